Background: an optimization exercise with open tools, aiming at small area, a short achievable clock period and few clock cycles per item. Do not read the settings as production practice.
RTL that was checked went through simulation tests only; none was proved equivalent to the original.
Order is by start time. A run may have started before the one above it ended, and the first run may already hold edits.
The series may have gaps, and a smaller design here may also do less where the tests do not look.
The RTL of runs 3 to 5 was laid out without a check of its function.
Power and IR drop assume default switching activity.

`flow/config.mk`:
```
export PLATFORM = sky130hd
export DESIGN_NAME = magma
export DESIGN_NICKNAME = magma
export VERILOG_FILES = /design/flow/design.v
export SDC_FILE = /design/flow/constraint.sdc
export NUM_CORES = 4
export LEC_CHECK = 0
export CAP_MARGIN = 20
export CORE_MARGIN = 2
export CORE_UTILIZATION = 40
export SLEW_MARGIN = 20
```
`flow/constraint.sdc`:
```
create_clock -name core_clock -period 8.0 [get_ports {clk}]
set_input_delay 1.6000 -clock core_clock [delete_from_list [all_inputs] [get_ports {clk}]]
set_output_delay 1.6000 -clock core_clock [all_outputs]
set_load 0.01 [all_outputs]
```
`flow/design.v`:
```
module magma (
    input wire          clk,           
    input wire          reset_,        
    input wire          start,          
    input wire [63:0]   data_in,        
    input wire [255:0]  key,            
    input wire          encr_decr,      
    output reg [63:0]   data_out,       
    output reg          done            
);
    reg  [31:0] left, right;            
    wire [31:0] round_keys [0:31];      
    reg  [5:0]  round;                  
    reg  [31:0] temp;                   
    reg  [1:0] cntrl;                   
    reg done_r, done_rr;                
    reg work;                           
    reg en_de;              
    always @(posedge clk or negedge reset_)
        if (~reset_)
            en_de <= 1'b1;  
        else
            en_de <= (start)? encr_decr : en_de;
        wire [0:3] T [7 : 0];
         genvar j;
         generate
         for (j = 0; j < 8; j = j + 1) begin : T_block                     
             assign T[j] = temp[4 * j + 3 : 4 * j];
         end
         endgenerate
    wire [3:0] SBOX [0:7][0:15];
    assign  {SBOX[0][0],SBOX[0][1],SBOX[0][2],SBOX[0][3],SBOX[0][4],SBOX[0][5],SBOX[0][6],SBOX[0][7],
            SBOX[0][8],SBOX[0][9],SBOX[0][10],SBOX[0][11],SBOX[0][12],SBOX[0][13],SBOX[0][14],SBOX[0][15]}
        =   {4'd12, 4'd4, 4'd6, 4'd2, 4'd10, 4'd5, 4'd11, 4'd9, 4'd14, 4'd8, 4'd13, 4'd7, 4'd0, 4'd3, 4'd15, 4'd1};
    assign  {SBOX[1][0],SBOX[1][1],SBOX[1][2],SBOX[1][3],SBOX[1][4],SBOX[1][5],SBOX[1][6],SBOX[1][7],
            SBOX[1][8],SBOX[1][9],SBOX[1][10],SBOX[1][11],SBOX[1][12],SBOX[1][13],SBOX[1][14],SBOX[1][15]}
        =   {4'd6, 4'd8, 4'd2, 4'd3, 4'd9, 4'd10, 4'd5, 4'd12, 4'd1, 4'd14, 4'd4, 4'd7, 4'd11, 4'd13, 4'd0, 4'd15};
    assign  {SBOX[2][0],SBOX[2][1],SBOX[2][2],SBOX[2][3],SBOX[2][4],SBOX[2][5],SBOX[2][6],SBOX[2][7],
            SBOX[2][8],SBOX[2][9],SBOX[2][10],SBOX[2][11],SBOX[2][12],SBOX[2][13],SBOX[2][14],SBOX[2][15]}
        =   {4'd11, 4'd3, 4'd5, 4'd8, 4'd2, 4'd15, 4'd10, 4'd13, 4'd14, 4'd1, 4'd7, 4'd4, 4'd12, 4'd9, 4'd6, 4'd0};
    assign  {SBOX[3][0],SBOX[3][1],SBOX[3][2],SBOX[3][3],SBOX[3][4],SBOX[3][5],SBOX[3][6],SBOX[3][7],
            SBOX[3][8],SBOX[3][9],SBOX[3][10],SBOX[3][11],SBOX[3][12],SBOX[3][13],SBOX[3][14],SBOX[3][15]}
        =   {4'd12, 4'd8, 4'd2, 4'd1, 4'd13, 4'd4, 4'd15, 4'd6, 4'd7, 4'd0, 4'd10, 4'd5, 4'd3, 4'd14, 4'd9, 4'd11};
    assign  {SBOX[4][0],SBOX[4][1],SBOX[4][2],SBOX[4][3],SBOX[4][4],SBOX[4][5],SBOX[4][6],SBOX[4][7],
            SBOX[4][8],SBOX[4][9],SBOX[4][10],SBOX[4][11],SBOX[4][12],SBOX[4][13],SBOX[4][14],SBOX[4][15]}
        =   {4'd7, 4'd15, 4'd5, 4'd10, 4'd8, 4'd1, 4'd6, 4'd13, 4'd0, 4'd9, 4'd3, 4'd14, 4'd11, 4'd4, 4'd2, 4'd12};
    assign  {SBOX[5][0],SBOX[5][1],SBOX[5][2],SBOX[5][3],SBOX[5][4],SBOX[5][5],SBOX[5][6],SBOX[5][7],
            SBOX[5][8],SBOX[5][9],SBOX[5][10],SBOX[5][11],SBOX[5][12],SBOX[5][13],SBOX[5][14],SBOX[5][15]}
        =   {4'd5, 4'd13, 4'd15, 4'd6, 4'd9, 4'd2, 4'd12, 4'd10, 4'd11, 4'd7, 4'd8, 4'd1, 4'd4, 4'd3, 4'd14, 4'd0};
    assign  {SBOX[6][0],SBOX[6][1],SBOX[6][2],SBOX[6][3],SBOX[6][4],SBOX[6][5],SBOX[6][6],SBOX[6][7],
            SBOX[6][8],SBOX[6][9],SBOX[6][10],SBOX[6][11],SBOX[6][12],SBOX[6][13],SBOX[6][14],SBOX[6][15]}
        =   {4'd8, 4'd14, 4'd2, 4'd5, 4'd6, 4'd9, 4'd1, 4'd12, 4'd15, 4'd4, 4'd11, 4'd0, 4'd13, 4'd10, 4'd3, 4'd7};
    assign  {SBOX[7][0],SBOX[7][1],SBOX[7][2],SBOX[7][3],SBOX[7][4],SBOX[7][5],SBOX[7][6],SBOX[7][7],
            SBOX[7][8],SBOX[7][9],SBOX[7][10],SBOX[7][11],SBOX[7][12],SBOX[7][13],SBOX[7][14],SBOX[7][15]}
        =   {4'd1, 4'd7, 4'd14, 4'd13, 4'd0, 4'd5, 4'd8, 4'd3, 4'd4, 4'd15, 4'd10, 4'd6, 4'd9, 4'd12, 4'd11, 4'd2};
        genvar i;
        generate
            for (i = 0; i < 8; i = i + 1) begin : gen_round_keys_1                      
                    assign round_keys[i] = key[255 - (i % 8) * 32 -: 32];              
            end
        endgenerate
        generate
            for (i = 8; i < 24; i = i + 1) begin : gen_round_keys_23                    
                    assign round_keys[i] = (en_de)? key[255 - (i % 8) * 32 -: 32] :    
                                                    key[255 - (7 - i % 8) * 32 -: 32]; 
            end
        endgenerate
        generate
            for (i = 24; i < 32; i = i + 1) begin : gen_round_keys_4                    
                    assign round_keys[i] = key[255 - (7 - i % 8) * 32 -: 32];          
            end
        endgenerate
        always @(posedge clk or negedge reset_)
            if (~reset_)
                {done, done_r} <= 2'b0;
            else
                {done, done_r} <= (start)? 2'b0 : {done_r & done_rr, done_rr};
        always @(posedge clk or negedge reset_)
            if (~reset_)
                work <= 1'b0;
            else
                work <= (start  )? 1'b1 :
                        (done & done_r)? 1'b0 :
                        work;
        always @(posedge clk or negedge reset_) begin
            if (~reset_) begin
                left    <= 1'b0;
                right   <= 1'b0;
                done_rr <= 1'b0;
                temp    <= 64'b0;
                round <= 1'b0;
                cntrl <= 1'b0;
            end else
            if (work) begin
                if (round == 0) begin
                    left   <= data_in[63:32];
                    right  <= data_in[31:0];
                    done_rr <= 1'b0;
                    round  <= 1;
                    cntrl  <= 0;
                end else if (round <= 32) begin
                    cntrl  <= (cntrl < 3)? cntrl + 1 : 0;
                    if (cntrl == 0) begin
                        temp <= right + round_keys[round - 1];
                    end
                    else if (cntrl == 1) begin
                        temp <= {SBOX[7][T[7]], SBOX[6][T[6]],
                                 SBOX[5][T[5]], SBOX[4][T[4]],
                                 SBOX[3][T[3]], SBOX[2][T[2]],
                                 SBOX[1][T[1]], SBOX[0][T[0]]};
                    end
                    else if (cntrl == 2) begin
                        temp <= {temp[20:0], temp[31:21]};
                    end
                    else if (cntrl == 3) begin
                        right <= left ^ temp;
                        left  <= right;
                        round <= round + 1;
                    end
                end
                else begin
                    data_out <= {right, left};
                    done_rr <= 1'b1;
                end
            end 
            else
                round <= 0;
        end
endmodule
```
`flow/run.sh`:
```
#!/bin/bash
# synth_recipe.tcl (not shown) runs the flow's synth.tcl, then flattens the netlist and writes it again
# the make line also repeats each setting of config.mk as NAME=value (left out here)
make -C /OpenROAD-flow-scripts/flow DESIGN_CONFIG=/design/flow/config.mk WORK_HOME=/design/flow/orfs CLKGATE_MAP_FILE= SYNTH_SCRIPT=/design/flow/synth_recipe.tcl finish
```
==> parameters.txt, run 1 <==
Parameter                              Value

Outcome
  Result of the run ... no timing/DRC/antenna violations

Worst setup path
  Arr. time, crit path ... 7.57 ns
  Critical Path Source ... round[0]$_DFFE_PN0P_
  Type of destination of the critical path ... flip-flop
  Required time of the critical path ... ~8.3 ns
  CP startpoint kind ... flip-flop
  Critical path fanouts, max ... 25
  Setup Crit Path Kind ... flip-flop to flip-flop
  Source of the worst register-to-register timing path ... round[0]$_DFFE_PN0P_

Synth
  Synthesized area per cell ... roughly 8.4 sq um
  Proportion of netlist area held by the largest area contributor ... 0.182
  Yosys Warn Count ... 1
  Async set-or-reset flop fraction in the synthesized netlist ... 0.630
  Leading post-synthesis cells by cell area ... sky130_fd_sc_hd__dfrtp_1, sky130_fd_sc_hd__edfxtp_1, sky130_fd_sc_hd__ha_1
  Post-synth cell types ... 82
  Part of the Yosys area used for sequential elements ... 0.314
  Number of instances in the synthesized netlist ... around 1.8k
  Netlist Area Pre-Place ... ~15,000 sq um
  EDFF count, synth ... 64
  Most area-hungry cell type in the Yosys netlist ... sky130_fd_sc_hd__dfrtp_1
  Net count of the mapped netlist ... between 2k and 2.5k
  Flop and latch count out of synthesis ... ~170
  Most used flip-flop cell after synthesis ... sky130_fd_sc_hd__dfrtp_1

Floorplanning
  Effective utilization at floorplan ... 0.406
  I/O pin count ... just under 400
  Area of the core ... approximately 37,000 sq um
  Die span in x ... about 200 um
  Die Area ... between 30,000 and 40,000 sq um
  Die height ... between 150 and 200 um
  # rows ... 70

GRT
  Total global routing overflow ... 0
  Antenna violations before repair ... 3
  Total routing resource utilization after global routing ... 0.336
  Global-route wire length before repair ... around 98 mm
  Pin count of the biggest net entering global routing ... 129
  Number of global-route vias before repair ... approximately 15k

STA
  Setup-failing EPs final ... 0
  Worst slew pin tran ... 0.918 ns
  Worst-case clock skew ... about 0.011 ns
  Least setup slack across all paths after layout ... between 0.7 and 0.8 ns
  Count of final max-slew check failures ... 0
  Period utilisation layout ... 0.905
  Fin. Hold Viols ... 0
  Time the worst path needs with I/O delays and setup ... between 7 and 8 ns
  Worst-case headroom to the max-slew limit ... 0.388
  Fin Setup TNS ... 0 ns
  Highest clock rate ... 138 MHz
  Setup repair after global routing missed its margin ... no

Layout
  Final cell count without fillers ... 2,536
  Fin nets ... ~2.5k
  Layout overhead on the synthesized area ... 31.7%
  Share of final-layout standard cells stronger than drive strength 1 ... 0.0532
  Final std cell area, no fill ... about 20,000 sq um
  Most frequent cells in the layout ... sky130_fd_sc_hd__clkdlybuf4s50_1, sky130_fd_sc_hd__nand2_1, sky130_fd_sc_hd__a21oi_1
  Most frequent standard cell in the layout excluding fill and tap cells ... sky130_fd_sc_hd__clkdlybuf4s50_1

Flow run
  Max-cap violations ... 0

Clock network
  TritonCTS clock tree ... done
  Maximum root-to-sink buffer count ... 2
  Clock tree root buffer cell ... sky130_fd_sc_hd__clkbuf_16
  PostCTS Resize Cnt ... 0
  Clock transition time at the flip-flop clock pins of the worst setup and hold paths ... 0.07 ns
  Setup Fix Bufs, Post-CTS ... 0
  Cts hold-fix bufs ... 0
  Cts bufs inserted ... 17
  CTS sink count ... 173
  Maximum level of the CTS H-tree ... 4
  Clock Latency Late Sink ... about 0.45 ns

Hold path
  Type of the tightest min-delay check ... flip-flop to flip-flop
  Min-delay src ... done_r$_DFF_PN0_

Placement
  Gpl congestion ... ~1
  Placed insts ... between 2k and 3k
  Instance area after placement ... roughly 19,000 sq um
  Buffers on Ports ... 388
  Minimum setup slack after placement ... between 0.9 and 1 ns
  HPWL after detailed placement ... 51.9 mm

Power and ir drop
  Fraction of power spent switching nets ... 0.534
  Total power draw ... ~9 mW
  Power density cells ... 456 nW/um^2
  Net Switching ... 4.76 mW
  Clock network power share ... 0.088
  Internal cell power ... 4.15 mW
  Worst supply voltage drop on vdd ... between 0.2 and 0.3 mV
  Leak pwr ... 7.69 nW
  Relative contribution of sequential cells to total power ... 0.201
  Comb pwr share ... 0.712

Route
  DRC violation count after routing ... 0
  Via count normalized by instance count ... between 6 and 7
  Routed Antenna Nets ... 0
  DRT Wirelength ... approximately 67 mm
  Routed WL per cell ... 26.5 um
  Number of search-and-repair iterations in the first detailed-routing pass ... 11
  Vias ... 16.3k
  Number of violations reported at the end of detailed-routing iteration 0 ... roughly 2.5k
## critical path: stages, from the launching register on
cell	delay (ns)
sky130_fd_sc_hd__dfrtp_1	0.55
sky130_fd_sc_hd__inv_1	0.19
sky130_fd_sc_hd__ha_1	0.70
sky130_fd_sc_hd__nor2b_1	0.37
sky130_fd_sc_hd__nand2_1	0.13
sky130_fd_sc_hd__o21ai_0	0.41
sky130_fd_sc_hd__a21o_1	0.42
sky130_fd_sc_hd__nand4bb_1	0.29
sky130_fd_sc_hd__or3_1	0.63
sky130_fd_sc_hd__a211oi_1	0.13
sky130_fd_sc_hd__a41oi_1	0.28
sky130_fd_sc_hd__ha_1	0.33
sky130_fd_sc_hd__and4_1	0.21
sky130_fd_sc_hd__o311ai_0	0.66
sky130_fd_sc_hd__o21ai_0	0.46
sky130_fd_sc_hd__a31oi_1	0.48
sky130_fd_sc_hd__a211oi_1	0.17
sky130_fd_sc_hd__o311ai_0	0.40
sky130_fd_sc_hd__mux2i_1	0.23
sky130_fd_sc_hd__nand2_1	0.06
## layout make-up
type | instances | area (sq um)
Clock inverter | 14 | 113
Tap cell | 468 | 586
Inverter | 44 | 165
Clock buffer | 18 | 429
Timing Repair Buffer | 421 | 4130
Multi-Input combinational cell | 1396 | 9440
Fill cell | 3424 | 17000
Sequential cell | 173 | 4650
Antenna cell | 2 | 5.00
## cells in the mapped netlist, types with 15 or more instances
library cell	number
sky130_fd_sc_hd__inv_1	44
sky130_fd_sc_hd__nand2_1	185
sky130_fd_sc_hd__dfrtp_1	108
sky130_fd_sc_hd__a21oi_1	149
sky130_fd_sc_hd__a21o_1	41
sky130_fd_sc_hd__mux2i_1	69
sky130_fd_sc_hd__nor2b_1	26
sky130_fd_sc_hd__a22oi_1	35
sky130_fd_sc_hd__nor2_1	120
sky130_fd_sc_hd__nand3_1	35
sky130_fd_sc_hd__nand4_1	21
sky130_fd_sc_hd__a221oi_1	52
sky130_fd_sc_hd__a31oi_1	29
sky130_fd_sc_hd__xor2_1	19
sky130_fd_sc_hd__nor3_1	25
sky130_fd_sc_hd__o211ai_1	18
sky130_fd_sc_hd__ha_1	76
sky130_fd_sc_hd__clkbuf_1	112
sky130_fd_sc_hd__buf_2	21
sky130_fd_sc_hd__and3_1	15
sky130_fd_sc_hd__xnor2_1	44
sky130_fd_sc_hd__a222oi_1	65
sky130_fd_sc_hd__o21ai_0	143
sky130_fd_sc_hd__edfxtp_1	64
sky130_fd_sc_hd__a211oi_1	29
## flip-flops by register name, summed over array words and instances, names as in the netlist
name	cells
work	1
cntrl	2
round	6
done_r	1
en_de	1
temp	32
done	1
left	32
right	32
data_out	64
done_rr	1
## final timing paths
path	slack, ns	cells past startpoint	endpoint
hold / removal	0.49	1	done$_DFF_PN0_
min in group asynchronous	1.23	1	right[21]$_DFFE_PN0P_
hold reg to reg	0.49	1	done$_DFF_PN0_
setup reg to reg	0.76	19	temp[29]$_DFFE_PN0P_
setup / recovery	0.76	19	temp[29]$_DFFE_PN0P_
max in group asynchronous	5.51	2	left[12]$_DFFE_PN0P_
## metrics by stage
stage | hold slack [ns] | util
2_1_floorplan | 0.454 | -
3_3_place_gp | 0.464 | 0.520
3_5_place_dp | 0.469 | 0.520
4_1_cts | 0.486 | 0.534
5_1_grt | 0.505 | 0.535
6_report | 0.492 | 0.535
## cells by family (layout without fill, tap and decap cells)
kind of cell / after synthesis / count (layout) / share of synthesized area
and+or+nand+nor: 500 / 500 / 0.160
xor gates and xnor gates: 63 / 63 / 0.0372
DFF: 173 / 173 / 0.314
AOI/OAI and AO/OA: 674 / 674 / 0.313
buffers and inverters: 191 / 497 / 0.0519
muxes: 82 / 82 / 0.0587
adders and majority gates: 77 / 77 / 0.0655
other: 0 / 2 / 0
## power groups by stage
| stage | Combinational (mW) | Sequential (mW) | Clock [mW] |
|---|---|---|---|
| after floorplan | 4.63 | 1.46 | 0 |
| after global placement | 6.08 | 1.79 | 0 |
| after detailed placement | 6.17 | 1.80 | 0 |
| after CTS | 6.21 | 1.79 | 0.793 |
| after global routing | 6.91 | 1.83 | 0.825 |
| final | 6.34 | 1.79 | 0.782 |
## metal layers
layer | wire length [um] | vias to the layer above | track usage | part of all wire
met5 | 16 | - | 0 | 0.00024
met4 | 3660 | 2 | 0.174 | 0.054
met3 | 5400 | 184 | 0.0472 | 0.080
met2 | 31000 | 1007 | 0.542 | 0.46
met1 | 27200 | 7821 | 0.440 | 0.40
li1 | - | 7331 | - | -
Testbench counts, summed over its fixed seeds: cycles 51,456, items 384.
==> inputs of run 2 (changes only) <==
==> flow/design.v (replaced) <==
module magma (
    input  wire         clk,
    input  wire         reset_,
    input  wire         start,
    input  wire [63:0]  data_in,
    input  wire [255:0] key,
    input  wire         encr_decr,
    output wire [63:0]  data_out,
    output reg          done
);
    reg  [31:0] left, right;    
    reg  [31:0] rkey;           
    reg  [4:0]  round;          
    reg         busy;
    reg         en_de;          
    wire [31:0] sum = right + rkey;
    reg  [31:0] sub;
    always @* begin
        case (sum[3:0])
            4'h0: sub[3:0] = 4'hC; 4'h1: sub[3:0] = 4'h4; 4'h2: sub[3:0] = 4'h6; 4'h3: sub[3:0] = 4'h2;
            4'h4: sub[3:0] = 4'hA; 4'h5: sub[3:0] = 4'h5; 4'h6: sub[3:0] = 4'hB; 4'h7: sub[3:0] = 4'h9;
            4'h8: sub[3:0] = 4'hE; 4'h9: sub[3:0] = 4'h8; 4'hA: sub[3:0] = 4'hD; 4'hB: sub[3:0] = 4'h7;
            4'hC: sub[3:0] = 4'h0; 4'hD: sub[3:0] = 4'h3; 4'hE: sub[3:0] = 4'hF; default: sub[3:0] = 4'h1;
        endcase
        case (sum[7:4])
            4'h0: sub[7:4] = 4'h6; 4'h1: sub[7:4] = 4'h8; 4'h2: sub[7:4] = 4'h2; 4'h3: sub[7:4] = 4'h3;
            4'h4: sub[7:4] = 4'h9; 4'h5: sub[7:4] = 4'hA; 4'h6: sub[7:4] = 4'h5; 4'h7: sub[7:4] = 4'hC;
            4'h8: sub[7:4] = 4'h1; 4'h9: sub[7:4] = 4'hE; 4'hA: sub[7:4] = 4'h4; 4'hB: sub[7:4] = 4'h7;
            4'hC: sub[7:4] = 4'hB; 4'hD: sub[7:4] = 4'hD; 4'hE: sub[7:4] = 4'h0; default: sub[7:4] = 4'hF;
        endcase
        case (sum[11:8])
            4'h0: sub[11:8] = 4'hB; 4'h1: sub[11:8] = 4'h3; 4'h2: sub[11:8] = 4'h5; 4'h3: sub[11:8] = 4'h8;
            4'h4: sub[11:8] = 4'h2; 4'h5: sub[11:8] = 4'hF; 4'h6: sub[11:8] = 4'hA; 4'h7: sub[11:8] = 4'hD;
            4'h8: sub[11:8] = 4'hE; 4'h9: sub[11:8] = 4'h1; 4'hA: sub[11:8] = 4'h7; 4'hB: sub[11:8] = 4'h4;
            4'hC: sub[11:8] = 4'hC; 4'hD: sub[11:8] = 4'h9; 4'hE: sub[11:8] = 4'h6; default: sub[11:8] = 4'h0;
        endcase
        case (sum[15:12])
            4'h0: sub[15:12] = 4'hC; 4'h1: sub[15:12] = 4'h8; 4'h2: sub[15:12] = 4'h2; 4'h3: sub[15:12] = 4'h1;
            4'h4: sub[15:12] = 4'hD; 4'h5: sub[15:12] = 4'h4; 4'h6: sub[15:12] = 4'hF; 4'h7: sub[15:12] = 4'h6;
            4'h8: sub[15:12] = 4'h7; 4'h9: sub[15:12] = 4'h0; 4'hA: sub[15:12] = 4'hA; 4'hB: sub[15:12] = 4'h5;
            4'hC: sub[15:12] = 4'h3; 4'hD: sub[15:12] = 4'hE; 4'hE: sub[15:12] = 4'h9; default: sub[15:12] = 4'hB;
        endcase
        case (sum[19:16])
            4'h0: sub[19:16] = 4'h7; 4'h1: sub[19:16] = 4'hF; 4'h2: sub[19:16] = 4'h5; 4'h3: sub[19:16] = 4'hA;
            4'h4: sub[19:16] = 4'h8; 4'h5: sub[19:16] = 4'h1; 4'h6: sub[19:16] = 4'h6; 4'h7: sub[19:16] = 4'hD;
            4'h8: sub[19:16] = 4'h0; 4'h9: sub[19:16] = 4'h9; 4'hA: sub[19:16] = 4'h3; 4'hB: sub[19:16] = 4'hE;
            4'hC: sub[19:16] = 4'hB; 4'hD: sub[19:16] = 4'h4; 4'hE: sub[19:16] = 4'h2; default: sub[19:16] = 4'hC;
        endcase
        case (sum[23:20])
            4'h0: sub[23:20] = 4'h5; 4'h1: sub[23:20] = 4'hD; 4'h2: sub[23:20] = 4'hF; 4'h3: sub[23:20] = 4'h6;
            4'h4: sub[23:20] = 4'h9; 4'h5: sub[23:20] = 4'h2; 4'h6: sub[23:20] = 4'hC; 4'h7: sub[23:20] = 4'hA;
            4'h8: sub[23:20] = 4'hB; 4'h9: sub[23:20] = 4'h7; 4'hA: sub[23:20] = 4'h8; 4'hB: sub[23:20] = 4'h1;
            4'hC: sub[23:20] = 4'h4; 4'hD: sub[23:20] = 4'h3; 4'hE: sub[23:20] = 4'hE; default: sub[23:20] = 4'h0;
        endcase
        case (sum[27:24])
            4'h0: sub[27:24] = 4'h8; 4'h1: sub[27:24] = 4'hE; 4'h2: sub[27:24] = 4'h2; 4'h3: sub[27:24] = 4'h5;
            4'h4: sub[27:24] = 4'h6; 4'h5: sub[27:24] = 4'h9; 4'h6: sub[27:24] = 4'h1; 4'h7: sub[27:24] = 4'hC;
            4'h8: sub[27:24] = 4'hF; 4'h9: sub[27:24] = 4'h4; 4'hA: sub[27:24] = 4'hB; 4'hB: sub[27:24] = 4'h0;
            4'hC: sub[27:24] = 4'hD; 4'hD: sub[27:24] = 4'hA; 4'hE: sub[27:24] = 4'h3; default: sub[27:24] = 4'h7;
        endcase
        case (sum[31:28])
            4'h0: sub[31:28] = 4'h1; 4'h1: sub[31:28] = 4'h7; 4'h2: sub[31:28] = 4'hE; 4'h3: sub[31:28] = 4'hD;
            4'h4: sub[31:28] = 4'h0; 4'h5: sub[31:28] = 4'h5; 4'h6: sub[31:28] = 4'h8; 4'h7: sub[31:28] = 4'h3;
            4'h8: sub[31:28] = 4'h4; 4'h9: sub[31:28] = 4'hF; 4'hA: sub[31:28] = 4'hA; 4'hB: sub[31:28] = 4'h6;
            4'hC: sub[31:28] = 4'h9; 4'hD: sub[31:28] = 4'hC; 4'hE: sub[31:28] = 4'hB; default: sub[31:28] = 4'h2;
        endcase
    end
    wire [31:0] fout = {sub[20:0], sub[31:21]};    
    wire [4:0] nround = start ? 5'd0 : round + 5'd1;
    wire       nenc   = start ? encr_decr : en_de;
    wire       rev    = nenc ? (nround[4:3] == 2'b11) : (nround[4:3] != 2'b00);
    wire [2:0] idx    = rev ? ~nround[2:0] : nround[2:0];
    always @(posedge clk)
        rkey <= key[255 - 32 * idx -: 32];
    always @(posedge clk)
        if (start) begin
            left  <= data_in[63:32];
            right <= data_in[31:0];
        end else if (busy) begin
            left  <= right;
            right <= left ^ fout;
        end
    assign data_out = {right, left};
    always @(posedge clk)
        if (start) begin
            round <= 5'd0;
            en_de <= encr_decr;
        end else if (busy)
            round <= round + 5'd1;
    always @(posedge clk or negedge reset_)
        if (~reset_) begin
            busy <= 1'b0;
            done <= 1'b0;
        end else if (start) begin
            busy <= 1'b1;
            done <= 1'b0;
        end else if (busy && round == 5'd31) begin
            busy <= 1'b0;
            done <= 1'b1;
        end
endmodule
==> run 2 against run 1 <==
Effect of this change: still clean; synthesized cell count shrank 43%; worst setup slack gained 2.4 ns; die area shrank 34%; fmax grew 48%; clock power shrank 42%; hold slack gained 0.021 ns; combinational power shrank 33%; sequential cell count shrank 69; clock skew grew 0.0033 ns; count of clock-buffer cells in the layout shrank 8; register-to-register slack gained 2.7 ns; largest power group unchanged.
==> parameters.txt, run 2 <==
Parameter                              Value

Clock network
  Clock transition time at the flip-flop clock pins of the worst setup and hold paths ... about 0.08 ns
  Maximum root-to-sink buffer count ... 2
  Maximum level of the CTS H-tree ... 3
  CTS sink count ... 104
  Clock tree root buffer cell ... sky130_fd_sc_hd__clkbuf_16
  PostCTS Resize Cnt ... 0
  Cts hold-fix bufs ... 0
  Clock Latency Late Sink ... 0.37 ns
  Setup Fix Bufs, Post-CTS ... 0
  TritonCTS clock tree ... done
  Cts bufs inserted ... 9

Power and ir drop
  Power density cells ... 405 nW/um^2
  Fraction of power spent switching nets ... 0.458
  Relative contribution of sequential cells to total power ... 0.182
  Comb pwr share ... 0.739
  Internal cell power ... about 3.1 mW
  Clock network power share ... 0.079
  Worst supply voltage drop on vdd ... ~0.18 mV
  Net Switching ... between 2 and 3 mW
  Leak pwr ... ~5.6 nW

Worst setup path
  Capturing point of the worst reg2reg path ... right[7]$_DFFE_PP_
  CP startpoint kind ... input pin
  Type of destination of the critical path ... flip-flop
  R2R Setup Slk ... 3.43 ns
  Setup Crit Path Kind ... input pin to flip-flop
  Critical path fanouts, max ... 63
  Source of the worst register-to-register timing path ... right[0]$_DFFE_PP_
  Required time of the critical path ... just over 8 ns
  Arr. time, crit path ... just over 5 ns
  Depth of the most critical reg-to-reg path ... 17

STA
  Setup-failing EPs final ... 0
  Worst-case headroom to the max-slew limit ... 0.305
  Fin. Hold Viols ... 0
  Time the worst path needs with I/O delays and setup ... roughly 5 ns
  Period utilisation layout ... 0.610
  Fin Setup TNS ... 0 ns
  Highest clock rate ... about 200 MHz
  Worst-case clock skew ... 0.0142 ns
  Least setup slack across all paths after layout ... 3.12 ns
  Worst slew pin tran ... roughly 1.0 ns
  Worst-case hold slack ... roughly 0.51 ns
  Count of final max-slew check failures ... 0
  Setup repair after global routing missed its margin ... no

GRT
  Antenna violations before repair ... 3
  Total global routing overflow ... 0
  Global-route wire length before repair ... around 52 mm
  Pin count of the biggest net entering global routing ... 82
  Total routing resource utilization after global routing ... 0.266
  Number of global-route vias before repair ... approximately 9.0k

Synth
  Post-synth cell types ... 75
  Most area-hungry cell type in the Yosys netlist ... sky130_fd_sc_hd__edfxtp_1
  Part of the Yosys area used for sequential elements ... 0.282
  Netlist Area Pre-Place ... a little under 10,000 sq um
  Async set-or-reset flop fraction in the synthesized netlist ... 0.0192
  Yosys Warn Count ... 1
  Flop and latch count out of synthesis ... between 100 and 150
  Most used flip-flop cell after synthesis ... sky130_fd_sc_hd__edfxtp_1
  Leading cell type by number of instances after synthesis ... sky130_fd_sc_hd__a21oi_1
  Net count of the mapped netlist ... roughly 1.4k
  Leading post-synthesis cells by cell area ... sky130_fd_sc_hd__edfxtp_1, sky130_fd_sc_hd__mux2_2, sky130_fd_sc_hd__mux4_2
  Commonest cells in the synthesized netlist ... sky130_fd_sc_hd__a21oi_1, sky130_fd_sc_hd__mux2_2, sky130_fd_sc_hd__ha_1, sky130_fd_sc_hd__nor2_1, sky130_fd_sc_hd__edfxtp_1
  EDFF count, synth ... 64
  Synthesized area per cell ... 9.69 sq um
  Proportion of netlist area held by the largest area contributor ... 0.199
  Number of instances in the synthesized netlist ... 999

Route
  Via count normalized by instance count ... approximately 5.4
  DRC violation count after routing ... 0
  Number of violations reported at the end of detailed-routing iteration 0 ... 641
  Vias ... approximately 9.1k
  Routed WL per cell ... 20.7 um
  Routed Antenna Nets ... 0
  DRT Wirelength ... approximately 35 mm
  Number of search-and-repair iterations in the first detailed-routing pass ... 5

Outcome
  Result of the run ... no timing/DRC/antenna violations

Hold path
  Instance count along the most critical hold path ... 2
  Type of the tightest min-delay check ... flip-flop to flip-flop
  Endpoint, Worst Hold ... done$_DFFE_PN0P_
  Min-delay src ... done$_DFFE_PN0P_

Floorplanning
  Die span in x ... between 150 and 200 um
  Area of the core ... between 20,000 and 25,000 sq um
  Die height ... about 160 um
  Effective utilization at floorplan ... 0.410
  I/O pin count ... between 300 and 400
  # rows ... 56
  Die Area ... around 25,000 sq um

Layout
  Layout overhead on the synthesized area ... 45.8%
  Most frequent standard cell in the layout excluding fill and tap cells ... sky130_fd_sc_hd__clkdlybuf4s50_1
  Share of final-layout standard cells stronger than drive strength 1 ... 0.122
  Most frequent cells in the layout ... sky130_fd_sc_hd__clkdlybuf4s50_1, sky130_fd_sc_hd__a21oi_1, sky130_fd_sc_hd__mux2_2
  Final cell count without fillers ... 1,673
  Registers with the most flip-flops ... left x32, right x32, rkey x32
  Fin nets ... about 1.7k
  Fill cell count ... between 2k and 2.5k

Placement
  HPWL after detailed placement ... roughly 28 mm
  Gpl congestion ... 0.921
  Buffers on Ports ... 388
  Minimum setup slack after placement ... around 2.7 ns
  Placed insts ... 1,654

Flow run
  Max-cap violations ... 0
[run 2: cell count changes in the layout (fill, tap and decap cells not counted), moves of 44 or more]
cell / before / now
sky130_fd_sc_hd__a21oi_1: 149 / 103
sky130_fd_sc_hd__nor2_1: 118 / 70
sky130_fd_sc_hd__mux2_2: 10 / 82
sky130_fd_sc_hd__a222oi_1: 65 / 0
sky130_fd_sc_hd__nand2_1: 185 / 61
sky130_fd_sc_hd__mux2i_1: 69 / 25
sky130_fd_sc_hd__a221oi_1: 52 / 1
sky130_fd_sc_hd__dfrtp_1: 108 / 2
sky130_fd_sc_hd__o21ai_0: 143 / 42
[run 2: cells by family after synthesis]
| family | count (synthesis) | share of synthesized area |
|---|---|---|
| flops | 104 | 0.282 |
| mux | 149 | 0.218 |
| xor+xnor | 64 | 0.0579 |
| simple gates | 263 | 0.139 |
| buf+inv | 93 | 0.0375 |
| compound gates | 253 | 0.170 |
| fa+ha+maj | 73 | 0.0949 |
[run 2: worst max-delay path, stage by stage]
cell and delay [ns]:
sky130_fd_sc_hd__buf_2 0.10, sky130_fd_sc_hd__inv_1 0.74, sky130_fd_sc_hd__nand2_4 0.51, sky130_fd_sc_hd__ha_4 0.35, sky130_fd_sc_hd__xnor2_2 0.14, sky130_fd_sc_hd__buf_4 0.53, sky130_fd_sc_hd__inv_1 0.18, sky130_fd_sc_hd__nor3_2 0.42
sky130_fd_sc_hd__buf_4 0.39, sky130_fd_sc_hd__a22o_1 0.20
[run 2: cell type report]
cell class	count	area [sq um]	share of cell area
diodes	3	7.51	0.000532
well taps	319	399	0.0283
flip-flops and latches	104	2730	0.194
clock inverters	6	61.3	0.00434
inverters	34	128	0.00904
multi-input cells	802	6620	0.469
repair buffers	395	3930	0.279
clock buffers	10	229	0.0162
[run 2: metrics by stage]
step                power (mW)  cell area (sq um)   util
floorplan                 4.05               9680      -
global placement          5.18              13800  0.585
detailed placement        5.26              13800  0.585
CTS                       5.74              14100  0.597
global route              6.22              14100  0.598
finish                    5.71              14100  0.598
[run 2: power groups by stage]
stage          combinational (mW)  clock (mW)  sequential, mW
2_1_floorplan                3.04           0            1.01
3_3_place_gp                 4.13           0            1.05
3_5_place_dp                 4.21           0            1.05
4_1_cts                      4.24       0.459            1.04
5_1_grt                      4.68       0.483            1.06
6_report                     4.22       0.451            1.04
[run 2: worst max-delay path by stage]
stage                from           endpoint  cells after the start
floorplan           start  left[0]$_DFFE_PP_                      5
global placement    start    rkey[3]$_DFF_P_                     10
detailed placement  start   rkey[21]$_DFF_P_                     10
CTS                 start   rkey[21]$_DFF_P_                     10
global route        start   rkey[23]$_DFF_P_                     10
finish              start   rkey[21]$_DFF_P_                     10
[run 2: routing by layer]
layer | part of all wire | wire [um] | up-vias | global-route usage
met3 | 0.060 | 2060 | 46 | 0.0448
met4 | 0.023 | 803 | 0 | 0.0752
met1 | 0.41 | 14300 | 4273 | 0.330
met5 | 0 | 0 | - | 0
met2 | 0.50 | 17500 | 329 | 0.473
li1 | - | - | 4460 | -
Testbench counts for the RTL of run 2, summed over its fixed seeds: cycles 13,056, items 384.
==> inputs of run 3 (changes only) <==
--- a/flow/design.v
+++ b/flow/design.v
@@ -66,12 +66,11 @@
         endcase
     end
     wire [31:0] fout = {sub[20:0], sub[31:21]};    
-    wire [4:0] nround = start ? 5'd0 : round + 5'd1;
-    wire       nenc   = start ? encr_decr : en_de;
-    wire       rev    = nenc ? (nround[4:3] == 2'b11) : (nround[4:3] != 2'b00);
+    wire [4:0] nround = round + 5'd1;
+    wire       rev    = en_de ? (nround[4:3] == 2'b11) : (nround[4:3] != 2'b00);
     wire [2:0] idx    = rev ? ~nround[2:0] : nround[2:0];
     always @(posedge clk)
-        rkey <= key[255 - 32 * idx -: 32];
+        rkey <= start ? key[255:224] : key[255 - 32 * idx -: 32];
     always @(posedge clk)
         if (start) begin
             left  <= data_in[63:32];
==> flow/flow/run.sh (new file) <==
#!/bin/bash
# Standard ORFS layout, but with the smallest buffer on every port.
set -euo pipefail
export BUFFER_PORTS_ARGS="-buffer_cell sky130_fd_sc_hd__buf_1"
bash standard.sh > standard.log 2>&1
==> flow/standard.sh (new file) <==
#!/bin/bash
# synth_recipe.tcl (not shown) runs the flow's synth.tcl, then flattens the netlist and writes it again
# the make line also repeats each setting of config.mk as NAME=value (left out here)
make -C /OpenROAD-flow-scripts/flow DESIGN_CONFIG=/design/flow/config.mk WORK_HOME=/design/flow/orfs CLKGATE_MAP_FILE= SYNTH_SCRIPT=/design/flow/synth_recipe.tcl "${@:-finish}"
--- a/flow/config.mk
+++ b/flow/config.mk
@@ -7,5 +7,6 @@
 export LEC_CHECK = 0
 export CAP_MARGIN = 20
 export CORE_MARGIN = 2
-export CORE_UTILIZATION = 40
+export CORE_UTILIZATION = 55
+export SETUP_SLACK_MARGIN = 4.5
 export SLEW_MARGIN = 20
removed: flow/run.sh
==> run 3 against run 2 <==
Effect of this change: still clean on timing, DRC and antenna; sequential power about the same; global-route usage increased by 8.6 points; cell area decreased by 10%; combinational power increased by 23%; non-clock buffer count increased by 66; sequential share of layout area increased by 2.3 points; synthesized cell count increased by 3.3%; via count increased by 11%; final cell count about the same; first-iteration DRC count increased by 69%; area after synthesis decreased by 1.3%; worst setup slack improved by 1.3 ns; largest cell class unchanged; largest power group unchanged.
==> parameters.txt, run 3 <==
Parameter                              Value

Flow run
  Max-cap violations ... 0

Layout
  Fill cell count ... between 1k and 1.5k
  Most frequent standard cell in the layout excluding fill and tap cells ... sky130_fd_sc_hd__buf_1
  Share of final-layout standard cells stronger than drive strength 1 ... 0.214
  Registers with the most flip-flops ... left x32, right x32, rkey x32
  Multi-input gate area ... 7110 sq um
  Layout overhead on the synthesized area ... 33.0%
  Fin nets ... approximately 1.8k
  Most frequent cells in the layout ... sky130_fd_sc_hd__buf_1, sky130_fd_sc_hd__nand2_1, sky130_fd_sc_hd__a21oi_1
  FF+latch area ... between 2000 and 3000 sq um

STA
  Count of final max-slew check failures ... 0
  Time the worst path needs with I/O delays and setup ... 3.62 ns
  Highest clock rate ... around 280 MHz
  Period utilisation layout ... 0.453
  Fin Setup TNS ... 0 ns
  Worst-case headroom to the max-slew limit ... 0.423
  Setup-failing EPs final ... 0
  Worst slew pin tran ... 0.865 ns
  Least setup slack across all paths after layout ... ~4.4 ns
  Fin. Hold Viols ... 0
  Worst-case clock skew ... between 0.015 and 0.02 ns
  Setup repair after global routing missed its margin ... yes

Clock network
  Clock transition time at the flip-flop clock pins of the worst setup and hold paths ... ~0.080 ns
  TritonCTS clock tree ... done
  Cts hold-fix bufs ... 0
  CTS sink count ... approximately 100
  Clock Latency Late Sink ... between 0.3 and 0.4 ns
  Maximum root-to-sink buffer count ... 2
  Maximum level of the CTS H-tree ... 3
  Cts bufs inserted ... 9
  Clock tree root buffer cell ... sky130_fd_sc_hd__clkbuf_16

GRT
  Number of global-route vias before repair ... between 8k and 9k
  Pin count of the biggest net entering global routing ... 81
  Total global routing overflow ... 0
  Total routing resource utilization after global routing ... 0.352
  Global-route wire length before repair ... 49.3 mm
  Antenna violations before repair ... 2

Placement
  HPWL after detailed placement ... 25.4 mm
  Buffers on Ports ... 388
  Minimum setup slack after placement ... around 3.7 ns
  Gpl congestion ... between 0.9 and 1

Power and ir drop
  Net Switching ... ~3.1 mW
  Comb pwr share ... 0.778
  Worst supply voltage drop on vdd ... about 0.27 mV
  Leak pwr ... ~4.9 nW
  Fraction of power spent switching nets ... 0.469
  Power density cells ... approximately 530 nW/um^2
  Clock network power share ... 0.067
  Internal cell power ... roughly 3.6 mW
  Relative contribution of sequential cells to total power ... 0.155

Route
  Routed Antenna Nets ... 0
  Via count normalized by instance count ... about 6
  DRC violation count after routing ... 0
  DRT Wirelength ... 34.7 mm
  Vias ... 10.1k
  Number of search-and-repair iterations in the first detailed-routing pass ... 5
  Number of violations reported at the end of detailed-routing iteration 0 ... around 1.1k
  Routed WL per cell ... 20.7 um

Floorplanning
  Area of the core ... ~17,000 sq um
  I/O pin count ... between 300 and 400
  Die span in x ... approximately 140 um
  Die Area ... between 15,000 and 20,000 sq um
  Effective utilization at floorplan ... 0.558
  # rows ... 48
  Die height ... 136 um

Synth
  Post-synth cell types ... between 70 and 80
  EDFF count, synth ... between 60 and 70
  Proportion of netlist area held by the largest area contributor ... 0.204
  Most used flip-flop cell after synthesis ... sky130_fd_sc_hd__edfxtp_1
  Commonest cells in the synthesized netlist ... sky130_fd_sc_hd__nand2_1, sky130_fd_sc_hd__a21oi_1, sky130_fd_sc_hd__ha_1, sky130_fd_sc_hd__nor2_1, sky130_fd_sc_hd__edfxtp_1
  Part of the Yosys area used for sequential elements ... 0.287
  Synthesized area per cell ... about 9.3 sq um
  Most area-hungry cell type in the Yosys netlist ... sky130_fd_sc_hd__edfxtp_1
  Yosys Warn Count ... 1
  Flop and latch count out of synthesis ... around 100
  Async set-or-reset flop fraction in the synthesized netlist ... 0.0192
  Net count of the mapped netlist ... about 1.4k
  Leading post-synthesis cells by cell area ... sky130_fd_sc_hd__edfxtp_1, sky130_fd_sc_hd__mux4_2, sky130_fd_sc_hd__ha_1
  Number of instances in the synthesized netlist ... about 1.0k
  Leading cell type by number of instances after synthesis ... sky130_fd_sc_hd__nand2_1
  Netlist Area Pre-Place ... between 9000 and 10,000 sq um

Worst setup path
  Critical Path Source ... right[9]$_DFFE_PP_
  Critical path fanouts, max ... 5
  Critical path destination ... right[7]$_DFFE_PP_
  Depth of the most critical reg-to-reg path ... 14
  Required time of the critical path ... slightly above 8 ns
  Type of destination of the critical path ... flip-flop
  CP startpoint kind ... flip-flop
  Source of the worst register-to-register timing path ... right[9]$_DFFE_PP_
  Setup Crit Path Kind ... flip-flop to flip-flop
  Capturing point of the worst reg2reg path ... right[7]$_DFFE_PP_
  Arr. time, crit path ... 3.71 ns
  R2R Setup Slk ... 4.38 ns

Outcome
  Result of the run ... no timing/DRC/antenna violations

Hold path
  Type of the tightest min-delay check ... flip-flop to flip-flop
[run 3: kinds of logic (layout without fill, tap and decap cells)]
family | count (synthesis) | after routing | synth area share
AO/OA/AOI/OAI | 285 | 285 | 0.195
other | 0 | 4 | 0
adder cells (fa/ha/maj) | 72 | 72 | 0.0950
multiplexers | 109 | 109 | 0.176
AND/OR/NAND/NOR | 286 | 286 | 0.135
buffers and inverters | 110 | 521 | 0.0474
XOR/XNOR | 66 | 66 | 0.0644
flip-flops | 104 | 104 | 0.287
[run 3: worst max-delay path, stage by stage (launching register included)]
cell                        delay (ns)
sky130_fd_sc_hd__edfxtp_1         0.47
sky130_fd_sc_hd__ha_4             0.31
sky130_fd_sc_hd__buf_4            0.14
sky130_fd_sc_hd__a21oi_1          0.18
sky130_fd_sc_hd__o21a_2           0.19
sky130_fd_sc_hd__o2bb2ai_1        0.13
sky130_fd_sc_hd__or3_1            0.42
sky130_fd_sc_hd__a31oi_2          0.20
sky130_fd_sc_hd__xnor2_2          0.16
sky130_fd_sc_hd__inv_2            0.17
sky130_fd_sc_hd__ha_2             0.21
sky130_fd_sc_hd__nor2_1           0.05
sky130_fd_sc_hd__mux4_2           0.47
sky130_fd_sc_hd__xor2_1           0.15
sky130_fd_sc_hd__o21ai_1          0.09
[run 3: worst min-delay path by stage]
stage                           from               endpoint  cells past startpoint
2_1_floorplan  round[4]$_SDFFE_PP0P_  round[4]$_SDFFE_PP0P_                      2
3_3_place_gp        done$_DFFE_PN0P_       done$_DFFE_PN0P_                      2
3_5_place_dp   round[4]$_SDFFE_PP0P_  round[4]$_SDFFE_PP0P_                      2
4_1_cts        round[4]$_SDFFE_PP0P_  round[4]$_SDFFE_PP0P_                      2
5_1_grt        round[4]$_SDFFE_PP0P_  round[4]$_SDFFE_PP0P_                      2
6_report       round[4]$_SDFFE_PP0P_  round[4]$_SDFFE_PP0P_                      2
[run 3: cell type report]
cell class / count / area share
Clock buffer: 11 / 0.0200
Multi-Input combinational cell: 818 / 0.560
Antenna cell: 4 / 0.000788
Inverter: 44 / 0.0130
Clock inverter: 5 / 0.00286
Sequential cell: 104 / 0.216
Tap cell: 225 / 0.0222
Timing Repair Buffer: 461 / 0.165
[run 3: metrics by stage]
step | power [mW] | hold slack (ns) | cell area, sq um | instances | utilization
finish | 6.69 | 0.530 | 12700 | 1672 | 0.742
global route | 7.15 | 0.568 | 12700 | 1670 | 0.742
CTS | 6.02 | 0.512 | 12100 | 1639 | 0.707
detailed placement | 5.10 | 0.492 | 11100 | 1585 | 0.648
global placement | 5.01 | 0.496 | 11100 | 1585 | 0.648
floorplan | 4.21 | 0.467 | 9570 | 1032 | -
[run 3: power by group through the flow]
stage	clock [mW]	sequential, mW	combinational (mW)
2_1_floorplan	0	1.00	3.21
3_3_place_gp	0	1.03	3.98
3_5_place_dp	0	1.03	4.07
4_1_cts	0.449	1.03	4.54
5_1_grt	0.467	1.05	5.63
6_report	0.450	1.04	5.21
[run 3: what timing repair did]
action | 4_1_cts | 5_1_grt
gates cloned | 2 | 1
buffers inserted | 36 | 28
endpoints found under the setup margin | 52 | 54
pin swaps | 26 | 50
gates resized for setup | 70 | 72
hold endpoints to repair | 0 | 0
[run 3: routing by layer]
layer,up-vias,wire [um],GRT usage
met4,0,1310,0.139
met5,-,0,0
met2,594,16500,0.566
met1,4757,14000,0.482
li1,4626,-,-
met3,98,2830,0.0501
==> inputs of run 4 (changes only) <==
==> flow/flow/run.sh (replaced) <==
#!/bin/bash
# Standard ORFS layout, but with the smallest buffer on every port and
# no half/full-adder cell extraction in synthesis.
set -euo pipefail
export BUFFER_PORTS_ARGS="-buffer_cell sky130_fd_sc_hd__buf_1"
bash standard.sh ADDER_MAP_FILE= > standard.log 2>&1
==> run 4 against run 3 <==
Effect of this change: still clean; total power decreased by 11%; global-route usage increased by 2.5 points; final cell count increased by 10%; utilization decreased by 1.5 points; largest cell class unchanged.
==> parameters.txt, run 4 <==
Parameter                              Value

STA
  Fin. Hold Viols ... 0
  Count of final max-slew check failures ... 0
  Worst-case hold slack ... around 0.54 ns
  Setup-failing EPs final ... 0
  Worst-case clock skew ... between 0.01 and 0.015 ns
  Worst slew pin tran ... between 0.8 and 0.9 ns
  Highest clock rate ... about 260 MHz
  Worst-case headroom to the max-slew limit ... 0.407
  Setup repair after global routing missed its margin ... yes
  Period utilisation layout ... 0.475
  Time the worst path needs with I/O delays and setup ... about 3.8 ns
  Fin Setup TNS ... 0 ns

Hold path
  Type of the tightest min-delay check ... flip-flop to flip-flop

Route
  DRC violation count after routing ... 0
  Number of violations reported at the end of detailed-routing iteration 0 ... slightly below 1k
  Via count normalized by instance count ... 6.09
  Number of search-and-repair iterations in the first detailed-routing pass ... 6
  Routed Antenna Nets ... 0
  Vias ... 11.2k
  DRT Wirelength ... approximately 38 mm
  Routed WL per cell ... approximately 20 um

Worst setup path
  Critical path fanouts, max ... 6
  Slowest library cell on the worst path ... sky130_fd_sc_hd__edfxtp_1
  Arr. time, crit path ... 3.92 ns
  Top Family by Delay on Critical Path ... compound AO/OA/AOI/OAI gates
  Required time of the critical path ... approximately 8.1 ns
  Sequence of cells on the critical path ... buf_4 -> xor2_2 -> and2_2 -> nand3_2 -> a211o_1 -> a21o_4 -> o2111ai_2 -> nand3_2 -> a311oi_4 -> buf_4 -> o21a_1 -> o221ai_1 -> a311oi_1 -> nor3_1
  CP startpoint kind ... flip-flop
  Type of destination of the critical path ... flip-flop
  Biggest cell delay along the critical path ... slightly below 0.5 ns
  Setup Crit Path Kind ... flip-flop to flip-flop
  Count of buffer and inverter cells on the critical path ... 2

Synth
  EDFF count, synth ... 65
  Net count of the mapped netlist ... approximately 1.5k
  Leading post-synthesis cells by cell area ... sky130_fd_sc_hd__edfxtp_1, sky130_fd_sc_hd__nand2_1, sky130_fd_sc_hd__dfxtp_1
  Post-synth cell types ... 92
  Async set-or-reset flop fraction in the synthesized netlist ... 0.0192
  Synthesized area per cell ... roughly 7.8 sq um
  Commonest cells in the synthesized netlist ... sky130_fd_sc_hd__nand2_1, sky130_fd_sc_hd__o21ai_0, sky130_fd_sc_hd__a21oi_1, sky130_fd_sc_hd__clkbuf_1, sky130_fd_sc_hd__edfxtp_1
  Leading cell type by number of instances after synthesis ... sky130_fd_sc_hd__nand2_1
  Yosys Warn Count ... 1
  Netlist Area Pre-Place ... approximately 9600 sq um
  Proportion of netlist area held by the largest area contributor ... 0.204
  Most used flip-flop cell after synthesis ... sky130_fd_sc_hd__edfxtp_1
  Flop and latch count out of synthesis ... approximately 100
  Number of instances in the synthesized netlist ... around 1.2k
  Most area-hungry cell type in the Yosys netlist ... sky130_fd_sc_hd__edfxtp_1
  Part of the Yosys area used for sequential elements ... 0.286

Layout
  Fin nets ... ~1.9k
  Fill cell count ... about 1.4k
  Share of final-layout standard cells stronger than drive strength 1 ... 0.147
  Registers with the most flip-flops ... left x32, right x32, rkey x32
  Final std cell area, no fill ... 12,500 sq um
  Most frequent cells in the layout ... sky130_fd_sc_hd__buf_1, sky130_fd_sc_hd__nand2_1, sky130_fd_sc_hd__o21ai_0
  Share of the core filled with cells ... 0.727
  Multi-input gate area ... about 7000 sq um
  FF+latch area ... 2750 sq um
  Most frequent standard cell in the layout excluding fill and tap cells ... sky130_fd_sc_hd__buf_1
  Layout overhead on the synthesized area ... 30.3%

Clock network
  Maximum root-to-sink buffer count ... 2
  Clock transition time at the flip-flop clock pins of the worst setup and hold paths ... 0.08 ns
  Clock Latency Late Sink ... approximately 0.37 ns
  Cts bufs inserted ... 9
  TritonCTS clock tree ... done
  CTS sink count ... ~100
  Clock tree root buffer cell ... sky130_fd_sc_hd__clkbuf_16
  Maximum level of the CTS H-tree ... 3

Floorplanning
  Area of the core ... 17,200 sq um
  Die Area ... about 19,000 sq um
  Effective utilization at floorplan ... 0.558
  # rows ... 48
  I/O pin count ... between 300 and 400
  Die height ... between 100 and 150 um
  Die span in x ... ~140 um

GRT
  Antenna violations before repair ... 3
  Total global routing overflow ... 0
  Total routing resource utilization after global routing ... 0.377
  Number of global-route vias before repair ... ~10k
  Global-route wire length before repair ... 53.4 mm
  Pin count of the biggest net entering global routing ... a little over 80

Placement
  Buffers on Ports ... about 390
  Instance area after placement ... 11,100 sq um
  HPWL after detailed placement ... ~28 mm
  Gpl congestion ... 1.03

Flow run
  Max-cap violations ... 0

Power and ir drop
  Clock network power share ... 0.084
  Internal cell power ... about 3.0 mW
  Power density cells ... approximately 470 nW/um^2
  Worst supply voltage drop on vdd ... between 0.3 and 0.4 mV
  Net Switching ... about 2.9 mW
  Leak pwr ... 4.68 nW
  Total power draw ... between 5 and 6 mW
  Relative contribution of sequential cells to total power ... 0.186
  Fraction of power spent switching nets ... 0.493
  Comb pwr share ... 0.731

Outcome
  Result of the run ... no timing/DRC/antenna violations
run 4: changes by cell type after synthesis, sizes merged, moves of 37 or more:
cell,before,now
nand2,144,262
ha,70,0
mux4,43,0
o21ai,71,110
a21oi,104,67
and3,5,42
run 4: worst min-delay path: cells and delay by family (launching register included):
kind	cells	cell delay, ns
AO/OA/AOI/OAI	1	0.05
flip-flops	1	0.38
AND/OR/NAND/NOR	1	0.08
run 4: power groups by stage:
| stage | Clock (mW) | Sequential, mW | Combinational, mW |
|---|---|---|---|
| 5_1_grt | 0.515 | 1.11 | 4.64 |
| 3_5_place_dp | 0 | 1.12 | 3.33 |
| 4_1_cts | 0.495 | 1.09 | 3.91 |
| 3_3_place_gp | 0 | 1.11 | 3.26 |
| 2_1_floorplan | 0 | 1.05 | 2.61 |
| 6_report | 0.496 | 1.10 | 4.33 |
run 4: timing repair:
action / in CTS / in global routing
gates cloned: 0 / 2
endpoints found under the hold margin: 0 / 0
resized for setup: 60 / 40
pin swaps: 27 / 14
hold buffers: 0 / 0
endpoints found under the setup margin: 25 / 47
buffers inserted: 45 / 14
run 4: layout make-up:
class | count | share of cell area
Antenna cell | 3 | 0.000601
Clock inverter | 7 | 0.00811
Timing Repair Buffer | 455 | 0.159
Inverter | 18 | 0.00541
Multi-Input combinational cell | 1022 | 0.566
Clock buffer | 9 | 0.0180
Sequential cell | 104 | 0.220
Tap cell | 225 | 0.0225
run 4: logic make-up after synthesis:
| logic type | count (synthesis) | synth area share |
|---|---|---|
| XOR/XNOR | 101 | 0.0958 |
| adder cells (fa/ha/maj) | 18 | 0.0192 |
| AND/OR/NAND/NOR | 499 | 0.242 |
| flip-flops | 104 | 0.286 |
| buffers and inverters | 98 | 0.0429 |
| multiplexers | 81 | 0.0897 |
| AO/OA/AOI/OAI | 321 | 0.224 |
run 4: worst paths after layout:
path / from / to / slack, ns / cells after the start
setup / recovery: right[12]$_DFFE_PP_ / right[10]$_DFFE_PP_ / 4.20 / 14
hold / removal: done$_DFFE_PN0P_ / done$_DFFE_PN0P_ / 0.54 / 2
setup reg to reg: right[12]$_DFFE_PP_ / right[10]$_DFFE_PP_ / 4.20 / 14
hold reg to reg: done$_DFFE_PN0P_ / done$_DFFE_PN0P_ / 0.54 / 2
max in group asynchronous: reset_ / busy$_DFFE_PN0P_ / 6.83 / 1
min in group asynchronous: reset_ / done$_DFFE_PN0P_ / 1.03 / 1
run 4: per-layer routing:
metal	GRT usage	wire [um]
met1	0.517	15300
met5	0	11
met4	0.145	1400
met2	0.590	17200
met3	0.0701	3760
run 4: through the flow:
step | setup WS, ns | cells
finish | 4.20 | 1843
global route | 4.19 | 1842
CTS | 4.35 | 1824
detailed placement | 3.99 | 1763
global placement | 4.12 | 1763
floorplan | 4.33 | 1222
==> inputs of run 5 (changes only) <==
==> flow/flow/run.sh (replaced) <==
#!/bin/bash
# Standard ORFS layout, but with the smallest buffer on every port.
set -euo pipefail
export BUFFER_PORTS_ARGS="-buffer_cell sky130_fd_sc_hd__buf_1"
bash standard.sh > standard.log 2>&1
--- a/flow/config.mk
+++ b/flow/config.mk
@@ -8,5 +8,6 @@
 export CAP_MARGIN = 20
 export CORE_MARGIN = 2
 export CORE_UTILIZATION = 55
-export SETUP_SLACK_MARGIN = 4.5
+export CTS_BUF_LIST = sky130_fd_sc_hd__clkbuf_4 sky130_fd_sc_hd__clkbuf_8
+export SETUP_SLACK_MARGIN = 3.5
 export SLEW_MARGIN = 20
==> run 5 against run 4 <==
Effect of this change: still clean on timing, DRC and antenna; utilization is 6.7 points lower; area after synthesis is 0.38% lower; hold slack worse by 0.031 ns; final cell count is 13% lower; global-route usage is 3.4 points lower; sequential share of layout area is 2.3 points higher; synthesized cell count is 16% lower; count of clock-buffer cells in the layout is 2 higher; critical path depth stayed put; critical path type unchanged.
==> parameters.txt, run 5 <==
Parameter                              Value

Clock network
  Cts bufs inserted ... 9
  Setup Fix Bufs, Post-CTS ... 0
  Clock tree root buffer cell ... sky130_fd_sc_hd__clkbuf_8
  TritonCTS clock tree ... done
  PostCTS Resize Cnt ... 0
  Clock Latency Late Sink ... 0.40 ns
  Maximum level of the CTS H-tree ... 3
  Cts hold-fix bufs ... 0
  CTS sink count ... about 100
  Clock transition time at the flip-flop clock pins of the worst setup and hold paths ... 0.11 ns
  Maximum root-to-sink buffer count ... 2

Floorplanning
  Effective utilization at floorplan ... 0.558
  Area of the core ... roughly 17,000 sq um
  Die height ... between 100 and 150 um
  # rows ... 48
  I/O pin count ... roughly 390
  Die Area ... between 15,000 and 20,000 sq um
  Die span in x ... 136 um

Placement
  Gpl congestion ... roughly 0.96
  Buffers on Ports ... ~390
  HPWL after detailed placement ... 26.0 mm

Flow run
  Max-cap violations ... 0

Synth
  Proportion of netlist area held by the largest area contributor ... 0.204
  Post-synth cell types ... 79
  Netlist Area Pre-Place ... 9550 sq um
  Number of instances in the synthesized netlist ... between 1k and 1.5k
  Leading post-synthesis cells by cell area ... sky130_fd_sc_hd__edfxtp_1, sky130_fd_sc_hd__mux4_2, sky130_fd_sc_hd__ha_1
  Most area-hungry cell type in the Yosys netlist ... sky130_fd_sc_hd__edfxtp_1
  EDFF count, synth ... 65
  Part of the Yosys area used for sequential elements ... 0.287
  Synthesized area per cell ... between 9 and 10 sq um
  Yosys Warn Count ... 1
  Flop and latch count out of synthesis ... about 100
  Net count of the mapped netlist ... about 1.4k
  Leading cell type by number of instances after synthesis ... sky130_fd_sc_hd__nand2_1
  Commonest cells in the synthesized netlist ... sky130_fd_sc_hd__nand2_1, sky130_fd_sc_hd__a21oi_1, sky130_fd_sc_hd__ha_1, sky130_fd_sc_hd__nor2_1, sky130_fd_sc_hd__edfxtp_1
  Most used flip-flop cell after synthesis ... sky130_fd_sc_hd__edfxtp_1
  Async set-or-reset flop fraction in the synthesized netlist ... 0.0192

STA
  Highest clock rate ... roughly 250 MHz
  Worst-case clock skew ... between 0.015 and 0.02 ns
  Time the worst path needs with I/O delays and setup ... between 3 and 4 ns
  Period utilisation layout ... 0.499
  Setup-failing EPs final ... 0
  Worst-case hold slack ... about 0.51 ns
  Worst-case headroom to the max-slew limit ... 0.346
  Setup repair after global routing missed its margin ... no
  Fin. Hold Viols ... 0
  Worst slew pin tran ... about 0.98 ns
  Count of final max-slew check failures ... 0
  Fin Setup TNS ... 0 ns

Route
  Vias ... approximately 9.4k
  Routed WL per cell ... approximately 20 um
  Via count normalized by instance count ... just under 6
  Routed Antenna Nets ... 0
  DRC violation count after routing ... 0
  Number of search-and-repair iterations in the first detailed-routing pass ... 7
  DRT Wirelength ... 32.1 mm
  Number of violations reported at the end of detailed-routing iteration 0 ... slightly below 700

Power and ir drop
  Power density cells ... roughly 500 nW/um^2
  Leak pwr ... around 4.3 nW
  Worst supply voltage drop on vdd ... about 0.25 mV

Worst setup path
  Type of destination of the critical path ... flip-flop
  CP startpoint kind ... flip-flop
  Required time of the critical path ... 8.15 ns
  Critical path fanouts, max ... 6
  Arr. time, crit path ... around 4.1 ns
  Setup Crit Path Kind ... flip-flop to flip-flop

Hold path
  Type of the tightest min-delay check ... flip-flop to flip-flop

GRT
  Total routing resource utilization after global routing ... 0.343
  Total global routing overflow ... 0
  Number of global-route vias before repair ... between 8k and 9k
  Antenna violations before repair ... 2
  Pin count of the biggest net entering global routing ... 76
  Global-route wire length before repair ... 47.6 mm

Layout
  Fin nets ... between 1.5k and 2k
  Registers with the most flip-flops ... left x32, right x32, rkey x32
  Most frequent cells in the layout ... sky130_fd_sc_hd__buf_1, sky130_fd_sc_hd__nand2_1, sky130_fd_sc_hd__a21oi_1
  Layout overhead on the synthesized area ... 18.2%
  Most frequent standard cell in the layout excluding fill and tap cells ... sky130_fd_sc_hd__buf_1
  Share of final-layout standard cells stronger than drive strength 1 ... 0.107

Outcome
  Result of the run ... no timing/DRC/antenna violations
run 5: logic make-up (layout without fill, tap and decap cells):
| kind of cell | Yosys count | in the layout | share of synthesized area |
|---|---|---|---|
| and+or+nand+nor | 286 | 286 | 0.135 |
| AOI/OAI and AO/OA | 285 | 285 | 0.195 |
| buffers and inverters | 110 | 456 | 0.0474 |
| muxes | 109 | 109 | 0.176 |
| DFF | 104 | 104 | 0.287 |
| adders and majority gates | 72 | 72 | 0.0950 |
| xor gates and xnor gates | 66 | 66 | 0.0644 |
| other | 0 | 2 | 0 |
run 5: through the flow:
| step | setup slack, ns | std cells | total power, mW | utilization | area, sq um |
|---|---|---|---|---|---|
| after floorplan | 4.46 | 1032 | 4.20 | - | 9550 |
| after global placement | 4.21 | 1587 | 5.07 | 0.648 | 11100 |
| after detailed placement | 4.08 | 1587 | 5.15 | 0.648 | 11100 |
| after CTS | 4.05 | 1603 | 5.52 | 0.659 | 11300 |
| after global routing | 3.81 | 1605 | 6.04 | 0.660 | 11300 |
| final | 4.01 | 1605 | 5.53 | 0.660 | 11300 |
run 5: final timing paths:
kind	startpoint	to	slack, ns	cells past startpoint
worst max-delay path	right[0]$_DFFE_PP_	right[27]$_DFFE_PP_	4.01	14
worst min register to register	done$_DFFE_PN0P_	done$_DFFE_PN0P_	0.51	2
min in group asynchronous	reset_	done$_DFFE_PN0P_	0.96	1
worst max register to register	right[0]$_DFFE_PP_	right[27]$_DFFE_PP_	4.01	14
max in group asynchronous	reset_	busy$_DFFE_PN0P_	6.91	1
worst min-delay path	done$_DFFE_PN0P_	done$_DFFE_PN0P_	0.51	2
run 5: cell type report:
cell class	instances	area (sq um)
fill	1582	5830
clock buffer	11	139
inverter	44	165
timing repair buffer	396	1520
sequential	104	2740
multi-input combinational	818	6380
clock inverter	5	56.3
tap	225	282
antenna	2	5.00
run 5: where the power goes:
group | internal (mW) | total [mW] | leakage [nW] | switching (mW)
clock network | 0.152 | 0.345 | 0.101 | 0.193
registers | 0.830 | 0.994 | 1.03 | 0.164
logic | 1.83 | 4.19 | 3.21 | 2.36
total | 2.81 | 5.53 | 4.34 | 2.72
run 5: critical path: stages (launching register included):
cell and delay, ns:
sky130_fd_sc_hd__edfxtp_1 0.39, sky130_fd_sc_hd__ha_1 0.23, sky130_fd_sc_hd__inv_1 0.08, sky130_fd_sc_hd__fa_1 0.42, sky130_fd_sc_hd__nor2b_1 0.27, sky130_fd_sc_hd__o21ai_2 0.14, sky130_fd_sc_hd__a21o_1 0.22, sky130_fd_sc_hd__o21ai_2 0.20
sky130_fd_sc_hd__a21oi_1 0.11, sky130_fd_sc_hd__xnor2_1 0.41, sky130_fd_sc_hd__inv_1 0.18, sky130_fd_sc_hd__ha_1 0.21, sky130_fd_sc_hd__mux4_2 0.47, sky130_fd_sc_hd__xor2_1 0.15, sky130_fd_sc_hd__mux2_2 0.25
run 5: per-layer routing:
layer	vias up	share of wire	global-route usage	routed length [um]
met5	-	0	0	0
li1	4488	-	-	-
met4	0	0.017	0.0903	555
met1	4486	0.43	0.479	13900
met3	34	0.071	0.0479	2280
met2	403	0.48	0.564	15400
==> inputs of run 6 (changes only) <==
==> flow/design.v (replaced) <==
module magma (
    input  wire         clk,
    input  wire         reset_,
    input  wire         start,
    input  wire [63:0]  data_in,
    input  wire [255:0] key,
    input  wire         encr_decr,
    output wire [63:0]  data_out,
    output reg          done
);
    reg  [31:0] left, right;    
    reg  [31:0] rkey;           
    reg  [4:0]  round;          
    reg         busy;
    reg         en_de;          
    wire [31:0] sum = right + rkey;
    reg  [31:0] sub;
    always @* begin
        case (sum[3:0])
            4'h0: sub[3:0] = 4'hC;
            4'h1: sub[3:0] = 4'h4;
            4'h2: sub[3:0] = 4'h6;
            4'h3: sub[3:0] = 4'h2;
            4'h4: sub[3:0] = 4'hA;
            4'h5: sub[3:0] = 4'h5;
            4'h6: sub[3:0] = 4'hB;
            4'h7: sub[3:0] = 4'h9;
            4'h8: sub[3:0] = 4'hE;
            4'h9: sub[3:0] = 4'h8;
            4'hA: sub[3:0] = 4'hD;
            4'hB: sub[3:0] = 4'h7;
            4'hC: sub[3:0] = 4'h0;
            4'hD: sub[3:0] = 4'h3;
            4'hE: sub[3:0] = 4'hF;
            default: sub[3:0] = 4'h1;
        endcase
        case (sum[7:4])
            4'h0: sub[7:4] = 4'h6;
            4'h1: sub[7:4] = 4'h8;
            4'h2: sub[7:4] = 4'h2;
            4'h3: sub[7:4] = 4'h3;
            4'h4: sub[7:4] = 4'h9;
            4'h5: sub[7:4] = 4'hA;
            4'h6: sub[7:4] = 4'h5;
            4'h7: sub[7:4] = 4'hC;
            4'h8: sub[7:4] = 4'h1;
            4'h9: sub[7:4] = 4'hE;
            4'hA: sub[7:4] = 4'h4;
            4'hB: sub[7:4] = 4'h7;
            4'hC: sub[7:4] = 4'hB;
            4'hD: sub[7:4] = 4'hD;
            4'hE: sub[7:4] = 4'h0;
            default: sub[7:4] = 4'hF;
        endcase
        case (sum[11:8])
            4'h0: sub[11:8] = 4'hB;
            4'h1: sub[11:8] = 4'h3;
            4'h2: sub[11:8] = 4'h5;
            4'h3: sub[11:8] = 4'h8;
            4'h4: sub[11:8] = 4'h2;
            4'h5: sub[11:8] = 4'hF;
            4'h6: sub[11:8] = 4'hA;
            4'h7: sub[11:8] = 4'hD;
            4'h8: sub[11:8] = 4'hE;
            4'h9: sub[11:8] = 4'h1;
            4'hA: sub[11:8] = 4'h7;
            4'hB: sub[11:8] = 4'h4;
            4'hC: sub[11:8] = 4'hC;
            4'hD: sub[11:8] = 4'h9;
            4'hE: sub[11:8] = 4'h6;
            default: sub[11:8] = 4'h0;
        endcase
        case (sum[15:12])
            4'h0: sub[15:12] = 4'hC;
            4'h1: sub[15:12] = 4'h8;
            4'h2: sub[15:12] = 4'h2;
            4'h3: sub[15:12] = 4'h1;
            4'h4: sub[15:12] = 4'hD;
            4'h5: sub[15:12] = 4'h4;
            4'h6: sub[15:12] = 4'hF;
            4'h7: sub[15:12] = 4'h6;
            4'h8: sub[15:12] = 4'h7;
            4'h9: sub[15:12] = 4'h0;
            4'hA: sub[15:12] = 4'hA;
            4'hB: sub[15:12] = 4'h5;
            4'hC: sub[15:12] = 4'h3;
            4'hD: sub[15:12] = 4'hE;
            4'hE: sub[15:12] = 4'h9;
            default: sub[15:12] = 4'hB;
        endcase
        case (sum[19:16])
            4'h0: sub[19:16] = 4'h7;
            4'h1: sub[19:16] = 4'hF;
            4'h2: sub[19:16] = 4'h5;
            4'h3: sub[19:16] = 4'hA;
            4'h4: sub[19:16] = 4'h8;
            4'h5: sub[19:16] = 4'h1;
            4'h6: sub[19:16] = 4'h6;
            4'h7: sub[19:16] = 4'hD;
            4'h8: sub[19:16] = 4'h0;
            4'h9: sub[19:16] = 4'h9;
            4'hA: sub[19:16] = 4'h3;
            4'hB: sub[19:16] = 4'hE;
            4'hC: sub[19:16] = 4'hB;
            4'hD: sub[19:16] = 4'h4;
            4'hE: sub[19:16] = 4'h2;
            default: sub[19:16] = 4'hC;
        endcase
        case (sum[23:20])
            4'h0: sub[23:20] = 4'h5;
            4'h1: sub[23:20] = 4'hD;
            4'h2: sub[23:20] = 4'hF;
            4'h3: sub[23:20] = 4'h6;
            4'h4: sub[23:20] = 4'h9;
            4'h5: sub[23:20] = 4'h2;
            4'h6: sub[23:20] = 4'hC;
            4'h7: sub[23:20] = 4'hA;
            4'h8: sub[23:20] = 4'hB;
            4'h9: sub[23:20] = 4'h7;
            4'hA: sub[23:20] = 4'h8;
            4'hB: sub[23:20] = 4'h1;
            4'hC: sub[23:20] = 4'h4;
            4'hD: sub[23:20] = 4'h3;
            4'hE: sub[23:20] = 4'hE;
            default: sub[23:20] = 4'h0;
        endcase
        case (sum[27:24])
            4'h0: sub[27:24] = 4'h8;
            4'h1: sub[27:24] = 4'hE;
            4'h2: sub[27:24] = 4'h2;
            4'h3: sub[27:24] = 4'h5;
            4'h4: sub[27:24] = 4'h6;
            4'h5: sub[27:24] = 4'h9;
            4'h6: sub[27:24] = 4'h1;
            4'h7: sub[27:24] = 4'hC;
            4'h8: sub[27:24] = 4'hF;
            4'h9: sub[27:24] = 4'h4;
            4'hA: sub[27:24] = 4'hB;
            4'hB: sub[27:24] = 4'h0;
            4'hC: sub[27:24] = 4'hD;
            4'hD: sub[27:24] = 4'hA;
            4'hE: sub[27:24] = 4'h3;
            default: sub[27:24] = 4'h7;
        endcase
        case (sum[31:28])
            4'h0: sub[31:28] = 4'h1;
            4'h1: sub[31:28] = 4'h7;
            4'h2: sub[31:28] = 4'hE;
            4'h3: sub[31:28] = 4'hD;
            4'h4: sub[31:28] = 4'h0;
            4'h5: sub[31:28] = 4'h5;
            4'h6: sub[31:28] = 4'h8;
            4'h7: sub[31:28] = 4'h3;
            4'h8: sub[31:28] = 4'h4;
            4'h9: sub[31:28] = 4'hF;
            4'hA: sub[31:28] = 4'hA;
            4'hB: sub[31:28] = 4'h6;
            4'hC: sub[31:28] = 4'h9;
            4'hD: sub[31:28] = 4'hC;
            4'hE: sub[31:28] = 4'hB;
            default: sub[31:28] = 4'h2;
        endcase
    end
    wire [31:0] fout = {sub[20:0], sub[31:21]};    
    reg  [7:0] ksel;
    wire [4:0] r2   = round + 5'd2;
    wire       rev  = en_de ? (r2[4:3] == 2'b11) : (r2[4:3] != 2'b00);
    wire [2:0] idx  = rev ? ~r2[2:0] : r2[2:0];
    always @(posedge clk or negedge reset_)
        if (~reset_)
            ksel <= 8'b0000_0001;
        else if (start)
            ksel <= 8'b0000_0010;
        else if (busy && round != 5'd31)
            ksel <= 8'b1 << idx;
        else
            ksel <= 8'b0000_0001;
    reg  [31:0] kmux;
    integer k;
    always @* begin
        kmux = 32'b0;
        for (k = 0; k < 8; k = k + 1)
            kmux = kmux | (key[255 - 32 * k -: 32] & {32{ksel[k]}});
    end
    always @(posedge clk)
        rkey <= kmux;
    always @(posedge clk)
        if (start) begin
            left  <= data_in[63:32];
            right <= data_in[31:0];
        end else if (busy) begin
            left  <= right;
            right <= left ^ fout;
        end
    assign data_out = {right, left};
    always @(posedge clk)
        if (start) begin
            round <= 5'd0;
            en_de <= encr_decr;
        end else if (busy)
            round <= round + 5'd1;
    always @(posedge clk or negedge reset_)
        if (~reset_) begin
            busy <= 1'b0;
            done <= 1'b0;
        end else if (start) begin
            busy <= 1'b1;
            done <= 1'b0;
        end else if (busy && round == 5'd31) begin
            busy <= 1'b0;
            done <= 1'b1;
        end
endmodule
==> flow/flow/run.sh (replaced) <==
#!/bin/bash
# Standard ORFS layout, but with the smallest buffer on every port and
# no half/full-adder cell extraction in synthesis.
set -euo pipefail
export BUFFER_PORTS_ARGS="-buffer_cell sky130_fd_sc_hd__buf_1"
bash standard.sh ADDER_MAP_FILE= > standard.log 2>&1
--- a/flow/config.mk
+++ b/flow/config.mk
@@ -9,5 +9,5 @@
 export CORE_MARGIN = 2
 export CORE_UTILIZATION = 55
 export CTS_BUF_LIST = sky130_fd_sc_hd__clkbuf_4 sky130_fd_sc_hd__clkbuf_8
-export SETUP_SLACK_MARGIN = 3.5
+export SETUP_SLACK_MARGIN = 4.5
 export SLEW_MARGIN = 20
==> run 6 against run 5 <==
Effect of this change: still clean; clock skew down 0.0058 ns; fmax up 7.9%; final cell count fell by 1.9%; total power decreased by 0.11%; routed wire length increased by 16%; utilization is 6.7 points higher; worst setup slack better by 0.29 ns; combinational power fell by 4%; register-to-register slack gained 0.29 ns; area after synthesis down 8.9%; critical path depth down 1; critical path type unchanged.
==> parameters.txt, run 6 <==
Parameter                              Value

Outcome
  Result of the run ... no timing/DRC/antenna violations

Floorplanning
  Effective utilization at floorplan ... 0.568
  I/O pin count ... 389
  Die Area ... 16,800 sq um
  Area of the core ... ~15,000 sq um
  Die span in x ... between 100 and 150 um
  # rows ... 45
  Die height ... 130 um

Synth
  Synthesized area per cell ... approximately 9 sq um
  Async set-or-reset flop fraction in the synthesized netlist ... 0.0893
  Net count of the mapped netlist ... approximately 1.3k
  Part of the Yosys area used for sequential elements ... 0.338
  EDFF count, synth ... between 60 and 70
  Leading cell type by number of instances after synthesis ... sky130_fd_sc_hd__a22oi_1
  Yosys Warn Count ... 1
  Netlist Area Pre-Place ... between 8000 and 9000 sq um
  Most used flip-flop cell after synthesis ... sky130_fd_sc_hd__edfxtp_1
  Post-synth cell types ... 86
  Commonest cells in the synthesized netlist ... sky130_fd_sc_hd__a22oi_1, sky130_fd_sc_hd__nor2_1, sky130_fd_sc_hd__edfxtp_1, sky130_fd_sc_hd__xnor2_1, sky130_fd_sc_hd__nand2_1
  Proportion of netlist area held by the largest area contributor ... 0.224
  Leading post-synthesis cells by cell area ... sky130_fd_sc_hd__edfxtp_1, sky130_fd_sc_hd__a22oi_1, sky130_fd_sc_hd__dfxtp_1
  Number of instances in the synthesized netlist ... roughly 970
  Most area-hungry cell type in the Yosys netlist ... sky130_fd_sc_hd__edfxtp_1
  Flop and latch count out of synthesis ... roughly 110

Worst setup path
  Type of destination of the critical path ... flip-flop
  R2R Setup Slk ... 4.30 ns
  CP startpoint kind ... flip-flop
  Arr. time, crit path ... approximately 3.8 ns
  Setup Crit Path Kind ... flip-flop to flip-flop
  Capturing point of the worst reg2reg path ... right[4]$_DFFE_PP_
  Source of the worst register-to-register timing path ... right[2]$_DFFE_PP_
  Required time of the critical path ... between 8 and 9 ns
  Critical path fanouts, max ... 5
  Depth of the most critical reg-to-reg path ... 13

Clock network
  Cts bufs inserted ... 9
  Maximum level of the CTS H-tree ... 3
  TritonCTS clock tree ... done
  Cts hold-fix bufs ... 0
  Clock Latency Late Sink ... 0.41 ns
  Clock transition time at the flip-flop clock pins of the worst setup and hold paths ... between 0.1 and 0.15 ns
  CTS sink count ... around 110
  Clock tree root buffer cell ... sky130_fd_sc_hd__clkbuf_8
  Maximum root-to-sink buffer count ... 2

GRT
  Global-route wire length before repair ... between 50 and 60 mm
  Antenna violations before repair ... 13
  Pin count of the biggest net entering global routing ... 68
  Total routing resource utilization after global routing ... 0.421
  Total global routing overflow ... 0
  Number of global-route vias before repair ... 8,888

Flow run
  Max-cap violations ... 0

Layout
  Most frequent standard cell in the layout excluding fill and tap cells ... sky130_fd_sc_hd__buf_1
  Registers with the most flip-flops ... left x32, right x32, rkey x32
  Layout overhead on the synthesized area ... 27.8%
  Share of the core filled with cells ... 0.726
  Fin nets ... about 1.7k
  Share of final-layout standard cells stronger than drive strength 1 ... 0.140
  Most frequent cells in the layout ... sky130_fd_sc_hd__buf_1, sky130_fd_sc_hd__a22oi_1, sky130_fd_sc_hd__nor2_1

STA
  Worst slew pin tran ... between 0.9 and 1 ns
  Period utilisation layout ... 0.462
  Worst-case clock skew ... 0.0131 ns
  Highest clock rate ... 271 MHz
  Setup repair after global routing missed its margin ... yes
  Fin. Hold Viols ... 0
  Worst-case headroom to the max-slew limit ... 0.394
  Time the worst path needs with I/O delays and setup ... ~3.7 ns
  Fin Setup TNS ... 0 ns
  Setup-failing EPs final ... 0
  Count of final max-slew check failures ... 0

Hold path
  Min-delay src ... done$_DFFE_PN0P_
  Instance count along the most critical hold path ... 2
  Type of the tightest min-delay check ... flip-flop to flip-flop
  Endpoint, Worst Hold ... done$_DFFE_PN0P_

Placement
  Buffers on Ports ... slightly below 400
  HPWL after detailed placement ... between 20 and 30 mm
  Gpl congestion ... 1.07

Route
  Number of violations reported at the end of detailed-routing iteration 0 ... 1,049
  DRT Wirelength ... approximately 37 mm
  Vias ... ~10k
  Number of search-and-repair iterations in the first detailed-routing pass ... 6
  Routed WL per cell ... between 20 and 25 um
  Via count normalized by instance count ... about 6.5
  DRC violation count after routing ... 0
  Routed Antenna Nets ... 0

Power and ir drop
  Power density cells ... slightly below 500 nW/um^2
  Leak pwr ... between 3 and 4 nW
  Worst supply voltage drop on vdd ... between 0.2 and 0.3 mV
-- run 6: cell families (layout without fill, tap and decap cells) --
logic type,Yosys count,in the layout,share of synthesized area
AOI/OAI and AO/OA,339,339,0.277
and+or+nand+nor,272,272,0.156
DFF,112,112,0.338
xor gates and xnor gates,109,109,0.112
buffers and inverters,73,455,0.0355
muxes,50,50,0.0640
adders and majority gates,14,14,0.0167
other,0,12,0
-- run 6: worst max path at each step --
stage | startpoint | to | slack (ns) | depth (start not counted)
2_1_floorplan | right[10]$_DFFE_PP_ | right[5]$_DFFE_PP_ | 4.56 | 13
3_3_place_gp | right[7]$_DFFE_PP_ | right[0]$_DFFE_PP_ | 4.32 | 12
3_5_place_dp | right[0]$_DFFE_PP_ | right[25]$_DFFE_PP_ | 4.19 | 12
4_1_cts | right[7]$_DFFE_PP_ | right[25]$_DFFE_PP_ | 4.42 | 12
5_1_grt | right[7]$_DFFE_PP_ | right[4]$_DFFE_PP_ | 4.21 | 14
6_report | right[2]$_DFFE_PP_ | right[4]$_DFFE_PP_ | 4.30 | 13
-- run 6: cell type report --
type	count	area (sq um)
clock buffers	9	124
inverters	8	30.0
diodes	12	30.0
flip-flops and latches	112	2950
well taps	211	264
fillers	1207	4190
multi-input cells	784	5870
repair buffers	431	1790
clock inverters	7	73.8
-- run 6: layer usage --
metal / up-vias / track usage / part of all wire
li1: 4499 / - / -
met1: 4776 / 0.555 / 0.38
met2: 761 / 0.638 / 0.44
met3: 118 / 0.139 / 0.14
met4: 8 / 0.180 / 0.045
met5: - / 0 / 0.0015
-- run 6: through the flow --
stage / area, sq um / hold WS, ns / worst slack, ns / std cells / power, mW
after floorplan: 8700 / 0.529 / 4.56 / 969 / 3.67
after global placement: 10200 / 0.485 / 4.32 / 1512 / 4.38
after detailed placement: 10200 / 0.494 / 4.19 / 1512 / 4.46
after CTS: 10700 / 0.522 / 4.42 / 1546 / 5.12
after global routing: 11100 / 0.566 / 4.21 / 1567 / 5.85
final: 11100 / 0.526 / 4.30 / 1574 / 5.52
-- run 6: repair_timing --
item / in CTS / in global routing
buffers inserted: 18 / 16
endpoints found under the setup margin: 23 / 26
gates resized for setup: 36 / 37
pin swaps: 6 / 21
cloned: 0 / 0
-- run 6: power breakdown --
group | total [mW] | switching (mW) | internal [mW]
Sequential | 1.16 | 0.296 | 0.862
Combinational | 4.02 | 2.27 | 1.75
Clock | 0.349 | 0.226 | 0.123
-- run 6: critical path: stages (launching register included) --
cell and delay (ns):
sky130_fd_sc_hd__edfxtp_1 0.48, sky130_fd_sc_hd__or2_2 0.38, sky130_fd_sc_hd__and3_1 0.17, sky130_fd_sc_hd__a21o_1 0.24
sky130_fd_sc_hd__o2111ai_2 0.30, sky130_fd_sc_hd__nand4_4 0.18, sky130_fd_sc_hd__a31oi_4 0.32, sky130_fd_sc_hd__o31ai_4 0.10
sky130_fd_sc_hd__xor2_2 0.20, sky130_fd_sc_hd__buf_4 0.18, sky130_fd_sc_hd__or4b_4 0.55, sky130_fd_sc_hd__o31ai_4 0.08
sky130_fd_sc_hd__xnor2_1 0.16, sky130_fd_sc_hd__o21ai_1 0.09
Testbench counts for the RTL of run 6, summed over its fixed seeds: cycles 13,056, items 384.
==> inputs of run 7 (changes only) <==
==> flow/design.v (replaced) <==
module magma (
    input  wire         clk,
    input  wire         reset_,
    input  wire         start,
    input  wire [63:0]  data_in,
    input  wire [255:0] key,
    input  wire         encr_decr,
    output wire [63:0]  data_out,
    output reg          done
);
    reg  [31:0] left, right;    
    reg  [31:0] rkey;           
    reg  [4:0]  round;          
    reg         busy;
    reg         en_de;          
    wire [7:0]  ng, np;
    wire [31:0] s0, s1;
    wire [4:0] ns0 = right[3:0] + rkey[3:0];
    assign s0[3:0] = ns0[3:0];
    assign s1[3:0] = right[3:0] + rkey[3:0] + 4'd1;
    assign ng[0] = ns0[4];
    assign np[0] = &(right[3:0] ^ rkey[3:0]);
    wire [4:0] ns1 = right[7:4] + rkey[7:4];
    assign s0[7:4] = ns1[3:0];
    assign s1[7:4] = right[7:4] + rkey[7:4] + 4'd1;
    assign ng[1] = ns1[4];
    assign np[1] = &(right[7:4] ^ rkey[7:4]);
    wire [4:0] ns2 = right[11:8] + rkey[11:8];
    assign s0[11:8] = ns2[3:0];
    assign s1[11:8] = right[11:8] + rkey[11:8] + 4'd1;
    assign ng[2] = ns2[4];
    assign np[2] = &(right[11:8] ^ rkey[11:8]);
    wire [4:0] ns3 = right[15:12] + rkey[15:12];
    assign s0[15:12] = ns3[3:0];
    assign s1[15:12] = right[15:12] + rkey[15:12] + 4'd1;
    assign ng[3] = ns3[4];
    assign np[3] = &(right[15:12] ^ rkey[15:12]);
    wire [4:0] ns4 = right[19:16] + rkey[19:16];
    assign s0[19:16] = ns4[3:0];
    assign s1[19:16] = right[19:16] + rkey[19:16] + 4'd1;
    assign ng[4] = ns4[4];
    assign np[4] = &(right[19:16] ^ rkey[19:16]);
    wire [4:0] ns5 = right[23:20] + rkey[23:20];
    assign s0[23:20] = ns5[3:0];
    assign s1[23:20] = right[23:20] + rkey[23:20] + 4'd1;
    assign ng[5] = ns5[4];
    assign np[5] = &(right[23:20] ^ rkey[23:20]);
    wire [4:0] ns6 = right[27:24] + rkey[27:24];
    assign s0[27:24] = ns6[3:0];
    assign s1[27:24] = right[27:24] + rkey[27:24] + 4'd1;
    assign ng[6] = ns6[4];
    assign np[6] = &(right[27:24] ^ rkey[27:24]);
    wire [4:0] ns7 = right[31:28] + rkey[31:28];
    assign s0[31:28] = ns7[3:0];
    assign s1[31:28] = right[31:28] + rkey[31:28] + 4'd1;
    assign ng[7] = ns7[4];
    assign np[7] = &(right[31:28] ^ rkey[31:28]);
    wire g10 = ng[1] | np[1] & ng[0];
    wire g32 = ng[3] | np[3] & ng[2];
    wire p32 = np[3] & np[2];
    wire g54 = ng[5] | np[5] & ng[4];
    wire p54 = np[5] & np[4];
    wire g30 = g32 | p32 & g10;
    wire g20 = ng[2] | np[2] & g10;
    wire g40 = ng[4] | np[4] & g30;
    wire g50 = g54 | p54 & g30;
    wire g60 = ng[6] | np[6] & g50;
    wire [7:0] cin = {g60, g50, g40, g30, g20, g10, ng[0], 1'b0};
    reg  [31:0] sub0, sub1;
    wire [31:0] sub0_w;
    magma_sbox0 u_sub00 (.x(s0[3:0]), .y(sub0_w[3:0]));
    magma_sbox1 u_sub01 (.x(s0[7:4]), .y(sub0_w[7:4]));
    magma_sbox2 u_sub02 (.x(s0[11:8]), .y(sub0_w[11:8]));
    magma_sbox3 u_sub03 (.x(s0[15:12]), .y(sub0_w[15:12]));
    magma_sbox4 u_sub04 (.x(s0[19:16]), .y(sub0_w[19:16]));
    magma_sbox5 u_sub05 (.x(s0[23:20]), .y(sub0_w[23:20]));
    magma_sbox6 u_sub06 (.x(s0[27:24]), .y(sub0_w[27:24]));
    magma_sbox7 u_sub07 (.x(s0[31:28]), .y(sub0_w[31:28]));
    always @* sub0 = sub0_w;
    wire [31:0] sub1_w;
    magma_sbox0 u_sub10 (.x(s1[3:0]), .y(sub1_w[3:0]));
    magma_sbox1 u_sub11 (.x(s1[7:4]), .y(sub1_w[7:4]));
    magma_sbox2 u_sub12 (.x(s1[11:8]), .y(sub1_w[11:8]));
    magma_sbox3 u_sub13 (.x(s1[15:12]), .y(sub1_w[15:12]));
    magma_sbox4 u_sub14 (.x(s1[19:16]), .y(sub1_w[19:16]));
    magma_sbox5 u_sub15 (.x(s1[23:20]), .y(sub1_w[23:20]));
    magma_sbox6 u_sub16 (.x(s1[27:24]), .y(sub1_w[27:24]));
    magma_sbox7 u_sub17 (.x(s1[31:28]), .y(sub1_w[31:28]));
    always @* sub1 = sub1_w;
    reg  [31:0] sub;
    integer b;
    always @* begin
        for (b = 0; b < 32; b = b + 1)
            sub[b] = cin[b / 4] ? sub1[b] : sub0[b];
    end
    wire [31:0] fout = {sub[20:0], sub[31:21]};    
    reg  [7:0] ksel;
    wire [4:0] r2   = round + 5'd2;
    wire       rev  = en_de ? (r2[4:3] == 2'b11) : (r2[4:3] != 2'b00);
    wire [2:0] idx  = rev ? ~r2[2:0] : r2[2:0];
    always @(posedge clk or negedge reset_)
        if (~reset_)
            ksel <= 8'b0000_0001;
        else if (start)
            ksel <= 8'b0000_0010;
        else if (busy && round != 5'd31)
            ksel <= 8'b1 << idx;
        else
            ksel <= 8'b0000_0001;
    reg  [31:0] kmux;
    integer k;
    always @* begin
        kmux = 32'b0;
        for (k = 0; k < 8; k = k + 1)
            kmux = kmux | (key[255 - 32 * k -: 32] & {32{ksel[k]}});
    end
    always @(posedge clk)
        rkey <= kmux;
    always @(posedge clk)
        if (start) begin
            left  <= data_in[63:32];
            right <= data_in[31:0];
        end else if (busy) begin
            left  <= right;
            right <= left ^ fout;
        end
    assign data_out = {right, left};
    always @(posedge clk)
        if (start) begin
            round <= 5'd0;
            en_de <= encr_decr;
        end else if (busy)
            round <= round + 5'd1;
    always @(posedge clk or negedge reset_)
        if (~reset_) begin
            busy <= 1'b0;
            done <= 1'b0;
        end else if (start) begin
            busy <= 1'b1;
            done <= 1'b0;
        end else if (busy && round == 5'd31) begin
            busy <= 1'b0;
            done <= 1'b1;
        end
endmodule
module magma_sbox0 (input wire [3:0] x, output reg [3:0] y);
    always @*
        case (x)
            4'h0: y = 4'hC;
            4'h1: y = 4'h4;
            4'h2: y = 4'h6;
            4'h3: y = 4'h2;
            4'h4: y = 4'hA;
            4'h5: y = 4'h5;
            4'h6: y = 4'hB;
            4'h7: y = 4'h9;
            4'h8: y = 4'hE;
            4'h9: y = 4'h8;
            4'hA: y = 4'hD;
            4'hB: y = 4'h7;
            4'hC: y = 4'h0;
            4'hD: y = 4'h3;
            4'hE: y = 4'hF;
            default: y = 4'h1;
        endcase
endmodule
module magma_sbox1 (input wire [3:0] x, output reg [3:0] y);
    always @*
        case (x)
            4'h0: y = 4'h6;
            4'h1: y = 4'h8;
            4'h2: y = 4'h2;
            4'h3: y = 4'h3;
            4'h4: y = 4'h9;
            4'h5: y = 4'hA;
            4'h6: y = 4'h5;
            4'h7: y = 4'hC;
            4'h8: y = 4'h1;
            4'h9: y = 4'hE;
            4'hA: y = 4'h4;
            4'hB: y = 4'h7;
            4'hC: y = 4'hB;
            4'hD: y = 4'hD;
            4'hE: y = 4'h0;
            default: y = 4'hF;
        endcase
endmodule
module magma_sbox2 (input wire [3:0] x, output reg [3:0] y);
    always @*
        case (x)
            4'h0: y = 4'hB;
            4'h1: y = 4'h3;
            4'h2: y = 4'h5;
            4'h3: y = 4'h8;
            4'h4: y = 4'h2;
            4'h5: y = 4'hF;
            4'h6: y = 4'hA;
            4'h7: y = 4'hD;
            4'h8: y = 4'hE;
            4'h9: y = 4'h1;
            4'hA: y = 4'h7;
            4'hB: y = 4'h4;
            4'hC: y = 4'hC;
            4'hD: y = 4'h9;
            4'hE: y = 4'h6;
            default: y = 4'h0;
        endcase
endmodule
module magma_sbox3 (input wire [3:0] x, output reg [3:0] y);
    always @*
        case (x)
            4'h0: y = 4'hC;
            4'h1: y = 4'h8;
            4'h2: y = 4'h2;
            4'h3: y = 4'h1;
            4'h4: y = 4'hD;
            4'h5: y = 4'h4;
            4'h6: y = 4'hF;
            4'h7: y = 4'h6;
            4'h8: y = 4'h7;
            4'h9: y = 4'h0;
            4'hA: y = 4'hA;
            4'hB: y = 4'h5;
            4'hC: y = 4'h3;
            4'hD: y = 4'hE;
            4'hE: y = 4'h9;
            default: y = 4'hB;
        endcase
endmodule
module magma_sbox4 (input wire [3:0] x, output reg [3:0] y);
    always @*
        case (x)
            4'h0: y = 4'h7;
            4'h1: y = 4'hF;
            4'h2: y = 4'h5;
            4'h3: y = 4'hA;
            4'h4: y = 4'h8;
            4'h5: y = 4'h1;
            4'h6: y = 4'h6;
            4'h7: y = 4'hD;
            4'h8: y = 4'h0;
            4'h9: y = 4'h9;
            4'hA: y = 4'h3;
            4'hB: y = 4'hE;
            4'hC: y = 4'hB;
            4'hD: y = 4'h4;
            4'hE: y = 4'h2;
            default: y = 4'hC;
        endcase
endmodule
module magma_sbox5 (input wire [3:0] x, output reg [3:0] y);
    always @*
        case (x)
            4'h0: y = 4'h5;
            4'h1: y = 4'hD;
            4'h2: y = 4'hF;
            4'h3: y = 4'h6;
            4'h4: y = 4'h9;
            4'h5: y = 4'h2;
            4'h6: y = 4'hC;
            4'h7: y = 4'hA;
            4'h8: y = 4'hB;
            4'h9: y = 4'h7;
            4'hA: y = 4'h8;
            4'hB: y = 4'h1;
            4'hC: y = 4'h4;
            4'hD: y = 4'h3;
            4'hE: y = 4'hE;
            default: y = 4'h0;
        endcase
endmodule
module magma_sbox6 (input wire [3:0] x, output reg [3:0] y);
    always @*
        case (x)
            4'h0: y = 4'h8;
            4'h1: y = 4'hE;
            4'h2: y = 4'h2;
            4'h3: y = 4'h5;
            4'h4: y = 4'h6;
            4'h5: y = 4'h9;
            4'h6: y = 4'h1;
            4'h7: y = 4'hC;
            4'h8: y = 4'hF;
            4'h9: y = 4'h4;
            4'hA: y = 4'hB;
            4'hB: y = 4'h0;
            4'hC: y = 4'hD;
            4'hD: y = 4'hA;
            4'hE: y = 4'h3;
            default: y = 4'h7;
        endcase
endmodule
module magma_sbox7 (input wire [3:0] x, output reg [3:0] y);
    always @*
        case (x)
            4'h0: y = 4'h1;
            4'h1: y = 4'h7;
            4'h2: y = 4'hE;
            4'h3: y = 4'hD;
            4'h4: y = 4'h0;
            4'h5: y = 4'h5;
            4'h6: y = 4'h8;
            4'h7: y = 4'h3;
            4'h8: y = 4'h4;
            4'h9: y = 4'hF;
            4'hA: y = 4'hA;
            4'hB: y = 4'h6;
            4'hC: y = 4'h9;
            4'hD: y = 4'hC;
            4'hE: y = 4'hB;
            default: y = 4'h2;
        endcase
endmodule
==> flow/flow/run.sh (replaced) <==
#!/bin/bash
# Standard ORFS layout (standard.sh), with two changes:
#  - every port gets the smallest buffer (buf_1) instead of the default choice;
#  - synthesis does not extract half/full-adder cells (ADDER_MAP_FILE empty), so
#    ABC maps the adder and S-box logic itself.
set -euo pipefail
export BUFFER_PORTS_ARGS="-buffer_cell sky130_fd_sc_hd__buf_1"
bash standard.sh ADDER_MAP_FILE= > standard.log 2>&1
--- a/flow/config.mk
+++ b/flow/config.mk
@@ -8,6 +8,6 @@
 export CAP_MARGIN = 20
 export CORE_MARGIN = 2
 export CORE_UTILIZATION = 55
-export CTS_BUF_LIST = sky130_fd_sc_hd__clkbuf_4 sky130_fd_sc_hd__clkbuf_8
-export SETUP_SLACK_MARGIN = 4.5
+export SETUP_SLACK_MARGIN = 5
 export SLEW_MARGIN = 20
+export SYNTH_HIERARCHICAL = 1
==> run 7 against run 6 <==
Effect of this change: hold slack got worse by 0.0036 ns; first-iteration DRC count grew 6.9%; register-to-register slack better by 0.56 ns; largest cell class unchanged.
==> parameters.txt, run 7 <==
Parameter                              Value

Outcome
  Result of the run ... no timing/DRC/antenna violations

Clock network
  Clock Latency Late Sink ... between 0.3 and 0.4 ns
  Cts bufs inserted ... 9
  Maximum root-to-sink buffer count ... 2
  Maximum level of the CTS H-tree ... 3
  TritonCTS clock tree ... done
  Clock transition time at the flip-flop clock pins of the worst setup and hold paths ... approximately 0.090 ns
  Clock tree root buffer cell ... sky130_fd_sc_hd__clkbuf_16
  CTS sink count ... 112
  Cts hold-fix bufs ... 0

GRT
  Total routing resource utilization after global routing ... 0.415
  Global-route wire length before repair ... about 56 mm
  Pin count of the biggest net entering global routing ... 77
  Total global routing overflow ... 0
  Number of global-route vias before repair ... slightly above 9k
  Antenna violations before repair ... 12

Synth
  Most used flip-flop cell after synthesis ... sky130_fd_sc_hd__edfxtp_1
  Part of the Yosys area used for sequential elements ... 0.307
  Net count of the mapped netlist ... 1,394
  Post-synthesis compound-gate area fraction ... 0.281
  Xor and xnor fraction of the mapped netlist area ... 0.105
  Yosys Warn Count ... 15
  Leading cell type by number of instances after synthesis ... sky130_fd_sc_hd__a22oi_1
  Async set-or-reset flop fraction in the synthesized netlist ... 0.0893
  Proportion of synthesized area in mux cells ... 0.0489
  Post-synth cell types ... roughly 80
  Number of instances in the synthesized netlist ... between 1k and 1.5k
  EDFF count, synth ... 65
  Proportion of netlist area held by the largest area contributor ... 0.204
  Area fraction in and, or, nand and nor cells after synthesis ... 0.183
  Commonest cells in the synthesized netlist ... sky130_fd_sc_hd__a22oi_1, sky130_fd_sc_hd__xnor2_1, sky130_fd_sc_hd__nand2_1, sky130_fd_sc_hd__edfxtp_1, sky130_fd_sc_hd__nor2_1
  Post-synthesis adder-cell area fraction ... 0.0228
  Leading post-synthesis cells by cell area ... sky130_fd_sc_hd__edfxtp_1, sky130_fd_sc_hd__a22oi_1, sky130_fd_sc_hd__dfxtp_1
  Combinational family with the most area after synthesis ... compound AO/OA/AOI/OAI gates
  Netlist Area Pre-Place ... ~9600 sq um
  Flop and latch count out of synthesis ... around 110
  Synthesized area per cell ... around 9 sq um
  Most area-hungry cell type in the Yosys netlist ... sky130_fd_sc_hd__edfxtp_1

Placement
  Buffers on Ports ... slightly below 400
  Gpl congestion ... 1.01
  Placed insts ... approximately 1.6k
  HPWL after detailed placement ... 30.9 mm

Layout
  Most frequent cells in the layout ... sky130_fd_sc_hd__buf_1, sky130_fd_sc_hd__a22oi_1, sky130_fd_sc_hd__nand2_1
  Fin nets ... 1,760
  Final cell count without fillers ... between 1.5k and 2k
  Most frequent standard cell in the layout excluding fill and tap cells ... sky130_fd_sc_hd__buf_1
  Share of final-layout standard cells stronger than drive strength 1 ... 0.129
  Registers with the most flip-flops ... left x32, right x32, rkey x32
  Layout overhead on the synthesized area ... 25.3%

Worst setup path
  Number of stages on the worst setup path ... 10
  CP startpoint kind ... flip-flop
  Setup Crit Path Kind ... flip-flop to flip-flop
  Count of buffer and inverter cells on the critical path ... 0
  Type of destination of the critical path ... flip-flop
  Critical path fanouts, max ... 7
  Biggest cell delay along the critical path ... 0.48 ns
  Top Family by Delay on Critical Path ... simple AND/OR/NAND/NOR gates
  Slowest library cell on the worst path ... sky130_fd_sc_hd__edfxtp_1
  Sequence of cells on the critical path ... or2_4 -> maj3_2 -> maj3_2 -> xnor2_4 -> nand2b_4 -> a21oi_1 -> a22oi_2 -> or3b_4 -> a211o_1 -> nand3_1
  Arr. time, crit path ... 3.38 ns
  Required time of the critical path ... a little over 8 ns
  CP dominant cell by count ... sky130_fd_sc_hd__maj3_2
  Depth of the most critical reg-to-reg path ... 10

Route
  Via count normalized by instance count ... 6.39
  Routed WL per cell ... ~24 um
  Number of violations reported at the end of detailed-routing iteration 0 ... 1,121
  Vias ... between 10k and 15k
  Routed Antenna Nets ... 0
  Number of search-and-repair iterations in the first detailed-routing pass ... 6
  DRC violation count after routing ... 0
  DRT Wirelength ... roughly 40 mm

Hold path
  Instance count along the most critical hold path ... 2
  Type of the tightest min-delay check ... flip-flop to flip-flop

Power and ir drop
  Worst supply voltage drop on vdd ... approximately 0.26 mV
  Power density cells ... 500 nW/um^2
  Leak pwr ... ~4.3 nW

Floorplanning
  I/O pin count ... a little under 400
  Die height ... 136 um
  Die Area ... approximately 19,000 sq um
  Area of the core ... around 17,000 sq um
  # rows ... 48
  Die span in x ... 136 um
  Effective utilization at floorplan ... 0.558

Flow run
  Max-cap violations ... 0

STA
  Setup repair after global routing missed its margin ... yes
  Fin. Hold Viols ... 0
  Highest clock rate ... approximately 320 MHz
  Worst-case clock skew ... 0.00963 ns
  Setup-failing EPs final ... 0
  Count of final max-slew check failures ... 0
  Period utilisation layout ... 0.393
  Worst-case headroom to the max-slew limit ... 0.343
  Fin Setup TNS ... 0 ns
  Time the worst path needs with I/O delays and setup ... approximately 3.1 ns
  Worst slew pin tran ... about 1 ns
## run 7: power breakdown
| group | leakage, nW | switching (mW) | internal, mW | total (mW) |
|---|---|---|---|---|
| logic | 2.99 | 2.44 | 1.95 | 4.38 |
| registers | 1.13 | 0.287 | 0.842 | 1.13 |
| clock network | 0.159 | 0.247 | 0.254 | 0.501 |
| total | 4.28 | 2.97 | 3.04 | 6.01 |
## run 7: worst paths after layout
check / from / endpoint / slack, ns
worst max-delay path: right[24]$_DFFE_PP_ / right[4]$_DFFE_PP_ / 4.86
max in group asynchronous: reset_ / ksel[4]$_DFF_PN0_ / 6.34
worst min register to register: done$_DFFE_PN0P_ / done$_DFFE_PN0P_ / 0.52
worst max register to register: right[24]$_DFFE_PP_ / right[4]$_DFFE_PP_ / 4.86
worst min-delay path: done$_DFFE_PN0P_ / done$_DFFE_PN0P_ / 0.52
min in group asynchronous: reset_ / done$_DFFE_PN0P_ / 1.23
## run 7: cells by family after synthesis
family,after synthesis
xor+xnor,115
compound gates,354
simple gates,311
mux,43
fa+ha+maj,21
flops,112
buf+inv,114
## run 7: per-module statistics from Yosys (local to each module, per instance)
| module | copies in the design | cell area [sq um] | cells | flops+latches |
|---|---|---|---|---|
| magma | 1 | 7840 | 809 | 112 |
| magma_sbox6 | 2 | 140 | 22 | 0 |
| magma_sbox3 | 2 | 129 | 19 | 0 |
| magma_sbox4 | 2 | 123 | 16 | 0 |
| magma_sbox5 | 2 | 113 | 17 | 0 |
| magma_sbox7 | 2 | 113 | 17 | 0 |
| magma_sbox0 | 1 | 109 | 17 | 0 |
| magma_sbox2 | 2 | 101 | 15 | 0 |
| magma_sbox1 | 2 | 100 | 16 | 0 |
## run 7: layer usage
metal | up-vias | GRT usage | wire length, um
met4 | 6 | 0.143 | 1110
met5 | - | 0 | 42
met3 | 91 | 0.0910 | 4970
li1 | 4853 | - | -
met1 | 5133 | 0.587 | 15800
met2 | 660 | 0.625 | 17800
## run 7: timing repair
item	CTS	global route
pin swaps	4	25
resized for setup	22	44
setup buffers	13	8
endpoints found under the setup margin	109	23
## run 7: stage by stage
stage	total power [mW]	area [sq um]	utilization	worst slack, ns	hold WS, ns
final	6.01	12000	0.700	4.86	0.522
after detailed placement	5.01	11100	0.649	4.26	0.501
after CTS	5.69	11700	0.680	4.90	0.518
after global routing	6.42	12000	0.698	4.81	0.535
after global placement	4.92	11100	0.649	4.29	0.492
after floorplan	4.25	9650	-	5.01	0.529
## run 7: cell type report
cell class	count	area (sq um)
timing repair buffer	417	1710
fill	1466	5160
sequential	112	2950
multi-input combinational	844	6520
inverter	52	195
tap	225	282
clock buffer	9	225
antenna	16	40.0
clock inverter	7	97.6
## run 7: worst register-to-register path, cell delays in order (launching register included)
cell and delay, ns:
sky130_fd_sc_hd__edfxtp_1 0.48, sky130_fd_sc_hd__or2_4 0.29, sky130_fd_sc_hd__maj3_2 0.34, sky130_fd_sc_hd__maj3_2 0.37, sky130_fd_sc_hd__xnor2_4 0.29, sky130_fd_sc_hd__nand2b_4 0.20, sky130_fd_sc_hd__a21oi_1 0.08, sky130_fd_sc_hd__a22oi_2 0.18
sky130_fd_sc_hd__or3b_4 0.39, sky130_fd_sc_hd__a211o_1 0.30, sky130_fd_sc_hd__nand3_1 0.09
Testbench counts for the RTL of run 7, summed over its fixed seeds: cycles 13,056, items 384.
==> inputs of run 8 (changes only) <==
--- a/flow/design.v
+++ b/flow/design.v
@@ -14,47 +14,39 @@
     reg         busy;
     reg         en_de;          
     wire [7:0]  ng, np;
-    wire [31:0] s0, s1;
-    wire [4:0] ns0 = right[3:0] + rkey[3:0];
-    assign s0[3:0] = ns0[3:0];
-    assign s1[3:0] = right[3:0] + rkey[3:0] + 4'd1;
-    assign ng[0] = ns0[4];
-    assign np[0] = &(right[3:0] ^ rkey[3:0]);
-    wire [4:0] ns1 = right[7:4] + rkey[7:4];
-    assign s0[7:4] = ns1[3:0];
-    assign s1[7:4] = right[7:4] + rkey[7:4] + 4'd1;
-    assign ng[1] = ns1[4];
-    assign np[1] = &(right[7:4] ^ rkey[7:4]);
-    wire [4:0] ns2 = right[11:8] + rkey[11:8];
-    assign s0[11:8] = ns2[3:0];
-    assign s1[11:8] = right[11:8] + rkey[11:8] + 4'd1;
-    assign ng[2] = ns2[4];
-    assign np[2] = &(right[11:8] ^ rkey[11:8]);
-    wire [4:0] ns3 = right[15:12] + rkey[15:12];
-    assign s0[15:12] = ns3[3:0];
-    assign s1[15:12] = right[15:12] + rkey[15:12] + 4'd1;
-    assign ng[3] = ns3[4];
-    assign np[3] = &(right[15:12] ^ rkey[15:12]);
-    wire [4:0] ns4 = right[19:16] + rkey[19:16];
-    assign s0[19:16] = ns4[3:0];
-    assign s1[19:16] = right[19:16] + rkey[19:16] + 4'd1;
-    assign ng[4] = ns4[4];
-    assign np[4] = &(right[19:16] ^ rkey[19:16]);
-    wire [4:0] ns5 = right[23:20] + rkey[23:20];
-    assign s0[23:20] = ns5[3:0];
-    assign s1[23:20] = right[23:20] + rkey[23:20] + 4'd1;
-    assign ng[5] = ns5[4];
-    assign np[5] = &(right[23:20] ^ rkey[23:20]);
-    wire [4:0] ns6 = right[27:24] + rkey[27:24];
-    assign s0[27:24] = ns6[3:0];
-    assign s1[27:24] = right[27:24] + rkey[27:24] + 4'd1;
-    assign ng[6] = ns6[4];
-    assign np[6] = &(right[27:24] ^ rkey[27:24]);
-    wire [4:0] ns7 = right[31:28] + rkey[31:28];
-    assign s0[31:28] = ns7[3:0];
-    assign s1[31:28] = right[31:28] + rkey[31:28] + 4'd1;
-    assign ng[7] = ns7[4];
-    assign np[7] = &(right[31:28] ^ rkey[31:28]);
+    wire [31:0] sub0, sub1;
+    wire [3:0] s0_0, s1_0;
+    magma_nadd u_nadd0 (.a(right[3:0]), .b(rkey[3:0]), .s0(s0_0), .s1(s1_0), .g(ng[0]), .p(np[0]));
+    magma_sbox0 u_sb0_0 (.x(s0_0), .y(sub0[3:0]));
+    magma_sbox0 u_sb1_0 (.x(s1_0), .y(sub1[3:0]));
+    wire [3:0] s0_1, s1_1;
+    magma_nadd u_nadd1 (.a(right[7:4]), .b(rkey[7:4]), .s0(s0_1), .s1(s1_1), .g(ng[1]), .p(np[1]));
+    magma_sbox1 u_sb0_1 (.x(s0_1), .y(sub0[7:4]));
+    magma_sbox1 u_sb1_1 (.x(s1_1), .y(sub1[7:4]));
+    wire [3:0] s0_2, s1_2;
+    magma_nadd u_nadd2 (.a(right[11:8]), .b(rkey[11:8]), .s0(s0_2), .s1(s1_2), .g(ng[2]), .p(np[2]));
+    magma_sbox2 u_sb0_2 (.x(s0_2), .y(sub0[11:8]));
+    magma_sbox2 u_sb1_2 (.x(s1_2), .y(sub1[11:8]));
+    wire [3:0] s0_3, s1_3;
+    magma_nadd u_nadd3 (.a(right[15:12]), .b(rkey[15:12]), .s0(s0_3), .s1(s1_3), .g(ng[3]), .p(np[3]));
+    magma_sbox3 u_sb0_3 (.x(s0_3), .y(sub0[15:12]));
+    magma_sbox3 u_sb1_3 (.x(s1_3), .y(sub1[15:12]));
+    wire [3:0] s0_4, s1_4;
+    magma_nadd u_nadd4 (.a(right[19:16]), .b(rkey[19:16]), .s0(s0_4), .s1(s1_4), .g(ng[4]), .p(np[4]));
+    magma_sbox4 u_sb0_4 (.x(s0_4), .y(sub0[19:16]));
+    magma_sbox4 u_sb1_4 (.x(s1_4), .y(sub1[19:16]));
+    wire [3:0] s0_5, s1_5;
+    magma_nadd u_nadd5 (.a(right[23:20]), .b(rkey[23:20]), .s0(s0_5), .s1(s1_5), .g(ng[5]), .p(np[5]));
+    magma_sbox5 u_sb0_5 (.x(s0_5), .y(sub0[23:20]));
+    magma_sbox5 u_sb1_5 (.x(s1_5), .y(sub1[23:20]));
+    wire [3:0] s0_6, s1_6;
+    magma_nadd u_nadd6 (.a(right[27:24]), .b(rkey[27:24]), .s0(s0_6), .s1(s1_6), .g(ng[6]), .p(np[6]));
+    magma_sbox6 u_sb0_6 (.x(s0_6), .y(sub0[27:24]));
+    magma_sbox6 u_sb1_6 (.x(s1_6), .y(sub1[27:24]));
+    wire [3:0] s0_7, s1_7;
+    magma_nadd u_nadd7 (.a(right[31:28]), .b(rkey[31:28]), .s0(s0_7), .s1(s1_7), .g(ng[7]), .p(np[7]));
+    magma_sbox7 u_sb0_7 (.x(s0_7), .y(sub0[31:28]));
+    magma_sbox7 u_sb1_7 (.x(s1_7), .y(sub1[31:28]));
     wire g10 = ng[1] | np[1] & ng[0];
     wire g32 = ng[3] | np[3] & ng[2];
     wire p32 = np[3] & np[2];
@@ -66,27 +58,6 @@
     wire g50 = g54 | p54 & g30;
     wire g60 = ng[6] | np[6] & g50;
     wire [7:0] cin = {g60, g50, g40, g30, g20, g10, ng[0], 1'b0};
-    reg  [31:0] sub0, sub1;
-    wire [31:0] sub0_w;
-    magma_sbox0 u_sub00 (.x(s0[3:0]), .y(sub0_w[3:0]));
-    magma_sbox1 u_sub01 (.x(s0[7:4]), .y(sub0_w[7:4]));
-    magma_sbox2 u_sub02 (.x(s0[11:8]), .y(sub0_w[11:8]));
-    magma_sbox3 u_sub03 (.x(s0[15:12]), .y(sub0_w[15:12]));
-    magma_sbox4 u_sub04 (.x(s0[19:16]), .y(sub0_w[19:16]));
-    magma_sbox5 u_sub05 (.x(s0[23:20]), .y(sub0_w[23:20]));
-    magma_sbox6 u_sub06 (.x(s0[27:24]), .y(sub0_w[27:24]));
-    magma_sbox7 u_sub07 (.x(s0[31:28]), .y(sub0_w[31:28]));
-    always @* sub0 = sub0_w;
-    wire [31:0] sub1_w;
-    magma_sbox0 u_sub10 (.x(s1[3:0]), .y(sub1_w[3:0]));
-    magma_sbox1 u_sub11 (.x(s1[7:4]), .y(sub1_w[7:4]));
-    magma_sbox2 u_sub12 (.x(s1[11:8]), .y(sub1_w[11:8]));
-    magma_sbox3 u_sub13 (.x(s1[15:12]), .y(sub1_w[15:12]));
-    magma_sbox4 u_sub14 (.x(s1[19:16]), .y(sub1_w[19:16]));
-    magma_sbox5 u_sub15 (.x(s1[23:20]), .y(sub1_w[23:20]));
-    magma_sbox6 u_sub16 (.x(s1[27:24]), .y(sub1_w[27:24]));
-    magma_sbox7 u_sub17 (.x(s1[31:28]), .y(sub1_w[31:28]));
-    always @* sub1 = sub1_w;
     reg  [31:0] sub;
     integer b;
     always @* begin
@@ -311,3 +282,18 @@
             default: y = 4'h2;
         endcase
 endmodule
+module magma_nadd (input wire [3:0] a, input wire [3:0] b,
+                   output wire [3:0] s0, output wire [3:0] s1, output wire g, output wire p);
+    wire [3:0] gk = a & b;
+    wire [3:0] pk = a ^ b;
+    wire c1 = gk[0];
+    wire c2 = gk[1] | pk[1] & gk[0];
+    wire c3 = gk[2] | pk[2] & gk[1] | pk[2] & pk[1] & gk[0];
+    wire d0 = gk[0] | pk[0];
+    wire d1 = gk[1] | pk[1] & d0;
+    wire d2 = gk[2] | pk[2] & gk[1] | pk[2] & pk[1] & d0;
+    assign s0 = pk ^ {c3, c2, c1, 1'b0};
+    assign s1 = pk ^ {d2, d1, d0, 1'b1};
+    assign g  = gk[3] | pk[3] & c3;
+    assign p  = &pk;
+endmodule
==> run 8 against run 7 <==
Effect of this change: cell area shrank 3.9%; utilization shrank 0.84 points; largest cell class unchanged; sequential share of layout area grew 0.99 points; worst setup slack gained 0.18 ns; count of clock-buffer cells in the layout grew 1; global-route usage shrank 4.5 points; area after synthesis shrank 1.4%.
==> parameters.txt, run 8 <==
Parameter                              Value

GRT
  Antenna violations before repair ... 10
  Pin count of the biggest net entering global routing ... 82
  Total routing resource utilization after global routing ... 0.370
  Global-route wire length before repair ... 50.6 mm
  Number of global-route vias before repair ... around 8.9k
  Total global routing overflow ... 0

Layout
  Registers with the most flip-flops ... left x32, right x32, rkey x32
  Most frequent standard cell in the layout excluding fill and tap cells ... sky130_fd_sc_hd__buf_1
  Layout overhead on the synthesized area ... 22.1%
  Most frequent cells in the layout ... sky130_fd_sc_hd__buf_1, sky130_fd_sc_hd__a22oi_1, sky130_fd_sc_hd__nand2_1
  Share of final-layout standard cells stronger than drive strength 1 ... 0.110
  Fin nets ... ~1.7k
  Final cell count without fillers ... around 1.6k

Clock network
  Cts hold-fix bufs ... 0
  Clock transition time at the flip-flop clock pins of the worst setup and hold paths ... about 0.080 ns
  TritonCTS clock tree ... done
  Maximum level of the CTS H-tree ... 3
  Cts bufs inserted ... 9
  CTS sink count ... between 100 and 150
  Clock tree root buffer cell ... sky130_fd_sc_hd__clkbuf_16
  Clock Latency Late Sink ... 0.37 ns
  Maximum root-to-sink buffer count ... 2

Floorplanning
  Effective utilization at floorplan ... 0.566
  I/O pin count ... roughly 390
  Die span in x ... approximately 140 um
  Area of the core ... roughly 17,000 sq um
  Die Area ... 18,300 sq um
  Die height ... about 140 um
  # rows ... 47

Flow run
  Max-cap violations ... 0

STA
  Time the worst path needs with I/O delays and setup ... around 3.0 ns
  Setup repair after global routing missed its margin ... yes
  Setup-failing EPs final ... 0
  Count of final max-slew check failures ... 0
  Worst-case headroom to the max-slew limit ... 0.319
  Fin. Hold Viols ... 0
  Worst slew pin tran ... between 1 and 1.5 ns
  Worst-case hold slack ... between 0.5 and 0.6 ns
  Worst-case clock skew ... around 0.010 ns
  Least setup slack across all paths after layout ... between 5 and 6 ns
  Period utilisation layout ... 0.370
  Fin Setup TNS ... 0 ns
  Highest clock rate ... about 340 MHz

Route
  Number of violations reported at the end of detailed-routing iteration 0 ... roughly 890
  Routed Antenna Nets ... 0
  DRT Wirelength ... 35.5 mm
  Via count normalized by instance count ... approximately 6.1
  Routed WL per cell ... around 22 um
  Vias ... around 10k
  DRC violation count after routing ... 0
  Number of search-and-repair iterations in the first detailed-routing pass ... 5

Placement
  Gpl congestion ... a little over 0.9
  Placed insts ... 1,604
  Buffers on Ports ... ~390
  Minimum setup slack after placement ... slightly below 4 ns
  HPWL after detailed placement ... ~27 mm

Worst setup path
  R2R Setup Slk ... 5.04 ns
  Count of buffer and inverter cells on the critical path ... 2
  Setup Crit Path Kind ... flip-flop to flip-flop
  Sequence of cells on the critical path ... xor2_1 -> inv_2 -> nor4_2 -> nand3_2 -> o221ai_4 -> buf_4 -> mux2i_1 -> xor2_1 -> o21ai_0
  Type of destination of the critical path ... flip-flop
  Biggest cell delay along the critical path ... between 0.5 and 0.6 ns
  Required time of the critical path ... ~8.1 ns
  Arr. time, crit path ... just over 3 ns
  Top Family by Delay on Critical Path ... simple AND/OR/NAND/NOR gates
  Critical path fanouts, max ... 11
  Capturing point of the worst reg2reg path ... right[2]$_DFFE_PP_
  Source of the worst register-to-register timing path ... right[9]$_DFFE_PP_
  Slowest library cell on the worst path ... sky130_fd_sc_hd__edfxtp_1
  CP dominant cell by count ... sky130_fd_sc_hd__xor2_1
  CP startpoint kind ... flip-flop
  Depth of the most critical reg-to-reg path ... 9

Power and ir drop
  Worst supply voltage drop on vdd ... around 0.24 mV
  Power density cells ... around 500 nW/um^2
  Leak pwr ... approximately 4 nW

Synth
  Number of instances in the synthesized netlist ... around 1.1k
  Synthesized area per cell ... 8.95 sq um
  Net count of the mapped netlist ... roughly 1.4k
  Yosys Warn Count ... 15
  Netlist Area Pre-Place ... approximately 9500 sq um

Hold path
  Endpoint, Worst Hold ... done$_DFFE_PN0P_
  Type of the tightest min-delay check ... flip-flop to flip-flop
  Min-delay src ... done$_DFFE_PN0P_
  Instance count along the most critical hold path ... 2

Outcome
  Result of the run ... no timing/DRC/antenna violations
[run 8: final cells by class]
cell class	instances	area, sq um
inverter	40	150
timing repair buffer	405	1640
clock inverter	6	46.3
multi-input combinational	838	6210
clock buffer	10	250
tap	220	275
antenna	9	22.5
sequential	112	2940
fill	1458	5160
[run 8: worst max path at each step]
stage	from	to	slack, ns	depth (start not counted)
2_1_floorplan	start	left[0]$_DFFE_PP_	5.01	4
3_3_place_gp	start	right[9]$_DFFE_PP_	3.92	7
3_5_place_dp	start	right[7]$_DFFE_PP_	3.91	7
4_1_cts	start	right[7]$_DFFE_PP_	5.01	7
5_1_grt	right[29]$_DFFE_PP_	right[10]$_DFFE_PP_	4.87	8
6_report	right[9]$_DFFE_PP_	right[2]$_DFFE_PP_	5.04	9
[run 8: worst reg2reg max path, delay by kind of cell (launching register included)]
kind / cells / cell delay [ns]
compound gates: 2 / 0.48
xor+xnor: 2 / 0.51
buf+inv: 2 / 0.28
flops: 1 / 0.52
mux: 1 / 0.24
simple gates: 2 / 0.68
[run 8: power by group]
group	total [mW]	internal, mW	switching (mW)
clock network	0.472	0.235	0.237
logic	4.13	1.75	2.38
registers	1.14	0.851	0.289
[run 8: routing by layer]
metal | GRT usage | vias to the layer above | routed length, um
met5 | 0 | - | 33
met4 | 0.177 | 4 | 1600
met3 | 0.0890 | 82 | 2980
met2 | 0.591 | 483 | 16800
met1 | 0.472 | 4719 | 14200
li1 | - | 4717 | -
[run 8: what timing repair did]
action	in CTS	in global routing
buffers inserted	2	6
setup endpoints to repair	96	19
gates resized for setup	10	19
pin swaps	2	3
cloned	1	2
[run 8: metrics by stage]
stage | total power, mW | instance area (sq um) | utilization
after floorplan | 4.30 | 9470 | -
after global placement | 4.95 | 10900 | 0.653
after detailed placement | 5.03 | 10900 | 0.653
after CTS | 5.57 | 11300 | 0.677
after global routing | 6.17 | 11500 | 0.691
final | 5.75 | 11500 | 0.691
Testbench counts for the RTL of run 8, summed over its fixed seeds: cycles 13,056, items 384.
==> inputs of run 9 (changes only) <==
==> flow/design.v (replaced) <==
module magma (
    input  wire         clk,
    input  wire         reset_,
    input  wire         start,
    input  wire [63:0]  data_in,
    input  wire [255:0] key,
    input  wire         encr_decr,
    output wire [63:0]  data_out,
    output reg          done
);
    reg  [31:0] left, right;    
    reg  [31:0] rkey;           
    reg  [4:0]  round;          
    reg         busy;
    reg         en_de;          
    wire [7:0]  ng, np;
    wire [31:0] sub0, sub1;
    wire [3:0] s0_0;
    magma_nadd u_nadd0 (.a(right[3:0]), .b(rkey[3:0]), .s(s0_0), .g(ng[0]), .p(np[0]));
    magma_sbox0 u_sb0 (.x(s0_0), .y(sub0[3:0]));
    assign sub1[3:0] = sub0[3:0];
    wire [3:0] s0_1;
    magma_nadd u_nadd1 (.a(right[7:4]), .b(rkey[7:4]), .s(s0_1), .g(ng[1]), .p(np[1]));
    magma_sboxd1 u_sbd1 (.x(s0_1), .y0(sub0[7:4]), .y1(sub1[7:4]));
    wire [3:0] s0_2;
    magma_nadd u_nadd2 (.a(right[11:8]), .b(rkey[11:8]), .s(s0_2), .g(ng[2]), .p(np[2]));
    magma_sboxd2 u_sbd2 (.x(s0_2), .y0(sub0[11:8]), .y1(sub1[11:8]));
    wire [3:0] s0_3;
    magma_nadd u_nadd3 (.a(right[15:12]), .b(rkey[15:12]), .s(s0_3), .g(ng[3]), .p(np[3]));
    magma_sboxd3 u_sbd3 (.x(s0_3), .y0(sub0[15:12]), .y1(sub1[15:12]));
    wire [3:0] s0_4;
    magma_nadd u_nadd4 (.a(right[19:16]), .b(rkey[19:16]), .s(s0_4), .g(ng[4]), .p(np[4]));
    magma_sboxd4 u_sbd4 (.x(s0_4), .y0(sub0[19:16]), .y1(sub1[19:16]));
    wire [3:0] s0_5;
    magma_nadd u_nadd5 (.a(right[23:20]), .b(rkey[23:20]), .s(s0_5), .g(ng[5]), .p(np[5]));
    magma_sboxd5 u_sbd5 (.x(s0_5), .y0(sub0[23:20]), .y1(sub1[23:20]));
    wire [3:0] s0_6;
    magma_nadd u_nadd6 (.a(right[27:24]), .b(rkey[27:24]), .s(s0_6), .g(ng[6]), .p(np[6]));
    magma_sboxd6 u_sbd6 (.x(s0_6), .y0(sub0[27:24]), .y1(sub1[27:24]));
    wire [3:0] s0_7;
    magma_nadd u_nadd7 (.a(right[31:28]), .b(rkey[31:28]), .s(s0_7), .g(ng[7]), .p(np[7]));
    magma_sboxd7 u_sbd7 (.x(s0_7), .y0(sub0[31:28]), .y1(sub1[31:28]));
    wire g10 = ng[1] | np[1] & ng[0];
    wire g32 = ng[3] | np[3] & ng[2];
    wire p32 = np[3] & np[2];
    wire g54 = ng[5] | np[5] & ng[4];
    wire p54 = np[5] & np[4];
    wire g30 = g32 | p32 & g10;
    wire g20 = ng[2] | np[2] & g10;
    wire g40 = ng[4] | np[4] & g30;
    wire g50 = g54 | p54 & g30;
    wire g60 = ng[6] | np[6] & g50;
    wire [7:0] cin = {g60, g50, g40, g30, g20, g10, ng[0], 1'b0};
    reg  [31:0] sub;
    integer b;
    always @* begin
        for (b = 0; b < 32; b = b + 1)
            sub[b] = cin[b / 4] ? sub1[b] : sub0[b];
    end
    wire [31:0] fout = {sub[20:0], sub[31:21]};    
    reg  [7:0] ksel;
    wire [4:0] r2   = round + 5'd2;
    wire       rev  = en_de ? (r2[4:3] == 2'b11) : (r2[4:3] != 2'b00);
    wire [2:0] idx  = rev ? ~r2[2:0] : r2[2:0];
    always @(posedge clk or negedge reset_)
        if (~reset_)
            ksel <= 8'b0000_0001;
        else if (start)
            ksel <= 8'b0000_0010;
        else if (busy && round != 5'd31)
            ksel <= 8'b1 << idx;
        else
            ksel <= 8'b0000_0001;
    reg  [31:0] kmux;
    integer k;
    always @* begin
        kmux = 32'b0;
        for (k = 0; k < 8; k = k + 1)
            kmux = kmux | (key[255 - 32 * k -: 32] & {32{ksel[k]}});
    end
    always @(posedge clk)
        rkey <= kmux;
    always @(posedge clk)
        if (start) begin
            left  <= data_in[63:32];
            right <= data_in[31:0];
        end else if (busy) begin
            left  <= right;
            right <= left ^ fout;
        end
    assign data_out = {right, left};
    always @(posedge clk)
        if (start) begin
            round <= 5'd0;
            en_de <= encr_decr;
        end else if (busy)
            round <= round + 5'd1;
    always @(posedge clk or negedge reset_)
        if (~reset_) begin
            busy <= 1'b0;
            done <= 1'b0;
        end else if (start) begin
            busy <= 1'b1;
            done <= 1'b0;
        end else if (busy && round == 5'd31) begin
            busy <= 1'b0;
            done <= 1'b1;
        end
endmodule
module magma_nadd (input wire [3:0] a, input wire [3:0] b,
                   output wire [3:0] s, output wire g, output wire p);
    wire [4:0] t = {1'b0, a} + {1'b0, b};
    assign s = t[3:0];
    assign g = t[4];
    assign p = &(a ^ b);
endmodule
module magma_sbox0 (input wire [3:0] x, output reg [3:0] y);
    always @*
        case (x)
            4'h0: y = 4'hC;
            4'h1: y = 4'h4;
            4'h2: y = 4'h6;
            4'h3: y = 4'h2;
            4'h4: y = 4'hA;
            4'h5: y = 4'h5;
            4'h6: y = 4'hB;
            4'h7: y = 4'h9;
            4'h8: y = 4'hE;
            4'h9: y = 4'h8;
            4'hA: y = 4'hD;
            4'hB: y = 4'h7;
            4'hC: y = 4'h0;
            4'hD: y = 4'h3;
            4'hE: y = 4'hF;
            default: y = 4'h1;
        endcase
endmodule
module magma_sboxd1 (input wire [3:0] x, output reg [3:0] y0, output reg [3:0] y1);
    always @*
        case (x)
            4'h0: begin y0 = 4'h6; y1 = 4'h8; end
            4'h1: begin y0 = 4'h8; y1 = 4'h2; end
            4'h2: begin y0 = 4'h2; y1 = 4'h3; end
            4'h3: begin y0 = 4'h3; y1 = 4'h9; end
            4'h4: begin y0 = 4'h9; y1 = 4'hA; end
            4'h5: begin y0 = 4'hA; y1 = 4'h5; end
            4'h6: begin y0 = 4'h5; y1 = 4'hC; end
            4'h7: begin y0 = 4'hC; y1 = 4'h1; end
            4'h8: begin y0 = 4'h1; y1 = 4'hE; end
            4'h9: begin y0 = 4'hE; y1 = 4'h4; end
            4'hA: begin y0 = 4'h4; y1 = 4'h7; end
            4'hB: begin y0 = 4'h7; y1 = 4'hB; end
            4'hC: begin y0 = 4'hB; y1 = 4'hD; end
            4'hD: begin y0 = 4'hD; y1 = 4'h0; end
            4'hE: begin y0 = 4'h0; y1 = 4'hF; end
            default: begin y0 = 4'hF; y1 = 4'h6; end
        endcase
endmodule
module magma_sboxd2 (input wire [3:0] x, output reg [3:0] y0, output reg [3:0] y1);
    always @*
        case (x)
            4'h0: begin y0 = 4'hB; y1 = 4'h3; end
            4'h1: begin y0 = 4'h3; y1 = 4'h5; end
            4'h2: begin y0 = 4'h5; y1 = 4'h8; end
            4'h3: begin y0 = 4'h8; y1 = 4'h2; end
            4'h4: begin y0 = 4'h2; y1 = 4'hF; end
            4'h5: begin y0 = 4'hF; y1 = 4'hA; end
            4'h6: begin y0 = 4'hA; y1 = 4'hD; end
            4'h7: begin y0 = 4'hD; y1 = 4'hE; end
            4'h8: begin y0 = 4'hE; y1 = 4'h1; end
            4'h9: begin y0 = 4'h1; y1 = 4'h7; end
            4'hA: begin y0 = 4'h7; y1 = 4'h4; end
            4'hB: begin y0 = 4'h4; y1 = 4'hC; end
            4'hC: begin y0 = 4'hC; y1 = 4'h9; end
            4'hD: begin y0 = 4'h9; y1 = 4'h6; end
            4'hE: begin y0 = 4'h6; y1 = 4'h0; end
            default: begin y0 = 4'h0; y1 = 4'hB; end
        endcase
endmodule
module magma_sboxd3 (input wire [3:0] x, output reg [3:0] y0, output reg [3:0] y1);
    always @*
        case (x)
            4'h0: begin y0 = 4'hC; y1 = 4'h8; end
            4'h1: begin y0 = 4'h8; y1 = 4'h2; end
            4'h2: begin y0 = 4'h2; y1 = 4'h1; end
            4'h3: begin y0 = 4'h1; y1 = 4'hD; end
            4'h4: begin y0 = 4'hD; y1 = 4'h4; end
            4'h5: begin y0 = 4'h4; y1 = 4'hF; end
            4'h6: begin y0 = 4'hF; y1 = 4'h6; end
            4'h7: begin y0 = 4'h6; y1 = 4'h7; end
            4'h8: begin y0 = 4'h7; y1 = 4'h0; end
            4'h9: begin y0 = 4'h0; y1 = 4'hA; end
            4'hA: begin y0 = 4'hA; y1 = 4'h5; end
            4'hB: begin y0 = 4'h5; y1 = 4'h3; end
            4'hC: begin y0 = 4'h3; y1 = 4'hE; end
            4'hD: begin y0 = 4'hE; y1 = 4'h9; end
            4'hE: begin y0 = 4'h9; y1 = 4'hB; end
            default: begin y0 = 4'hB; y1 = 4'hC; end
        endcase
endmodule
module magma_sboxd4 (input wire [3:0] x, output reg [3:0] y0, output reg [3:0] y1);
    always @*
        case (x)
            4'h0: begin y0 = 4'h7; y1 = 4'hF; end
            4'h1: begin y0 = 4'hF; y1 = 4'h5; end
            4'h2: begin y0 = 4'h5; y1 = 4'hA; end
            4'h3: begin y0 = 4'hA; y1 = 4'h8; end
            4'h4: begin y0 = 4'h8; y1 = 4'h1; end
            4'h5: begin y0 = 4'h1; y1 = 4'h6; end
            4'h6: begin y0 = 4'h6; y1 = 4'hD; end
            4'h7: begin y0 = 4'hD; y1 = 4'h0; end
            4'h8: begin y0 = 4'h0; y1 = 4'h9; end
            4'h9: begin y0 = 4'h9; y1 = 4'h3; end
            4'hA: begin y0 = 4'h3; y1 = 4'hE; end
            4'hB: begin y0 = 4'hE; y1 = 4'hB; end
            4'hC: begin y0 = 4'hB; y1 = 4'h4; end
            4'hD: begin y0 = 4'h4; y1 = 4'h2; end
            4'hE: begin y0 = 4'h2; y1 = 4'hC; end
            default: begin y0 = 4'hC; y1 = 4'h7; end
        endcase
endmodule
module magma_sboxd5 (input wire [3:0] x, output reg [3:0] y0, output reg [3:0] y1);
    always @*
        case (x)
            4'h0: begin y0 = 4'h5; y1 = 4'hD; end
            4'h1: begin y0 = 4'hD; y1 = 4'hF; end
            4'h2: begin y0 = 4'hF; y1 = 4'h6; end
            4'h3: begin y0 = 4'h6; y1 = 4'h9; end
            4'h4: begin y0 = 4'h9; y1 = 4'h2; end
            4'h5: begin y0 = 4'h2; y1 = 4'hC; end
            4'h6: begin y0 = 4'hC; y1 = 4'hA; end
            4'h7: begin y0 = 4'hA; y1 = 4'hB; end
            4'h8: begin y0 = 4'hB; y1 = 4'h7; end
            4'h9: begin y0 = 4'h7; y1 = 4'h8; end
            4'hA: begin y0 = 4'h8; y1 = 4'h1; end
            4'hB: begin y0 = 4'h1; y1 = 4'h4; end
            4'hC: begin y0 = 4'h4; y1 = 4'h3; end
            4'hD: begin y0 = 4'h3; y1 = 4'hE; end
            4'hE: begin y0 = 4'hE; y1 = 4'h0; end
            default: begin y0 = 4'h0; y1 = 4'h5; end
        endcase
endmodule
module magma_sboxd6 (input wire [3:0] x, output reg [3:0] y0, output reg [3:0] y1);
    always @*
        case (x)
            4'h0: begin y0 = 4'h8; y1 = 4'hE; end
            4'h1: begin y0 = 4'hE; y1 = 4'h2; end
            4'h2: begin y0 = 4'h2; y1 = 4'h5; end
            4'h3: begin y0 = 4'h5; y1 = 4'h6; end
            4'h4: begin y0 = 4'h6; y1 = 4'h9; end
            4'h5: begin y0 = 4'h9; y1 = 4'h1; end
            4'h6: begin y0 = 4'h1; y1 = 4'hC; end
            4'h7: begin y0 = 4'hC; y1 = 4'hF; end
            4'h8: begin y0 = 4'hF; y1 = 4'h4; end
            4'h9: begin y0 = 4'h4; y1 = 4'hB; end
            4'hA: begin y0 = 4'hB; y1 = 4'h0; end
            4'hB: begin y0 = 4'h0; y1 = 4'hD; end
            4'hC: begin y0 = 4'hD; y1 = 4'hA; end
            4'hD: begin y0 = 4'hA; y1 = 4'h3; end
            4'hE: begin y0 = 4'h3; y1 = 4'h7; end
            default: begin y0 = 4'h7; y1 = 4'h8; end
        endcase
endmodule
module magma_sboxd7 (input wire [3:0] x, output reg [3:0] y0, output reg [3:0] y1);
    always @*
        case (x)
            4'h0: begin y0 = 4'h1; y1 = 4'h7; end
            4'h1: begin y0 = 4'h7; y1 = 4'hE; end
            4'h2: begin y0 = 4'hE; y1 = 4'hD; end
            4'h3: begin y0 = 4'hD; y1 = 4'h0; end
            4'h4: begin y0 = 4'h0; y1 = 4'h5; end
            4'h5: begin y0 = 4'h5; y1 = 4'h8; end
            4'h6: begin y0 = 4'h8; y1 = 4'h3; end
            4'h7: begin y0 = 4'h3; y1 = 4'h4; end
            4'h8: begin y0 = 4'h4; y1 = 4'hF; end
            4'h9: begin y0 = 4'hF; y1 = 4'hA; end
            4'hA: begin y0 = 4'hA; y1 = 4'h6; end
            4'hB: begin y0 = 4'h6; y1 = 4'h9; end
            4'hC: begin y0 = 4'h9; y1 = 4'hC; end
            4'hD: begin y0 = 4'hC; y1 = 4'hB; end
            4'hE: begin y0 = 4'hB; y1 = 4'h2; end
            default: begin y0 = 4'h2; y1 = 4'h1; end
        endcase
endmodule
==> run 9 against run 8 <==
Effect of this change: hold slack improved by 0.0092 ns; sequential cell count did not move; first-iteration DRC count increased by 17%; register-to-register slack improved by 0.12 ns; combinational power fell by 6.3%; non-clock buffer count is 17 higher; critical endpoint is now data_out[33]; worst setup slack better by 0.024 ns; critical path type is now flip-flop to output port; clock power down 4.4%; largest cell class unchanged.
==> parameters.txt, run 9 <==
Parameter                              Value

Power and ir drop
  Net Switching ... ~2.7 mW
  Clock network power share ... 0.083
  Internal cell power ... between 2 and 3 mW
  Power density cells ... about 480 nW/um^2
  Worst supply voltage drop on vdd ... around 0.23 mV
  Fraction of power spent switching nets ... 0.499
  Leak pwr ... around 3.9 nW
  Relative contribution of sequential cells to total power ... 0.206
  Comb pwr share ... 0.711

STA
  Fin Setup TNS ... 0 ns
  Period utilisation layout ... 0.367
  Setup repair after global routing missed its margin ... yes
  Worst-case headroom to the max-slew limit ... 0.342
  Time the worst path needs with I/O delays and setup ... between 2 and 3 ns
  Fin. Hold Viols ... 0
  Worst slew pin tran ... slightly below 1 ns
  Worst-case clock skew ... slightly below 0.008 ns
  Setup-failing EPs final ... 0
  Count of final max-slew check failures ... 0
  Highest clock rate ... roughly 340 MHz

Clock network
  CTS sink count ... between 100 and 150
  Clock tree root buffer cell ... sky130_fd_sc_hd__clkbuf_16
  Maximum root-to-sink buffer count ... 2
  Cts hold-fix bufs ... 0
  TritonCTS clock tree ... done
  Maximum level of the CTS H-tree ... 3
  Clock Latency Late Sink ... around 0.37 ns
  Clock transition time at the flip-flop clock pins of the worst setup and hold paths ... 0.08 ns
  Cts bufs inserted ... 9

Route
  DRT Wirelength ... ~36 mm
  Number of search-and-repair iterations in the first detailed-routing pass ... 6
  DRC violation count after routing ... 0
  Vias ... just under 10k
  Routed WL per cell ... ~23 um
  Via count normalized by instance count ... about 6.3
  Number of violations reported at the end of detailed-routing iteration 0 ... 1,041
  Routed Antenna Nets ... 0

Layout
  Registers with the most flip-flops ... left x32, right x32, rkey x32
  Share of final-layout standard cells stronger than drive strength 1 ... 0.123
  Layout overhead on the synthesized area ... 25.3%
  Fin nets ... roughly 1.7k
  Fill cell count ... about 1.4k
  Share of the core filled with cells ... 0.707
  Most frequent cells in the layout ... sky130_fd_sc_hd__buf_1, sky130_fd_sc_hd__a22oi_1, sky130_fd_sc_hd__nand2_1
  Final cell count without fillers ... approximately 1.6k
  Final std cell area, no fill ... approximately 11,000 sq um
  Most frequent standard cell in the layout excluding fill and tap cells ... sky130_fd_sc_hd__buf_1

Floorplanning
  I/O pin count ... between 300 and 400
  Die height ... roughly 130 um
  Die Area ... around 17,000 sq um
  Die span in x ... about 130 um
  Area of the core ... between 15,000 and 20,000 sq um
  # rows ... 46
  Effective utilization at floorplan ... 0.564

GRT
  Number of global-route vias before repair ... approximately 9.1k
  Total routing resource utilization after global routing ... 0.391
  Total global routing overflow ... 0
  Global-route wire length before repair ... about 52 mm
  Antenna violations before repair ... 4
  Pin count of the biggest net entering global routing ... 65

Placement
  Instance area after placement ... approximately 10,000 sq um
  Buffers on Ports ... approximately 390
  Gpl congestion ... 1.04
  HPWL after detailed placement ... 27.1 mm
  Placed insts ... about 1.5k

Synth
  Netlist Area Pre-Place ... ~9000 sq um
  Net count of the mapped netlist ... between 1k and 1.5k
  Synthesized area per cell ... a little over 9 sq um
  Yosys Warn Count ... 15
  Number of instances in the synthesized netlist ... ~990

Outcome
  Result of the run ... no timing/DRC/antenna violations

Worst setup path
  Setup Crit Path Kind ... flip-flop to output port
  CP startpoint kind ... flip-flop
  Type of destination of the critical path ... output port
  Required time of the critical path ... about 6.4 ns
  Critical path fanouts, max ... 4
  Arr. time, crit path ... 1.34 ns

Hold path
  Type of the tightest min-delay check ... flip-flop to flip-flop

Flow run
  Max-cap violations ... 0
-- run 9: area by class of cell --
type,instances,area [sq um],share of cell area
Multi-Input combinational cell,780,5880,0.522
Clock buffer,10,239,0.0212
Sequential cell,112,2950,0.261
Antenna cell,7,17.5,0.00155
Tap cell,216,270,0.0240
Timing Repair Buffer,422,1790,0.158
Inverter,20,75.1,0.00666
Clock inverter,6,52.6,0.00466
-- run 9: power groups by stage --
stage,registers (mW),clock network [mW],logic (mW)
3_5_place_dp,1.14,0,3.43
2_1_floorplan,1.09,0,2.84
4_1_cts,1.13,0.453,3.56
3_3_place_gp,1.14,0,3.36
6_report,1.12,0.451,3.87
5_1_grt,1.13,0.474,4.22
-- run 9: timing repair --
action,4_1_cts,5_1_grt
buffers inserted,6,17
hold endpoints to repair,0,0
pin swaps,1,6
resized for setup,25,18
setup endpoints to repair,47,22
cloned,1,1
-- run 9: layer usage --
metal / up-vias / track usage / wire (um)
li1: 4489 / - / -
met1: 4691 / 0.516 / 14000
met2: 660 / 0.595 / 16200
met3: 108 / 0.110 / 4090
met4: 2 / 0.170 / 1390
met5: - / 0.0389 / 93
-- run 9: path summary, 6_finish.rpt --
kind | startpoint | endpoint | slack [ns] | depth (start not counted)
worst max-delay path | right[1]$_DFFE_PP_ | data_out[33] | 5.06 | 2
worst min-delay path | done$_DFFE_PN0P_ | done$_DFFE_PN0P_ | 0.53 | 2
worst max register to register | right[0]$_DFFE_PP_ | right[10]$_DFFE_PP_ | 5.16 | 10
worst min register to register | done$_DFFE_PN0P_ | done$_DFFE_PN0P_ | 0.53 | 2
max in group asynchronous | reset_ | ksel[6]$_DFF_PN0_ | 6.41 | 1
min in group asynchronous | reset_ | done$_DFFE_PN0P_ | 1.19 | 1
-- run 9: stage by stage --
step                setup slack, ns  total power [mW]  hold slack, ns
finish                         5.06              5.44           0.528
global route                   4.95              5.83           0.584
CTS                            5.00              5.14           0.510
detailed placement             4.02              4.57           0.492
global placement               4.03              4.50           0.478
floorplan                      5.01              3.94           0.529
-- run 9: critical path: stages (launching register included) --
cell and delay, ns:
sky130_fd_sc_hd__edfxtp_1 0.57, sky130_fd_sc_hd__buf_4 0.20, sky130_fd_sc_hd__buf_1 0.20
Testbench counts for the RTL of run 9, summed over its fixed seeds: cycles 13,056, items 384.
==> inputs of run 10 (changes only) <==
--- a/flow/design.v
+++ b/flow/design.v
@@ -40,16 +40,20 @@
     wire [3:0] s0_7;
     magma_nadd u_nadd7 (.a(right[31:28]), .b(rkey[31:28]), .s(s0_7), .g(ng[7]), .p(np[7]));
     magma_sboxd7 u_sbd7 (.x(s0_7), .y0(sub0[31:28]), .y1(sub1[31:28]));
-    wire g10 = ng[1] | np[1] & ng[0];
-    wire g32 = ng[3] | np[3] & ng[2];
+    wire g10, g32, g54, g30, g20, g40, g50, g60;
     wire p32 = np[3] & np[2];
-    wire g54 = ng[5] | np[5] & ng[4];
     wire p54 = np[5] & np[4];
-    wire g30 = g32 | p32 & g10;
-    wire g20 = ng[2] | np[2] & g10;
-    wire g40 = ng[4] | np[4] & g30;
-    wire g50 = g54 | p54 & g30;
-    wire g60 = ng[6] | np[6] & g50;
+    magma_gnode u_g10 (.gh(ng[1]), .ph(np[1]), .gl(ng[0]), .g(g10));
+    magma_gnode u_g32 (.gh(ng[3]), .ph(np[3]), .gl(ng[2]), .g(g32));
+    magma_gnode u_g54 (.gh(ng[5]), .ph(np[5]), .gl(ng[4]), .g(g54));
+    magma_gnode u_g30 (.gh(g32), .ph(p32), .gl(g10), .g(g30));
+    magma_gnode u_g20 (.gh(ng[2]), .ph(np[2]), .gl(g10), .g(g20));
+    magma_gnode u_g40 (.gh(ng[4]), .ph(np[4]), .gl(g30), .g(g40));
+    magma_gnode u_g50 (.gh(g54), .ph(p54), .gl(g30), .g(g50));
+    wire g64;
+    wire p64 = np[6] & p54;
+    magma_gnode u_g64 (.gh(ng[6]), .ph(np[6]), .gl(g54), .g(g64));
+    magma_gnode u_g60 (.gh(g64), .ph(p64), .gl(g30), .g(g60));
     wire [7:0] cin = {g60, g50, g40, g30, g20, g10, ng[0], 1'b0};
     reg  [31:0] sub;
     integer b;
@@ -282,3 +286,6 @@
             default: begin y0 = 4'h2; y1 = 4'h1; end
         endcase
 endmodule
+module magma_gnode (input wire gh, input wire ph, input wire gl, output wire g);
+    assign g = gh | ph & gl;
+endmodule
==> run 10 against run 9 <==
Effect of this change: clock skew increased by 0.0061 ns; total power decreased by 7.4%; critical path depth unchanged; final cell count decreased by 5.0%; combinational power decreased by 13%; first-iteration DRC count decreased by 10%; die area decreased by 2.3%; count of clock-buffer cells in the layout decreased by 1; non-clock buffer count decreased by 20; global-route usage decreased by 1.4 points; worst setup slack improved by 0.055 ns; cell area decreased by 4.0%.
==> parameters.txt, run 10 <==
Parameter                              Value

Outcome
  Result of the run ... no timing/DRC/antenna violations

Power and ir drop
  Leak pwr ... around 3.8 nW
  Fraction of power spent switching nets ... 0.476
  Clock network power share ... 0.102
  Relative contribution of sequential cells to total power ... 0.228
  Net Switching ... between 2 and 2.5 mW
  Comb pwr share ... 0.670
  Power density cells ... about 470 nW/um^2
  Internal cell power ... ~2.6 mW
  Worst supply voltage drop on vdd ... slightly below 0.2 mV

Worst setup path
  CP startpoint kind ... flip-flop
  Required time of the critical path ... between 6 and 7 ns
  Slowest library cell on the worst path ... sky130_fd_sc_hd__edfxtp_1
  Sequence of cells on the critical path ... buf_4 -> buf_1
  Type of destination of the critical path ... output port
  Critical path fanouts, max ... 6
  Biggest cell delay along the critical path ... roughly 0.58 ns
  Arr. time, crit path ... around 1.3 ns
  Setup Crit Path Kind ... flip-flop to output port
  Top Family by Delay on Critical Path ... flip-flops
  Count of buffer and inverter cells on the critical path ... 2

Route
  DRC violation count after routing ... 0
  Routed Antenna Nets ... 0
  Number of violations reported at the end of detailed-routing iteration 0 ... between 900 and 1k
  Via count normalized by instance count ... 6.04
  Number of search-and-repair iterations in the first detailed-routing pass ... 6
  DRT Wirelength ... about 33 mm
  Routed WL per cell ... around 22 um
  Vias ... 9,024

Clock network
  Maximum root-to-sink buffer count ... 2
  Maximum level of the CTS H-tree ... 3
  Cts hold-fix bufs ... 0
  Clock Latency Late Sink ... between 0.3 and 0.4 ns
  TritonCTS clock tree ... done
  Clock transition time at the flip-flop clock pins of the worst setup and hold paths ... roughly 0.080 ns
  CTS sink count ... approximately 110
  Cts bufs inserted ... 9
  Clock tree root buffer cell ... sky130_fd_sc_hd__clkbuf_16

STA
  Time the worst path needs with I/O delays and setup ... 2.88 ns
  Count of final max-slew check failures ... 0
  Fin. Hold Viols ... 0
  Worst-case hold slack ... 0.537 ns
  Setup repair after global routing missed its margin ... no
  Fin Setup TNS ... 0 ns
  Period utilisation layout ... 0.360
  Highest clock rate ... 347 MHz
  Worst-case headroom to the max-slew limit ... 0.351
  Worst slew pin tran ... around 1 ns
  Setup-failing EPs final ... 0
  Worst-case clock skew ... about 0.014 ns

Synth
  Net count of the mapped netlist ... 1,249
  Synthesized area per cell ... between 9 and 10 sq um
  Netlist Area Pre-Place ... between 8000 and 9000 sq um
  Yosys Warn Count ... 15
  Number of instances in the synthesized netlist ... slightly above 900

Floorplanning
  Die height ... 130 um
  Effective utilization at floorplan ... 0.557
  I/O pin count ... between 300 and 400
  Area of the core ... around 16,000 sq um
  Die span in x ... about 130 um
  Die Area ... ~17,000 sq um
  # rows ... 46

Layout
  Most frequent cells in the layout ... sky130_fd_sc_hd__buf_1, sky130_fd_sc_hd__a22oi_1, sky130_fd_sc_hd__nand2_1
  Share of final-layout standard cells stronger than drive strength 1 ... 0.121
  Fin nets ... roughly 1.6k
  Most frequent standard cell in the layout excluding fill and tap cells ... sky130_fd_sc_hd__buf_1
  Registers with the most flip-flops ... left x32, right x32, rkey x32
  Layout overhead on the synthesized area ... 23.2%

Placement
  HPWL after detailed placement ... about 26 mm
  Gpl congestion ... roughly 0.95
  Buffers on Ports ... a little under 400

GRT
  Total routing resource utilization after global routing ... 0.376
  Pin count of the biggest net entering global routing ... 97
  Number of global-route vias before repair ... a little over 8k
  Global-route wire length before repair ... about 47 mm
  Total global routing overflow ... 0
  Antenna violations before repair ... 9

Hold path
  Type of the tightest min-delay check ... flip-flop to flip-flop

Flow run
  Max-cap violations ... 0
run 10: area by class of cell:
type,count,area (sq um)
clock buffers,9,225
repair buffers,402,1570
clock inverters,7,104
well taps,216,270
flip-flops and latches,112,2940
inverters,13,48.8
fillers,1358,4950
multi-input cells,722,5630
diodes,13,32.5
run 10: path summary, 6_finish.rpt:
path	from	endpoint	slack, ns	cells past startpoint
max	right[4]$_DFFE_PP_	data_out[36]	5.12	2
min	done$_DFFE_PN0P_	done$_DFFE_PN0P_	0.54	1
max reg2reg	right[4]$_DFFE_PP_	right[31]$_DFFE_PP_	5.14	9
min reg2reg	done$_DFFE_PN0P_	done$_DFFE_PN0P_	0.54	1
max in group asynchronous	reset_	ksel[0]$_DFF_PN1_	6.43	1
min in group asynchronous	reset_	done$_DFFE_PN0P_	1.19	1
run 10: metrics by stage:
stage	worst slack [ns]	cell area, sq um	utilization	instances	power, mW
5_1_grt	4.97	10800	0.685	1485	5.41
2_1_floorplan	5.10	8790	-	925	3.78
6_report	5.12	10800	0.686	1494	5.04
3_3_place_gp	4.62	10100	0.643	1459	4.25
3_5_place_dp	4.57	10200	0.644	1459	4.31
4_1_cts	5.00	10600	0.669	1475	4.86
run 10: worst reg2reg max path, stage by stage, from the launching register on:
cell and delay, ns:
sky130_fd_sc_hd__edfxtp_1 0.56, sky130_fd_sc_hd__a31oi_2 0.35, sky130_fd_sc_hd__o31ai_4 0.11, sky130_fd_sc_hd__maj3_2 0.32, sky130_fd_sc_hd__a21o_4 0.24, sky130_fd_sc_hd__a21o_2 0.28, sky130_fd_sc_hd__a21o_2 0.28, sky130_fd_sc_hd__mux2i_1 0.21
sky130_fd_sc_hd__xor2_1 0.16, sky130_fd_sc_hd__o21ai_0 0.08
run 10: timing repair:
action,4_1_cts,5_1_grt
pin swaps,0,2
gates resized for setup,11,22
buffers inserted,0,6
setup endpoints to repair,22,53
run 10: per-layer routing:
layer	GRT usage	wire (um)	vias up
li1	-	-	4164
met1	0.529	13300	4284
met3	0.0951	3880	56
met2	0.569	15000	516
met5	0	24	-
met4	0.123	998	4
run 10: power groups by stage:
stage                     Sequential, mW  Combinational (mW)  Clock, mW
final                               1.15                3.38      0.512
after floorplan                     1.09                2.69          0
after global routing                1.16                3.71      0.535
after detailed placement            1.13                3.18          0
after CTS                           1.13                3.22      0.513
after global placement              1.13                3.12          0
Testbench counts for the RTL of run 10, summed over its fixed seeds: cycles 13,056, items 384.
==> inputs of run 11 (changes only) <==
==> flow/flow/run.sh (replaced) <==
#!/bin/bash
# Standard ORFS layout (standard.sh), with three changes:
#  - every port gets the smallest buffer (buf_1) instead of the default choice;
#  - synthesis does not extract half/full-adder cells (ADDER_MAP_FILE empty);
#  - ABC maps the logic for area (abc.script here) instead of ORFS's speed script,
#    which upsizes every gate; timing repair in the later steps sizes the
#    critical paths instead.  The ORFS scripts are copied unchanged apart from
#    that one ABC script.
set -euo pipefail
here=$(pwd)
rm -rf "$here/orfs_scripts"
cp -r "$FLOW_HOME/scripts" "$here/orfs_scripts"
cp "$here/flow/abc.script" "$here/orfs_scripts/abc_speed.script"
export BUFFER_PORTS_ARGS="-buffer_cell sky130_fd_sc_hd__buf_1"
bash standard.sh ADDER_MAP_FILE= SCRIPTS_DIR="$here/orfs_scripts" > standard.log 2>&1
==> flow/flow/abc.script (new file) <==
strash
dch
map -a
topo
==> run 11 against run 10 <==
Effect of this change: register-to-register slack improved by 0.05 ns; sequential cell count did not move; routed wire length fell by 12%; fmax rose by 1.9%; still clean; final cell count rose by 10%; largest cell class unchanged; area after synthesis fell by 10%; critical path depth rose by 2; count of clock-buffer cells in the layout rose by 1; critical endpoint is now right[17]$_DFFE_PP_.
==> parameters.txt, run 11 <==
Parameter                              Value

Outcome
  Result of the run ... no timing/DRC/antenna violations

Layout
  Share of final-layout standard cells stronger than drive strength 1 ... 0.0484
  Layout overhead on the synthesized area ... 28.8%
  Multi-input gate area ... approximately 4700 sq um
  Registers with the most flip-flops ... left x32, right x32, rkey x32
  FF+latch area ... around 2900 sq um
  # diodes ... 0
  Fill cell count ... 1,191
  Most frequent standard cell in the layout excluding fill and tap cells ... sky130_fd_sc_hd__buf_1
  Most frequent cells in the layout ... sky130_fd_sc_hd__buf_1, sky130_fd_sc_hd__nand2_1, sky130_fd_sc_hd__nor2_1
  Fin nets ... around 1.8k

Clock network
  Cts bufs inserted ... 9
  TritonCTS clock tree ... done
  CTS sink count ... approximately 110
  Clock transition time at the flip-flop clock pins of the worst setup and hold paths ... around 0.080 ns
  Clock Latency Late Sink ... approximately 0.37 ns
  Maximum level of the CTS H-tree ... 3
  Clock tree root buffer cell ... sky130_fd_sc_hd__clkbuf_16
  Maximum root-to-sink buffer count ... 2

STA
  Period utilisation layout ... 0.353
  Least setup slack across all paths after layout ... a little over 5 ns
  Worst slew pin tran ... between 0.8 and 0.9 ns
  Count of final max-slew check failures ... 0
  Worst-case headroom to the max-slew limit ... 0.446
  Setup repair after global routing missed its margin ... no
  Time the worst path needs with I/O delays and setup ... 2.83 ns
  Setup-failing EPs final ... 0
  Fin. Hold Viols ... 0
  Worst-case clock skew ... about 0.016 ns
  Highest clock rate ... 354 MHz
  Fin Setup TNS ... 0 ns

Synth
  Net count of the mapped netlist ... between 1k and 1.5k
  Synthesized area per cell ... 7.55 sq um
  Number of instances in the synthesized netlist ... about 1.0k
  Netlist Area Pre-Place ... 7900 sq um
  Yosys Warn Count ... 15

Floorplanning
  Area of the core ... between 10,000 and 15,000 sq um
  Effective utilization at floorplan ... 0.567
  # rows ... 43
  I/O pin count ... approximately 400
  Die height ... 124 um
  Die span in x ... about 120 um
  Die Area ... ~15,000 sq um

Placement
  Gpl congestion ... approximately 0.91
  HPWL after detailed placement ... 21.5 mm
  Minimum setup slack after placement ... 3.45 ns
  Buffers on Ports ... between 300 and 400

Route
  Routed WL per cell ... approximately 18 um
  Top Layer Used ... met4
  DRT Wirelength ... approximately 29 mm
  Vias ... 9,621
  DR WL met3 ... 2.93 mm
  Number of search-and-repair iterations in the first detailed-routing pass ... 6
  DRC violation count after routing ... 0
  Routed metal-1 wirelength ... roughly 11 mm
  Via count normalized by instance count ... ~6
  Routed Antenna Nets ... 0
  Amount of wire on met2 after detailed routing ... ~14 mm
  Number of violations reported at the end of detailed-routing iteration 0 ... between 1k and 1.5k

Worst setup path
  Biggest cell delay along the critical path ... between 0.3 and 0.4 ns
  Critical path fanouts, max ... between 100 and 150
  Critical Path Source ... start
  Setup Crit Path Kind ... input pin to flip-flop
  R2R Setup Slk ... 5.19 ns
  Type of destination of the critical path ... flip-flop
  Source of the worst register-to-register timing path ... right[14]$_DFFE_PP_
  Required time of the critical path ... 8.03 ns
  Slowest library cell on the worst path ... sky130_fd_sc_hd__buf_12
  Arr. time, crit path ... 2.85 ns
  CP startpoint kind ... input pin
  Sequence of cells on the critical path ... clkbuf_4 -> buf_12 -> clkinv_8 -> nand2_8

GRT
  Global-route wire length before repair ... around 43 mm
  Pin count of the biggest net entering global routing ... 103
  Antenna violations before repair ... 0
  Number of global-route vias before repair ... roughly 8.6k
  Total global routing overflow ... 0
  Total routing resource utilization after global routing ... 0.370

Power and ir drop
  Total power draw ... approximately 4.0 mW
  Power density cells ... a little under 400 nW/um^2
  Leak pwr ... slightly below 4 nW
  Worst supply voltage drop on vdd ... roughly 0.20 mV

Hold path
  Min-delay src ... round[2]$_SDFFE_PP0P_
  Type of the tightest min-delay check ... flip-flop to flip-flop

Flow run
  Max-cap violations ... 0
run 11: changes by cell type in the layout (fill, tap and decap cells not counted), sizes merged, moves of 14 or more:
cell,before,now
nand2b,14,0
nor2b,15,0
xnor2,55,4
nand2,72,202
clkinv,1,117
nor2,44,163
mux2,35,0
o21ai,55,80
run 11: layout make-up:
cell class              instances  area share
multi-input cells             819       0.458
flip-flops and latches        112       0.289
repair buffers                404       0.157
inverters                     117      0.0444
clock buffers                  10      0.0235
well taps                     180      0.0221
clock inverters                 6     0.00566
run 11: path summary, 6_finish.rpt:
kind                                        to  cells past startpoint
hold / removal               ksel[3]$_DFF_PN0_                      1
setup / recovery           right[17]$_DFFE_PP_                      4
hold reg to reg              ksel[3]$_DFF_PN0_                      1
max in group asynchronous    ksel[4]$_DFF_PN0_                      1
min in group asynchronous     done$_DFFE_PN0P_                      1
setup reg to reg           right[31]$_DFFE_PP_                     11
run 11: critical path: cells and delay by family:
family	cells	cell delay (ns)
buf+inv	3	0.80
simple gates	1	0.36
run 11: per-layer routing:
| metal | vias up | track usage |
|---|---|---|
| met4 | 0 | 0.166 |
| met5 | - | 0 |
| met1 | 4396 | 0.471 |
| met2 | 597 | 0.605 |
| li1 | 4552 | - |
| met3 | 76 | 0.0774 |
run 11: report_power, final:
part	total [mW]	internal, mW	switching, mW
sequential	1.00	0.821	0.183
combinational	2.55	0.958	1.59
clock	0.456	0.228	0.228
run 11: per-stage QoR:
step / utilization / hold slack [ns] / instance area, sq um / std cells
floorplan: - / 0.450 / 7920 / 1047
global placement: 0.694 / 0.482 / 9660 / 1623
detailed placement: 0.694 / 0.487 / 9660 / 1623
CTS: 0.719 / 0.503 / 10000 / 1640
global route: 0.730 / 0.531 / 10200 / 1648
finish: 0.730 / 0.506 / 10200 / 1648
run 11: what timing repair did:
| action | CTS | global route |
|---|---|---|
| endpoints found under the hold margin | 0 | 0 |
| resized for setup | 7 | 15 |
| hold buffers | 0 | 0 |
| setup endpoints to repair | 122 | 89 |
| cloned | 1 | 0 |
| pin swaps | 1 | 2 |
| buffers inserted | 0 | 8 |
==> inputs of run 12 (changes only) <==
==> flow/flow/run.sh (replaced) <==
#!/bin/bash
set -euo pipefail
here=$(pwd)
rm -rf "$here/orfs_scripts"
cp -r "$FLOW_HOME/scripts" "$here/orfs_scripts"
cp "$here/flow/abc.script" "$here/orfs_scripts/abc_speed.script"
export BUFFER_PORTS_ARGS="-buffer_cell sky130_fd_sc_hd__buf_1"
bash standard.sh ADDER_MAP_FILE= SCRIPTS_DIR="$here/orfs_scripts" SETUP_SLACK_MARGIN=5.2 > standard.log 2>&1
==> run 12 against run 11 <==
Effect of this change: synthesized cell count unchanged; area after synthesis is the same; critical path depth shrank 2; cell area rose by 2.3%; still clean on timing, DRC and antenna; sequential cell count stayed put.
==> parameters.txt, run 12 <==
Parameter                              Value

Power and ir drop
  Relative contribution of sequential cells to total power ... 0.241
  Power density cells ... 399 nW/um^2
  Comb pwr share ... 0.650
  Fraction of power spent switching nets ... 0.499
  Clock network power share ... 0.109
  Internal cell power ... 2.08 mW
  Leak pwr ... between 3 and 4 nW
  Net Switching ... 2.07 mW
  Worst supply voltage drop on vdd ... ~0.20 mV
  Total power draw ... 4.15 mW

Layout
  Fin nets ... approximately 1.8k
  Most frequent standard cell in the layout excluding fill and tap cells ... sky130_fd_sc_hd__buf_1
  Fill cell count ... between 1k and 1.5k
  Most frequent cells in the layout ... sky130_fd_sc_hd__buf_1, sky130_fd_sc_hd__nand2_1, sky130_fd_sc_hd__nor2_1
  Layout overhead on the synthesized area ... 31.8%
  # diodes ... 0
  Share of final-layout standard cells stronger than drive strength 1 ... 0.0812
  FF+latch area ... just under 3000 sq um
  Registers with the most flip-flops ... left x32, right x32, rkey x32
  Multi-input gate area ... 4850 sq um
  Final cell count without fillers ... between 1.5k and 2k

Route
  DRC violation count after routing ... 0
  Routed Antenna Nets ... 0
  Vias ... roughly 9.7k
  Via count normalized by instance count ... about 6
  DRT Wirelength ... 29.5 mm
  Number of search-and-repair iterations in the first detailed-routing pass ... 6
  Routed WL per cell ... approximately 18 um
  Number of violations reported at the end of detailed-routing iteration 0 ... 1,052

Worst setup path
  Top Family by Delay on Critical Path ... flip-flops
  Arr. time, crit path ... 1.15 ns
  CP startpoint kind ... flip-flop
  Slowest library cell on the worst path ... sky130_fd_sc_hd__edfxtp_1
  Source of the worst register-to-register timing path ... right[15]$_DFFE_PP_
  Depth of the most critical reg-to-reg path ... 11
  Type of destination of the critical path ... output port
  Sequence of cells on the critical path ... buf_4 -> buf_1
  Capturing point of the worst reg2reg path ... right[6]$_DFFE_PP_
  Critical Path Source ... right[7]$_DFFE_PP_
  Count of buffer and inverter cells on the critical path ... 2
  R2R Setup Slk ... 5.31 ns
  Critical path destination ... data_out[39]
  Critical path fanouts, max ... 3
  Number of stages on the worst setup path ... 2
  Setup Crit Path Kind ... flip-flop to output port
  Required time of the critical path ... around 6.4 ns
  Biggest cell delay along the critical path ... approximately 0.47 ns

Floorplanning
  I/O pin count ... 389
  Die height ... 124 um
  Area of the core ... roughly 14,000 sq um
  Effective utilization at floorplan ... 0.567
  # rows ... 43
  Die Area ... around 15,000 sq um
  Die span in x ... ~120 um

GRT
  Total routing resource utilization after global routing ... 0.371
  Pin count of the biggest net entering global routing ... between 100 and 150
  Global-route wire length before repair ... roughly 43 mm
  Number of global-route vias before repair ... between 8k and 9k
  Total global routing overflow ... 0
  Antenna violations before repair ... 0

STA
  Count of final max-slew check failures ... 0
  Worst-case clock skew ... 0.0137 ns
  Least setup slack across all paths after layout ... 5.25 ns
  Time the worst path needs with I/O delays and setup ... 2.75 ns
  Worst-case headroom to the max-slew limit ... 0.447
  Setup-failing EPs final ... 0
  Fin Setup TNS ... 0 ns
  Setup repair after global routing missed its margin ... no
  Worst-case hold slack ... 0.506 ns
  Period utilisation layout ... 0.343
  Fin. Hold Viols ... 0
  Worst slew pin tran ... approximately 0.83 ns
  Highest clock rate ... between 300 and 400 MHz

Clock network
  Clock tree root buffer cell ... sky130_fd_sc_hd__clkbuf_16
  Clock transition time at the flip-flop clock pins of the worst setup and hold paths ... around 0.080 ns
  Maximum root-to-sink buffer count ... 2
  TritonCTS clock tree ... done
  Cts hold-fix bufs ... 0
  Clock Latency Late Sink ... around 0.37 ns
  CTS sink count ... 112
  Maximum level of the CTS H-tree ... 3
  Cts bufs inserted ... 9

Placement
  Placed insts ... 1,623
  Gpl congestion ... slightly above 0.9
  HPWL after detailed placement ... ~22 mm
  Buffers on Ports ... around 390
  Minimum setup slack after placement ... 3.45 ns

Synth
  Netlist Area Pre-Place ... 7900 sq um
  Synthesized area per cell ... around 7.5 sq um
  Yosys Warn Count ... 15
  Net count of the mapped netlist ... 1,371
  Number of instances in the synthesized netlist ... roughly 1.0k

Hold path
  Type of the tightest min-delay check ... flip-flop to flip-flop

Flow run
  Max-cap violations ... 0

Outcome
  Result of the run ... no timing/DRC/antenna violations
==> run 12: area by class of cell <==
class | instances | share of cell area
multi-input combinational | 821 | 0.466
sequential | 112 | 0.283
timing repair buffer | 411 | 0.158
inverter | 117 | 0.0435
clock buffer | 10 | 0.0230
tap | 180 | 0.0216
clock inverter | 6 | 0.00553
==> run 12: what timing repair did <==
item,CTS,global route
endpoints found under the hold margin,0,0
cloned,1,2
gates resized for setup,15,52
setup endpoints to repair,133,93
buffers inserted,2,13
pin swaps,3,4
==> run 12: through the flow <==
stage | utilization | cell area, sq um
floorplan | - | 7920
global placement | 0.694 | 9660
detailed placement | 0.694 | 9660
CTS | 0.723 | 10100
global route | 0.747 | 10400
finish | 0.747 | 10400
==> run 12: power by group through the flow <==
stage / clock network, mW / logic, mW / registers [mW]
3_3_place_gp: 0 / 2.34 / 1.01
4_1_cts: 0.457 / 2.44 / 0.997
3_5_place_dp: 0 / 2.38 / 1.01
5_1_grt: 0.475 / 2.99 / 1.01
6_report: 0.453 / 2.70 / 1.00
2_1_floorplan: 0 / 1.72 / 1.01
==> run 12: worst min-delay path by stage <==
stage / from / end / cells past startpoint
after floorplan: round[2]$_SDFFE_PP0P_ / ksel[2]$_DFF_PN0_ / 1
after global placement: round[2]$_SDFFE_PP0P_ / ksel[3]$_DFF_PN0_ / 1
after detailed placement: round[2]$_SDFFE_PP0P_ / ksel[3]$_DFF_PN0_ / 1
after CTS: round[2]$_SDFFE_PP0P_ / ksel[3]$_DFF_PN0_ / 1
after global routing: round[3]$_SDFFE_PP0P_ / round[3]$_SDFFE_PP0P_ / 2
final: round[2]$_SDFFE_PP0P_ / ksel[3]$_DFF_PN0_ / 1
==> run 12: routing by layer <==
metal | track usage | up-vias | wire length [um]
met1 | 0.473 | 4420 | 11200
li1 | - | 4574 | -
met5 | 0 | - | 0
met3 | 0.0774 | 74 | 3310
met4 | 0.161 | 0 | 977
met2 | 0.612 | 620 | 14000
==> run 12: worst reg2reg max path, delay by kind of cell (launching register included) <==
family | cells | cell delay [ns]
AO/OA/AOI/OAI | 3 | 0.51
XOR/XNOR | 1 | 0.18
buffers and inverters | 1 | 0.08
flip-flops | 1 | 0.47
multiplexers | 1 | 0.26
AND/OR/NAND/NOR | 5 | 0.94

[afterwards: timing with drivers on the ports]
The results above use ideal ports. As a check the final layouts listed here were re-extracted and re-timed, cells and wires unchanged.
Step 1 sets driving cells, clkbuf_16 on the clock port and buf_2 on the other inputs (assumed; they add their load-dependent delay and slew).
Step 2 also shifts input and output timing later by t, the mid clock arrival at the registers, as if the neighbouring blocks saw the same clock.
Slacks: no drivers / after step 1 / after step 2; pairs: no drivers / after step 1.
| run | t (ns) | setup WS [ns] | worst data-port slew with drivers (ns) |
|---|---|---|---|
| run 1 | 0.486 | 0.762 / 0.762 / 0.762 | 0.09 |
| run 2 | 0.406 | 3.124 / 3.143 / 2.737 | 0.09 |
| run 3 | 0.408 | 4.378 / 4.378 / 4.362 | 0.11 |
| run 4 | 0.412 | 4.199 / 4.199 / 4.186 | 0.13 |
| run 5 | 0.438 | 4.010 / 4.010 / 4.010 | 0.11 |
| run 6 | 0.444 | 4.303 / 4.303 / 4.303 | 0.15 |
| run 7 | 0.411 | 4.860 / 4.860 / 4.674 | 0.18 |
| run 8 | 0.411 | 5.038 / 5.023 / 4.686 | 0.13 |
| run 9 | 0.412 | 5.062 / 5.012 / 4.825 | 0.17 |
| run 10 | 0.400 | 5.117 / 5.070 / 4.819 | 0.13 |
| run 11 | 0.405 | 5.172 / 5.191 / 4.789 | 0.08 |
| run 12 | 0.405 | 5.255 / 5.208 / 5.005 | 0.08 |
After both steps setup and hold are still met in every run listed. For run 2, which loses most, drivers alone change the setup slack by +0.019 ns; drivers and shift together by -0.387 ns.
